Background: an optimization exercise with open tools, aiming at small area and few clock cycles. Do not read the settings as production practice. RTL that was checked went through simulation tests only; none was proved equivalent to the original. Runs are listed by start time; runs that overlapped did not see each other's results, and the first one shown may already differ from the original design. Some runs may be left out. An edit can pass the tests and still lose a function that they never use. The RTL of run 17 was laid out without a check of its function. No activity file was given, so power comes from the tool's default toggle rates.

[flow/config.mk]
export PLATFORM = sky130hd
export DESIGN_NAME = c6502
export DESIGN_NICKNAME = c6502
export VERILOG_FILES = /design/flow/design.v
export SDC_FILE = /design/flow/constraint.sdc
export NUM_CORES = 4
export LEC_CHECK = 0
export CAP_MARGIN = 20
export CORE_MARGIN = 2
export CORE_UTILIZATION = 40
export SLEW_MARGIN = 20
[flow/constraint.sdc]
create_clock -name core_clock -period 10.0 [get_ports {clock}]
set_input_delay 2.0000 -clock core_clock [delete_from_list [all_inputs] [get_ports {clock}]]
set_output_delay 2.0000 -clock core_clock [all_outputs]
set_load 0.01 [all_outputs]
[flow/design.v]
module c6502
(
    input               clock,
    input               ce,
    input               reset_n,
    output      [15:0]  address,
    input       [ 7:0]  in,
    output reg  [ 7:0]  out,
    output reg          we
);
assign address = cp ? ab : pc;
localparam
    LDC = 0,
    ZP  = 1,    ZPX = 2,    ZPY = 3,
    ABS = 4,    ABX = 5,    ABY = 6,    ABZ = 7,
    IX  = 8,    IX2 = 9,    IX3 = 10,
    IY  = 11,   IY2 = 12,   IY3 = 13,
    RUN = 14,   BRA = 15,
    JP1 = 16,   JP2 = 17,
    JND = 18,   TRM = 19,   POP = 20,   JSR = 21,
    RTS = 22;
localparam
    ORA = 0,    AND = 1,    EOR = 2,    ADC = 3,
    STA = 4,    LDA = 5,    CMP = 6,    SBC = 7,
    ASL = 8,    ROL = 9,    LSR = 10,   ROR = 11,
    BIT = 13,   DEC = 14,   INC = 15;
localparam
    DST_A = 0,  DST_X = 1,  DST_Y = 2,  DST_S = 3,
    SRC_D = 0,  SRC_X = 1,  SRC_Y = 2,  SRC_A = 3;
reg [ 7:0]  a, x, y, s, p;
reg         cp;
reg [ 4:0]  t;           
reg [ 2:0]  m;           
reg [15:0]  ab, pc;
reg [ 7:0]  op, w;       
reg [ 3:0]  alu;         
reg [ 1:0]  dst, src;
wire [8:0] zpx = in + x;
wire [8:0] zpy = in + y;
wire [3:0] bra = {p[1], p[0], p[6], p[7]};  
wire [7:0] sn  = s + 1;
always @(posedge clock)
if (reset_n == 1'b0) begin
    p  <= 8'b01100001;
    t  <= 1'b0;
    cp <= 1'b0;
    pc <= 16'h0000;
    a  <= 8'h80;
    x  <= 8'hFE;
    y  <= 8'hDA;
    s  <= 8'h00;
    we <= 1'b0;
end
else if (ce) begin
    we  <= 1'b0;
    case (t)
    LDC: begin
        pc  <= pc + 1;
        m   <= 0;
        op  <= in;
        dst <= DST_A;
        src <= SRC_D;
        casex (in)
        8'b010_011_00: t <= JP1;  
        8'b011_011_00: t <= JND;  
        8'b001_000_00: t <= JSR;  
        8'b011_000_00: t <= RTS;  
        8'bxxx_000_x1: t <= IX;
        8'bxxx_010_x1,
        8'b1xx_000_x0: t <= RUN;  
        8'bxxx_100_x1: t <= IY;
        8'bxxx_110_x1: t <= ABY;
        8'bxxx_001_xx: t <= ZP;
        8'bxxx_011_xx,
        8'b001_000_00: t <= ABS;
        8'b10x_101_1x: t <= ZPY;
        8'bxxx_101_xx: t <= ZPX;
        8'b10x_111_1x: t <= ABY;
        8'bxxx_111_xx: t <= ABX;
        8'bxxx_100_00: t <= BRA;
        default:       t <= RUN;
        endcase
        casex (in)
        8'bxxx_xxx_01: begin alu <= in[7:5]; end
        8'b100_xx1_x0: begin alu <= STA; end
        8'b101_xx1_x0,
        8'b101_000_x0,
        8'b101_010_00,
        8'b10x_010_10,
        8'b100_110_00: begin alu <= LDA; end
        8'b11x_000_00,
        8'b11x_xx1_00: begin alu <= CMP; end
        8'b001_0x1_00: begin alu <= BIT; end
        8'b110_xx1_10,
        8'b100_010_00,
        8'b110_010_10: begin alu <= DEC; end
        8'b111_xx1_10,
        8'b11x_010_00: begin alu <= INC; end
        8'b00x_110_00: begin p[0] <= in[5]; t <= LDC; end  
        8'b01x_110_00: begin p[2] <= in[5]; t <= LDC; end  
        8'b101_110_00: begin p[6] <= 1'b0;  t <= LDC; end  
        8'b11x_110_00: begin p[3] <= in[5]; t <= LDC; end  
        8'b0xx_010_10: begin alu <= {1'b1, in[7:5]}; src <= SRC_A; end
        8'b0xx_xx1_10: begin alu <= {1'b1, in[7:5]}; end
        8'b111_010_10: begin t <= LDC; end
        8'b100_110_10: begin t <= LDC; s <= x; end
        8'b101_110_10: begin x <= s; p[7] <= s[7]; p[1] <= s == 0; t <= LDC; end
        8'b0x0_010_00: begin
            t   <= TRM;
            we  <= 1;
            cp  <= 1;
            out <= in[6] ? a : (p | 8'h30);
            ab  <= {8'h01, s};
            s   <= s - 1;
        end
        8'b0x1_010_00: begin t <= POP; cp <= 1; ab <= {8'h01, sn}; s <= sn; end
        8'b011_000_00: begin cp <= 1; ab <= {8'h01, sn}; end
        endcase
        casex (in)
        8'h86, 8'hA6, 8'hB6, 8'h96, 8'h8E, 8'hAE,
        8'hBE, 8'hA2, 8'hCA, 8'hE8, 8'h9A,
        8'hE0, 8'b111_xx1_00:
            dst <= DST_X;
        8'hA0, 8'h84, 8'hA4, 8'h88, 8'hC8,
        8'h8C, 8'hAC, 8'h94, 8'hB4, 8'hBC,
        8'hC0, 8'b110_xx1_00:
            dst <= DST_Y;
        endcase
        case (in)
        8'hE8, 8'hCA, 8'h8A: src <= SRC_X;  
        8'h88, 8'hC8, 8'h98: src <= SRC_Y;  
        8'hA8, 8'hAA: src <= SRC_A;  
        endcase
    end
    ZP:  begin t <= RUN; ab <= in;       cp <= 1; pc <= pc + 1; end
    ZPX: begin t <= RUN; ab <= zpx[7:0]; cp <= 1; pc <= pc + 1; end
    ZPY: begin t <= RUN; ab <= zpy[7:0]; cp <= 1; pc <= pc + 1; end
    ABS: begin t <= ABZ; pc <= pc + 1; ab <= in; end
    ABX: begin t <= ABZ; pc <= pc + 1; ab <= zpx; end
    ABY: begin t <= ABZ; pc <= pc + 1; ab <= zpy; end
    ABZ: begin t <= RUN; pc <= pc + 1; ab[15:8] <= ab[15:8] + in; cp <= 1; end
    IX:  begin t <= IX2; pc <= pc + 1; cp <= 1; ab <= zpx[7:0]; end
    IY:  begin t <= IY2; pc <= pc + 1; cp <= 1; ab <= in; end
    IX2: begin t <= IX3; w  <= in; ab[7:0] <= ab[7:0] + 1; end
    IY2: begin t <= IY3; w  <= in; ab[7:0] <= ab[7:0] + 1; end
    IX3: begin t <= RUN; ab <= {in, w}; end
    IY3: begin t <= RUN; ab <= {in, w} + y; end
    BRA: begin t <= LDC; pc <= pc + 1 + ((bra[op[7:6]] == op[5]) ? {{8{in[7]}}, in[7:0]} : 0); end
    JP1: begin t <= JP2; pc <= pc + 1; w <= in; end
    JP2: begin t <= LDC; pc <= {in, w}; end
    JND: case (m)
        0: begin m <= 1;   ab[ 7:0] <= in; pc <= pc + 1; end
        1: begin m <= 2;   ab[15:8] <= in; pc <= pc + 1; cp <= 1; end
        2: begin m <= 3;   pc[ 7:0] <= in; ab[7:0] <= ab[7:0] + 1; end
        3: begin t <= LDC; pc[15:8] <= in; cp <= 0; end
    endcase
    POP: begin t <= LDC; cp <= 0; if (op[6]) begin a <= in; p[7] <= in[7]; p[1] <= in == 0; end else p <= in; end
    JSR: case (m)
        0: begin m <= 1; w  <= in; pc <= pc + 1; end
        1: begin m <= 2; we <= 1; out <= pc[15:8]; ab      <= {8'h01, s};  pc[15:8] <= in; cp <= 1;end
        2: begin m <= 3; we <= 1; out <= pc[ 7:0]; ab[7:0] <= ab[7:0] - 1; pc[7:0]  <= w;  end
        3: begin t <= LDC; cp <= 0; s <= s - 2; end
    endcase
    RTS: case (m)
        0: begin m <= 1;   pc[7:0] <= in; ab[7:0] <= ab[7:0] + 1; end
        1: begin t <= LDC; pc <= {in, pc[7:0]} + 1; s <= s + 2; cp <= 0; end
    endcase
    RUN: begin
        cp <= 0;
        t  <= LDC;
        casex (op) 8'bxxx_010_x1, 8'b1xx_000_x0: pc <= pc + 1; endcase
        casex (op)
            8'b100_xxx_01,
            8'b100_xx1_x0: begin t <= TRM; out <= R; we <= 1'b1; cp <= 1'b1; end
            8'bxxx_xxx_01,
            8'b0xx_010_10,
            8'b100_010_10,
            8'b100_110_00: begin a <= R; p <= F; end
            8'b101_xx1_00,
            8'b101_000_00,
            8'b1x0_010_00,
            8'b101_010_00: begin y <= R; p <= F; end
            8'b101_xx1_10,
            8'b101_000_10,
            8'b111_010_00,
            8'b110_010_10,
            8'b101_010_10: begin x <= R; p <= F; end
            8'b0xx_xx1_10,
            8'b11x_xx1_10: begin t <= TRM; out <= R; we <= 1'b1; cp <= 1'b1; p <= F; end
            8'b110_xxx_01,
            8'b11x_000_00,
            8'b11x_xx1_00,
            8'b001_0x1_00: begin p <= F; end
        endcase
    end
    TRM: begin cp <= 0; t <= LDC; end
    endcase
end
wire [7:0] op1 =
    dst == DST_A ? a :
    dst == DST_X ? x :
    dst == DST_Y ? y : s;
wire [7:0] op2 =
    src == SRC_A ? a :
    src == SRC_X ? x :
    src == SRC_Y ? y : in;
wire [8:0] R =
    alu == ORA ? op1 | op2 :
    alu == AND ? op1 & op2 :
    alu == EOR ? op1 ^ op2 :
    alu == ADC ? op1 + op2 + cin :
    alu == STA ? op1 :
    alu == LDA ? op2 :
    alu == CMP ? op1 - op2 :
    alu == SBC ? op1 - op2 - !cin :
    alu == ASL ? {op2[6:0], 1'b0} :
    alu == ROL ? {op2[6:0], cin} :
    alu == LSR ? {1'b0, op2[7:1]} :
    alu == ROR ? {cin, op2[7:1]} :
    alu == BIT ? op1 & op2 :
    alu == DEC ? op2 - 1 :
    alu == INC ? op2 + 1 : 0;
wire sign  =  R[7];         
wire zero  = ~|R[7:0];      
wire oadc  = (op1[7] ^ op2[7] ^ 1'b1) & (op1[7] ^ R[7]);
wire osbc  = (op1[7] ^ op2[7] ^ 1'b0) & (op1[7] ^ R[7]);
wire cin   =  p[0];
wire carry =  R[8];
wire [7:0] F =
    alu == ADC ? {sign, oadc, p[5:2], zero,  carry} :
    alu == CMP ? {sign,       p[6:2], zero, ~carry} :
    alu == SBC ? {sign, osbc, p[5:2], zero, ~carry} :
    alu == ASL || alu == ROL ? {sign, p[6:2], zero, op2[7]} :
    alu == LSR || alu == ROR ? {sign, p[6:2], zero, op2[0]} :
    alu == BIT ? {op2[7:6], p[5:2], zero, p[0]} :
                 {sign,     p[6:2], zero, p[0]};
endmodule
[flow/run.sh]
#!/bin/bash
# synth_recipe.tcl (not shown) runs the flow's synth.tcl, then flattens the netlist and writes it again
# the make line also repeats each setting of config.mk as NAME=value (left out here)
make -C /OpenROAD-flow-scripts/flow DESIGN_CONFIG=/design/flow/config.mk WORK_HOME=/design/flow/orfs CLKGATE_MAP_FILE= SYNTH_SCRIPT=/design/flow/synth_recipe.tcl finish
==> Implementation_results.wiki, run 1 <==
{| class="wikitable"
! Metric !! Value
|-
| Count of hold buffers inserted by post-cts repair || 0
|-
| Final Hold Viols || 0
|-
| Setup Fix Bufs, Post-CTS || 0
|-
| Gate count after technology mapping || 1739
|-
| Path type of the worst setup path || in -> reg
|-
| Largest net degree at the start of global routing || 48
|-
| Sink count of the clock tree || 111
|-
| Clock network latency to the later pin of the worst-skew pair || 380 ps
|-
| Post-layout minimum cycle time || 5999 ps
|-
| Most instantiated flip-flop cell in the synthesis netlist || sky130_fd_sc_hd__dfxtp_1
|-
| Crit path max-delay cell type || sky130_fd_sc_hd__mux4_2
|-
| Fillers || 3365
|-
| Core Rows || 66
|-
| Worst endpoint required time || 10130 ps
|-
| Fin. max-slew vios || 0
|-
| Post-detailed-route wirelength per cell || 23.04 µm
|-
| Category of the worst setup path launch point || primary input
|-
| Weighted congestion reported at the end of routability-driven placement || 0.9746
|-
| Number of warnings reported in the yosys synthesis log || 1
|-
| Wire length of the first global-routing pass || 76340 µm
|-
| Vias after detailed routing || 13880
|-
| Post-synth ARST share || 0
|-
| Clock tree from TritonCTS || yes
|-
| Die width || 185.1 µm
|-
| Peak supply drop || 0.08071 mV
|-
| Share of the clock period used by the worst path after layout || 0.5999
|-
| Global router's overall resource usage || 0.2888
|-
| Power density of the placed cells || 117.6 nW/µm²
|-
| Total core area || 32450 µm²
|-
| F_max || 166.7 MHz
|-
| Final HPWL DP || 36230 µm
|-
| Mean cell area of the mapped netlist || 7.544 µm²
|-
| Highest routed metal layer || met4
|-
| Drt pass-1 iters || 9
|-
| Vertical die dimension || 185.1 µm
|-
| Count of nets after finishing || 1792
|-
| Data arrival time of the critical path || 6130 ps
|-
| Cell area after synthesis || 13120 µm²
|-
| Number of flops mapped to enable cells by yosys || 50
|-
| Count of different cell masters after synthesis || 96
|-
| Run status || finished clean
|-
| Final Routed Wirelength || 49300 µm
|-
| Share of final-layout standard cells stronger than drive strength 1 || 0.06423
|-
| Maximum clock path buffer count || 2
|-
| Area delta synth->final || 7.182%
|-
| Post-Route Setup TNS || 0 ps
|-
| Wire length on met1 || 19900 µm
|-
| Number of buffers created by CTS || 9
|-
| Highest cell delay on the worst timing path || 480 ps
|-
| Via/cell ratio || 6.484
|-
| Net count after synthesis || 1839
|-
| Post-detailed-placement cell area || 13760 µm²
|-
| Element type at the critical path end || flop
|-
| Max Clock Skew || 13.39 ps
|-
| Final routed DRC violation total || 0
|-
| Port bufs || 35
|-
| Final count of negative-setup-slack endpoints || 0
|-
| Remaining Overflow, GRT || 0
|-
| Number of antenna violations at the first check in global routing || 0
|-
| Post-route antenna net violation count || 0
|-
| Leakage power of the design || 5.280 nW
|-
| Crit path cell chain || clkdlybuf4s50_1, buf_4, mux4_2, inv_1, ha_1, or2_2, a21o_1, o41ai_1, xnor2_1, nand4_1, nor4_1, o21ai_1, a21oi_2, o41ai_2, a21oi_1, o21ai_0
|-
| Number of top-level pins || 36
|-
| Root Buffer Master || sky130_fd_sc_hd__clkbuf_16
|-
| Die Outline Area || 34260 µm²
|-
| Clock input transition at the sequential cells of the worst setup and hold paths || 90 ps
|-
| Type of the worst min-delay path || reg -> reg
|-
| Number of maximum-capacitance violations || 0
|-
| Share of synthesized area occupied by flip-flops and latches || 0.2075
|-
| Detailed route wirelength on metal2 || 22910 µm
|-
| Area of combinational cells with multiple inputs || 9635 µm²
|-
| H-tree depth reported by CTS || 3
|-
| Final design instance area without fill || 14060 µm²
|-
| Via count of the first global-routing pass || 12930
|-
| Max Fanout on Critical Path || 32
|-
| Total of flip-flops plus latches after synthesis || 111
|-
| Initial core utilization || 0.4042
|-
| First DRT Iteration DRCs || 1694
|-
| Sequential standard cell area || 2723 µm²
|-
| Number of gates given a new drive strength after cts || 0
|-
| Pin slew with the least headroom to its limit || 1156 ps
|-
| Tightest slew margin relative to the limit || 0.2236
|-
| Met3 wire length || 4448 µm
|-
| RSZ-0062 raised after global routing || false
|}
==> cells by family (layout without fill, tap and decap cells) <==
kind of cell    after synthesis  in the layout  share of synthesized area
xor+xnor                     97             97                    0.06476
simple gates                577            577                     0.2012
mux                          67             67                    0.07334
flops                       111            111                     0.2075
other cells                   0              1                          0
buf+inv                     198            156                    0.05951
fa+ha+maj                    89             89                    0.08946
compound gates              600            600                     0.3041
==> metrics by stage <==
step	hold slack (ps)	std cells	total power [mW]	utilization	setup WS, ps
6_report	508.3	2140	1.654	0.4333	4001
3_5_place_dp	487.9	2123	1.257	0.4240	3637
2_1_floorplan	447.3	1739	1.043	-	4487
3_3_place_gp	477.7	2123	1.254	0.4239	3657
5_1_grt	537.5	2139	1.747	0.4332	3718
4_1_cts	500.3	2139	1.649	0.4332	4028
==> per-layer routing <==
layer / track usage / up-vias
met5: 0 / -
met4: 0.1219 / 0
met2: 0.4793 / 735
li1: - / 6402
met1: 0.3710 / 6603
met3: 0.04778 / 135
==> layout by cell type, fill, tap and decap left out, types with 15 or more instances in the layout <==
master	n
sky130_fd_sc_hd__o211ai_1	27
sky130_fd_sc_hd__mux2i_1	32
sky130_fd_sc_hd__buf_4	32
sky130_fd_sc_hd__edfxtp_1	50
sky130_fd_sc_hd__a22oi_1	15
sky130_fd_sc_hd__a21oi_1	159
sky130_fd_sc_hd__ha_1	81
sky130_fd_sc_hd__a221oi_1	18
sky130_fd_sc_hd__a21o_1	22
sky130_fd_sc_hd__inv_1	69
sky130_fd_sc_hd__a211oi_1	15
sky130_fd_sc_hd__mux2_2	15
sky130_fd_sc_hd__a31oi_1	27
sky130_fd_sc_hd__nand3_1	45
sky130_fd_sc_hd__o21bai_1	24
sky130_fd_sc_hd__xnor2_1	63
sky130_fd_sc_hd__xor2_1	34
sky130_fd_sc_hd__nand2_1	195
sky130_fd_sc_hd__dfxtp_1	61
sky130_fd_sc_hd__nor3_1	56
sky130_fd_sc_hd__nor2b_1	20
sky130_fd_sc_hd__o21ai_0	133
sky130_fd_sc_hd__clkdlybuf4s50_1	32
sky130_fd_sc_hd__nor2_1	158
==> worst paths after layout <==
check	from	endpoint	slack, ps	cells past startpoint
worst max-delay path	in[2]	out[7]	4000	16
worst min-delay path	p[7]	p[7]	510	2
worst max register to register	op[7]	pc[15]	5060	15
worst min register to register	p[7]	p[7]	510	2
==> registers in the layout, indices dropped and copies added, names as in the netlist, 8 cells and up <==
signal,cells
a,8
ab,16
op,8
out,8
pc,16
s,8
w,8
x,8
y,8
==> critical path: cells and delay by family <==
family / cells / cell delay (ps)
AOI/OAI and AO/OA: 7 / 1140
xor gates and xnor gates: 1 / 340
adders and majority gates: 1 / 370
buffers and inverters: 3 / 930
muxes: 1 / 480
and+or+nand+nor: 3 / 850
==> Yosys cell counts (9+ instances only) <==
cell / instances / share of area
sky130_fd_sc_hd__clkbuf_1: 102 / 0.029
sky130_fd_sc_hd__dfxtp_1: 61 / 0.093
sky130_fd_sc_hd__o211ai_1: 27 / 0.015
sky130_fd_sc_hd__nor4_1: 10 / 0.0048
sky130_fd_sc_hd__edfxtp_1: 50 / 0.11
sky130_fd_sc_hd__mux2i_1: 32 / 0.024
sky130_fd_sc_hd__a221oi_1: 18 / 0.012
sky130_fd_sc_hd__o221ai_1: 9 / 0.0060
sky130_fd_sc_hd__mux4_2: 14 / 0.024
sky130_fd_sc_hd__a22oi_1: 15 / 0.0086
sky130_fd_sc_hd__ha_1: 81 / 0.077
sky130_fd_sc_hd__nand3_1: 45 / 0.017
sky130_fd_sc_hd__a31oi_1: 27 / 0.013
sky130_fd_sc_hd__a21o_1: 22 / 0.013
sky130_fd_sc_hd__nor2_1: 159 / 0.045
sky130_fd_sc_hd__nand2_1: 195 / 0.056
sky130_fd_sc_hd__or3_1: 11 / 0.0052
sky130_fd_sc_hd__nand2b_1: 14 / 0.0067
sky130_fd_sc_hd__o22ai_1: 14 / 0.0067
sky130_fd_sc_hd__xor2_1: 34 / 0.023
sky130_fd_sc_hd__buf_1: 9 / 0.0026
sky130_fd_sc_hd__mux2_2: 15 / 0.013
sky130_fd_sc_hd__o21ai_0: 133 / 0.051
sky130_fd_sc_hd__o311ai_0: 10 / 0.0067
sky130_fd_sc_hd__a32oi_1: 10 / 0.0067
sky130_fd_sc_hd__nor2b_1: 20 / 0.0095
sky130_fd_sc_hd__nor3_1: 56 / 0.021
sky130_fd_sc_hd__and3_1: 14 / 0.0067
sky130_fd_sc_hd__inv_1: 69 / 0.020
sky130_fd_sc_hd__a21oi_1: 159 / 0.061
sky130_fd_sc_hd__a211oi_1: 16 / 0.0092
sky130_fd_sc_hd__and2_1: 14 / 0.0067
sky130_fd_sc_hd__o21bai_1: 24 / 0.014
sky130_fd_sc_hd__a222oi_1: 11 / 0.0084
sky130_fd_sc_hd__xnor2_1: 63 / 0.042
sky130_fd_sc_hd__nand4_1: 14 / 0.0067
==> layout make-up <==
| cell class | instances | area share |
|---|---|---|
| Inverter | 73 | 0.01949 |
| Sequential cell | 111 | 0.1936 |
| Timing Repair Buffer | 67 | 0.04093 |
| Tap cell | 442 | 0.03933 |
| Multi-Input combinational cell | 1430 | 0.6853 |
| Antenna cell | 1 | 0.0001780 |
| Clock buffer | 11 | 0.01655 |
| Clock inverter | 5 | 0.004627 |
==> where the power goes <==
group / switching (mW) / internal, mW / total [mW]
combinational: 0.426 / 0.274 / 0.700
sequential: 0.0575 / 0.509 / 0.566
clock: 0.190 / 0.198 / 0.388
Testbench counts, summed over its fixed seeds: cycles 95,498.
==> run 2: changes to the inputs <==
==> flow/design.v (replaced) <==
module c6502
(
    input               clock,
    input               ce,
    input               reset_n,
    output reg  [15:0]  address,
    input       [ 7:0]  in,
    output      [ 7:0]  out,
    output              we
);
localparam [3:0]
    F   = 4'd0,      
    FA  = 4'd1,      
    OP1 = 4'd2,      
    OP2 = 4'd3,      
    IP1 = 4'd4,      
    IP2 = 4'd5,      
    DAT = 4'd6,      
    BR  = 4'd7,      
    BRH = 4'd8,      
    PSH = 4'd9,      
    PUL = 4'd10,     
    JS1 = 4'd11,     
    JS2 = 4'd12,     
    PL  = 4'd13,     
    PH  = 4'd14;     
localparam [3:0]
    LA = 4'd0, LX = 4'd1, LY = 4'd2, LS = 4'd3, LP = 4'd4,
    LPL = 4'd5, LPH = 4'd6, L0 = 4'd7, LFF = 4'd8;
localparam [1:0] RIN = 2'd0, RNOT = 2'd1, R00 = 2'd2, RFF = 2'd3;
localparam [1:0] C0 = 2'd0, C1 = 2'd1, CC = 2'd2, CT_ = 2'd3;
localparam [2:0] OSUM = 3'd0, OAND = 3'd1, OOR = 3'd2, OEOR = 3'd3, OSL = 3'd4, OSR = 3'd5;
reg [7:0] A, X, Y, S, IR, ABL, ABH, PCL, PCH;
reg       N, V, D, I, Z, C, CT;
reg [3:0] st;
wire [8:0] sum;
wire       cout;
wire isF = (st == F) | (st == FA);
wire [7:0] op = isF ? in : IR;
wire [2:0] aaa = op[7:5];
wire [2:0] bbb = op[4:2];
wire [1:0] cc  = op[1:0];
reg [3:0] e_l;
reg [1:0] e_r, e_c;
reg [2:0] e_o;
reg e_wA, e_wX, e_wY, e_wS, e_nz, e_wC, e_wV, e_bit, e_mem;
reg e_fC, e_fI, e_fD, e_fV;
always @* begin
    e_l = L0; e_r = R00; e_c = C0; e_o = OOR;
    e_wA = 0; e_wX = 0; e_wY = 0; e_wS = 0; e_nz = 0; e_wC = 0; e_wV = 0;
    e_bit = 0; e_mem = 0; e_fC = 0; e_fI = 0; e_fD = 0; e_fV = 0;
    case (cc)
    2'b01: case (aaa)
        3'd0: begin e_l = LA; e_r = RIN; e_o = OOR;  e_wA = 1; e_nz = 1; end
        3'd1: begin e_l = LA; e_r = RIN; e_o = OAND; e_wA = 1; e_nz = 1; end
        3'd2: begin e_l = LA; e_r = RIN; e_o = OEOR; e_wA = 1; e_nz = 1; end
        3'd3: begin e_l = LA; e_r = RIN; e_c = CC; e_o = OSUM; e_wA = 1; e_nz = 1; e_wC = 1; e_wV = 1; end
        3'd4: begin e_l = LA; e_mem = 1; end
        3'd5: begin e_r = RIN; e_wA = 1; e_nz = 1; end
        3'd6: begin e_l = LA; e_r = RNOT; e_c = C1; e_o = OSUM; e_wA = 1; e_nz = 1; e_wC = 1; end
        3'd7: begin e_l = LA; e_r = RNOT; e_c = CC; e_o = OSUM; e_wA = 1; e_nz = 1; e_wC = 1; e_wV = 1; end
    endcase
    2'b10: case (aaa)
        3'd0, 3'd1, 3'd2, 3'd3: begin
            e_o = aaa[1] ? OSR : OSL; e_nz = 1; e_wC = 1;
            if (bbb == 3'b010) begin e_l = LA; e_wA = 1; end
            else begin e_r = RIN; e_mem = 1; end
        end
        3'd4: begin
            e_l = LX;
            if (bbb == 3'b010) begin e_wA = 1; e_nz = 1; end
            else if (bbb == 3'b110) e_wS = 1;
            else e_mem = 1;
        end
        3'd5: begin
            e_nz = 1; e_wX = 1;
            if (bbb == 3'b010) e_l = LA;
            else if (bbb == 3'b110) e_l = LS;
            else e_r = RIN;
        end
        3'd6: begin
            e_o = OSUM; e_nz = 1;
            if (bbb == 3'b010) begin e_l = LX; e_r = RFF; e_wX = 1; end
            else begin e_l = LFF; e_r = RIN; e_mem = 1; end
        end
        3'd7: begin
            if (bbb != 3'b010) begin e_r = RIN; e_c = C1; e_o = OSUM; e_nz = 1; e_mem = 1; end
        end
    endcase
    default: begin  
        if (bbb == 3'b110) case (aaa)
            3'd0, 3'd1: e_fC = 1;
            3'd2, 3'd3: e_fI = 1;
            3'd4: begin e_l = LY; e_wA = 1; e_nz = 1; end
            3'd5: e_fV = 1;
            default: e_fD = 1;
        endcase
        else if (bbb == 3'b010) case (aaa)
            3'd4: begin e_l = LY; e_r = RFF; e_o = OSUM; e_wY = 1; e_nz = 1; end
            3'd5: begin e_l = LA; e_wY = 1; e_nz = 1; end
            3'd6: begin e_l = LY; e_c = C1; e_o = OSUM; e_wY = 1; e_nz = 1; end
            default: begin e_l = LX; e_c = C1; e_o = OSUM; e_wX = 1; e_nz = 1; end
        endcase
        else case (aaa)
            3'd4: begin e_l = LY; e_mem = 1; end
            3'd5: begin e_r = RIN; e_wY = 1; e_nz = 1; end
            3'd6: begin e_l = LY; e_r = RNOT; e_c = C1; e_o = OSUM; e_nz = 1; e_wC = 1; end
            3'd7: begin e_l = LX; e_r = RNOT; e_c = C1; e_o = OSUM; e_nz = 1; e_wC = 1; end
            default: begin e_l = LA; e_r = RIN; e_o = OAND; e_bit = 1; end
        endcase
    end
    endcase
end
wire i_impl = (in[1:0] == 2'b00) ? ((in[4:2] == 3'b110) | (in[4:2] == 3'b010 & in[7]))
                                 : (~in[0] & ((in[4:2] == 3'b010) | (in[4:2] == 3'b110)));
wire i_bra  = in[4:0] == 5'b10000;
wire i_psh  = {in[7], in[5:0]} == 7'b0_001000 & ~in[5];
wire i_pul  = {in[7], in[5:0]} == 7'b0_101000;
wire i_rts  = in == 8'h60;
wire m_imm  = (IR[1:0] == 2'b01) ? (IR[4:2] == 3'b010) : (IR[4:2] == 3'b000 & IR[7]);
wire m_zp   = IR[3:2] == 2'b01;                                
wire m_ind  = IR[1:0] == 2'b01 & IR[3:2] == 2'b00;             
wire m_jsr  = IR == 8'h20;
wire m_jmp  = IR[7:6] == 2'b01 & IR[4:0] == 5'b01100;          
wire useY   = (IR[1:0] == 2'b01) ? (IR[4:2] == 3'b110)
                                 : (IR[1:0] == 2'b10 & IR[7:6] == 2'b10 & IR[4]);
wire useX   = IR[4] & ~useY & ~(IR[1:0] == 2'b01 & IR[4:2] == 3'b100) |
              (IR[1:0] == 2'b01 & IR[4:2] == 3'b000);
reg fsel;
always @* case (in[7:6])
    2'b00: fsel = N;
    2'b01: fsel = V;
    2'b10: fsel = C;
    default: fsel = Z;
endcase
wire taken = fsel == in[5];
reg [3:0] lsel;
reg [1:0] rmode, csel;
reg [2:0] osel;
reg [3:0] nst;
reg wA, wX, wY, wSr, sinc, sdec, wnz, wC, wV, bitop, plp, wm;
reg fC, fI, fD, fV;
reg pcinc, skip, wPCL, wPCH, wABL, ablinc, ablh, wABH, wIR, zpf;
reg [1:0] asel;  
always @* begin
    lsel = L0; rmode = R00; csel = C0; osel = OOR; nst = st;
    wA = 0; wX = 0; wY = 0; wSr = 0; sinc = 0; sdec = 0; wnz = 0; wC = 0; wV = 0;
    bitop = 0; plp = 0; wm = 0; fC = 0; fI = 0; fD = 0; fV = 0;
    pcinc = 0; skip = 0; wPCL = 0; wPCH = 0; wABL = 0; ablinc = 0; ablh = 0; wABH = 0;
    wIR = 0; zpf = 0; asel = 2'd0;
    case (st)
    F, FA: begin
        asel = (st == FA) ? 2'd1 : 2'd0;
        wIR = 1; pcinc = 1;
        if (i_impl) begin
            lsel = e_l; rmode = e_r; csel = e_c; osel = e_o;
            wA = e_wA; wX = e_wX; wY = e_wY; wSr = e_wS; wnz = e_nz; wC = e_wC;
            fC = e_fC; fI = e_fI; fD = e_fD; fV = e_fV;
            nst = F;
        end else if (i_bra) begin
            skip = ~taken;
            nst = taken ? BR : F;
        end else if (i_psh) nst = PSH;
        else if (i_pul) begin sinc = 1; nst = PUL; end
        else if (i_rts) begin sinc = 1; nst = PL; end
        else nst = OP1;
    end
    OP1: begin
        pcinc = 1;
        if (m_imm) begin
            lsel = e_l; rmode = e_r; csel = e_c; osel = e_o;
            wA = e_wA; wX = e_wX; wY = e_wY; wnz = e_nz; wC = e_wC; wV = e_wV; bitop = e_bit;
            nst = F;
        end else begin
            lsel = useX ? LX : useY ? LY : L0; rmode = RIN; osel = OSUM; wABL = 1;
            nst = m_jsr ? JS1 : m_ind ? IP1 : m_zp ? DAT : OP2;
        end
    end
    OP2: begin
        pcinc = 1; rmode = RIN; csel = CT_; osel = OSUM; wABH = 1;
        nst = m_jsr | IR == 8'h4C ? FA : m_jmp ? PL : DAT;
    end
    IP1: begin
        asel = 2'd1; zpf = 1;
        lsel = IR[4] ? LY : L0; rmode = RIN; osel = OSUM; wABH = 1;
        wABL = 1; ablinc = 1;
        nst = IP2;
    end
    IP2: begin
        asel = 2'd1; zpf = 1;
        rmode = RIN; csel = CT_; osel = OSUM; wABH = 1;
        wABL = 1; ablh = 1;
        nst = DAT;
    end
    DAT: begin
        asel = 2'd1; zpf = m_zp;
        lsel = e_l; rmode = e_r; csel = e_c; osel = e_o;
        wA = e_wA; wX = e_wX; wY = e_wY; wnz = e_nz; wC = e_wC; wV = e_wV; bitop = e_bit;
        wm = e_mem;
        nst = F;
    end
    BR: begin
        lsel = LPL; rmode = RIN; csel = C1; osel = OSUM; wPCL = 1;
        nst = (cout ^ in[7]) ? BRH : F;
    end
    BRH: begin
        lsel = LPH; rmode = CT ? R00 : RFF; csel = CT_; osel = OSUM; wPCH = 1;
        nst = F;
    end
    PSH: begin
        asel = 2'd2; lsel = IR[6] ? LA : LP; wm = 1; sdec = 1;
        nst = F;
    end
    PUL: begin
        asel = 2'd2; rmode = RIN;
        if (IR[6]) begin wA = 1; wnz = 1; end else plp = 1;
        nst = F;
    end
    JS1: begin
        asel = 2'd2; lsel = LPH; wm = 1; sdec = 1;
        nst = JS2;
    end
    JS2: begin
        asel = 2'd2; lsel = LPL; wm = 1; sdec = 1;
        nst = OP2;
    end
    PL: begin
        asel = IR[3] ? 2'd1 : 2'd2; rmode = RIN; csel = IR[3] ? C0 : C1; osel = OSUM; wPCL = 1;
        wABL = 1; ablinc = 1; sinc = ~IR[3];
        nst = PH;
    end
    PH: begin
        asel = IR[3] ? 2'd1 : 2'd2; rmode = RIN; csel = CT_; osel = OSUM; wPCH = 1;
        nst = F;
    end
    default: nst = F;
    endcase
end
always @* case (asel)
    2'd1:    address = {ABH & {8{~zpf}}, ABL};
    2'd2:    address = {8'h01, S};
    default: address = {PCH, PCL};
endcase
wire [15:0] ic;
assign ic[0] = ~skip;
assign ic[1] = skip | address[0];
genvar gi;
generate for (gi = 2; gi < 16; gi = gi + 1) begin : icg
    assign ic[gi] = ic[gi-1] & address[gi-1];
end endgenerate
wire [15:0] inc = address ^ ic;
reg [7:0] L;
always @* case (lsel)
    LA:  L = A;
    LX:  L = X;
    LY:  L = Y;
    LS:  L = S;
    LP:  L = {N, V, 2'b11, D, I, Z, C};
    LPL: L = PCL;
    LPH: L = PCH;
    LFF: L = 8'hFF;
    default: L = 8'h00;
endcase
reg [7:0] R;
always @* case (rmode)
    RIN:  R = in;
    RNOT: R = ~in;
    R00:  R = 8'h00;
    default: R = 8'hFF;
endcase
reg cin;
always @* case (csel)
    C0: cin = 1'b0;
    C1: cin = 1'b1;
    CC: cin = C;
    default: cin = CT;
endcase
assign sum = {1'b0, L} + {1'b0, R} + {8'd0, cin};
assign cout = sum[8];
wire [7:0] lor = L | R;
wire       sin = op[5] & C;      
reg [7:0] res;
always @* case (osel)
    OSUM: res = sum[7:0];
    OAND: res = L & R;
    OEOR: res = L ^ R;
    OSL:  res = {lor[6:0], sin};
    OSR:  res = {sin, lor[7:1]};
    default: res = lor;
endcase
wire ovf = (L[7] ~^ R[7]) & (L[7] ^ sum[7]);
wire cnew = (osel == OSL) ? lor[7] : (osel == OSR) ? lor[0] : cout;
assign out = res;
assign we  = wm;
always @(posedge clock)
if (!reset_n) begin
    st  <= F;
    PCL <= 8'h00; PCH <= 8'h00;
    A   <= 8'h80; X <= 8'hFE; Y <= 8'hDA; S <= 8'h00;
    N <= 0; V <= 1; D <= 0; I <= 0; Z <= 0; C <= 1;
end else if (ce) begin
    st <= nst;
    CT <= cout;
    if (wIR) IR <= in;
    if (wA) A <= res;
    if (wX) X <= res;
    if (wY) Y <= res;
    if (wSr) S <= res;
    else if (sinc | sdec) S <= S + {{7{sdec}}, 1'b1};
    if (pcinc) begin PCL <= inc[7:0]; PCH <= inc[15:8]; end
    if (wPCL) PCL <= res;
    if (wPCH) PCH <= res;
    if (wABL) ABL <= ablinc ? inc[7:0] : ablh ? ABH : res;
    if (wABH) ABH <= res;
    if (wnz) begin N <= res[7]; Z <= res == 8'h00; end
    if (wC) C <= cnew;
    if (wV) V <= ovf;
    if (bitop) begin N <= in[7]; V <= in[6]; Z <= res == 8'h00; end
    if (plp) begin N <= res[7]; V <= res[6]; D <= res[3]; I <= res[2]; Z <= res[1]; C <= res[0]; end
    if (fC) C <= in[5];
    if (fI) I <= in[5];
    if (fD) D <= in[5];
    if (fV) V <= 1'b0;
end
endmodule
--- a/flow/config.mk
+++ b/flow/config.mk
@@ -5,6 +5,7 @@
 export SDC_FILE = /design/flow/constraint.sdc
 export NUM_CORES = 4
 export LEC_CHECK = 0
+export ABC_AREA = 1
 export CAP_MARGIN = 20
 export CORE_MARGIN = 2
 export CORE_UTILIZATION = 40
==> run 2 against run 1 <==
First-iteration DRC count fell by 46%. Register-to-register slack got worse by 1400 ps. Count of clock-buffer cells in the layout fell by 1. Combinational power fell by 23%. Core utilization rose by 2.4 points. Critical path depth rose by 15. Worst hold slack got worse by 43 ps. Largest power group unchanged. Critical path type is now in -> out. Synthesized cell count fell by 32%.
==> Implementation_results.wiki, run 2 <==
{| class="wikitable"
! Metric !! Value
|-
| Category of the worst setup path launch point || primary input
|-
| WP buf/inv || 7 (+4)
|-
| Initial core utilization || 0.4097 (+0.005434)
|-
| Tightest slew margin relative to the limit || 0.2848 (+0.06120)
|-
| Switch Pwr || 0.5384 mW (-20%)
|-
| Die width || 142.6 µm (-23%)
|-
| Worst flop-to-flop path startpoint || st[3]
|-
| Core Rows || 50 (-24%)
|-
| Max Fanout on Critical Path || 10 (-69%)
|-
| Sink count of the clock tree || 83 (-25%)
|-
| Post-synth ARST share || 0 (unchanged)
|-
| Final design instance area without fill || 8591 µm² (-39%)
|-
| Non-Filler Instances || 1454 (-32%)
|-
| Root Buffer Master || sky130_fd_sc_hd__clkbuf_16
|-
| Cell area after synthesis || 7689 µm² (-41%)
|-
| Area of combinational cells with multiple inputs || 4848 µm² (-50%)
|-
| Power density of the placed cells || 147.0 nW/µm² (+25%)
|-
| Switching part of the total power || 0.4264 (+0.01942)
|-
| Post-route total power || 1.263 mW (-24%)
|-
| Net count after synthesis || 1247 (-32%)
|-
| Element type at the critical path end || output port
|-
| Number of top-level pins || 36 (unchanged)
|-
| Clock tree from TritonCTS || yes
|-
| Peak supply drop || 0.1130 mV (+40%)
|-
| RSZ-0062 raised after global routing || false
|-
| Top cells by area, synth || sky130_fd_sc_hd__dfxtp_1, sky130_fd_sc_hd__nand2_1, sky130_fd_sc_hd__edfxtp_1
|-
| Highest cell delay on the worst timing path || 550 ps (+70 ps)
|-
| Portion of total power attributed to the clock network || 0.277 (+0.043)
|-
| Clock network latency to the later pin of the worst-skew pair || 350 ps (-30 ps)
|-
| Number of antenna violations at the first check in global routing || 0 (unchanged)
|-
| Die Outline Area || 20350 µm² (-41%)
|-
| Share of the clock period used by the worst path after layout || 0.9548 (+0.3550)
|-
| Share of final-layout standard cells stronger than drive strength 1 || 0.08279 (+0.01856)
|-
| Final routed DRC violation total || 0 (unchanged)
|-
| Final Routed Wirelength || 28070 µm (-43%)
|-
| Post-Place Cells || 1437 (-32%)
|-
| Core utilization of the finished layout || 0.4577 (+0.02447)
|-
| Final Hold Viols || 0 (unchanged)
|-
| Mean cell area of the mapped netlist || 6.483 µm² (-14%)
|-
| Largest net degree at the start of global routing || 39 (-19%)
|-
| Leakage power of the design || 4.038 nW (-24%)
|-
| Via/cell ratio || 5.663 (-13%)
|-
| Most frequent cell on the critical path || sky130_fd_sc_hd__nand2_1
|-
| Dominant cell type by area after synthesis || sky130_fd_sc_hd__dfxtp_1
|-
| Share of synthesized area occupied by flip-flops and latches || 0.2487 (+0.04112)
|-
| Drt pass-1 iters || 6 (-3)
|-
| Run status || finished clean
|-
| Fillers || 1983 (-41%)
|-
| Instance count on the critical path || 31 (+15)
|-
| Vias after detailed routing || 8234 (-41%)
|-
| Number of flops mapped to enable cells by yosys || 25 (-50%)
|-
| Port bufs || 35 (unchanged)
|-
| Pin slew with the least headroom to its limit || 1068 ps (-87.89 ps)
|-
| Via count of the first global-routing pass || 7813 (-40%)
|-
| Startpoint of the worst setup timing path || in[6]
|-
| Total core area || 18770 µm² (-42%)
|-
| Post-detailed-placement cell area || 8257 µm² (-40%)
|-
| Number of maximum-capacitance violations || 0 (unchanged)
|-
| Count of nets after finishing || 1276 (-29%)
|-
| Origin of the worst min-delay path || PCH[3]
|-
| Weighted congestion reported at the end of routability-driven placement || 0.9809 (+0.65%)
|-
| Final HPWL DP || 21870 µm (-40%)
|-
| H-tree depth reported by CTS || 3 (unchanged)
|-
| Share of power burned in registers || 0.296 (-0.046)
|-
| Proportion of netlist area held by the largest area contributor || 0.1510 (+0.03657)
|-
| Post-detailed-route wirelength per cell || 19.30 µm (-16%)
|-
| Area delta synth->final || 11.73%
|-
| Cell with the most instances after synthesis || sky130_fd_sc_hd__nand2_1
|-
| Depth of the worst hold-timing path || 2 (unchanged)
|-
| F_max || 104.7 MHz (-37%)
|-
| Post-Route Setup TNS || 0 ps (unchanged)
|-
| Post-layout minimum cycle time || 9548 ps (+3550 ps)
|-
| Sequential standard cell area || 1912 µm² (-30%)
|-
| Internal || 0.7243 mW (-26%)
|-
| Worst endpoint required time || 8000 ps (-2130 ps)
|-
| Clock input transition at the sequential cells of the worst setup and hold paths || 70 ps (-20 ps)
|-
| Inserted Diodes || 0 (-1)
|-
| Vertical die dimension || 142.6 µm (-23%)
|-
| Gate count after technology mapping || 1186 (-32%)
|-
| Crit path max-delay cell type || sky130_fd_sc_hd__clkdlybuf4s50_1
|-
| Number of buffers created by CTS || 9 (unchanged)
|-
| Leading post-synthesis cells by instance count || sky130_fd_sc_hd__nand2_1, sky130_fd_sc_hd__inv_1, sky130_fd_sc_hd__nor2_1
|-
| Combinational power share || 0.427 (+0.004)
|-
| Total of flip-flops plus latches after synthesis || 83 (-25%)
|-
| Number of warnings reported in the yosys synthesis log || 1 (unchanged)
|-
| Path type of the worst setup path || in -> out
|-
| Final count of negative-setup-slack endpoints || 0 (unchanged)
|-
| Type of the worst min-delay path || reg -> reg
|-
| Data arrival time of the critical path || 7550 ps (+1420 ps)
|-
| Family with the most delay on the worst path || simple AND/OR/NAND/NOR gates
|-
| R2R cell count || 37 (+22)
|-
| Most common cell after layout, fill and taps aside || sky130_fd_sc_hd__nand2_1
|-
| Max Clock Skew || 9.889 ps (-3.499 ps)
|-
| Count of different cell masters after synthesis || 52 (-46%)
|-
| Wire length of the first global-routing pass || 44100 µm (-42%)
|-
| Global router's overall resource usage || 0.2817 (-0.007168)
|-
| Most instantiated flip-flop cell in the synthesis netlist || sky130_fd_sc_hd__dfxtp_1
|-
| Maximum clock path buffer count || 2 (unchanged)
|-
| Fin. max-slew vios || 0 (unchanged)
|-
| First DRT Iteration DRCs || 912 (-46%)
|-
| Top library cells by usage in the layout, fill and taps aside || sky130_fd_sc_hd__nand2_1, sky130_fd_sc_hd__inv_1, sky130_fd_sc_hd__nor2_1
|-
| Remaining Overflow, GRT || 0 (unchanged)
|-
| Post-route antenna net violation count || 0 (unchanged)
|}
## run 2: cell types whose count changed in the layout (fill, tap and decap cells not counted), moves of 34 or more
cell,change
sky130_fd_sc_hd__inv_1,+118
sky130_fd_sc_hd__a21oi_1,-60
sky130_fd_sc_hd__xnor2_1,-59
sky130_fd_sc_hd__nor2_1,-51
sky130_fd_sc_hd__o21ai_0,-49
sky130_fd_sc_hd__nand2_1,+39
sky130_fd_sc_hd__ha_1,-34
## run 2: what timing repair did
action | 4_1_cts | 5_1_grt
gates resized for setup | 0 | 6
setup buffers | 0 | 0
hold buffers | 0 | 0
setup endpoints to repair | 0 | 4
## run 2: metrics by stage
stage                     hold WS (ps)  worst slack [ps]
after floorplan                  440.4              2007
after global placement           449.0             409.1
after detailed placement         454.2             371.1
after CTS                        464.8             350.6
after global routing             481.1             3.949
final                            464.9             451.7
## run 2: final cells by class
type,count,area share
multi-input combinational,865,0.5644
sequential,83,0.2225
inverter,208,0.09161
timing repair buffer,48,0.05243
tap,234,0.03408
clock buffer,10,0.02665
clock inverter,6,0.008302
## run 2: cells by family after synthesis
logic type	Yosys count	share of synthesized area
and+or+nand+nor	517	0.3107
xor gates and xnor gates	16	0.01823
adders and majority gates	50	0.08430
AOI/OAI and AO/OA	282	0.2148
buffers and inverters	238	0.1234
DFF	83	0.2487
## run 2: layer usage
| layer | GRT usage | vias up | part of all wire |
|---|---|---|---|
| li1 | - | 4011 | - |
| met2 | 0.4608 | 332 | 0.46 |
| met5 | 0 | - | 0 |
| met3 | 0.03421 | 61 | 0.062 |
| met1 | 0.3820 | 3830 | 0.44 |
| met4 | 0.1032 | 0 | 0.037 |
## run 2: worst paths after layout
| kind | end | slack [ps] |
|---|---|---|
| max | out[6] | 450 |
| min | PCH[3] | 460 |
| max reg2reg | Z | 3670 |
| min reg2reg | PCH[3] | 460 |
## run 2: power by group through the flow
stage | registers (mW) | logic (mW) | clock network, mW
finish | 0.374 | 0.539 | 0.350
global route | 0.375 | 0.587 | 0.367
CTS | 0.373 | 0.526 | 0.354
detailed placement | 0.381 | 0.524 | 0
global placement | 0.381 | 0.532 | 0
floorplan | 0.377 | 0.334 | 0
## run 2: tightest hold or removal path, stage by stage, from the launching register on
cell                      delay [ps]
sky130_fd_sc_hd__dfxtp_1         310
sky130_fd_sc_hd__nand2_1          60
sky130_fd_sc_hd__a21oi_1          50
Testbench counts for the RTL of run 2, summed over its fixed seeds: cycles 84,884.
==> run 3: changes to the inputs <==
--- a/flow/design.v
+++ b/flow/design.v
@@ -249,18 +249,9 @@
     assign ic[gi] = ic[gi-1] & address[gi-1];
 end endgenerate
 wire [15:0] inc = address ^ ic;
-reg [7:0] L;
-always @* case (lsel)
-    LA:  L = A;
-    LX:  L = X;
-    LY:  L = Y;
-    LS:  L = S;
-    LP:  L = {N, V, 2'b11, D, I, Z, C};
-    LPL: L = PCL;
-    LPH: L = PCH;
-    LFF: L = 8'hFF;
-    default: L = 8'h00;
-endcase
+wire [7:0] L = ({8{lsel == LA}}  & A) | ({8{lsel == LX}}  & X)   | ({8{lsel == LY}} & Y) |
+               ({8{lsel == LS}}  & S) | ({8{lsel == LP}}  & {N, V, 2'b11, D, I, Z, C}) |
+               ({8{lsel == LPL}} & PCL) | ({8{lsel == LPH}} & PCH) | {8{lsel == LFF}};
 reg [7:0] R;
 always @* case (rmode)
     RIN:  R = in;
@@ -275,21 +266,24 @@
     CC: cin = C;
     default: cin = CT;
 endcase
-assign sum = {1'b0, L} + {1'b0, R} + {8'd0, cin};
-assign cout = sum[8];
-wire [7:0] lor = L | R;
+wire [7:0] p = L ^ R;
+wire [7:0] g = L & R;
+wire [8:0] c;
+assign c[0] = cin;
+generate for (gi = 0; gi < 8; gi = gi + 1) begin : acg
+    assign c[gi+1] = g[gi] | (p[gi] & c[gi]);
+end endgenerate
+assign sum  = {c[8], p ^ c[7:0]};
+assign cout = c[8];
 wire       sin = op[5] & C;      
-reg [7:0] res;
-always @* case (osel)
-    OSUM: res = sum[7:0];
-    OAND: res = L & R;
-    OEOR: res = L ^ R;
-    OSL:  res = {lor[6:0], sin};
-    OSR:  res = {sin, lor[7:1]};
-    default: res = lor;
-endcase
-wire ovf = (L[7] ~^ R[7]) & (L[7] ^ sum[7]);
-wire cnew = (osel == OSL) ? lor[7] : (osel == OSR) ? lor[0] : cout;
+wire cen  = osel == OSUM;
+wire mp   = osel != OAND;
+wire gsel = (osel == OAND) | (osel == OOR);
+wire [7:0] core = ((p & {8{mp}}) ^ (c[7:0] & {8{cen}})) | (g & {8{gsel}});
+wire [7:0] res = (osel == OSL) ? {p[6:0], sin} :
+                 (osel == OSR) ? {sin, p[7:1]} : core;
+wire ovf  = c[8] ^ c[7];
+wire cnew = (osel == OSL) ? p[7] : (osel == OSR) ? p[0] : cout;
 assign out = res;
 assign we  = wm;
 always @(posedge clock)
==> run 3 against run 2 <==
Count of clock-buffer cells in the layout decreased by 1. Register-to-register slack got worse by 1200 ps. Global-route usage decreased by 0.35 points. Still clean on timing, DRC and antenna. Critical path depth increased by 8. Sequential share of layout area increased by 0.67 points. Cell area decreased by 2.9%. Sequential power about the same. Non-clock buffer count increased by 5. Setup slack improved by 20 ps. Largest cell class unchanged. Cell count decreased by 4.3%. Synthesized cell count decreased by 5.5%.
==> Implementation_results.wiki, run 3 <==
{| class="wikitable"
! Metric !! Value
|-
| Via count of the first global-routing pass || 7366 (-5.7%)
|-
| Die Outline Area || 19530 µm² (-4.0%)
|-
| Peak supply drop || 0.1033 mV (-8.6%)
|-
| Clock tree from TritonCTS || yes
|-
| Top cells by area, synth || sky130_fd_sc_hd__dfxtp_1, sky130_fd_sc_hd__nand2_1, sky130_fd_sc_hd__edfxtp_1
|-
| Number of warnings reported in the yosys synthesis log || 1 (unchanged)
|-
| Tightest slew margin relative to the limit || 0.2897 (+0.004953)
|-
| Element type at the critical path end || output port
|-
| Post-route antenna net violation count || 0 (unchanged)
|-
| Max Fanout on Critical Path || 8 (-2)
|-
| Inserted Diodes || 0 (unchanged)
|-
| Worst hold slack || 466.4 ps (+1.414 ps)
|-
| Post-synth ARST share || 0 (unchanged)
|-
| Share of the clock period used by the worst path after layout || 0.9528 (-0.002040)
|-
| Count of different cell masters after synthesis || 64 (+23%)
|-
| Highest cell delay on the worst timing path || 600 ps (+50 ps)
|-
| Final count of negative-setup-slack endpoints || 0 (unchanged)
|-
| Core Rows || 49 (-2.0%)
|-
| Total of flip-flops plus latches after synthesis || 83 (unchanged)
|-
| Fin. max-slew vios || 0 (unchanged)
|-
| Pin slew with the least headroom to its limit || 1065 ps (-2.445 ps)
|-
| Vertical die dimension || 139.7 µm (-2.0%)
|-
| Dominant cell type by area after synthesis || sky130_fd_sc_hd__dfxtp_1
|-
| Wire length of the first global-routing pass || 42420 µm (-3.8%)
|-
| Most common cell after layout, fill and taps aside || sky130_fd_sc_hd__nand2_1
|-
| Clock network latency to the later pin of the worst-skew pair || 350 ps (about the same)
|-
| Share of power burned in registers || 0.307 (+0.011)
|-
| Clock input transition at the sequential cells of the worst setup and hold paths || 70 ps (about the same)
|-
| Gate count after technology mapping || 1121 (-5.5%)
|-
| Final HPWL DP || 21490 µm (-1.7%)
|-
| Crit path max-delay cell type || sky130_fd_sc_hd__clkdlybuf4s50_1
|-
| Mean cell area of the mapped netlist || 6.575 µm² (+1.4%)
|-
| Vias after detailed routing || 8001 (-2.8%)
|-
| Initial core utilization || 0.4089 (-0.0007398)
|-
| Total core area || 18020 µm² (-4.0%)
|-
| Most frequent cell on the critical path || sky130_fd_sc_hd__nand2_2
|-
| First DRT Iteration DRCs || 927 (+1.6%)
|-
| Run status || finished clean
|-
| Share of synthesized area occupied by flip-flops and latches || 0.2594 (+0.01072)
|-
| Number of antenna violations at the first check in global routing || 0 (unchanged)
|-
| Share of final-layout standard cells stronger than drive strength 1 || 0.08606 (+0.003272)
|-
| Leading post-synthesis cells by instance count || sky130_fd_sc_hd__nand2_1, sky130_fd_sc_hd__inv_1, sky130_fd_sc_hd__a21oi_1
|-
| R2R cell count || 34 (-8.1%)
|-
| Top library cells by usage in the layout, fill and taps aside || sky130_fd_sc_hd__nand2_1, sky130_fd_sc_hd__inv_1, sky130_fd_sc_hd__a21oi_1
|-
| Global router's overall resource usage || 0.2782 (-0.003515)
|-
| Cell with the most instances after synthesis || sky130_fd_sc_hd__nand2_1
|-
| Post-detailed-route wirelength per cell || 19.62 µm (+1.7%)
|-
| Number of flops mapped to enable cells by yosys || 25 (unchanged)
|-
| Via/cell ratio || 5.752 (+1.6%)
|-
| Drt pass-1 iters || 6 (unchanged)
|-
| Count of nets after finishing || 1207 (-5.4%)
|-
| Number of top-level pins || 36 (unchanged)
|-
| Final routed DRC violation total || 0 (unchanged)
|-
| Depth of the worst hold-timing path || 2 (unchanged)
|-
| Fillers || 1959 (-1.2%)
|-
| Non-Filler Instances || 1391 (-4.3%)
|-
| Setup Fix Bufs, Post-CTS || 0 (unchanged)
|-
| Power density of the placed cells || 145.5 nW/µm² (-1.0%)
|-
| Data arrival time of the critical path || 7530 ps (-20 ps)
|-
| Final Routed Wirelength || 27300 µm (-2.7%)
|-
| Sink count of the clock tree || 83 (unchanged)
|-
| Most instantiated flip-flop cell in the synthesis netlist || sky130_fd_sc_hd__dfxtp_1
|-
| Root Buffer Master || sky130_fd_sc_hd__clkbuf_16
|-
| Net count after synthesis || 1171 (-6.1%)
|-
| Number of maximum-capacitance violations || 0 (unchanged)
|-
| Number of buffers created by CTS || 9 (unchanged)
|-
| Internal || 0.7366 mW (+1.7%)
|-
| Die width || 139.7 µm (-2.0%)
|-
| F_max || 105.0 MHz (+0.21%)
|-
| H-tree depth reported by CTS || 3 (unchanged)
|-
| Post-Route Setup TNS || 0 ps (unchanged)
|-
| Proportion of netlist area held by the largest area contributor || 0.1575 (+0.006511)
|-
| Max Clock Skew || 9.060 ps (-0.8289 ps)
|-
| Portion of total power attributed to the clock network || 0.308 (+0.031)
|-
| Area delta synth->final || 13.16%
|-
| Category of the worst setup path launch point || primary input
|-
| Switch Pwr || 0.4767 mW (-11%)
|-
| Remaining Overflow, GRT || 0 (unchanged)
|-
| Weighted congestion reported at the end of routability-driven placement || 0.9567 (-2.5%)
|-
| RSZ-0062 raised after global routing || false
|-
| Maximum clock path buffer count || 2 (unchanged)
|-
| Leakage power of the design || 3.698 nW (-8.4%)
|-
| Port bufs || 35 (unchanged)
|-
| Switching part of the total power || 0.3929 (-0.03348)
|-
| Cell area after synthesis || 7371 µm² (-4.1%)
|-
| Post-layout minimum cycle time || 9528 ps (-20.40 ps)
|-
| Type of the worst min-delay path || reg -> reg
|-
| Worst endpoint required time || 8000 ps (about the same)
|-
| Largest net degree at the start of global routing || 58 (+49%)
|-
| Final Hold Viols || 0 (unchanged)
|-
| Path type of the worst setup path || in -> out
|-
| Post-Place Cells || 1375 (-4.3%)
|-
| Combinational power share || 0.385 (-0.042)
|}
==> run 3: area by class of cell <==
class                      instances  area, µm²  share of cell area
multi-input combinational        819       4601              0.5516
sequential                        83       1912              0.2292
inverter                         191      730.7             0.08761
timing repair buffer              53      485.5             0.05821
tap                              229      286.5             0.03435
clock buffer                       9      225.2             0.02700
clock inverter                     7      100.1             0.01200
==> run 3: critical path, delay by kind of cell <==
kind,cells,cell delay [ps]
AO/OA/AOI/OAI,6,1140
adder cells (fa/ha/maj),2,510
buffers and inverters,6,1640
AND/OR/NAND/NOR,25,2200
==> run 3: through the flow <==
step / total power, mW / setup WS [ps] / utilization / area [µm²]
after floorplan: 0.6626 / 2304 / - / 7371
after global placement: 0.8387 / 536.2 / 0.4440 / 8003
after detailed placement: 0.8356 / 386.6 / 0.4442 / 8006
after CTS: 1.207 / 351.9 / 0.4622 / 8332
after global routing: 1.271 / 108.3 / 0.4627 / 8341
final: 1.213 / 472.1 / 0.4627 / 8341
==> run 3: kinds of logic after synthesis <==
family                     Yosys count  share of synthesized area
AOI/OAI and AO/OA                  286                     0.2280
and+or+nand+nor                    475                     0.3028
adders and majority gates           39                    0.06722
buffers and inverters              219                     0.1200
xor gates and xnor gates            19                    0.02258
DFF                                 83                     0.2594
==> run 3: layer usage <==
metal  routed length, µm  part of all wire  track usage  up-vias
met3                2041             0.075      0.03441       51
met1               12360              0.45       0.4009     3749
li1                    -                 -            -     3833
met5                   0                 0            0        -
met2               12210              0.45       0.4377      368
met4                 683             0.025      0.07789        0
==> run 3: what timing repair did <==
action,in CTS,in global routing
hold endpoints to repair,0,0
hold buffers,0,0
gates resized for setup,0,3
setup endpoints to repair,0,3
==> run 3: path summary, 6_finish.rpt <==
kind	from	to	slack, ps
worst max register to register	st[2]	PCH[7]	2430
worst min-delay path	PCL[2]	PCL[2]	470
worst max-delay path	in[6]	out[7]	470
worst min register to register	PCL[2]	PCL[2]	470
==> run 3: power groups by stage <==
| stage | clock network [mW] | registers [mW] | logic (mW) |
|---|---|---|---|
| 6_report | 0.374 | 0.372 | 0.467 |
| 2_1_floorplan | 0 | 0.376 | 0.286 |
| 3_5_place_dp | 0 | 0.380 | 0.456 |
| 3_3_place_gp | 0 | 0.379 | 0.459 |
| 5_1_grt | 0.392 | 0.373 | 0.505 |
| 4_1_cts | 0.376 | 0.372 | 0.458 |
Testbench counts for the RTL of run 3, summed over its fixed seeds: cycles 84,884.
==> run 4: changes to the inputs <==
==> flow/design.v (replaced) <==
module c6502
(
    input               clock,
    input               ce,
    input               reset_n,
    output reg  [15:0]  address,
    input       [ 7:0]  in,
    output      [ 7:0]  out,
    output              we
);
localparam [3:0]
    F   = 4'd0,      
    FA  = 4'd1,      
    OP1 = 4'd2,      
    OP2 = 4'd3,      
    IP1 = 4'd4,      
    IP2 = 4'd5,      
    DAT = 4'd6,      
    BR  = 4'd7,      
    BRH = 4'd8,      
    PSH = 4'd9,      
    PUL = 4'd10,     
    JS1 = 4'd11,     
    JS2 = 4'd12,     
    PL  = 4'd13,     
    PH  = 4'd14;     
localparam [1:0] C0 = 2'd0, C1 = 2'd1, CC = 2'd2, CT_ = 2'd3;
reg [7:0] A, X, Y, S, IR, ABL, ABH, PCL, PCH;
reg       N, V, D, I, Z, C, CT;
reg [3:0] st;
wire isF = (st == F) | (st == FA);
wire [2:0] aaa = IR[7:5];
wire [2:0] bbb = IR[4:2];
wire [1:0] cc  = IR[1:0];
reg eLA, eLX, eLY, eLS, eLFF, ren, rinv, emp, ecen, egsel, eshl, eshr;
reg [1:0] ecin;
reg e_wA, e_wX, e_wY, e_wS, e_nz, e_wC, e_wV, e_bit, e_mem;
reg e_fC, e_fI, e_fD, e_fV;
always @* begin
    {eLA, eLX, eLY, eLS, eLFF} = 5'b0;
    ren = 1'bx; rinv = 1'bx; ecin = 2'bxx;
    emp = 1'bx; ecen = 1'bx; egsel = 1'bx; eshl = 1'b0; eshr = 1'b0;
    e_wA = 0; e_wX = 0; e_wY = 0; e_wS = 0; e_nz = 0; e_wC = 0; e_wV = 0;
    e_bit = 0; e_mem = 0; e_fC = 0; e_fI = 0; e_fD = 0; e_fV = 0;
    case (cc)
    2'b01: begin
        eLA = aaa != 3'd5;
        ren = aaa != 3'd4;
        rinv = aaa[2] & aaa[1];
        e_wA = aaa != 3'd4;
        e_nz = aaa != 3'd4;
        e_mem = aaa == 3'd4;
        case (aaa)
            3'd0: begin emp = 1; ecen = 0; egsel = 1; end                  
            3'd1: begin emp = 0; ecen = 0; egsel = 1; end                  
            3'd2: begin emp = 1; ecen = 0; egsel = 0; end                  
            3'd3: begin emp = 1; ecen = 1; egsel = 0; ecin = CC; e_wC = 1; e_wV = 1; end  
            3'd4, 3'd5: begin emp = 1; ecen = 0; end                       
            3'd6: begin emp = 1; ecen = 1; egsel = 0; ecin = C1; e_wC = 1; end
            default: begin emp = 1; ecen = 1; egsel = 0; ecin = CC; e_wC = 1; e_wV = 1; end  
        endcase
    end
    2'b10: case (aaa)
        3'd0, 3'd1, 3'd2, 3'd3: begin                                      
            eshl = ~aaa[1]; eshr = aaa[1]; e_nz = 1; e_wC = 1;
            rinv = 0;
            if (bbb == 3'b010) begin eLA = 1; ren = 0; e_wA = 1; end
            else begin ren = 1; e_mem = 1; end
        end
        3'd4: begin                                                        
            eLX = 1; ren = 0; rinv = 0; emp = 1; ecen = 0;
            if (bbb == 3'b010) begin e_wA = 1; e_nz = 1; end
            else if (bbb == 3'b110) e_wS = 1;
            else e_mem = 1;
        end
        3'd5: begin                                                        
            e_nz = 1; e_wX = 1; rinv = 0; emp = 1; ecen = 0;
            if (bbb == 3'b010) begin eLA = 1; ren = 0; end
            else if (bbb == 3'b110) begin eLS = 1; ren = 0; end
            else ren = 1;
        end
        3'd6: begin                                                        
            emp = 1; ecen = 1; egsel = 0; ecin = C0; e_nz = 1;
            if (bbb == 3'b010) begin eLX = 1; ren = 0; rinv = 1; e_wX = 1; end
            else begin eLFF = 1; ren = 1; rinv = 0; e_mem = 1; end
        end
        default: begin                                                     
            if (bbb != 3'b010) begin
                ren = 1; rinv = 0; ecin = C1; emp = 1; ecen = 1; egsel = 0; e_nz = 1; e_mem = 1;
            end
        end
    endcase
    default: begin  
        if (bbb == 3'b110) case (aaa)
            3'd0, 3'd1: e_fC = 1;                                          
            3'd2, 3'd3: e_fI = 1;                                          
            3'd4: begin eLY = 1; ren = 0; rinv = 0; emp = 1; ecen = 0; e_wA = 1; e_nz = 1; end  
            3'd5: e_fV = 1;                                                
            default: e_fD = 1;                                             
        endcase
        else if (bbb == 3'b010) begin                                      
            ren = 0; emp = 1; e_nz = 1;
            case (aaa[1:0])
                2'd0: begin eLY = 1; rinv = 1; ecin = C0; ecen = 1; egsel = 0; e_wY = 1; end
                2'd1: begin eLA = 1; rinv = 0; ecen = 0; e_wY = 1; end
                2'd2: begin eLY = 1; rinv = 0; ecin = C1; ecen = 1; egsel = 0; e_wY = 1; end
                default: begin eLX = 1; rinv = 0; ecin = C1; ecen = 1; egsel = 0; e_wX = 1; end
            endcase
        end
        else case (aaa)
            3'd4: begin eLY = 1; ren = 0; rinv = 0; emp = 1; ecen = 0; e_mem = 1; end      
            3'd5: begin ren = 1; rinv = 0; emp = 1; ecen = 0; e_wY = 1; e_nz = 1; end     
            3'd6: begin eLY = 1; ren = 1; rinv = 1; ecin = C1; emp = 1; ecen = 1; egsel = 0; e_nz = 1; e_wC = 1; end  
            3'd7: begin eLX = 1; ren = 1; rinv = 1; ecin = C1; emp = 1; ecen = 1; egsel = 0; e_nz = 1; e_wC = 1; end  
            default: begin eLA = 1; ren = 1; rinv = 0; emp = 0; ecen = 0; egsel = 1; e_bit = 1; end  
        endcase
    end
    endcase
end
wire d_impl = (cc == 2'b00) ? ((bbb == 3'b110) | (bbb == 3'b010 & aaa[2]))
                            : (~cc[0] & ((bbb == 3'b010) | (bbb == 3'b110)));
wire d_imm  = (cc == 2'b01) ? (bbb == 3'b010) : (bbb == 3'b000 & aaa[2]);
wire m_zp   = IR[3:2] == 2'b01;                                
wire m_ind  = cc == 2'b01 & IR[3:2] == 2'b00;                  
wire m_jsr  = IR == 8'h20;
wire m_jmp  = IR[7:6] == 2'b01 & IR[4:0] == 5'b01100;          
wire useY   = (cc == 2'b01) ? (bbb == 3'b110) : (cc[1] & aaa[2:1] == 2'b10 & bbb[2]);
wire useX   = (cc == 2'b01) ? (bbb == 3'b000 | bbb == 3'b101 | bbb == 3'b111) : (bbb[2] & ~useY);
wire i_impl = (in[1:0] == 2'b00) ? ((in[4:2] == 3'b110) | (in[4:2] == 3'b010 & in[7]))
                                 : (~in[0] & ((in[4:2] == 3'b010) | (in[4:2] == 3'b110)));
wire i_bra  = in[4:0] == 5'b10000;
wire i_psh  = {in[7], in[5:0]} == 7'b0_001000;
wire i_pul  = {in[7], in[5:0]} == 7'b0_101000;
wire i_rts  = in == 8'h60;
reg sLA, sLX, sLY, sLS, sLP, sLPL, sLPH, sLFF;
reg sren, srinv, mp, cen, gsel, shl, shr;
reg [1:0] csel;
reg [3:0] nst;
reg wA, wX, wY, wSr, sinc, sdec, wnz, wC, wV, bitop, plp, wm;
reg fC, fI, fD, fV;
reg pcinc, skip, wPCL, wPCH, wABL, ablinc, ablh, wABH, zpf;
reg [1:0] asel;  
reg ex;          
reg taken;
always @* begin
    {sLA, sLX, sLY, sLS, sLP, sLPL, sLPH, sLFF} = 8'b0;
    sren = 1; srinv = 0; csel = C0; mp = 1; cen = 1; gsel = 0; shl = 0; shr = 0;
    nst = F; ex = 0;
    sinc = 0; sdec = 0; plp = 0; wm = 0; wA = 0; wnz = 0;
    pcinc = 0; skip = 0; wPCL = 0; wPCH = 0; wABL = 0; ablinc = 0; ablh = 0; wABH = 0;
    zpf = 0; asel = 2'd0;
    case (st)
    F, FA: begin
        asel = {1'b0, st == FA};
        pcinc = 1;
        ex = d_impl;
        skip = i_bra & ~taken;
        sinc = i_pul | i_rts;
        nst = i_impl | (i_bra & ~taken) ? F :
              i_bra ? BR : i_psh ? PSH : i_pul ? PUL : i_rts ? PL : OP1;
    end
    OP1: begin
        pcinc = 1;
        if (d_imm) ex = 1;
        else begin
            sLX = useX; sLY = useY; wABL = 1;
            nst = m_jsr ? JS1 : m_ind ? IP1 : m_zp ? DAT : OP2;
        end
    end
    OP2: begin
        pcinc = 1; csel = CT_; wABH = 1;
        nst = m_jsr | (m_jmp & ~IR[5]) ? FA : m_jmp ? PL : DAT;
    end
    IP1: begin
        asel = 2'd1; zpf = 1;
        sLY = IR[4]; wABH = 1;
        wABL = 1; ablinc = 1;
        nst = IP2;
    end
    IP2: begin
        asel = 2'd1; zpf = 1;
        csel = CT_; wABH = 1;
        wABL = 1; ablh = 1;
        nst = DAT;
    end
    DAT: begin
        asel = 2'd1; zpf = m_zp;
        ex = 1;
    end
    BR: begin
        sLPL = 1; csel = C1; wPCL = 1;
        nst = (CTn ^ in[7]) ? BRH : F;
    end
    BRH: begin
        sLPH = 1; sren = 0; srinv = ~CT; csel = CT_; wPCH = 1;
    end
    PSH: begin
        asel = 2'd2; sLA = IR[6]; sLP = ~IR[6]; sren = 0; wm = 1; sdec = 1;
    end
    PUL: begin
        asel = 2'd2;
        if (IR[6]) begin wA = 1; wnz = 1; end else plp = 1;
    end
    JS1: begin
        asel = 2'd2; sLPH = 1; sren = 0; wm = 1; sdec = 1;
        nst = JS2;
    end
    JS2: begin
        asel = 2'd2; sLPL = 1; sren = 0; wm = 1; sdec = 1;
        nst = OP2;
    end
    PL: begin
        asel = IR[3] ? 2'd1 : 2'd2; csel = IR[3] ? C0 : C1; wPCL = 1;
        wABL = 1; ablinc = 1; sinc = ~IR[3];
        nst = PH;
    end
    PH: begin
        asel = IR[3] ? 2'd1 : 2'd2; csel = CT_; wPCH = 1;
    end
    default: ;
    endcase
end
wire uLA  = ex ? eLA  : sLA;
wire uLX  = ex ? eLX  : sLX;
wire uLY  = ex ? eLY  : sLY;
wire uLS  = ex & eLS;
wire uLFF = ex & eLFF;
wire uren  = ex ? ren  : sren;
wire urinv = ex ? rinv : srinv;
wire [1:0] ucin = ex ? ecin : csel;
wire ump   = ex ? emp   : mp;
wire ucen  = ex ? ecen  : cen;
wire ugsel = ex ? egsel : gsel;
wire ushl  = ex & eshl;
wire ushr  = ex & eshr;
wire xA  = ex & e_wA | wA;
wire xX  = ex & e_wX;
wire xY  = ex & e_wY;
wire xS  = ex & e_wS;
wire xnz = ex & e_nz | wnz;
wire xC  = ex & e_wC;
wire xV  = ex & e_wV;
wire xbit = ex & e_bit;
wire xfC = ex & e_fC;
wire xfI = ex & e_fI;
wire xfD = ex & e_fD;
wire xfV = ex & e_fV;
assign we = ex & e_mem | wm;
always @* case (asel)
    2'd1:    address = {ABH & {8{~zpf}}, ABL};
    2'd2:    address = {8'h01, S};
    default: address = {PCH, PCL};
endcase
wire [15:0] ic;
assign ic[0] = ~skip;
assign ic[1] = skip | address[0];
genvar gi;
generate for (gi = 2; gi < 16; gi = gi + 1) begin : icg
    assign ic[gi] = ic[gi-1] & address[gi-1];
end endgenerate
wire [15:0] inc = address ^ ic;
wire [7:0] L = ({8{uLA}}  & A)   | ({8{uLX}}  & X)   | ({8{uLY}} & Y) |
               ({8{uLS}}  & S)   | ({8{sLP}}  & {N, V, 2'b11, D, I, Z, C}) |
               ({8{sLPL}} & PCL) | ({8{sLPH}} & PCH) | {8{uLFF}};
wire [7:0] R = (in & {8{uren}}) ^ {8{urinv}};
reg cin;
always @* case (ucin)
    C0: cin = 1'b0;
    C1: cin = 1'b1;
    CC: cin = C;
    default: cin = CT;
endcase
wire [7:0] p = L ^ R;
wire [7:0] g = L & R;
wire [8:0] c;
assign c[0] = cin;
generate for (gi = 0; gi < 8; gi = gi + 1) begin : acg
    assign c[gi+1] = g[gi] | (p[gi] & c[gi]);
end endgenerate
wire CTn = c[8];
wire sin = IR[5] & C;            
wire [7:0] core = ((p & {8{ump}}) ^ (c[7:0] & {8{ucen}})) | (g & {8{ugsel}});
wire [7:0] res = ushl ? {p[6:0], sin} : ushr ? {sin, p[7:1]} : core;
wire zres = res == 8'h00;
assign out = res;
wire Nn = plp ? res[7] : xbit ? in[7] : xnz ? res[7] : N;
wire Zn = plp ? res[1] : (xbit | xnz) ? zres : Z;
wire Cn = plp ? res[0] : xC ? (ushl ? p[7] : ushr ? p[0] : c[8]) : xfC ? IR[5] : C;
wire Vn = plp ? res[6] : xbit ? in[6] : xV ? c[8] ^ c[7] : ~xfV & V;
wire Dn = plp ? res[3] : xfD ? IR[5] : D;
wire In = plp ? res[2] : xfI ? IR[5] : I;
always @* case (in[7:6])
    2'b00:   taken = Nn == in[5];
    2'b01:   taken = Vn == in[5];
    2'b10:   taken = Cn == in[5];
    default: taken = Zn == in[5];
endcase
always @(posedge clock)
if (!reset_n) begin
    st  <= F;
    IR  <= 8'hEA;                
    PCL <= 8'h00; PCH <= 8'h00;
    A   <= 8'h80; X <= 8'hFE; Y <= 8'hDA; S <= 8'h00;
    N <= 0; V <= 1; D <= 0; I <= 0; Z <= 0; C <= 1;
end else if (ce) begin
    st <= nst;
    CT <= CTn;
    if (isF) IR <= in;
    if (xA) A <= res;
    if (xX) X <= res;
    if (xY) Y <= res;
    if (xS | sinc | sdec) S <= (xS ? res : S) + {{7{sdec}}, sinc | sdec};
    if (pcinc) begin PCL <= inc[7:0]; PCH <= inc[15:8]; end
    if (wPCL) PCL <= res;
    if (wPCH) PCH <= res;
    if (wABL) ABL <= ablinc ? inc[7:0] : ablh ? ABH : res;
    if (wABH) ABH <= res;
    N <= Nn; Z <= Zn; C <= Cn; V <= Vn; D <= Dn; I <= In;
end
endmodule
==> flow/flow/run.sh (new file) <==
#!/bin/bash
# Standard layout, except that the combinational part of the standard
# synthesis netlist is mapped again for area (flip-flops untouched), and the
# port buffers use the smallest buffer cell.
set -euo pipefail
RES=orfs/results/sky130hd/c6502/base
PORTBUF="BUFFER_PORTS_ARGS=-buffer_cell sky130_fd_sc_hd__buf_1"
bash standard.sh synth > synth.log 2>&1
cp $RES/1_2_yosys.v $RES/1_2_yosys_standard.v
bash flow/remap.sh $RES/1_2_yosys_standard.v $RES/1_2_yosys.v "$PWD/flow/area.abc" remap.log
rm -f $RES/1_synth.odb $RES/1_synth.sdc
bash standard.sh "$PORTBUF" finish > layout.log 2>&1
==> flow/flow/area.abc (new file) <==
strash
dch -f
amap
strash
dch -f
amap -m
topo
dnsize
==> flow/flow/dont_use.txt (new file) <==
-dont_use sky130_fd_sc_hd__lpflow_bleeder_1 -dont_use sky130_fd_sc_hd__lpflow_clkbufkapwr_1 -dont_use sky130_fd_sc_hd__lpflow_clkbufkapwr_16 -dont_use sky130_fd_sc_hd__lpflow_clkbufkapwr_2 -dont_use sky130_fd_sc_hd__lpflow_clkbufkapwr_4 -dont_use sky130_fd_sc_hd__lpflow_clkbufkapwr_8 -dont_use sky130_fd_sc_hd__lpflow_clkinvkapwr_1 -dont_use sky130_fd_sc_hd__lpflow_clkinvkapwr_16 -dont_use sky130_fd_sc_hd__lpflow_clkinvkapwr_2 -dont_use sky130_fd_sc_hd__lpflow_clkinvkapwr_4 -dont_use sky130_fd_sc_hd__lpflow_clkinvkapwr_8 -dont_use sky130_fd_sc_hd__lpflow_decapkapwr_12 -dont_use sky130_fd_sc_hd__lpflow_decapkapwr_3 -dont_use sky130_fd_sc_hd__lpflow_decapkapwr_4 -dont_use sky130_fd_sc_hd__lpflow_decapkapwr_6 -dont_use sky130_fd_sc_hd__lpflow_decapkapwr_8 -dont_use sky130_fd_sc_hd__lpflow_inputiso0n_1 -dont_use sky130_fd_sc_hd__lpflow_inputiso0p_1 -dont_use sky130_fd_sc_hd__lpflow_inputiso1n_1 -dont_use sky130_fd_sc_hd__lpflow_inputiso1p_1 -dont_use sky130_fd_sc_hd__lpflow_inputisolatch_1 -dont_use sky130_fd_sc_hd__lpflow_isobufsrc_1 -dont_use sky130_fd_sc_hd__lpflow_isobufsrc_16 -dont_use sky130_fd_sc_hd__lpflow_isobufsrc_2 -dont_use sky130_fd_sc_hd__lpflow_isobufsrc_4 -dont_use sky130_fd_sc_hd__lpflow_isobufsrc_8 -dont_use sky130_fd_sc_hd__lpflow_isobufsrckapwr_16 -dont_use sky130_fd_sc_hd__lpflow_lsbuf_lh_hl_isowell_tap_1 -dont_use sky130_fd_sc_hd__lpflow_lsbuf_lh_hl_isowell_tap_2 -dont_use sky130_fd_sc_hd__lpflow_lsbuf_lh_hl_isowell_tap_4 -dont_use sky130_fd_sc_hd__lpflow_lsbuf_lh_isowell_4 -dont_use sky130_fd_sc_hd__lpflow_lsbuf_lh_isowell_tap_1 -dont_use sky130_fd_sc_hd__lpflow_lsbuf_lh_isowell_tap_2 -dont_use sky130_fd_sc_hd__lpflow_lsbuf_lh_isowell_tap_4 -dont_use sky130_fd_sc_hd__probe_p_8 -dont_use sky130_fd_sc_hd__probec_p_8 
==> flow/flow/remap.sh (new file) <==
#!/bin/bash
# remap.sh IN_V OUT_V ABC_SCRIPT LOG
# Maps the combinational logic of the standard synthesis netlist again, with an
# area-oriented ABC script. Flip-flop instances (names, cell types and
# connections) are kept exactly as the standard synthesis made them.
set -euo pipefail
IN=$1; OUT=$2; SCR=$3; LOG=$4
HERE=$(cd "$(dirname "$0")" && pwd)
LIB=$FLOW_HOME/platforms/sky130hd/lib/sky130_fd_sc_hd__tt_025C_1v80.lib
DU=$(cat "$HERE/dont_use.txt")
SEQ=$(grep -oE "sky130_fd_sc_hd__(e?df|sdf|dl)[a-z0-9_]+" "$IN" | sort -u | tr '\n' ' ')
YS=$PWD/remap.ys
cat > "$YS" <<EOY
read_liberty -ignore_miss_func $LIB
read_verilog $IN
hierarchy -top c6502
setattr -mod -set keep_hierarchy 1 $SEQ
flatten
blackbox $SEQ
opt_clean -purge
abc -liberty $LIB $DU -D 10000 -script $SCR
opt_clean -purge
hilomap -singleton -hicell sky130_fd_sc_hd__conb_1 HI -locell sky130_fd_sc_hd__conb_1 LO
insbuf -buf sky130_fd_sc_hd__buf_4 A X
splitnets
opt_clean -purge
select -module c6502
stat -liberty $LIB
select -clear
write_verilog -noattr -nohex -nodec -selected $OUT.tmp
EOY
yosys -s "$YS" > "$LOG" 2>&1
# keep only the top module
awk '/^module c6502/{p=1} p{print} /^endmodule/{if(p) exit}' "$OUT.tmp" > "$OUT"
rm -f "$OUT.tmp"
==> flow/standard.sh (new file) <==
#!/bin/bash
# synth_recipe.tcl (not shown) runs the flow's synth.tcl, then flattens the netlist and writes it again
# the make line also repeats each setting of config.mk as NAME=value (left out here)
make -C /OpenROAD-flow-scripts/flow DESIGN_CONFIG=/design/flow/config.mk WORK_HOME=/design/flow/orfs CLKGATE_MAP_FILE= SYNTH_SCRIPT=/design/flow/synth_recipe.tcl "${@:-finish}"
--- a/flow/config.mk
+++ b/flow/config.mk
@@ -5,7 +5,6 @@
 export SDC_FILE = /design/flow/constraint.sdc
 export NUM_CORES = 4
 export LEC_CHECK = 0
-export ABC_AREA = 1
 export CAP_MARGIN = 20
 export CORE_MARGIN = 2
 export CORE_UTILIZATION = 40
removed: flow/run.sh
==> run 4 against run 3 <==
Non-clock buffer count grew 24. Global-route usage grew 3.6 points. Maximum frequency grew 5.9%. Largest power group unchanged.
==> Implementation_results.wiki, run 4 <==
{| class="wikitable"
! Metric !! Value
|-
| Path type of the worst setup path || reg -> reg
|-
| Count of hold buffers inserted by post-cts repair || 0 (unchanged)
|-
| Post-route antenna net violation count || 0 (unchanged)
|-
| First DRT Iteration DRCs || 1013 (+9.3%)
|-
| Peak supply drop || 0.1690 mV (+64%)
|-
| Post-route total power || 1.589 mW (+31%)
|-
| Fillers || 1558 (-20%)
|-
| Via count of the first global-routing pass || 6840 (-7.1%)
|-
| Post-layout minimum cycle time || 8996 ps (-531.6 ps)
|-
| Root Buffer Master || sky130_fd_sc_hd__clkbuf_16
|-
| Share of final-layout standard cells stronger than drive strength 1 || 0.06398 (-0.02208)
|-
| Remaining Overflow, GRT || 0 (unchanged)
|-
| Highest cell delay on the worst timing path || 660 ps (+60 ps)
|-
| Setup Fix Bufs, Post-CTS || 0 (unchanged)
|-
| Leakage power of the design || 2.323 nW (-37%)
|-
| Total core area || 15090 µm² (-16%)
|-
| Max Fanout on Critical Path || 10 (+2)
|-
| Number of buffers created by CTS || 9 (unchanged)
|-
| Die Outline Area || 16310 µm² (-16%)
|-
| F_max || 111.2 MHz (+5.9%)
|-
| Vias after detailed routing || 7598 (-5.0%)
|-
| Port bufs || 35 (unchanged)
|-
| Final Hold Viols || 0 (unchanged)
|-
| WP buf/inv || 8 (+2)
|-
| RSZ-0062 raised after global routing || false
|-
| Via/cell ratio || 6.311 (+9.7%)
|-
| Clock input transition at the sequential cells of the worst setup and hold paths || 60 ps (about the same)
|-
| Final HPWL DP || 19540 µm (-9.1%)
|-
| Type of the worst min-delay path || reg -> reg
|-
| Final count of negative-setup-slack endpoints || 0 (unchanged)
|-
| Wire length of the first global-routing pass || 39670 µm (-6.5%)
|-
| Most frequent cell on the critical path || sky130_fd_sc_hd__nor2_1
|-
| Max Clock Skew || 7.345 ps (-1.715 ps)
|-
| Die width || 127.7 µm (-8.6%)
|-
| Number of antenna violations at the first check in global routing || 0 (unchanged)
|-
| Worst endpoint required time || 10290 ps (+2290 ps)
|-
| Core Rows || 45 (-8.2%)
|-
| Net count after synthesis || 934 (-20%)
|-
| Element type at the critical path end || flop
|-
| Crit path max-delay cell type || sky130_fd_sc_hd__dfxtp_1
|-
| Area delta synth->final || 16.41%
|-
| Final design instance area without fill || 7127 µm² (-15%)
|-
| Weighted congestion reported at the end of routability-driven placement || 1.072 (+12%)
|-
| Fin. max-slew vios || 0 (unchanged)
|-
| Final routed DRC violation total || 0 (unchanged)
|-
| Vertical die dimension || 127.7 µm (-8.6%)
|-
| Largest net degree at the start of global routing || 46 (-21%)
|-
| Number of warnings reported in the yosys synthesis log || 1 (unchanged)
|-
| Category of the worst setup path launch point || flop
|-
| Cell area after synthesis || 6122 µm² (-17%)
|-
| Data arrival time of the critical path || 9290 ps (+1760 ps)
|-
| Count of nets after finishing || 1022 (-15%)
|-
| Gate count after technology mapping || 923 (-18%)
|-
| Number of top-level pins || 36 (unchanged)
|-
| Final Routed Wirelength || 25670 µm (-6.0%)
|-
| Maximum clock path buffer count || 2 (unchanged)
|-
| Post-detailed-route wirelength per cell || 21.32 µm (+8.6%)
|-
| Pin slew with the least headroom to its limit || 951.5 ps (-113.9 ps)
|-
| Initial core utilization || 0.4057 (-0.003205)
|-
| Global router's overall resource usage || 0.3146 (+0.03643)
|-
| Share of the clock period used by the worst path after layout || 0.8996 (-0.05316)
|-
| Drt pass-1 iters || 5 (-1)
|-
| Power density of the placed cells || 222.9 nW/µm² (+53%)
|-
| Tightest slew margin relative to the limit || 0.3657 (+0.07595)
|-
| Number of maximum-capacitance violations || 0 (unchanged)
|-
| Post-detailed-placement cell area || 6822 µm² (-15%)
|-
| Clock network latency to the later pin of the worst-skew pair || 350 ps (about the same)
|-
| Most common cell after layout, fill and taps aside || sky130_fd_sc_hd__nor2_1
|-
| Core utilization of the finished layout || 0.4723 (+0.009581)
|-
| Top library cells by usage in the layout, fill and taps aside || sky130_fd_sc_hd__nor2_1, sky130_fd_sc_hd__clkinv_1, sky130_fd_sc_hd__a21oi_1
|-
| Mean cell area of the mapped netlist || 6.633 µm² (+0.88%)
|-
| Run status || finished clean
|-
| Clock tree from TritonCTS || yes
|-
| H-tree depth reported by CTS || 3 (unchanged)
|-
| Family with the most delay on the worst path || simple AND/OR/NAND/NOR gates
|-
| Sink count of the clock tree || 83 (unchanged)
|-
| Inserted Diodes || 0 (unchanged)
|-
| Post-Route Setup TNS || 0 ps (unchanged)
|}
## run 4: per-layer routing
metal | share of wire | wire [µm] | global-route usage | vias up
met5 | 0 | 0 | 0 | -
met4 | 0.040 | 1030 | 0.1325 | 0
met3 | 0.088 | 2266 | 0.06469 | 76
met2 | 0.43 | 11080 | 0.4803 | 436
met1 | 0.44 | 11300 | 0.4324 | 3488
li1 | - | - | - | 3598
## run 4: stage by stage
stage / instances / worst slack, ps / hold WS (ps)
after floorplan: 923 / 565.5 / 434.5
after global placement: 1188 / 1010 / 462.2
after detailed placement: 1188 / 687.7 / 460.7
after CTS: 1204 / 632.9 / 469.2
after global routing: 1204 / 51.20 / 480.9
final: 1204 / 1004 / 468.8
## run 4: worst reg2reg max path, delay by kind of cell (launching register included)
kind	cells	cell delay (ps)
DFF	1	660
buffers and inverters	8	1550
AOI/OAI and AO/OA	14	2620
and+or+nand+nor	27	4070
## run 4: power by group
| part | switching (mW) | internal (mW) |
|---|---|---|
| logic | 0.602 | 0.250 |
| registers | 0.0204 | 0.385 |
| clock network | 0.147 | 0.184 |
| total | 0.770 | 0.819 |
## run 4: final cells by class
type | instances | area [µm²] | share of cell area
multi-input cells | 704 | 3817 | 0.5356
flip-flops and latches | 83 | 1832 | 0.2570
inverters | 136 | 514.2 | 0.07216
repair buffers | 77 | 446.7 | 0.06268
clock buffers | 13 | 261.5 | 0.03669
well taps | 188 | 235.2 | 0.03301
clock inverters | 3 | 20.02 | 0.002809
## run 4: final timing paths
| check | startpoint | end | slack (ps) | depth (start not counted) |
|---|---|---|---|---|
| worst min-delay path | A[1] | A[1] | 470 | 2 |
| worst min register to register | A[1] | A[1] | 470 | 2 |
| worst max-delay path | IR[5] | PCH[7] | 1000 | 49 |
| worst max register to register | IR[5] | PCH[7] | 1000 | 49 |
## run 4: timing repair
item                                    CTS  global route
resized for setup                         0             8
endpoints found under the setup margin    0             7
hold endpoints to repair                  0             0
Testbench counts for the RTL of run 4, summed over its fixed seeds: cycles 84,884.
==> run 5: changes to the inputs <==
==> flow/run.sh (new file) <==
#!/bin/bash
# synth_recipe.tcl (not shown) runs the flow's synth.tcl, then flattens the netlist and writes it again
# the make line also repeats each setting of config.mk as NAME=value (left out here)
make -C /OpenROAD-flow-scripts/flow DESIGN_CONFIG=/design/flow/config.mk WORK_HOME=/design/flow/orfs CLKGATE_MAP_FILE= SYNTH_SCRIPT=/design/flow/synth_recipe.tcl finish
--- a/flow/config.mk
+++ b/flow/config.mk
@@ -5,6 +5,7 @@
 export SDC_FILE = /design/flow/constraint.sdc
 export NUM_CORES = 4
 export LEC_CHECK = 0
+export ABC_AREA = 1
 export CAP_MARGIN = 20
 export CORE_MARGIN = 2
 export CORE_UTILIZATION = 40
removed: flow/flow/run.sh
removed: flow/flow/area.abc
removed: flow/flow/dont_use.txt
removed: flow/flow/remap.sh
removed: flow/standard.sh
==> run 5 against run 4 <==
Still clean on timing, DRC and antenna. Cell count increased by 7.4%. Area after synthesis increased by 11%. Sequential cell count unchanged. Global-route usage decreased by 4.5 points. Register-to-register slack improved by 700 ps. Power decreased by 5.6%. Core utilization decreased by 1.4 points. Critical path depth increased by 2. Sequential power decreased by 2%. Largest power group unchanged.
==> Implementation_results.wiki, run 5 <==
{| class="wikitable"
! Metric !! Value
|-
| Run status || finished clean
|-
| Clock network latency to the later pin of the worst-skew pair || 360 ps (about the same)
|-
| Path type of the worst setup path || reg -> reg
|-
| Worst endpoint required time || 10290 ps (about the same)
|-
| Number of buffers created by CTS || 9 (unchanged)
|-
| Highest cell delay on the worst timing path || 730 ps (+70 ps)
|-
| Final HPWL DP || 18180 µm (-7.0%)
|-
| Net count after synthesis || 1099 (+18%)
|-
| Setup Fix Bufs, Post-CTS || 0 (unchanged)
|-
| Max Clock Skew || 9.408 ps (+2.063 ps)
|-
| Count of different cell masters after synthesis || 52
|-
| Clock input transition at the sequential cells of the worst setup and hold paths || 70 ps (about the same)
|-
| Depth of the worst hold-timing path || 2 (unchanged)
|-
| Top cells by area, synth || sky130_fd_sc_hd__dfxtp_1, sky130_fd_sc_hd__nand2_1, sky130_fd_sc_hd__inv_1
|-
| Vias after detailed routing || 7289 (-4.1%)
|-
| Die Outline Area || 18120 µm² (+11%)
|-
| Number of gates given a new drive strength after cts || 0 (unchanged)
|-
| Cell area after synthesis || 6825 µm² (+11%)
|-
| H-tree depth reported by CTS || 3 (unchanged)
|-
| Most common cell after layout, fill and taps aside || sky130_fd_sc_hd__nand2_1
|-
| Vertical die dimension || 134.6 µm (+5.4%)
|-
| Maximum clock path buffer count || 2 (unchanged)
|-
| Port bufs || 35 (unchanged)
|-
| Core Rows || 47 (+4.4%)
|-
| Number of maximum-capacitance violations || 0 (unchanged)
|-
| Post-detailed-route wirelength per cell || 18.49 µm (-13%)
|-
| Final Hold Viols || 0 (unchanged)
|-
| Largest net degree at the start of global routing || 37 (-20%)
|-
| Total of flip-flops plus latches after synthesis || 83
|-
| Via count of the first global-routing pass || 6715 (-1.8%)
|-
| Sink count of the clock tree || 83 (unchanged)
|-
| Share of the clock period used by the worst path after layout || 0.8292 (-0.07048)
|-
| Leading post-synthesis cells by instance count || sky130_fd_sc_hd__nand2_1, sky130_fd_sc_hd__inv_1, sky130_fd_sc_hd__o21ai_0
|-
| Cell with the most instances after synthesis || sky130_fd_sc_hd__nand2_1
|-
| Remaining Overflow, GRT || 0 (unchanged)
|-
| Max Fanout on Critical Path || 8 (-2)
|-
| Gate count after technology mapping || 1052 (+14%)
|-
| Origin of the worst min-delay path || Y[2]
|-
| Pin slew with the least headroom to its limit || 1017 ps (+65.57 ps)
|-
| F_max || 120.6 MHz (+8.5%)
|-
| Number of warnings reported in the yosys synthesis log || 1 (unchanged)
|-
| Final count of negative-setup-slack endpoints || 0 (unchanged)
|-
| Tightest slew margin relative to the limit || 0.3220 (-0.04372)
|-
| Post-Place Cells || 1277 (+7.5%)
|-
| Data arrival time of the critical path || 8580 ps (-710 ps)
|-
| First DRT Iteration DRCs || 597 (-41%)
|-
| Element type at the critical path end || flop
|-
| Setup slack of the worst register-to-register path || 1710 ps (+700 ps)
|-
| Mean cell area of the mapped netlist || 6.488 µm² (-2.2%)
|-
| Type of the worst min-delay path || reg -> reg
|-
| Total core area || 16640 µm² (+10%)
|-
| Category of the worst setup path launch point || flop
|-
| Count of nets after finishing || 1115 (+9.1%)
|-
| Post-layout minimum cycle time || 8292 ps (-704.8 ps)
|-
| RSZ-0062 raised after global routing || false
|-
| Most frequent cell on the critical path || sky130_fd_sc_hd__ha_1
|-
| Non-Filler Instances || 1293 (+7.4%)
|-
| Leakage power of the design || 3.351 nW (+44%)
|-
| Top library cells by usage in the layout, fill and taps aside || sky130_fd_sc_hd__nand2_1, sky130_fd_sc_hd__inv_1, sky130_fd_sc_hd__o21ai_0
|-
| Setup slack after placement || 1727 ps (+1040 ps)
|-
| Post-route total power || 1.499 mW (-5.6%)
|-
| Die width || 134.6 µm (+5.4%)
|-
| Clock tree from TritonCTS || yes
|-
| Setup slack of the critical path after layout || 1708 ps (+704.8 ps)
|-
| Most instantiated flip-flop cell in the synthesis netlist || sky130_fd_sc_hd__dfxtp_1
|-
| Area delta synth->final || 11.84%
|-
| Dominant cell type by area after synthesis || sky130_fd_sc_hd__dfxtp_1
|-
| Final routed DRC violation total || 0 (unchanged)
|-
| Global router's overall resource usage || 0.2696 (-0.04498)
|-
| Wire length of the first global-routing pass || 37650 µm (-5.1%)
|-
| R2R cell count || 51 (+4.1%)
|-
| Worst hold slack || 467.4 ps (-1.388 ps)
|-
| Crit path max-delay cell type || sky130_fd_sc_hd__o21ai_1
|-
| Share of synthesized area occupied by flip-flops and latches || 0.2684
|-
| Drt pass-1 iters || 5 (unchanged)
|-
| Power density of the placed cells || 196.4 nW/µm² (-12%)
|-
| Count of hold buffers inserted by post-cts repair || 0 (unchanged)
|-
| Post-synth ARST share || 0
|-
| Weighted congestion reported at the end of routability-driven placement || 0.9821 (-8.4%)
|-
| Number of top-level pins || 36 (unchanged)
|-
| Number of antenna violations at the first check in global routing || 0 (unchanged)
|-
| Post-route antenna net violation count || 0 (unchanged)
|-
| Final Routed Wirelength || 23910 µm (-6.8%)
|-
| Fin. max-slew vios || 0 (unchanged)
|-
| RR Endpoint || PCH[7]
|-
| Inserted Diodes || 0 (unchanged)
|-
| Proportion of netlist area held by the largest area contributor || 0.1936
|-
| Via/cell ratio || 5.637 (-11%)
|-
| Root Buffer Master || sky130_fd_sc_hd__clkbuf_16
|-
| Initial core utilization || 0.4101 (+0.004398)
|-
| Share of final-layout standard cells stronger than drive strength 1 || 0.08481 (+0.02083)
|-
| Worst flop-to-flop path startpoint || IR[3]
|-
| Post-Route Setup TNS || 0 ps (unchanged)
|-
| Peak supply drop || 0.1113 mV (-34%)
|-
| Number of flops mapped to enable cells by yosys || 17
|-
| End of the worst hold path || Y[2]
|}
## run 5: where the power goes
part	internal, mW	total [mW]	switching [mW]
Clock	0.204	0.358	0.154
Sequential	0.382	0.399	0.0170
Combinational	0.239	0.742	0.503
## run 5: final cells by class
type	count	area (µm²)
clock inverters	6	72.57
inverters	172	648.1
fillers	1771	9009
clock buffers	10	239.0
repair buffers	41	395.4
well taps	220	275.3
multi-input cells	761	4172
flip-flops and latches	83	1832
## run 5: worst max-delay path: cells and delay by family, from the launching register on
kind	cells	cell delay [ps]
AO/OA/AOI/OAI	10	2350
AND/OR/NAND/NOR	22	1910
flip-flops	1	530
buffers and inverters	3	390
adder cells (fa/ha/maj)	16	3020
## run 5: cell families (layout without fill, tap and decap cells)
logic type,after synthesis,after routing,synth area share
xor+xnor,17,17,0.02182
buf+inv,208,229,0.1234
flops,83,83,0.2684
simple gates,427,427,0.2764
fa+ha+maj,36,36,0.06709
compound gates,281,281,0.2429
## run 5: stage by stage
| stage | utilization | area (µm²) |
|---|---|---|
| after detailed placement | 0.4394 | 7312 |
| final | 0.4587 | 7634 |
| after CTS | 0.4581 | 7624 |
| after global routing | 0.4587 | 7634 |
| after global placement | 0.4391 | 7308 |
| after floorplan | - | 6825 |
## run 5: per-layer routing
layer  global-route usage  wire [µm]  vias to the layer above
li1                     -          -                     3532
met1               0.3690      10510                     3384
met2               0.4351      11000                      318
met3              0.03491       1591                       55
met4              0.09825        812                        0
met5                    0          0                        -
## run 5: worst max-delay path by stage
stage,slack (ps),start,endpoint
after floorplan,2880,in[0],PCH[6]
after global placement,1900,in[0],PCH[6]
after detailed placement,1730,in[0],PCH[6]
after CTS,1830,IR[1],PCH[7]
after global routing,1050,IR[1],PCH[6]
final,1710,IR[3],PCH[7]
==> run 6: changes to the inputs <==
==> flow/flow/run.sh (new file) <==
#!/bin/bash
# Standard layout, except that the combinational part of the standard
# synthesis netlist is mapped again for area (flip-flops untouched), and the
# port buffers use the smallest buffer cell.
set -euo pipefail
RES=orfs/results/sky130hd/c6502/base
PORTBUF="BUFFER_PORTS_ARGS=-buffer_cell sky130_fd_sc_hd__buf_1"
bash standard.sh synth > synth.log 2>&1
cp $RES/1_2_yosys.v $RES/1_2_yosys_standard.v
bash flow/remap.sh $RES/1_2_yosys_standard.v $RES/1_2_yosys.v "$PWD/flow/area.abc" remap.log
rm -f $RES/1_synth.odb $RES/1_synth.sdc
bash standard.sh "$PORTBUF" finish > layout.log 2>&1
==> flow/flow/area.abc (new file) <==
strash
dch -f
amap
strash
dch -f
amap -m
topo
dnsize
==> flow/flow/dont_use.txt (new file) <==
-dont_use sky130_fd_sc_hd__lpflow_bleeder_1 -dont_use sky130_fd_sc_hd__lpflow_clkbufkapwr_1 -dont_use sky130_fd_sc_hd__lpflow_clkbufkapwr_16 -dont_use sky130_fd_sc_hd__lpflow_clkbufkapwr_2 -dont_use sky130_fd_sc_hd__lpflow_clkbufkapwr_4 -dont_use sky130_fd_sc_hd__lpflow_clkbufkapwr_8 -dont_use sky130_fd_sc_hd__lpflow_clkinvkapwr_1 -dont_use sky130_fd_sc_hd__lpflow_clkinvkapwr_16 -dont_use sky130_fd_sc_hd__lpflow_clkinvkapwr_2 -dont_use sky130_fd_sc_hd__lpflow_clkinvkapwr_4 -dont_use sky130_fd_sc_hd__lpflow_clkinvkapwr_8 -dont_use sky130_fd_sc_hd__lpflow_decapkapwr_12 -dont_use sky130_fd_sc_hd__lpflow_decapkapwr_3 -dont_use sky130_fd_sc_hd__lpflow_decapkapwr_4 -dont_use sky130_fd_sc_hd__lpflow_decapkapwr_6 -dont_use sky130_fd_sc_hd__lpflow_decapkapwr_8 -dont_use sky130_fd_sc_hd__lpflow_inputiso0n_1 -dont_use sky130_fd_sc_hd__lpflow_inputiso0p_1 -dont_use sky130_fd_sc_hd__lpflow_inputiso1n_1 -dont_use sky130_fd_sc_hd__lpflow_inputiso1p_1 -dont_use sky130_fd_sc_hd__lpflow_inputisolatch_1 -dont_use sky130_fd_sc_hd__lpflow_isobufsrc_1 -dont_use sky130_fd_sc_hd__lpflow_isobufsrc_16 -dont_use sky130_fd_sc_hd__lpflow_isobufsrc_2 -dont_use sky130_fd_sc_hd__lpflow_isobufsrc_4 -dont_use sky130_fd_sc_hd__lpflow_isobufsrc_8 -dont_use sky130_fd_sc_hd__lpflow_isobufsrckapwr_16 -dont_use sky130_fd_sc_hd__lpflow_lsbuf_lh_hl_isowell_tap_1 -dont_use sky130_fd_sc_hd__lpflow_lsbuf_lh_hl_isowell_tap_2 -dont_use sky130_fd_sc_hd__lpflow_lsbuf_lh_hl_isowell_tap_4 -dont_use sky130_fd_sc_hd__lpflow_lsbuf_lh_isowell_4 -dont_use sky130_fd_sc_hd__lpflow_lsbuf_lh_isowell_tap_1 -dont_use sky130_fd_sc_hd__lpflow_lsbuf_lh_isowell_tap_2 -dont_use sky130_fd_sc_hd__lpflow_lsbuf_lh_isowell_tap_4 -dont_use sky130_fd_sc_hd__probe_p_8 -dont_use sky130_fd_sc_hd__probec_p_8 
==> flow/flow/remap.sh (new file) <==
#!/bin/bash
# remap.sh IN_V OUT_V ABC_SCRIPT LOG
# Maps the combinational logic of the standard synthesis netlist again, with an
# area-oriented ABC script. Flip-flop instances (names, cell types and
# connections) are kept exactly as the standard synthesis made them.
set -euo pipefail
IN=$1; OUT=$2; SCR=$3; LOG=$4
HERE=$(cd "$(dirname "$0")" && pwd)
LIB=$FLOW_HOME/platforms/sky130hd/lib/sky130_fd_sc_hd__tt_025C_1v80.lib
DU=$(cat "$HERE/dont_use.txt")
SEQ=$(grep -oE "sky130_fd_sc_hd__(e?df|sdf|dl)[a-z0-9_]+" "$IN" | sort -u | tr '\n' ' ')
YS=$PWD/remap.ys
cat > "$YS" <<EOY
read_liberty -ignore_miss_func $LIB
read_verilog $IN
hierarchy -top c6502
setattr -mod -set keep_hierarchy 1 $SEQ
flatten
blackbox $SEQ
opt_clean -purge
abc -liberty $LIB $DU -D 10000 -script $SCR
opt_clean -purge
hilomap -singleton -hicell sky130_fd_sc_hd__conb_1 HI -locell sky130_fd_sc_hd__conb_1 LO
insbuf -buf sky130_fd_sc_hd__buf_4 A X
splitnets
opt_clean -purge
select -module c6502
stat -liberty $LIB
select -clear
write_verilog -noattr -nohex -nodec -selected $OUT.tmp
EOY
yosys -s "$YS" > "$LOG" 2>&1
# keep only the top module
awk '/^module c6502/{p=1} p{print} /^endmodule/{if(p) exit}' "$OUT.tmp" > "$OUT"
rm -f "$OUT.tmp"
==> flow/standard.sh (new file) <==
#!/bin/bash
# synth_recipe.tcl (not shown) runs the flow's synth.tcl, then flattens the netlist and writes it again
# the make line also repeats each setting of config.mk as NAME=value (left out here)
make -C /OpenROAD-flow-scripts/flow DESIGN_CONFIG=/design/flow/config.mk WORK_HOME=/design/flow/orfs CLKGATE_MAP_FILE= SYNTH_SCRIPT=/design/flow/synth_recipe.tcl "${@:-finish}"
--- a/flow/config.mk
+++ b/flow/config.mk
@@ -9,4 +9,5 @@
 export CAP_MARGIN = 20
 export CORE_MARGIN = 2
 export CORE_UTILIZATION = 40
+export GPL_TIMING_DRIVEN = 0
 export SLEW_MARGIN = 20
removed: flow/run.sh
==> run 6 against run 5 <==
Die area fell by 14%. Largest power group unchanged. Still clean on timing, DRC and antenna. Critical path type unchanged. Combinational power fell by 12%. Sequential cell count did not move. Clock skew about the same. Register-to-register slack worse by 900 ps.
==> Implementation_results.wiki, run 6 <==
{| class="wikitable"
! Metric !! Value
|-
| Worst endpoint required time || 10230 ps (-60 ps)
|-
| Weighted congestion reported at the end of routability-driven placement || 0.9517 (-3.1%)
|-
| Tightest slew margin relative to the limit || 0.2519 (-0.07008)
|-
| Final HPWL DP || 17340 µm (-4.6%)
|-
| Switch Pwr || 0.6286 mW (-6.8%)
|-
| Post-Place Cells || 1105 (-13%)
|-
| Port bufs || 35 (unchanged)
|-
| Post-detailed-route wirelength per cell || 20.54 µm (+11%)
|-
| Switching part of the total power || 0.4498 (about the same)
|-
| Net count after synthesis || 889 (-19%)
|-
| Leakage power of the design || 2.264 nW (-32%)
|-
| Fin. max-slew vios || 0 (unchanged)
|-
| Crit path max-delay cell type || sky130_fd_sc_hd__dfxtp_2
|-
| Maximum clock path buffer count || 2 (unchanged)
|-
| H-tree depth reported by CTS || 3 (unchanged)
|-
| Drt pass-1 iters || 6 (+1)
|-
| Number of buffers created by CTS || 9 (unchanged)
|-
| Clock tree from TritonCTS || yes
|-
| Vias after detailed routing || 7058 (-3.2%)
|-
| Max Fanout on Critical Path || 10 (+2)
|-
| Area of combinational cells with multiple inputs || 3735 µm² (-10%)
|-
| Share of final-layout standard cells stronger than drive strength 1 || 0.09283 (+0.008018)
|-
| Combinational power share || 0.467 (-0.028)
|-
| Peak supply drop || 0.1182 mV (+6.3%)
|-
| Die Outline Area || 15520 µm² (-14%)
|-
| Type of the worst min-delay path || reg -> reg
|-
| Run status || finished clean
|-
| Highest cell delay on the worst timing path || 370 ps (-360 ps)
|-
| Fillers || 1549 (-13%)
|-
| Sink count of the clock tree || 83 (unchanged)
|-
| Final Hold Viols || 0 (unchanged)
|-
| Non-Filler Instances || 1132 (-12%)
|-
| Via/cell ratio || 6.235 (+11%)
|-
| Clock network latency to the later pin of the worst-skew pair || 360 ps (about the same)
|-
| Data arrival time of the critical path || 9420 ps (+840 ps)
|-
| Vertical die dimension || 124.6 µm (-7.5%)
|-
| Final count of negative-setup-slack endpoints || 0 (unchanged)
|-
| Remaining Overflow, GRT || 0 (unchanged)
|-
| Post-Route Setup TNS || 0 ps (unchanged)
|-
| Clock input transition at the sequential cells of the worst setup and hold paths || 70 ps (about the same)
|-
| Share of the clock period used by the worst path after layout || 0.9188 (+0.08964)
|-
| First DRT Iteration DRCs || 868 (+45%)
|-
| Element type at the critical path end || flop
|-
| Gate count after technology mapping || 878 (-17%)
|-
| Final Routed Wirelength || 23250 µm (-2.8%)
|-
| Wire length of the first global-routing pass || 36070 µm (-4.2%)
|-
| Post-route antenna net violation count || 0 (unchanged)
|-
| Power density of the placed cells || 203.4 nW/µm² (+3.5%)
|-
| Path type of the worst setup path || reg -> reg
|-
| Root Buffer Master || sky130_fd_sc_hd__clkbuf_16
|-
| Number of maximum-capacitance violations || 0 (unchanged)
|-
| Final design instance area without fill || 6873 µm² (-10%)
|-
| Category of the worst setup path launch point || flop
|-
| Setup slack of the critical path after layout || 812.1 ps (-896.4 ps)
|-
| Internal || 0.7690 mW (-6.8%)
|-
| Core Rows || 44 (-6.4%)
|-
| Post-detailed-placement cell area || 6305 µm² (-14%)
|-
| Number of top-level pins || 36 (unchanged)
|-
| Mean cell area of the mapped netlist || 6.625 µm² (+2.1%)
|-
| Portion of total power attributed to the clock network || 0.247 (+0.008)
|-
| Pin slew with the least headroom to its limit || 1110 ps (+93.38 ps)
|-
| Setup slack of the worst register-to-register path || 810 ps (-900 ps)
|-
| Share of power burned in registers || 0.286 (+0.020)
|-
| Post-layout minimum cycle time || 9188 ps (+896.4 ps)
|-
| Final routed DRC violation total || 0 (unchanged)
|-
| Inserted Diodes || 0 (unchanged)
|-
| Setup slack after placement || -2130 ps (-3858 ps)
|-
| Global router's overall resource usage || 0.2949 (+0.02534)
|-
| Via count of the first global-routing pass || 6319 (-5.9%)
|-
| Cell area after synthesis || 5817 µm² (-15%)
|-
| Most frequent cell on the critical path || sky130_fd_sc_hd__nor2_1
|-
| Largest net degree at the start of global routing || 38 (+2.7%)
|-
| Most common cell after layout, fill and taps aside || sky130_fd_sc_hd__nor2_1
|-
| Total core area || 14370 µm² (-14%)
|-
| Top library cells by usage in the layout, fill and taps aside || sky130_fd_sc_hd__nor2_1, sky130_fd_sc_hd__o21ai_0, sky130_fd_sc_hd__clkinv_1
|-
| F_max || 108.8 MHz (-9.8%)
|-
| Max Clock Skew || 9.303 ps (-0.1052 ps)
|-
| Count of nets after finishing || 954 (-14%)
|-
| Count of hold buffers inserted by post-cts repair || 0 (unchanged)
|-
| Sequential standard cell area || 1836 µm² (+0.20%)
|-
| Initial core utilization || 0.4048 (-0.005295)
|-
| Die width || 124.6 µm (-7.5%)
|-
| Area delta synth->final || 18.15%
|-
| Number of warnings reported in the yosys synthesis log || 1 (unchanged)
|-
| Number of antenna violations at the first check in global routing || 0 (unchanged)
|}
[run 6: power groups by stage]
stage / Clock (mW) / Combinational, mW / Sequential (mW)
after floorplan: 0 / 0.360 / 0.399
after global placement: 0 / 0.562 / 0.405
after detailed placement: 0 / 0.596 / 0.405
after CTS: 0.348 / 0.607 / 0.398
after global routing: 0.364 / 0.701 / 0.402
final: 0.345 / 0.652 / 0.400
[run 6: metrics by stage]
| stage | power, mW | hold WS [ps] | utilization |
|---|---|---|---|
| CTS | 1.353 | 479.3 | 0.4652 |
| global placement | 0.9675 | 454.5 | 0.4300 |
| global route | 1.467 | 518.8 | 0.4783 |
| finish | 1.398 | 481.9 | 0.4783 |
| detailed placement | 1.000 | 461.6 | 0.4388 |
| floorplan | 0.7591 | 437.5 | - |
[run 6: final timing paths]
path,start,depth (start not counted),endpoint
setup reg to reg,IR[3],64,PCH[6]
setup / recovery,IR[3],64,PCH[6]
hold reg to reg,X[7],2,X[7]
hold / removal,X[7],2,X[7]
[run 6: worst max-delay path, delay by kind of cell (launching register included)]
family                 cells  cell delay [ps]
buffers and inverters      9             1180
AO/OA/AOI/OAI             18             2920
flip-flops                 1              370
AND/OR/NAND/NOR           37             4600
[run 6: metal layers]
metal | GRT usage | routed length, µm | vias to the layer above
met2 | 0.4497 | 10300 | 371
met3 | 0.05842 | 2169 | 50
met1 | 0.4181 | 10120 | 3300
met5 | 0 | 0 | -
met4 | 0.09584 | 665 | 0
li1 | - | - | 3337
[run 6: what timing repair did]
item	in CTS	in global routing
setup buffers	1	9
resized for setup	20	31
setup endpoints to repair	26	12
pin swaps	1	2
[run 6: layout make-up]
type / instances / area share
clock inverter: 7 / 0.01129
multi-input combinational: 670 / 0.5434
inverter: 124 / 0.07155
buffer: 1 / 0.001456
clock buffer: 9 / 0.03277
sequential: 83 / 0.2671
timing repair buffer: 54 / 0.03896
tap: 184 / 0.03350
==> run 7: changes to the inputs <==
--- a/flow/config.mk
+++ b/flow/config.mk
@@ -8,6 +8,6 @@
 export ABC_AREA = 1
 export CAP_MARGIN = 20
 export CORE_MARGIN = 2
-export CORE_UTILIZATION = 40
+export CORE_UTILIZATION = 60
 export GPL_TIMING_DRIVEN = 0
 export SLEW_MARGIN = 20
==> run 7 against run 6 <==
Clock skew up 2.7 ps. Critical endpoint unchanged. Still clean on timing, DRC and antenna. Largest cell class unchanged. Setup slack worse by 180 ps. Critical path depth fell by 8. Area after synthesis unchanged.
==> Implementation_results.wiki, run 7 <==
{| class="wikitable"
! Metric !! Value
|-
| Final count of negative-setup-slack endpoints || 0 (unchanged)
|-
| Number of warnings reported in the yosys synthesis log || 1 (unchanged)
|-
| Clock input transition at the sequential cells of the worst setup and hold paths || 100 ps (+30 ps)
|-
| Type of the worst min-delay path || reg -> reg
|-
| Clock tree from TritonCTS || yes
|-
| Post-route antenna net violation count || 0 (unchanged)
|-
| Path type of the worst setup path || reg -> reg
|-
| Sequential standard cell area || 1833 µm² (-0.14%)
|-
| Cell area after synthesis || 5817 µm² (unchanged)
|-
| Origin of the worst min-delay path || PCL[1]
|-
| Top library cells by usage in the layout, fill and taps aside || sky130_fd_sc_hd__nor2_1, sky130_fd_sc_hd__o21ai_0, sky130_fd_sc_hd__clkinv_1
|-
| Category of the worst setup path launch point || flop
|-
| Area of combinational cells with multiple inputs || 3734 µm² (about the same)
|-
| Crit path max-delay cell type || sky130_fd_sc_hd__a2111oi_0
|-
| Initial core utilization || 0.6236 (+0.2188)
|-
| Number of buffers created by CTS || 9 (unchanged)
|-
| Setup slack of the critical path after layout || 631.9 ps (-180.1 ps)
|-
| Gate count after technology mapping || 878 (unchanged)
|-
| Data arrival time of the critical path || 9620 ps (+200 ps)
|-
| Post-detailed-route wirelength per cell || 20.63 µm (+0.46%)
|-
| Via count of the first global-routing pass || 6293 (-0.41%)
|-
| Sink count of the clock tree || 83 (unchanged)
|-
| Port bufs || 35 (unchanged)
|-
| End of the worst hold path || PCL[1]
|-
| Weighted congestion reported at the end of routability-driven placement || 1.070 (+12%)
|-
| Number of top-level pins || 36 (unchanged)
|-
| Setup slack of the worst register-to-register path || 630 ps (-180 ps)
|-
| Worst flop-to-flop path startpoint || IR[1]
|-
| Wire length of the first global-routing pass || 33010 µm (-8.5%)
|-
| Max Clock Skew || 11.96 ps (+2.662 ps)
|-
| Post-detailed-placement cell area || 6205 µm² (-1.6%)
|-
| Internal || 0.6651 mW (-14%)
|-
| Share of the clock period used by the worst path after layout || 0.9368 (+0.01801)
|-
| Largest net degree at the start of global routing || 38 (unchanged)
|-
| Post-Route Setup TNS || 0 ps (unchanged)
|-
| Max Fanout on Critical Path || 10 (unchanged)
|-
| Drt pass-1 iters || 6 (unchanged)
|-
| Post-route total power || 1.293 mW (-7.5%)
|-
| Clock network latency to the later pin of the worst-skew pair || 370 ps (about the same)
|-
| Number of maximum-capacitance violations || 0 (unchanged)
|-
| Most common cell after layout, fill and taps aside || sky130_fd_sc_hd__nor2_1
|-
| Die width || 102.5 µm (-18%)
|-
| Depth of the worst hold-timing path || 2 (unchanged)
|-
| Maximum clock path buffer count || 2 (unchanged)
|-
| Vertical die dimension || 102.5 µm (-18%)
|-
| Worst endpoint required time || 10250 ps (+20 ps)
|-
| Number of antenna violations at the first check in global routing || 0 (unchanged)
|-
| Combinational power share || 0.507 (+0.040)
|-
| Peak supply drop || 0.1687 mV (+43%)
|-
| Net count after synthesis || 889 (unchanged)
|-
| Global router's overall resource usage || 0.4142 (+0.1193)
|-
| Count of nets after finishing || 950 (-0.42%)
|-
| Fin. max-slew vios || 0 (unchanged)
|-
| Portion of total power attributed to the clock network || 0.184 (-0.063)
|-
| Element type at the critical path end || flop
|-
| Final Hold Viols || 0 (unchanged)
|-
| Share of power burned in registers || 0.309 (+0.023)
|-
| Share of final-layout standard cells stronger than drive strength 1 || 0.08475 (-0.008081)
|-
| Switch Pwr || 0.6275 mW (-0.18%)
|-
| Startpoint of the worst setup timing path || IR[1]
|-
| Core Rows || 35 (-20%)
|-
| Total core area || 9328 µm² (-35%)
|-
| Leakage power of the design || 2.222 nW (-1.9%)
|-
| Post-Place Cells || 1047 (-5.2%)
|-
| Mean cell area of the mapped netlist || 6.625 µm² (unchanged)
|-
| Pin slew with the least headroom to its limit || 1171 ps (+60.20 ps)
|-
| Via/cell ratio || 6.852 (+9.9%)
|-
| Vias after detailed routing || 7352 (+4.2%)
|-
| Tightest slew margin relative to the limit || 0.2113 (-0.04056)
|-
| Core utilization of the finished layout || 0.7159 (+0.2376)
|-
| Fillers || 834 (-46%)
|-
| Setup slack after placement || -2605 ps (-475.0 ps)
|-
| RR Endpoint || PCH[6]
|-
| Die Outline Area || 10500 µm² (-32%)
|-
| Power density of the placed cells || 193.6 nW/µm² (-4.8%)
|-
| Final routed DRC violation total || 0 (unchanged)
|-
| Final HPWL DP || 16400 µm (-5.4%)
|-
| Highest cell delay on the worst timing path || 620 ps (+250 ps)
|-
| H-tree depth reported by CTS || 3 (unchanged)
|-
| Final design instance area without fill || 6678 µm² (-2.8%)
|-
| Inserted Diodes || 0 (unchanged)
|-
| Non-Filler Instances || 1073 (-5.2%)
|-
| R2R cell count || 56 (-13%)
|-
| Switching part of the total power || 0.4855 (+0.03568)
|-
| Post-layout minimum cycle time || 9368 ps (+180.1 ps)
|-
| Final Routed Wirelength || 22140 µm (-4.8%)
|-
| Remaining Overflow, GRT || 0 (unchanged)
|-
| Run status || finished clean
|-
| Count of hold buffers inserted by post-cts repair || 0 (unchanged)
|-
| Area delta synth->final || 14.80%
|-
| Worst hold slack || 491.0 ps (+9.101 ps)
|-
| F_max || 106.7 MHz (-1.9%)
|-
| Root Buffer Master || sky130_fd_sc_hd__clkbuf_8
|-
| Most frequent cell on the critical path || sky130_fd_sc_hd__nor2_1
|-
| First DRT Iteration DRCs || 1154 (+33%)
|}
## run 7: cell type report
| class | count | area share |
|---|---|---|
| Buffer | 1 | 0.001499 |
| Timing Repair Buffer | 50 | 0.04010 |
| Tap cell | 129 | 0.02417 |
| Multi-Input combinational cell | 670 | 0.5591 |
| Inverter | 124 | 0.07326 |
| Clock inverter | 7 | 0.008806 |
| Clock buffer | 9 | 0.01855 |
| Sequential cell | 83 | 0.2745 |
## run 7: worst max path at each step
stage                        end  slack, ps  cells after the start
after floorplan           PCH[6]        830                     59
after CTS                 PCH[6]         20                     60
after detailed placement  PCH[6]      -2610                     50
after global routing      PCH[6]        -10                     64
after global placement    PCH[6]      -2790                     54
final                     PCH[6]        630                     56
## run 7: critical path, delay by kind of cell (launching register included)
family                 cells  cell delay [ps]
DFF                        1              360
AOI/OAI and AO/OA         19             3480
buffers and inverters     10             1390
and+or+nand+nor           27             4020
## run 7: power groups by stage
stage	combinational (mW)	clock, mW	sequential (mW)
CTS	0.593	0.235	0.398
finish	0.656	0.238	0.399
detailed placement	0.582	0	0.405
global placement	0.545	0	0.404
global route	0.693	0.249	0.402
floorplan	0.360	0	0.399
## run 7: metal layers
metal,global-route usage,share of wire,up-vias
met5,0,0,-
met4,0.1733,0.042,0
met1,0.5791,0.39,3332
met2,0.6224,0.43,592
li1,-,-,3328
met3,0.08482,0.14,100
## run 7: repair_timing
| action | in CTS | in global routing |
|---|---|---|
| endpoints found under the setup margin | 33 | 11 |
| pin swaps | 1 | 2 |
| resized for setup | 17 | 36 |
| buffers inserted | 1 | 8 |
==> run 8: changes to the inputs <==
--- a/flow/design.v
+++ b/flow/design.v
@@ -11,24 +11,25 @@
 localparam [3:0]
     F   = 4'd0,      
     FA  = 4'd1,      
-    OP1 = 4'd2,      
-    OP2 = 4'd3,      
-    IP1 = 4'd4,      
-    IP2 = 4'd5,      
-    DAT = 4'd6,      
-    BR  = 4'd7,      
-    BRH = 4'd8,      
-    PSH = 4'd9,      
-    PUL = 4'd10,     
-    JS1 = 4'd11,     
+    FB  = 4'd2,      
+    OP1 = 4'd3,      
+    OP2 = 4'd4,      
+    IP1 = 4'd5,      
+    IP2 = 4'd6,      
+    DAT = 4'd7,      
+    BR  = 4'd8,      
+    HI  = 4'd9,      
+    PSH = 4'd10,     
+    PUL = 4'd11,     
     JS2 = 4'd12,     
-    PL  = 4'd13,     
-    PH  = 4'd14;     
+    RL  = 4'd13,     
+    JL  = 4'd14,     
+    JH  = 4'd15;     
 localparam [1:0] C0 = 2'd0, C1 = 2'd1, CC = 2'd2, CT_ = 2'd3;
 reg [7:0] A, X, Y, S, IR, ABL, ABH, PCL, PCH;
 reg       N, V, D, I, Z, C, CT;
 reg [3:0] st;
-wire isF = (st == F) | (st == FA);
+wire isF = (st == F) | (st == FA) | (st == FB);
 wire [2:0] aaa = IR[7:5];
 wire [2:0] bbb = IR[4:2];
 wire [1:0] cc  = IR[1:0];
@@ -138,84 +139,95 @@
 reg [3:0] nst;
 reg wA, wX, wY, wSr, sinc, sdec, wnz, wC, wV, bitop, plp, wm;
 reg fC, fI, fD, fV;
-reg pcinc, skip, wPCL, wPCH, wABL, ablinc, ablh, wABH, zpf;
-reg [1:0] asel;  
+reg pcinc, skip, wABL, ablinc, ablh, ablir, wABH, zpf, wIR;
+reg [1:0] alo, ahi;  
 reg ex;          
+wire hz = (st == F) & d_impl & (e_nz | e_wC | e_fC | e_fV);
 reg taken;
 always @* begin
     {sLA, sLX, sLY, sLS, sLP, sLPL, sLPH, sLFF} = 8'b0;
     sren = 1; srinv = 0; csel = C0; mp = 1; cen = 1; gsel = 0; shl = 0; shr = 0;
     nst = F; ex = 0;
     sinc = 0; sdec = 0; plp = 0; wm = 0; wA = 0; wnz = 0;
-    pcinc = 0; skip = 0; wPCL = 0; wPCH = 0; wABL = 0; ablinc = 0; ablh = 0; wABH = 0;
-    zpf = 0; asel = 2'd0;
+    pcinc = 0; skip = 0; wABL = 0; ablinc = 0; ablh = 0; ablir = 0; wABH = 0;
+    zpf = 0; alo = 2'd0; ahi = 2'd0; wIR = 0;
     case (st)
-    F, FA: begin
-        asel = {1'b0, st == FA};
-        pcinc = 1;
-        ex = d_impl;
-        skip = i_bra & ~taken;
+    F, FA, FB: begin
+        alo = {1'b0, st != F};
+        ahi = {1'b0, st == FA};
+        pcinc = 1; wIR = 1;
+        ex = (st == F) & d_impl;
+        skip = i_bra & ~taken & ~hz;
         sinc = i_pul | i_rts;
-        nst = i_impl | (i_bra & ~taken) ? F :
-              i_bra ? BR : i_psh ? PSH : i_pul ? PUL : i_rts ? PL : OP1;
+        nst = i_impl | skip ? F :
+              i_bra ? BR : i_psh ? PSH : i_pul ? PUL : i_rts ? RL : OP1;
     end
     OP1: begin
         pcinc = 1;
         if (d_imm) ex = 1;
         else begin
             sLX = useX; sLY = useY; wABL = 1;
-            nst = m_jsr ? JS1 : m_ind ? IP1 : m_zp ? DAT : OP2;
+            nst = m_jsr ? PSH : m_ind ? IP1 : m_zp ? DAT : OP2;
         end
     end
     OP2: begin
         pcinc = 1; csel = CT_; wABH = 1;
-        nst = m_jsr | (m_jmp & ~IR[5]) ? FA : m_jmp ? PL : DAT;
+        nst = m_jsr | (m_jmp & ~IR[5]) ? FA : m_jmp ? JL : DAT;
     end
     IP1: begin
-        asel = 2'd1; zpf = 1;
+        alo = 2'd1; ahi = 2'd1; zpf = 1;
         sLY = IR[4]; wABH = 1;
         wABL = 1; ablinc = 1;
         nst = IP2;
     end
     IP2: begin
-        asel = 2'd1; zpf = 1;
+        alo = 2'd1; ahi = 2'd1; zpf = 1;
         csel = CT_; wABH = 1;
         wABL = 1; ablh = 1;
         nst = DAT;
     end
     DAT: begin
-        asel = 2'd1; zpf = m_zp;
+        alo = 2'd1; ahi = 2'd1; zpf = m_zp;
         ex = 1;
     end
     BR: begin
-        sLPL = 1; csel = C1; wPCL = 1;
-        nst = (CTn ^ in[7]) ? BRH : F;
-    end
-    BRH: begin
-        sLPH = 1; sren = 0; srinv = ~CT; csel = CT_; wPCH = 1;
+        sLPL = 1; csel = C1;
+        if (btaken) begin
+            wABL = 1;
+            nst = (CTn ^ in[7]) ? HI : FB;
+        end else pcinc = 1;
+    end
+    HI: begin
+        alo = 2'd2; ahi = 2'd2;
+        sLPH = IR[4]; sren = ~IR[4]; srinv = IR[4] & ~CT; csel = CT_; wABH = 1;
+        nst = FA;
     end
     PSH: begin
-        asel = 2'd2; sLA = IR[6]; sLP = ~IR[6]; sren = 0; wm = 1; sdec = 1;
+        alo = 2'd2; ahi = 2'd2; sren = 0; wm = 1; sdec = 1;
+        sLPH = IR[5]; sLA = ~IR[5] & IR[6]; sLP = ~IR[5] & ~IR[6];
+        nst = IR[5] ? JS2 : F;
     end
     PUL: begin
-        asel = 2'd2;
+        alo = 2'd2; ahi = 2'd2;
         if (IR[6]) begin wA = 1; wnz = 1; end else plp = 1;
     end
-    JS1: begin
-        asel = 2'd2; sLPH = 1; sren = 0; wm = 1; sdec = 1;
-        nst = JS2;
-    end
     JS2: begin
-        asel = 2'd2; sLPL = 1; sren = 0; wm = 1; sdec = 1;
+        alo = 2'd2; ahi = 2'd2; sLPL = 1; sren = 0; wm = 1; sdec = 1;
         nst = OP2;
     end
-    PL: begin
-        asel = IR[3] ? 2'd1 : 2'd2; csel = IR[3] ? C0 : C1; wPCL = 1;
-        wABL = 1; ablinc = 1; sinc = ~IR[3];
-        nst = PH;
+    RL: begin
+        alo = 2'd2; ahi = 2'd2; csel = C1; wABL = 1; sinc = 1;
+        nst = HI;
     end
-    PH: begin
-        asel = IR[3] ? 2'd1 : 2'd2; csel = CT_; wPCH = 1;
+    JL: begin
+        alo = 2'd1; ahi = 2'd1; wIR = 1;
+        wABL = 1; ablinc = 1;
+        nst = JH;
+    end
+    JH: begin
+        alo = 2'd1; ahi = 2'd1; wABH = 1;
+        wABL = 1; ablir = 1;
+        nst = FA;
     end
     default: ;
     endcase
@@ -246,11 +258,18 @@
 wire xfD = ex & e_fD;
 wire xfV = ex & e_fV;
 assign we = ex & e_mem | wm;
-always @* case (asel)
-    2'd1:    address = {ABH & {8{~zpf}}, ABL};
-    2'd2:    address = {8'h01, S};
-    default: address = {PCH, PCL};
-endcase
+always @* begin
+    case (alo)
+        2'd1:    address[7:0] = ABL;
+        2'd2:    address[7:0] = S;
+        default: address[7:0] = PCL;
+    endcase
+    case (ahi)
+        2'd1:    address[15:8] = ABH & {8{~zpf}};
+        2'd2:    address[15:8] = 8'h01;
+        default: address[15:8] = PCH;
+    endcase
+end
 wire [15:0] ic;
 assign ic[0] = ~skip;
 assign ic[1] = skip | address[0];
@@ -280,7 +299,7 @@
 wire CTn = c[8];
 wire sin = IR[5] & C;            
 wire [7:0] core = ((p & {8{ump}}) ^ (c[7:0] & {8{ucen}})) | (g & {8{ugsel}});
-wire [7:0] res = ushl ? {p[6:0], sin} : ushr ? {sin, p[7:1]} : core;
+wire [7:0] res = ({8{ushl}} & {p[6:0], sin}) | ({8{ushr}} & {sin, p[7:1]}) | ({8{~ushl & ~ushr}} & core);
 wire zres = res == 8'h00;
 assign out = res;
 wire Nn = plp ? res[7] : xbit ? in[7] : xnz ? res[7] : N;
@@ -290,10 +309,17 @@
 wire Dn = plp ? res[3] : xfD ? IR[5] : D;
 wire In = plp ? res[2] : xfI ? IR[5] : I;
 always @* case (in[7:6])
-    2'b00:   taken = Nn == in[5];
-    2'b01:   taken = Vn == in[5];
-    2'b10:   taken = Cn == in[5];
-    default: taken = Zn == in[5];
+    2'b00:   taken = N == in[5];
+    2'b01:   taken = V == in[5];
+    2'b10:   taken = C == in[5];
+    default: taken = Z == in[5];
+endcase
+reg btaken;
+always @* case (IR[7:6])
+    2'b00:   btaken = N == IR[5];
+    2'b01:   btaken = V == IR[5];
+    2'b10:   btaken = C == IR[5];
+    default: btaken = Z == IR[5];
 endcase
 always @(posedge clock)
 if (!reset_n) begin
@@ -305,15 +331,13 @@
 end else if (ce) begin
     st <= nst;
     CT <= CTn;
-    if (isF) IR <= in;
+    if (wIR) IR <= in;
     if (xA) A <= res;
     if (xX) X <= res;
     if (xY) Y <= res;
     if (xS | sinc | sdec) S <= (xS ? res : S) + {{7{sdec}}, sinc | sdec};
     if (pcinc) begin PCL <= inc[7:0]; PCH <= inc[15:8]; end
-    if (wPCL) PCL <= res;
-    if (wPCH) PCH <= res;
-    if (wABL) ABL <= ablinc ? inc[7:0] : ablh ? ABH : res;
+    if (wABL) ABL <= ablinc ? inc[7:0] : ablh ? ABH : ablir ? IR : res;
     if (wABH) ABH <= res;
     N <= Nn; Z <= Zn; C <= Cn; V <= Vn; D <= Dn; I <= In;
 end
--- a/flow/config.mk
+++ b/flow/config.mk
@@ -8,6 +8,6 @@
 export ABC_AREA = 1
 export CAP_MARGIN = 20
 export CORE_MARGIN = 2
-export CORE_UTILIZATION = 60
+export CORE_UTILIZATION = 40
 export GPL_TIMING_DRIVEN = 0
 export SLEW_MARGIN = 20
==> run 8 against run 7 <==
Setup slack lost 160 ps. Sequential share of layout area grew 0.37 points. Area after synthesis is essentially flat. Core utilization shrank 26 points. Global-route usage shrank 12 points. Critical path type is now reg -> out. Largest cell class unchanged.
==> Implementation_results.wiki, run 8 <==
{| class="wikitable"
! Metric !! Value
|-
| Most frequent cell on the critical path || sky130_fd_sc_hd__nor2_1
|-
| F_max || 105.0 MHz (-1.7%)
|-
| Via count of the first global-routing pass || 6263 (-0.48%)
|-
| Internal || 0.7498 mW (+13%)
|-
| Number of warnings reported in the yosys synthesis log || 1 (unchanged)
|-
| RR Endpoint || S[7]
|-
| Clock tree from TritonCTS || yes
|-
| R2R cell count || 39 (-30%)
|-
| Cell area after synthesis || 5812 µm² (about the same)
|-
| Sink count of the clock tree || 83 (unchanged)
|-
| Clock network latency to the later pin of the worst-skew pair || 360 ps (about the same)
|-
| Largest net degree at the start of global routing || 50 (+32%)
|-
| Initial core utilization || 0.4045 (-0.2191)
|-
| Data arrival time of the critical path || 7530 ps (-2090 ps)
|-
| Final count of negative-setup-slack endpoints || 0 (unchanged)
|-
| Number of antenna violations at the first check in global routing || 0 (unchanged)
|-
| Vertical die dimension || 124.5 µm (+22%)
|-
| Power density of the placed cells || 202.4 nW/µm² (+4.6%)
|-
| Worst endpoint required time || 8000 ps (-2250 ps)
|-
| Category of the worst setup path launch point || flop
|-
| Max Fanout on Critical Path || 11 (+1)
|-
| Drt pass-1 iters || 7 (+1)
|-
| H-tree depth reported by CTS || 3 (unchanged)
|-
| Inserted Diodes || 0 (unchanged)
|-
| Clock input transition at the sequential cells of the worst setup and hold paths || 70 ps (-30 ps)
|-
| Leakage power of the design || 2.154 nW (-3.0%)
|-
| Fillers || 1497 (+79%)
|-
| Total core area || 14370 µm² (+54%)
|-
| Number of maximum-capacitance violations || 0 (unchanged)
|-
| Area delta synth->final || 13.28%
|-
| Switch Pwr || 0.5831 mW (-7.1%)
|-
| Post-detailed-route wirelength per cell || 21.04 µm (+2.0%)
|-
| Die width || 124.5 µm (+22%)
|-
| Share of power burned in registers || 0.305 (-0.004)
|-
| Final HPWL DP || 17290 µm (+5.4%)
|-
| Most common cell after layout, fill and taps aside || sky130_fd_sc_hd__nor2_1
|-
| Fin. max-slew vios || 0 (unchanged)
|-
| Peak supply drop || 0.1744 mV (+3.3%)
|-
| Portion of total power attributed to the clock network || 0.256 (+0.072)
|-
| Gate count after technology mapping || 855 (-2.6%)
|-
| Remaining Overflow, GRT || 0 (unchanged)
|-
| First DRT Iteration DRCs || 892 (-23%)
|-
| Share of final-layout standard cells stronger than drive strength 1 || 0.03842 (-0.04633)
|-
| Max Clock Skew || 12.38 ps (+0.4116 ps)
|-
| Run status || finished clean
|-
| Die Outline Area || 15510 µm² (+48%)
|-
| Highest cell delay on the worst timing path || 630 ps (about the same)
|-
| Root Buffer Master || sky130_fd_sc_hd__clkbuf_16
|-
| Tightest slew margin relative to the limit || 0.3162 (+0.1049)
|-
| Global router's overall resource usage || 0.2933 (-0.1210)
|-
| Post-layout minimum cycle time || 9527 ps (+159.3 ps)
|-
| End of the worst hold path || PCH[3]
|-
| Pin slew with the least headroom to its limit || 1019 ps (-151.8 ps)
|-
| Path type of the worst setup path || reg -> out
|-
| Port bufs || 35 (unchanged)
|-
| Switching part of the total power || 0.4375 (-0.04799)
|-
| Number of top-level pins || 36 (unchanged)
|-
| Worst hold slack || 463.1 ps (-27.90 ps)
|-
| Core utilization of the finished layout || 0.4582 (-0.2577)
|-
| Core Rows || 44 (+26%)
|-
| Origin of the worst min-delay path || PCH[3]
|-
| Vias after detailed routing || 6783 (-7.7%)
|-
| Top library cells by usage in the layout, fill and taps aside || sky130_fd_sc_hd__nor2_1, sky130_fd_sc_hd__clkinv_1, sky130_fd_sc_hd__o21ai_0
|-
| Crit path max-delay cell type || sky130_fd_sc_hd__or3_1
|-
| Depth of the worst hold-timing path || 2 (unchanged)
|-
| Via/cell ratio || 6.195 (-9.6%)
|-
| Count of nets after finishing || 917 (-3.5%)
|-
| Final Hold Viols || 0 (unchanged)
|-
| Setup slack of the worst register-to-register path || 1450 ps (+820 ps)
|-
| Number of buffers created by CTS || 9 (unchanged)
|-
| Final routed DRC violation total || 0 (unchanged)
|-
| Final Routed Wirelength || 23040 µm (+4.1%)
|-
| Element type at the critical path end || output port
|-
| Weighted congestion reported at the end of routability-driven placement || 0.9622 (-10%)
|-
| Maximum clock path buffer count || 2 (unchanged)
|-
| Combinational power share || 0.439 (-0.068)
|-
| RSZ-0062 raised after global routing || false
|-
| Net count after synthesis || 866 (-2.6%)
|-
| Worst flop-to-flop path startpoint || IR[3]
|-
| Type of the worst min-delay path || reg -> reg
|-
| Post-route antenna net violation count || 0 (unchanged)
|-
| Mean cell area of the mapped netlist || 6.797 µm² (+2.6%)
|-
| Wire length of the first global-routing pass || 36050 µm (+9.2%)
|-
| Share of the clock period used by the worst path after layout || 0.9527 (+0.01593)
|}
run 8: cell types whose count changed in the layout (fill, tap and decap cells not counted), moves of 8 or more:
cell	change
sky130_fd_sc_hd__o21ai_0	-31
sky130_fd_sc_hd__a221oi_1	+18
sky130_fd_sc_hd__a21oi_1	-17
sky130_fd_sc_hd__clkbuf_16	+10
sky130_fd_sc_hd__nand3_1	+9
sky130_fd_sc_hd__or2_0	+9
sky130_fd_sc_hd__buf_4	-8
sky130_fd_sc_hd__clkbuf_8	-8
run 8: metal layers:
metal	track usage	vias to the layer above	part of all wire
li1	-	3257	-
met1	0.4107	3142	0.45
met2	0.4564	329	0.44
met3	0.04854	55	0.076
met4	0.1044	0	0.029
met5	0	-	0
run 8: through the flow:
step                setup WS (ps)  total power, mW  cell area, µm²  TNS (ps)  std cells
global placement            -1299           0.9704            6173     -6022       1074
CTS                         152.3            1.313            6564         0       1094
finish                      472.7            1.333            6584         0       1095
floorplan                    2088           0.7780            5812         0        855
global route                15.50            1.394            6584         0       1095
detailed placement         -503.7           0.9739            6247    -665.9       1078
run 8: cell type report:
cell class	count	area, µm²	share of cell area
clock buffer	12	267.8	0.04067
clock inverter	4	31.28	0.004751
inverter	119	449.2	0.06823
multi-input combinational	653	3608	0.5481
sequential	83	1832	0.2782
tap	184	230.2	0.03497
timing repair buffer	40	165.2	0.02509
run 8: worst max path at each step:
stage / start / to / depth (start not counted)
global route: IR[3] / out[7] / 34
global placement: IR[3] / out[7] / 30
CTS: IR[3] / out[7] / 34
floorplan: IR[3] / out[7] / 32
finish: IR[3] / out[7] / 34
detailed placement: IR[3] / out[7] / 35
run 8: power groups by stage:
| stage | Clock (mW) | Sequential [mW] | Combinational [mW] |
|---|---|---|---|
| 2_1_floorplan | 0 | 0.403 | 0.375 |
| 3_3_place_gp | 0 | 0.412 | 0.558 |
| 3_5_place_dp | 0 | 0.413 | 0.561 |
| 4_1_cts | 0.341 | 0.406 | 0.567 |
| 5_1_grt | 0.352 | 0.409 | 0.634 |
| 6_report | 0.341 | 0.407 | 0.585 |
run 8: repair_timing:
item                       CTS  global route
setup buffers                0             0
hold buffers                 0             0
resized for setup            5             4
cloned                       0             0
setup endpoints to repair    4             3
pin swaps                    0             1
run 8: worst max-delay path, delay by kind of cell (launching register included):
| family | cells | cell delay (ps) |
|---|---|---|
| DFF | 1 | 410 |
| and+or+nand+nor | 16 | 2640 |
| AOI/OAI and AO/OA | 12 | 2660 |
| buffers and inverters | 6 | 1450 |
Testbench counts for the RTL of run 8, summed over its fixed seeds: cycles 85,565.
==> run 9: changes to the inputs <==
==> flow/flow/area.abc (replaced) <==
strash
&get -n
&deepsyn -T 60
&put
amap -m
topo
dnsize
==> run 9 against run 8 <==
Combinational power down 37%. Sequential share of layout area up 2.1 points. Clock skew down 5.0 ps. Critical path depth down 3. Clock power up 4%. Count of clock-buffer cells in the layout down 3. Power down 16%. Sequential cell count unchanged. Critical path type unchanged.
==> Implementation_results.wiki, run 9 <==
{| class="wikitable"
! Metric !! Value
|-
| Number of buffers created by CTS || 9 (unchanged)
|-
| Root Buffer Master || sky130_fd_sc_hd__clkbuf_16
|-
| Mean cell area of the mapped netlist || 7.083 µm² (+4.2%)
|-
| Max Clock Skew || 7.377 ps (-4.999 ps)
|-
| Die Outline Area || 14470 µm² (-6.7%)
|-
| Post-Route Setup TNS || 0 ps (unchanged)
|-
| Share of final-layout standard cells stronger than drive strength 1 || 0.03060 (-0.007820)
|-
| Net count after synthesis || 775 (-11%)
|-
| Run status || finished clean
|-
| Port bufs || 35 (unchanged)
|-
| Gate count after technology mapping || 764 (-11%)
|-
| Core Rows || 42 (-4.5%)
|-
| Share of power burned in registers || 0.353 (+0.048)
|-
| Post-layout minimum cycle time || 9550 ps (+22.38 ps)
|-
| Crit path max-delay cell type || sky130_fd_sc_hd__dfxtp_1
|-
| Post-detailed-route wirelength per cell || 21.81 µm (+3.7%)
|-
| Fillers || 1418 (-5.3%)
|-
| Switching part of the total power || 0.4032 (-0.03430)
|-
| WP buf/inv || 10 (+4)
|-
| Family with the most delay on the worst path || compound AO/OA/AOI/OAI gates
|-
| Number of top-level pins || 36 (unchanged)
|-
| Sink count of the clock tree || 83 (unchanged)
|-
| Total core area || 13240 µm² (-7.8%)
|-
| Data arrival time of the critical path || 7550 ps (+20 ps)
|-
| Switch Pwr || 0.4495 mW (-23%)
|-
| Internal || 0.6655 mW (-11%)
|-
| Element type at the critical path end || output port
|-
| Tightest slew margin relative to the limit || 0.2203 (-0.09590)
|-
| Post-route antenna net violation count || 0 (unchanged)
|-
| Portion of total power attributed to the clock network || 0.316 (+0.060)
|-
| Final HPWL DP || 16950 µm (-2.0%)
|-
| Leakage power of the design || 2.014 nW (-6.5%)
|-
| Inserted Diodes || 0 (unchanged)
|-
| Die width || 120.3 µm (-3.4%)
|-
| H-tree depth reported by CTS || 3 (unchanged)
|-
| Count of nets after finishing || 823 (-10%)
|-
| Clock tree from TritonCTS || yes
|-
| Final Hold Viols || 0 (unchanged)
|-
| Number of antenna violations at the first check in global routing || 0 (unchanged)
|-
| Category of the worst setup path launch point || flop
|-
| F_max || 104.7 MHz (-0.23%)
|-
| Top library cells by usage in the layout, fill and taps aside || sky130_fd_sc_hd__clkinv_1, sky130_fd_sc_hd__nor2_1, sky130_fd_sc_hd__dfxtp_1
|-
| Vertical die dimension || 120.3 µm (-3.4%)
|-
| RSZ-0062 raised after global routing || false
|-
| Peak supply drop || 0.1177 mV (-32%)
|-
| Via/cell ratio || 6.359 (+2.6%)
|-
| Drt pass-1 iters || 7 (unchanged)
|-
| Path type of the worst setup path || reg -> out
|-
| Maximum clock path buffer count || 2 (unchanged)
|-
| Type of the worst min-delay path || reg -> reg
|-
| Global router's overall resource usage || 0.3044 (+0.01107)
|-
| Final routed DRC violation total || 0 (unchanged)
|-
| Number of maximum-capacitance violations || 0 (unchanged)
|-
| Most frequent cell on the critical path || sky130_fd_sc_hd__clkinv_1
|-
| Remaining Overflow, GRT || 0 (unchanged)
|-
| Setup Fix Bufs, Post-CTS || 0 (unchanged)
|-
| Highest cell delay on the worst timing path || 480 ps (-150 ps)
|-
| Initial core utilization || 0.4086 (+0.004160)
|-
| Final Routed Wirelength || 21660 µm (-6.0%)
|-
| First DRT Iteration DRCs || 1055 (+18%)
|-
| Clock input transition at the sequential cells of the worst setup and hold paths || 70 ps (about the same)
|-
| Pin slew with the least headroom to its limit || 1157 ps (+138.5 ps)
|-
| Non-Filler Instances || 993 (-9.3%)
|-
| Cell area after synthesis || 5411 µm² (-6.9%)
|-
| Power density of the placed cells || 182.0 nW/µm² (-10%)
|-
| Vias after detailed routing || 6314 (-6.9%)
|-
| Wire length of the first global-routing pass || 33490 µm (-7.1%)
|-
| Weighted congestion reported at the end of routability-driven placement || 1.026 (+6.6%)
|-
| Post-Place Cells || 977 (-9.4%)
|-
| Largest net degree at the start of global routing || 19 (-62%)
|-
| Max Fanout on Critical Path || 9 (-2)
|-
| Combinational power share || 0.330 (-0.109)
|-
| Clock network latency to the later pin of the worst-skew pair || 360 ps (about the same)
|-
| Worst endpoint required time || 8000 ps (about the same)
|-
| Share of the clock period used by the worst path after layout || 0.9550 (+0.002238)
|-
| Area delta synth->final || 13.20% (about the same)
|-
| Number of warnings reported in the yosys synthesis log || 1 (unchanged)
|-
| Via count of the first global-routing pass || 5768 (-7.9%)
|-
| Final count of negative-setup-slack endpoints || 0 (unchanged)
|-
| Fin. max-slew vios || 0 (unchanged)
|}
## run 9: stage by stage
| stage | power, mW | hold slack [ps] | utilization | worst slack, ps | area [µm²] |
|---|---|---|---|---|---|
| final | 1.115 | 458.3 | 0.4626 | 450.3 | 6126 |
| after global routing | 1.161 | 480.7 | 0.4626 | 75.45 | 6126 |
| after CTS | 1.099 | 461.0 | 0.4615 | 309.1 | 6112 |
| after detailed placement | 0.7533 | 451.6 | 0.4377 | 420.1 | 5797 |
| after global placement | 0.7493 | 441.3 | 0.4352 | 529.1 | 5763 |
| after floorplan | 0.6197 | 432.0 | - | 2793 | 5411 |
## run 9: area by class of cell
type,instances,area (µm²),share of cell area
multi-input combinational,541,3098,0.5057
sequential,83,1832,0.2990
inverter,140,525.5,0.08578
clock buffer,9,225.2,0.03676
tap,176,220.2,0.03595
timing repair buffer,37,141.4,0.02308
clock inverter,7,83.83,0.01368
## run 9: timing repair
item	CTS	global route
pin swaps	0	0
endpoints found under the setup margin	1	2
hold buffers	0	0
resized for setup	1	3
## run 9: power groups by stage
stage	Clock [mW]	Combinational, mW	Sequential (mW)
2_1_floorplan	0	0.231	0.389
3_3_place_gp	0	0.349	0.400
3_5_place_dp	0	0.353	0.400
4_1_cts	0.351	0.356	0.393
5_1_grt	0.367	0.398	0.395
6_report	0.353	0.368	0.394
## run 9: metal layers
metal  global-route usage  part of all wire  vias up
met4               0.1221             0.042        0
met2               0.4670              0.43      354
met1               0.4149              0.43     2953
li1                     -                 -     2938
met5                    0                 0        -
met3              0.06840             0.096       69
## run 9: worst paths after layout
kind	startpoint	end	slack, ps	cells after the start
max	st[1]	out[6]	450	31
min	A[6]	A[6]	460	2
max reg2reg	st[1]	S[7]	1530	32
min reg2reg	A[6]	A[6]	460	2
## run 9: worst reg2reg max path, delay by kind of cell (launching register included)
family	cells	cell delay (ps)
buffers and inverters	9	2030
AOI/OAI and AO/OA	9	2200
DFF	1	480
and+or+nand+nor	14	3680
==> run 10: changes to the inputs <==
--- a/flow/design.v
+++ b/flow/design.v
@@ -71,13 +71,13 @@
         3'd4: begin                                                        
             eLX = 1; ren = 0; rinv = 0; emp = 1; ecen = 0;
             if (bbb == 3'b010) begin e_wA = 1; e_nz = 1; end
-            else if (bbb == 3'b110) e_wS = 1;
+            else if (bbb == 3'b110) begin ecin = C1; ecen = 1; egsel = 0; e_wS = 1; end  
             else e_mem = 1;
         end
         3'd5: begin                                                        
             e_nz = 1; e_wX = 1; rinv = 0; emp = 1; ecen = 0;
             if (bbb == 3'b010) begin eLA = 1; ren = 0; end
-            else if (bbb == 3'b110) begin eLS = 1; ren = 0; end
+            else if (bbb == 3'b110) begin eLS = 1; ren = 0; rinv = 1; ecin = C0; ecen = 1; egsel = 0; end  
             else ren = 1;
         end
         3'd6: begin                                                        
@@ -158,7 +158,7 @@
         pcinc = 1; wIR = 1;
         ex = (st == F) & d_impl;
         skip = i_bra & ~taken & ~hz;
-        sinc = i_pul | i_rts;
+        sdec = i_psh;
         nst = i_impl | skip ? F :
               i_bra ? BR : i_psh ? PSH : i_pul ? PUL : i_rts ? RL : OP1;
     end
@@ -166,7 +166,7 @@
         pcinc = 1;
         if (d_imm) ex = 1;
         else begin
-            sLX = useX; sLY = useY; wABL = 1;
+            sLX = useX; sLY = useY; wABL = 1; sdec = m_jsr;
             nst = m_jsr ? PSH : m_ind ? IP1 : m_zp ? DAT : OP2;
         end
     end
@@ -200,19 +200,20 @@
     HI: begin
         alo = 2'd2; ahi = 2'd2;
         sLPH = IR[4]; sren = ~IR[4]; srinv = IR[4] & ~CT; csel = CT_; wABH = 1;
+        sinc = ~IR[4];
         nst = FA;
     end
     PSH: begin
-        alo = 2'd2; ahi = 2'd2; sren = 0; wm = 1; sdec = 1;
+        alo = 2'd2; ahi = 2'd2; sren = 0; wm = 1; sdec = IR[5];
         sLPH = IR[5]; sLA = ~IR[5] & IR[6]; sLP = ~IR[5] & ~IR[6];
         nst = IR[5] ? JS2 : F;
     end
     PUL: begin
-        alo = 2'd2; ahi = 2'd2;
+        alo = 2'd2; ahi = 2'd2; sinc = 1;
         if (IR[6]) begin wA = 1; wnz = 1; end else plp = 1;
     end
     JS2: begin
-        alo = 2'd2; ahi = 2'd2; sLPL = 1; sren = 0; wm = 1; sdec = 1;
+        alo = 2'd2; ahi = 2'd2; sLPL = 1; sren = 0; wm = 1;
         nst = OP2;
     end
     RL: begin
@@ -321,12 +322,19 @@
     2'b10:   btaken = C == IR[5];
     default: btaken = Z == IR[5];
 endcase
+wire [7:0] sb = xS ? res : S;
+wire [8:0] sbw;
+assign sbw[0] = sdec;
+generate for (gi = 0; gi < 8; gi = gi + 1) begin : sbg
+    assign sbw[gi+1] = sbw[gi] & ~sb[gi];
+end endgenerate
+wire [7:0] sn = sb ^ sbw[7:0];
 always @(posedge clock)
 if (!reset_n) begin
     st  <= F;
     IR  <= 8'hEA;                
     PCL <= 8'h00; PCH <= 8'h00;
-    A   <= 8'h80; X <= 8'hFE; Y <= 8'hDA; S <= 8'h00;
+    A   <= 8'h80; X <= 8'hFE; Y <= 8'hDA; S <= 8'h01;
     N <= 0; V <= 1; D <= 0; I <= 0; Z <= 0; C <= 1;
 end else if (ce) begin
     st <= nst;
@@ -335,7 +343,8 @@
     if (xA) A <= res;
     if (xX) X <= res;
     if (xY) Y <= res;
-    if (xS | sinc | sdec) S <= (xS ? res : S) + {{7{sdec}}, sinc | sdec};
+    if (sinc) S <= inc[7:0];
+    else if (xS | sdec) S <= sn;
     if (pcinc) begin PCL <= inc[7:0]; PCH <= inc[15:8]; end
     if (wABL) ABL <= ablinc ? inc[7:0] : ablh ? ABH : ablir ? IR : res;
     if (wABH) ABH <= res;
==> run 10 against run 9 <==
Largest power group is now combinational cells. Power up 4.5%. Area after synthesis up 0.74%. Critical endpoint is now out[7]. Via count up 1.3%.
==> Implementation_results.wiki, run 10 <==
{| class="wikitable"
! Metric !! Value
|-
| Run status || finished clean
|-
| Clock input transition at the sequential cells of the worst setup and hold paths || 70 ps (about the same)
|-
| Tightest slew margin relative to the limit || 0.1975 (-0.02285)
|-
| Non-Filler Instances || 1012 (+1.9%)
|-
| Post-detailed-route wirelength per cell || 21.72 µm (-0.41%)
|-
| Worst hold slack || 457.2 ps (-1.109 ps)
|-
| Leakage power of the design || 1.938 nW (-3.8%)
|-
| Sequential standard cell area || 1832 µm² (unchanged)
|-
| Max Fanout on Critical Path || 8 (-1)
|-
| Number of buffers created by CTS || 9 (unchanged)
|-
| Number of maximum-capacitance violations || 0 (unchanged)
|-
| Sink count of the clock tree || 83 (unchanged)
|-
| Data arrival time of the critical path || 7330 ps (-220 ps)
|-
| Highest routed metal layer || met4
|-
| Clock network latency to the later pin of the worst-skew pair || 360 ps (about the same)
|-
| Global router's overall resource usage || 0.3063 (+0.001931)
|-
| Root Buffer Master || sky130_fd_sc_hd__clkbuf_16
|-
| Total core area || 13300 µm² (+0.40%)
|-
| Final Hold Viols || 0 (unchanged)
|-
| Crit path max-delay cell type || sky130_fd_sc_hd__or3_1
|-
| Setup slack of the worst register-to-register path || 2240 ps (+710 ps)
|-
| RSZ-0062 raised after global routing || false
|-
| Weighted congestion reported at the end of routability-driven placement || 0.9543 (-7.0%)
|-
| Detailed route wirelength on metal2 || 9715 µm (+3.5%)
|-
| Cell area after synthesis || 5451 µm² (+0.74%)
|-
| Core Rows || 42 (unchanged)
|-
| Wire length of the first global-routing pass || 33720 µm (+0.70%)
|-
| Remaining Overflow, GRT || 0 (unchanged)
|-
| Post-route antenna net violation count || 0 (unchanged)
|-
| Worst endpoint required time || 8000 ps (about the same)
|-
| Via/cell ratio || 6.323 (-0.56%)
|-
| Final Routed Wirelength || 21980 µm (+1.5%)
|-
| H-tree depth reported by CTS || 3 (unchanged)
|-
| Setup Fix Bufs, Post-CTS || 0 (unchanged)
|-
| Number of warnings reported in the yosys synthesis log || 1 (unchanged)
|-
| Via count of the first global-routing pass || 5757 (-0.19%)
|-
| Share of final-layout standard cells stronger than drive strength 1 || 0.03349 (+0.002893)
|-
| Count of nets after finishing || 842 (+2.3%)
|-
| Largest net degree at the start of global routing || 17 (-2)
|-
| Share of the clock period used by the worst path after layout || 0.9331 (-0.02187)
|-
| Highest cell delay on the worst timing path || 500 ps (+20 ps)
|-
| Wire length on met1 || 9450 µm (+1.7%)
|-
| Vertical die dimension || 120.7 µm (+0.36%)
|-
| Post-route total power || 1.165 mW (+4.5%)
|-
| Post-Route Setup TNS || 0 ps (unchanged)
|-
| Origin of the worst min-delay path || A[6]
|-
| F_max || 107.2 MHz (+2.3%)
|-
| Gate count after technology mapping || 783 (+2.5%)
|-
| Element type at the critical path end || output port
|-
| Initial core utilization || 0.4100 (+0.001396)
|-
| Category of the worst setup path launch point || flop
|-
| Post-Place Cells || 996 (+1.9%)
|-
| Met3 wire length || 2226 µm (+7.0%)
|-
| Max Clock Skew || 16.04 ps (+8.663 ps)
|-
| Top library cells by usage in the layout, fill and taps aside || sky130_fd_sc_hd__nor2_1, sky130_fd_sc_hd__clkinv_1, sky130_fd_sc_hd__dfxtp_1
|-
| Post-detailed-placement cell area || 5828 µm² (+0.54%)
|-
| Final design instance area without fill || 6150 µm² (+0.39%)
|-
| Final HPWL DP || 17040 µm (+0.51%)
|-
| Mean cell area of the mapped netlist || 6.962 µm² (-1.7%)
|-
| Vias after detailed routing || 6399 (+1.3%)
|-
| Final routed DRC violation total || 0 (unchanged)
|-
| Drt pass-1 iters || 8 (+1)
|-
| Post-layout minimum cycle time || 9331 ps (-218.7 ps)
|-
| Path type of the worst setup path || reg -> out
|-
| First DRT Iteration DRCs || 1036 (-1.8%)
|-
| Area delta synth->final || 12.81%
|-
| Port bufs || 35 (unchanged)
|-
| Most frequent cell on the critical path || sky130_fd_sc_hd__nor2_1
|-
| Clock tree from TritonCTS || yes
|-
| Die Outline Area || 14580 µm² (+0.72%)
|-
| Net count after synthesis || 794 (+2.5%)
|-
| Maximum clock path buffer count || 2 (unchanged)
|-
| Type of the worst min-delay path || reg -> reg
|-
| Die width || 120.7 µm (+0.36%)
|-
| Worst flop-to-flop path startpoint || IR[3]
|-
| Inserted Diodes || 0 (unchanged)
|-
| Startpoint of the worst setup timing path || IR[3]
|-
| Number of antenna violations at the first check in global routing || 0 (unchanged)
|-
| Pin slew with the least headroom to its limit || 1173 ps (+16.16 ps)
|-
| Count of hold buffers inserted by post-cts repair || 0 (unchanged)
|-
| Final count of negative-setup-slack endpoints || 0 (unchanged)
|-
| Area of combinational cells with multiple inputs || 3110 µm² (+0.40%)
|-
| Fin. max-slew vios || 0 (unchanged)
|-
| Power density of the placed cells || 189.4 nW/µm² (+4.1%)
|-
| Fillers || 1393 (-1.8%)
|-
| Number of top-level pins || 36 (unchanged)
|-
| Peak supply drop || 0.1253 mV (+6.5%)
|-
| Most common cell after layout, fill and taps aside || sky130_fd_sc_hd__nor2_1
|}
[run 10: worst max-delay path: cells and delay by family, from the launching register on]
kind            cells  cell delay [ps]
compound gates     12             2760
buf+inv             6             1330
flops               1              390
simple gates       14             2480
[run 10: final cells by class]
| class | count | share of cell area |
|---|---|---|
| multi-input combinational | 550 | 0.5058 |
| inverter | 150 | 0.09217 |
| tap | 176 | 0.03581 |
| sequential | 83 | 0.2979 |
| timing repair buffer | 37 | 0.02380 |
| clock inverter | 7 | 0.007935 |
| clock buffer | 9 | 0.03662 |
[run 10: power by group]
part           internal, mW  total [mW]  switching [mW]
combinational         0.118       0.449           0.332
sequential            0.374       0.395          0.0218
clock                 0.170       0.320           0.151
[run 10: through the flow]
step           worst slack [ps]  utilization
6_report                  669.0       0.4625
5_1_grt                   147.0       0.4625
4_1_cts                   94.56       0.4599
3_5_place_dp             -202.7       0.4384
3_3_place_gp             -185.9       0.4365
2_1_floorplan              2497            -
[run 10: path summary, 6_finish.rpt]
kind | cells past startpoint | endpoint
setup reg to reg | 34 | S[7]
hold reg to reg | 2 | A[6]
hold / removal | 2 | A[6]
setup / recovery | 32 | out[7]
[run 10: what timing repair did]
| action | in CTS | in global routing |
|---|---|---|
| endpoints found under the setup margin | 1 | 3 |
| gates resized for setup | 3 | 7 |
| pin swaps | 0 | 0 |
| cloned | 0 | 0 |
[run 10: routing by layer]
layer,global-route usage,vias to the layer above
met3,0.06887,44
li1,-,2976
met5,0,-
met2,0.4626,392
met1,0.4263,2987
met4,0.1126,0
Testbench counts for the RTL of run 10, summed over its fixed seeds: cycles 85,565.
==> run 11: changes to the inputs <==
--- a/flow/config.mk
+++ b/flow/config.mk
@@ -9,5 +9,6 @@
 export CAP_MARGIN = 20
 export CORE_MARGIN = 2
 export CORE_UTILIZATION = 40
+export CTS_BUF_LIST = sky130_fd_sc_hd__clkbuf_8
 export GPL_TIMING_DRIVEN = 0
 export SLEW_MARGIN = 20
==> run 11 against run 10 <==
Still clean. Synthesized cell count unchanged. Via count decreased by 0.20%. Cell area fell by 1.6%. Core utilization is 0.76 points lower. Power is 7.5% lower. Sequential cell count unchanged. Register-to-register slack worse by 60 ps. Combinational power about the same. Cell count stayed put. Largest cell class unchanged. Largest power group unchanged.
==> Implementation_results.wiki, run 11 <==
{| class="wikitable"
! Metric !! Value
|-
| Final Hold Viols || 0 (unchanged)
|-
| Path type of the worst setup path || reg -> out
|-
| Peak supply drop || 0.1206 mV (-3.8%)
|-
| RR Endpoint || S[7]
|-
| Net count after synthesis || 794 (unchanged)
|-
| RSZ-0062 raised after global routing || false
|-
| Root Buffer Master || sky130_fd_sc_hd__clkbuf_8
|-
| Run status || finished clean
|-
| Post-layout minimum cycle time || 9381 ps (+49.69 ps)
|-
| Via count of the first global-routing pass || 5750 (-0.12%)
|-
| Weighted congestion reported at the end of routability-driven placement || 0.9543 (unchanged)
|-
| Data arrival time of the critical path || 7380 ps (+50 ps)
|-
| First DRT Iteration DRCs || 946 (-8.7%)
|-
| Number of warnings reported in the yosys synthesis log || 1 (unchanged)
|-
| Max Fanout on Critical Path || 8 (unchanged)
|-
| Number of antenna violations at the first check in global routing || 0 (unchanged)
|-
| Non-Filler Instances || 1012 (unchanged)
|-
| Global router's overall resource usage || 0.3053 (-0.0009980)
|-
| Area of combinational cells with multiple inputs || 3110 µm² (unchanged)
|-
| End of the worst hold path || A[6]
|-
| Cell area after synthesis || 5451 µm² (unchanged)
|-
| Share of final-layout standard cells stronger than drive strength 1 || 0.03349 (unchanged)
|-
| Die Outline Area || 14580 µm² (unchanged)
|-
| Most frequent cell on the critical path || sky130_fd_sc_hd__nor2_1
|-
| F_max || 106.6 MHz (-0.53%)
|-
| Sequential standard cell area || 1832 µm² (unchanged)
|-
| Drt pass-1 iters || 9 (+1)
|-
| Post-route antenna net violation count || 0 (unchanged)
|-
| Total core area || 13300 µm² (unchanged)
|-
| Post-Route Setup TNS || 0 ps (unchanged)
|-
| Die width || 120.7 µm (unchanged)
|-
| Port bufs || 35 (unchanged)
|-
| Core Rows || 42 (unchanged)
|-
| Tightest slew margin relative to the limit || 0.1667 (-0.03079)
|-
| Post-detailed-route wirelength per cell || 21.69 µm (-0.14%)
|-
| Clock network latency to the later pin of the worst-skew pair || 400 ps (+40 ps)
|-
| Final count of negative-setup-slack endpoints || 0 (unchanged)
|-
| Most common cell after layout, fill and taps aside || sky130_fd_sc_hd__nor2_1
|-
| Worst flop-to-flop path startpoint || IR[3]
|-
| Vertical die dimension || 120.7 µm (unchanged)
|-
| Remaining Overflow, GRT || 0 (unchanged)
|-
| Via/cell ratio || 6.310 (-0.20%)
|-
| Mean cell area of the mapped netlist || 6.962 µm² (unchanged)
|-
| Final Routed Wirelength || 21950 µm (-0.14%)
|-
| Power density of the placed cells || 178.3 nW/µm² (-5.9%)
|-
| Type of the worst min-delay path || reg -> reg
|-
| Fillers || 1394 (+0.072%)
|-
| Max Clock Skew || 21.99 ps (+5.950 ps)
|-
| Post-Place Cells || 996 (unchanged)
|-
| Initial core utilization || 0.4100 (unchanged)
|-
| Inserted Diodes || 0 (unchanged)
|-
| Pin slew with the least headroom to its limit || 1218 ps (+45.02 ps)
|-
| Clock input transition at the sequential cells of the worst setup and hold paths || 100 ps (+30 ps)
|-
| Count of nets after finishing || 842 (unchanged)
|-
| Element type at the critical path end || output port
|-
| Category of the worst setup path launch point || flop
|-
| Depth of the worst hold-timing path || 2 (unchanged)
|-
| Setup slack of the worst register-to-register path || 2180 ps (-60 ps)
|-
| Number of buffers created by CTS || 9 (unchanged)
|-
| Crit path max-delay cell type || sky130_fd_sc_hd__or3_1
|-
| Fin. max-slew vios || 0 (unchanged)
|-
| Worst endpoint required time || 8000 ps (about the same)
|-
| Largest net degree at the start of global routing || 17 (unchanged)
|-
| Share of the clock period used by the worst path after layout || 0.9381 (+0.004969)
|-
| Origin of the worst min-delay path || A[6]
|-
| Final routed DRC violation total || 0 (unchanged)
|-
| Number of top-level pins || 36 (unchanged)
|-
| Count of hold buffers inserted by post-cts repair || 0 (unchanged)
|-
| R2R cell count || 34 (unchanged)
|-
| Final HPWL DP || 17040 µm (unchanged)
|-
| Highest cell delay on the worst timing path || 490 ps (about the same)
|-
| Leakage power of the design || 1.892 nW (-2.4%)
|-
| Gate count after technology mapping || 783 (unchanged)
|-
| H-tree depth reported by CTS || 3 (unchanged)
|-
| Clock tree from TritonCTS || yes
|-
| Area delta synth->final || 10.95%
|-
| Maximum clock path buffer count || 2 (unchanged)
|-
| Top library cells by usage in the layout, fill and taps aside || sky130_fd_sc_hd__nor2_1, sky130_fd_sc_hd__clkinv_1, sky130_fd_sc_hd__dfxtp_1
|-
| Wire length of the first global-routing pass || 33620 µm (-0.29%)
|-
| Sink count of the clock tree || 83 (unchanged)
|-
| Number of maximum-capacitance violations || 0 (unchanged)
|-
| Vias after detailed routing || 6386 (-0.20%)
|}
[run 11: worst max-delay path, delay by kind of cell, from the launching register on]
kind                   cells  cell delay [ps]
AO/OA/AOI/OAI             12             2770
buffers and inverters      6             1340
AND/OR/NAND/NOR           14             2460
flip-flops                 1              400
[run 11: final cells by class]
type | instances | area share
Sequential cell | 83 | 0.3029
Multi-Input combinational cell | 550 | 0.5143
Tap cell | 176 | 0.03641
Clock inverter | 7 | 0.008068
Timing Repair Buffer | 37 | 0.02420
Inverter | 150 | 0.09371
Clock buffer | 9 | 0.02048
[run 11: worst max-delay path by stage]
stage,to,startpoint,depth (start not counted)
2_1_floorplan,out[7],IR[0],30
3_3_place_gp,out[7],IR[0],28
3_5_place_dp,out[7],IR[0],29
4_1_cts,out[7],IR[0],32
5_1_grt,out[7],IR[3],31
6_report,out[7],IR[3],32
[run 11: power by group]
part | leakage (nW) | switching, mW | internal (mW) | total (mW)
Clock | 0.0918 | 0.140 | 0.0915 | 0.232
Sequential | 0.692 | 0.0218 | 0.373 | 0.395
Combinational | 1.11 | 0.334 | 0.118 | 0.451
[run 11: per-stage QoR]
stage / utilization / cell area (µm²) / worst slack [ps] / total power, mW / hold WS (ps)
6_report: 0.4549 / 6048 / 619.3 / 1.078 / 458.8
4_1_cts: 0.4523 / 6013 / 41.43 / 1.062 / 461.5
5_1_grt: 0.4549 / 6048 / 85.46 / 1.130 / 473.2
2_1_floorplan: - / 5451 / 2497 / 0.6663 / 433.0
3_5_place_dp: 0.4384 / 5828 / -202.7 / 0.8317 / 449.7
3_3_place_gp: 0.4365 / 5803 / -185.9 / 0.8257 / 444.6
[run 11: metal layers]
| layer | global-route usage | routed length, µm |
|---|---|---|
| met1 | 0.4251 | 9427 |
| met2 | 0.4672 | 9785 |
| met5 | 0 | 0 |
| met4 | 0.1025 | 465 |
| met3 | 0.06651 | 2275 |
[run 11: what timing repair did]
item | CTS | global route
gates cloned | 0 | 0
resized for setup | 3 | 7
setup buffers | 0 | 0
endpoints found under the setup margin | 1 | 3
==> run 12: changes to the inputs <==
==> flow/design.v: back to that of run 8 <==
==> flow/flow/run.sh (replaced) <==
#!/bin/bash
# Standard layout, except that:
# - the combinational part of the standard synthesis netlist is mapped again
#   for area (flip-flops untouched: same names, cells and connections);
# - the port buffers use the smallest buffer cell;
# - clock tree synthesis uses clkbuf_8 and inserts no dummy loads.
set -euo pipefail
RES=orfs/results/sky130hd/c6502/base
VARS=("BUFFER_PORTS_ARGS=-buffer_cell sky130_fd_sc_hd__buf_1"
      "CTS_ARGS=-sink_clustering_enable -repair_clock_nets -dont_use_dummy_load -buf_list sky130_fd_sc_hd__clkbuf_8")
bash standard.sh synth > synth.log 2>&1
cp $RES/1_2_yosys.v $RES/1_2_yosys_standard.v
bash flow/remap.sh $RES/1_2_yosys_standard.v $RES/1_2_yosys.v "$PWD/flow/area.abc" remap.log
rm -f $RES/1_synth.odb $RES/1_synth.sdc
bash standard.sh "${VARS[@]}" finish > layout.log 2>&1
--- a/flow/config.mk
+++ b/flow/config.mk
@@ -8,7 +8,6 @@
 export ABC_AREA = 1
 export CAP_MARGIN = 20
 export CORE_MARGIN = 2
-export CORE_UTILIZATION = 40
-export CTS_BUF_LIST = sky130_fd_sc_hd__clkbuf_8
+export CORE_UTILIZATION = 55
 export GPL_TIMING_DRIVEN = 0
 export SLEW_MARGIN = 20
==> run 12 against run 11 <==
Cell count fell by 6.7%. Critical endpoint is now out[6]. Core utilization rose by 16 points. Still clean. Maximum frequency barely moved. Sequential share of layout area rose by 0.83 points. Register-to-register slack got worse by 360 ps. Count of clock-buffer cells in the layout did not move. Clock skew rose by 14 ps. Sequential cell count did not move. Routed wire length fell by 6.1%. Power fell by 12%. Critical path type unchanged.
==> Implementation_results.wiki, run 12 <==
{| class="wikitable"
! Metric !! Value
|-
| Post-layout minimum cycle time || 9377 ps (-4.160 ps)
|-
| Data arrival time of the critical path || 7380 ps (about the same)
|-
| Drt pass-1 iters || 9 (unchanged)
|-
| Inserted Diodes || 0 (unchanged)
|-
| Total core area || 9639 µm² (-27%)
|-
| RSZ-0062 raised after global routing || false
|-
| Post-detailed-route wirelength per cell || 21.83 µm (+0.61%)
|-
| F_max || 106.6 MHz (about the same)
|-
| Post-route total power || 0.9482 mW (-12%)
|-
| Highest cell delay on the worst timing path || 470 ps (-20 ps)
|-
| Power density of the placed cells || 161.1 nW/µm² (-9.6%)
|-
| Mean cell area of the mapped netlist || 7.083 µm² (+1.7%)
|-
| Category of the worst setup path launch point || flop
|-
| Clock network latency to the later pin of the worst-skew pair || 360 ps (-40 ps)
|-
| Wire length of the first global-routing pass || 30880 µm (-8.1%)
|-
| Largest net degree at the start of global routing || 19 (+2)
|-
| Core Rows || 36 (-14%)
|-
| Final count of negative-setup-slack endpoints || 0 (unchanged)
|-
| Path type of the worst setup path || reg -> out
|-
| Clock input transition at the sequential cells of the worst setup and hold paths || 80 ps (-20 ps)
|-
| Remaining Overflow, GRT || 0 (unchanged)
|-
| Root Buffer Master || sky130_fd_sc_hd__clkbuf_8
|-
| Number of buffers created by CTS || 9 (unchanged)
|-
| Vertical die dimension || 103.2 µm (-15%)
|-
| Most frequent cell on the critical path || sky130_fd_sc_hd__clkinv_1
|-
| Final Hold Viols || 0 (unchanged)
|-
| Clock tree from TritonCTS || yes
|-
| Element type at the critical path end || output port
|-
| Post-route antenna net violation count || 0 (unchanged)
|-
| Peak supply drop || 0.1189 mV (-1.4%)
|-
| Max Fanout on Critical Path || 9 (+1)
|-
| Final routed DRC violation total || 0 (unchanged)
|-
| Cell area after synthesis || 5411 µm² (-0.73%)
|-
| Worst endpoint required time || 8000 ps (about the same)
|-
| Number of antenna violations at the first check in global routing || 0 (unchanged)
|-
| Pin slew with the least headroom to its limit || 1090 ps (-128.7 ps)
|-
| Weighted congestion reported at the end of routability-driven placement || 1.074 (+13%)
|-
| Sink count of the clock tree || 83 (unchanged)
|-
| Crit path max-delay cell type || sky130_fd_sc_hd__dfxtp_1
|-
| Final Routed Wirelength || 20600 µm (-6.1%)
|-
| Post-Route Setup TNS || 0 ps (unchanged)
|-
| Maximum clock path buffer count || 2 (unchanged)
|-
| Number of warnings reported in the yosys synthesis log || 1 (unchanged)
|-
| Top library cells by usage in the layout, fill and taps aside || sky130_fd_sc_hd__clkinv_1, sky130_fd_sc_hd__nor2_1, sky130_fd_sc_hd__dfxtp_1
|-
| Area delta synth->final || 8.786%
|-
| Vias after detailed routing || 6408 (+0.34%)
|-
| Gate count after technology mapping || 764 (-2.4%)
|-
| Share of the clock period used by the worst path after layout || 0.9377 (about the same)
|-
| Run status || finished clean
|-
| First DRT Iteration DRCs || 902 (-4.7%)
|-
| Via/cell ratio || 6.788 (+7.6%)
|-
| Fin. max-slew vios || 0 (unchanged)
|-
| Initial core utilization || 0.5614 (+0.1514)
|-
| Via count of the first global-routing pass || 5597 (-2.7%)
|-
| Number of maximum-capacitance violations || 0 (unchanged)
|-
| H-tree depth reported by CTS || 3 (unchanged)
|-
| Final HPWL DP || 16030 µm (-5.9%)
|-
| Leakage power of the design || 1.935 nW (+2.3%)
|-
| Type of the worst min-delay path || reg -> reg
|-
| Tightest slew margin relative to the limit || 0.2735 (+0.1068)
|-
| Share of final-layout standard cells stronger than drive strength 1 || 0.02219 (-0.01130)
|-
| Die width || 103.2 µm (-15%)
|-
| Max Clock Skew || 35.95 ps (+13.96 ps)
|-
| Die Outline Area || 10650 µm² (-27%)
|-
| Number of top-level pins || 36 (unchanged)
|-
| Port bufs || 35 (unchanged)
|-
| Global router's overall resource usage || 0.3888 (+0.08356)
|-
| Net count after synthesis || 775 (-2.4%)
|-
| Count of nets after finishing || 824 (-2.1%)
|}
==> run 12: final cells by class <==
type	instances	area [µm²]
timing repair buffer	38	146.4
clock buffer	9	123.9
fill	915	3752
inverter	140	525.5
tap	133	166.4
multi-input combinational	541	3093
sequential	83	1832
==> run 12: what timing repair did <==
item / CTS / global route
resized for setup: 0 / 4
endpoints found under the setup margin: 0 / 3
setup buffers: 0 / 0
hold endpoints to repair: 0 / 0
hold buffers: 0 / 0
==> run 12: final timing paths <==
kind	from	endpoint	slack, ps	cells after the start
hold reg to reg	X[0]	X[0]	460	2
setup reg to reg	st[1]	S[7]	1820	32
hold / removal	X[0]	X[0]	460	2
setup / recovery	st[1]	out[6]	620	31
==> run 12: report_power, final <==
| group | total [mW] | switching, mW | internal, mW |
|---|---|---|---|
| Sequential | 0.394 | 0.0251 | 0.369 |
| Combinational | 0.366 | 0.268 | 0.0985 |
| Clock | 0.188 | 0.107 | 0.0805 |
==> run 12: layer usage <==
metal / up-vias / GRT usage / wire, µm
met3: 78 / 0.1075 / 2841
met5: - / 0 / 0
li1: 2922 / - / -
met4: 0 / 0.1559 / 833
met2: 488 / 0.5929 / 9082
met1: 2920 / 0.5237 / 7845
==> run 12: worst max-delay path, delay by kind of cell, from the launching register on <==
| kind | cells | cell delay (ps) |
|---|---|---|
| AO/OA/AOI/OAI | 13 | 3120 |
| buffers and inverters | 10 | 2230 |
| AND/OR/NAND/NOR | 8 | 1200 |
| flip-flops | 1 | 470 |
==> run 12: through the flow <==
| stage | instance area [µm²] | utilization | hold slack [ps] | instances | setup WS (ps) |
|---|---|---|---|---|---|
| after floorplan | 5411 | - | 432.0 | 764 | 2793 |
| after global placement | 5709 | 0.5923 | 441.1 | 932 | 693.8 |
| after detailed placement | 5733 | 0.5948 | 445.8 | 933 | 677.0 |
| after CTS | 5857 | 0.6076 | 458.9 | 942 | 293.9 |
| after global routing | 5887 | 0.6107 | 479.2 | 944 | 174.2 |
| final | 5887 | 0.6107 | 462.5 | 944 | 623.5 |
Testbench counts for the RTL of run 12, summed over its fixed seeds: cycles 85,565.
==> run 13: changes to the inputs <==
==> flow/design.v: back to that of run 10 <==
==> run 13 against run 12 <==
Still clean. Sequential cell count stayed put. Power is 9.7% higher. Sequential share of layout area is 0.38 points lower. Non-clock buffer count is 1 higher. Routed wire length is 0.68% higher. Register-to-register slack better by 220 ps. Cell count is 2.1% higher. Setup slack worse by 6.8 ps. Die area is 0.71% higher. Largest power group is now combinational cells. Highest routed layer unchanged.
==> Implementation_results.wiki, run 13 <==
{| class="wikitable"
! Metric !! Value
|-
| Worst hold slack || 462.3 ps (-0.2500 ps)
|-
| Most common cell after layout, fill and taps aside || sky130_fd_sc_hd__nor2_1
|-
| Mean cell area of the mapped netlist || 6.962 µm² (-1.7%)
|-
| Combinational power share || 0.433 (+0.047)
|-
| Category of the worst setup path launch point || flop
|-
| Post-route antenna net violation count || 0 (unchanged)
|-
| Vias after detailed routing || 6407 (-0.016%)
|-
| Via count of the first global-routing pass || 6039 (+7.9%)
|-
| Fin. max-slew vios || 0 (unchanged)
|-
| Root Buffer Master || sky130_fd_sc_hd__clkbuf_8
|-
| Post-route total power || 1.040 mW (+9.7%)
|-
| Core Rows || 36 (unchanged)
|-
| F_max || 106.6 MHz (about the same)
|-
| H-tree depth reported by CTS || 3 (unchanged)
|-
| Portion of total power attributed to the clock network || 0.188 (-0.010)
|-
| Family with the most delay on the worst path || compound AO/OA/AOI/OAI gates
|-
| Max Fanout on Critical Path || 8 (-1)
|-
| Total core area || 9684 µm² (+0.47%)
|-
| Tightest slew margin relative to the limit || 0.2204 (-0.05316)
|-
| Number of top-level pins || 36 (unchanged)
|-
| Post-Place Cells || 953 (+2.1%)
|-
| Die Outline Area || 10720 µm² (+0.71%)
|-
| RSZ-0062 raised after global routing || false
|-
| Element type at the critical path end || output port
|-
| Inserted Diodes || 0 (unchanged)
|-
| Switching part of the total power || 0.4465 (+0.02491)
|-
| Count of hold buffers inserted by post-cts repair || 0 (unchanged)
|-
| Post-detailed-placement cell area || 5774 µm² (+0.72%)
|-
| Core utilization of the finished layout || 0.6154 (+0.004653)
|-
| Pin slew with the least headroom to its limit || 1157 ps (+67.52 ps)
|-
| Final HPWL DP || 16090 µm (+0.36%)
|-
| Final Hold Viols || 0 (unchanged)
|-
| Initial core utilization || 0.5629 (+0.001523)
|-
| Number of antenna violations at the first check in global routing || 0 (unchanged)
|-
| Gate count after technology mapping || 783 (+2.5%)
|-
| Non-Filler Instances || 964 (+2.1%)
|-
| Crit path max-delay cell type || sky130_fd_sc_hd__or3_1
|-
| Number of maximum-capacitance violations || 0 (unchanged)
|-
| Switch Pwr || 0.4643 mW (+16%)
|-
| Via/cell ratio || 6.646 (-2.1%)
|-
| Sink count of the clock tree || 83 (unchanged)
|-
| WP buf/inv || 7 (-3)
|-
| Share of final-layout standard cells stronger than drive strength 1 || 0.02768 (+0.005483)
|-
| Data arrival time of the critical path || 7380 ps (about the same)
|-
| Post-layout minimum cycle time || 9383 ps (+6.808 ps)
|-
| Final routed DRC violation total || 0 (unchanged)
|-
| Peak supply drop || 0.1237 mV (+4.0%)
|-
| Clock tree from TritonCTS || yes
|-
| Share of power burned in registers || 0.379 (-0.037)
|-
| Cell area after synthesis || 5451 µm² (+0.74%)
|-
| Number of warnings reported in the yosys synthesis log || 1 (unchanged)
|-
| Count of nets after finishing || 844 (+2.4%)
|-
| Type of the worst min-delay path || reg -> reg
|-
| Remaining Overflow, GRT || 0 (unchanged)
|-
| Clock network latency to the later pin of the worst-skew pair || 370 ps (about the same)
|-
| Post-detailed-route wirelength per cell || 21.52 µm (-1.4%)
|-
| Wire length of the first global-routing pass || 32790 µm (+6.2%)
|-
| Final count of negative-setup-slack endpoints || 0 (unchanged)
|-
| Port bufs || 35 (unchanged)
|-
| Net count after synthesis || 794 (+2.5%)
|-
| Worst endpoint required time || 8000 ps (about the same)
|-
| Leakage power of the design || 1.872 nW (-3.2%)
|-
| Post-Route Setup TNS || 0 ps (unchanged)
|-
| Weighted congestion reported at the end of routability-driven placement || 0.9886 (-8.0%)
|-
| Global router's overall resource usage || 0.3885 (about the same)
|-
| Run status || finished clean
|-
| Highest cell delay on the worst timing path || 490 ps (+20 ps)
|-
| First DRT Iteration DRCs || 879 (-2.5%)
|-
| Clock input transition at the sequential cells of the worst setup and hold paths || 70 ps (about the same)
|-
| Die width || 103.6 µm (+0.35%)
|-
| Top library cells by usage in the layout, fill and taps aside || sky130_fd_sc_hd__nor2_1, sky130_fd_sc_hd__clkinv_1, sky130_fd_sc_hd__dfxtp_1
|-
| Share of the clock period used by the worst path after layout || 0.9383 (about the same)
|-
| Final design instance area without fill || 5959 µm² (+1.2%)
|-
| Power density of the placed cells || 174.5 nW/µm² (+8.3%)
|-
| Path type of the worst setup path || reg -> out
|-
| Final Routed Wirelength || 20740 µm (+0.68%)
|-
| Setup slack after placement || -152.7 ps (-829.7 ps)
|-
| Maximum clock path buffer count || 2 (unchanged)
|-
| Area delta synth->final || 9.318%
|-
| Drt pass-1 iters || 10 (+1)
|-
| Internal || 0.5755 mW (+4.9%)
|-
| Most frequent cell on the critical path || sky130_fd_sc_hd__nor2_1
|-
| Largest net degree at the start of global routing || 17 (-2)
|-
| Number of buffers created by CTS || 9 (unchanged)
|-
| Vertical die dimension || 103.6 µm (+0.35%)
|-
| Setup slack of the critical path after layout || 616.7 ps (-6.808 ps)
|-
| Max Clock Skew || 21.43 ps (-14.51 ps)
|}
run 13: power groups by stage:
stage | registers (mW) | logic (mW) | clock network, mW
2_1_floorplan | 0.393 | 0.274 | 0
3_3_place_gp | 0.400 | 0.411 | 0
3_5_place_dp | 0.400 | 0.420 | 0
4_1_cts | 0.393 | 0.422 | 0.197
5_1_grt | 0.396 | 0.479 | 0.209
6_report | 0.394 | 0.450 | 0.196
run 13: layout make-up:
cell class / count / area, µm²
Timing Repair Buffer: 39 / 161.4
Sequential cell: 83 / 1832
Fill cell: 928 / 3725
Multi-Input combinational cell: 550 / 3105
Tap cell: 133 / 166.4
Clock buffer: 9 / 123.9
Inverter: 150 / 570.5
run 13: layer usage:
layer  GRT usage  vias up  part of all wire
met3      0.1064       75              0.11
li1            -     2962                 -
met4      0.1708        0             0.047
met5           0        -                 0
met2      0.6050      424              0.44
met1      0.5065     2946              0.40
run 13: worst paths after layout:
path | startpoint | endpoint | slack (ps) | depth (start not counted)
setup / recovery | IR[3] | out[7] | 620 | 33
hold / removal | A[6] | A[6] | 460 | 2
setup reg to reg | IR[3] | S[7] | 2040 | 34
hold reg to reg | A[6] | A[6] | 460 | 2
run 13: worst min-delay path, stage by stage (launching register included):
cell	delay, ps
sky130_fd_sc_hd__dfxtp_1	300
sky130_fd_sc_hd__clkinv_1	50
sky130_fd_sc_hd__o22ai_1	70
run 13: timing repair:
item | in CTS | in global routing
setup endpoints to repair | 1 | 2
gates cloned | 0 | 0
pin swaps | 0 | 2
gates resized for setup | 3 | 6
setup buffers | 0 | 2
Testbench counts for the RTL of run 13, summed over its fixed seeds: cycles 85,565.
==> run 14: changes to the inputs <==
--- a/flow/design.v
+++ b/flow/design.v
@@ -71,7 +71,7 @@
         3'd4: begin                                                        
             eLX = 1; ren = 0; rinv = 0; emp = 1; ecen = 0;
             if (bbb == 3'b010) begin e_wA = 1; e_nz = 1; end
-            else if (bbb == 3'b110) begin ecin = C1; ecen = 1; egsel = 0; e_wS = 1; end  
+            else if (bbb == 3'b110) begin ecin = CT_; ecen = 1; egsel = 0; e_wS = 1; end  
             else e_mem = 1;
         end
         3'd5: begin                                                        
@@ -158,7 +158,7 @@
         pcinc = 1; wIR = 1;
         ex = (st == F) & d_impl;
         skip = i_bra & ~taken & ~hz;
-        sdec = i_psh;
+        sdec = i_psh & ~xS;
         nst = i_impl | skip ? F :
               i_bra ? BR : i_psh ? PSH : i_pul ? PUL : i_rts ? RL : OP1;
     end
@@ -288,7 +288,7 @@
     C0: cin = 1'b0;
     C1: cin = 1'b1;
     CC: cin = C;
-    default: cin = CT;
+    default: cin = ex ? ~i_psh : CT;
 endcase
 wire [7:0] p = L ^ R;
 wire [7:0] g = L & R;
@@ -322,7 +322,7 @@
     2'b10:   btaken = C == IR[5];
     default: btaken = Z == IR[5];
 endcase
-wire [7:0] sb = xS ? res : S;
+wire [7:0] sb = S;
 wire [8:0] sbw;
 assign sbw[0] = sdec;
 generate for (gi = 0; gi < 8; gi = gi + 1) begin : sbg
@@ -332,7 +332,7 @@
 always @(posedge clock)
 if (!reset_n) begin
     st  <= F;
-    IR  <= 8'hEA;                
+    IR[0] <= 1'b1;               
     PCL <= 8'h00; PCH <= 8'h00;
     A   <= 8'h80; X <= 8'hFE; Y <= 8'hDA; S <= 8'h01;
     N <= 0; V <= 1; D <= 0; I <= 0; Z <= 0; C <= 1;
@@ -344,7 +344,8 @@
     if (xX) X <= res;
     if (xY) Y <= res;
     if (sinc) S <= inc[7:0];
-    else if (xS | sdec) S <= sn;
+    else if (xS) S <= res;
+    else if (sdec) S <= sn;
     if (pcinc) begin PCL <= inc[7:0]; PCH <= inc[15:8]; end
     if (wABL) ABL <= ablinc ? inc[7:0] : ablh ? ABH : ablir ? IR : res;
     if (wABH) ABH <= res;
==> flow/flow/run.sh (replaced) <==
#!/bin/bash
# Standard layout, except that:
# - the combinational part of the standard synthesis netlist is mapped again
#   for area, twice (flip-flops untouched: same names, cells and connections);
# - the port buffers use the smallest buffer cell;
# - clock tree synthesis uses clkbuf_8 and inserts no dummy loads.
set -euo pipefail
RES=orfs/results/sky130hd/c6502/base
VARS=("BUFFER_PORTS_ARGS=-buffer_cell sky130_fd_sc_hd__buf_1"
      "CTS_ARGS=-sink_clustering_enable -repair_clock_nets -dont_use_dummy_load -buf_list sky130_fd_sc_hd__clkbuf_8")
bash standard.sh synth > synth.log 2>&1
cp $RES/1_2_yosys.v $RES/1_2_yosys_standard.v
bash flow/remap.sh $RES/1_2_yosys_standard.v $RES/1_2_yosys_pass1.v "$PWD/flow/area.abc" remap1.log
bash flow/remap.sh $RES/1_2_yosys_pass1.v $RES/1_2_yosys.v "$PWD/flow/area.abc" remap2.log
rm -f $RES/1_synth.odb $RES/1_synth.sdc
bash standard.sh "${VARS[@]}" finish > layout.log 2>&1
==> run 14 against run 13 <==
Sequential power decreased by 3%. Still clean. Non-clock buffer count decreased by 4. Critical path type unchanged. Critical path depth decreased by 5. Count of clock-buffer cells in the layout unchanged. Cell count decreased by 3.7%. Cell area decreased by 1.9%. Worst hold slack improved by 13 ps. Clock skew increased by 4.5 ps.
==> Implementation_results.wiki, run 14 <==
{| class="wikitable"
! Metric !! Value
|-
| Post-layout minimum cycle time || 9230 ps (-153.5 ps)
|-
| First DRT Iteration DRCs || 915 (+4.1%)
|-
| Run status || finished clean
|-
| Most frequent cell on the critical path || sky130_fd_sc_hd__nor2_1
|-
| Most common cell after layout, fill and taps aside || sky130_fd_sc_hd__clkinv_1
|-
| Core Rows || 36 (unchanged)
|-
| Largest net degree at the start of global routing || 18 (+1)
|-
| Vertical die dimension || 103.1 µm (-0.45%)
|-
| Drt pass-1 iters || 9 (-1)
|-
| Via count of the first global-routing pass || 5745 (-4.9%)
|-
| Global router's overall resource usage || 0.4004 (+0.01194)
|-
| Depth of the worst hold-timing path || 2 (unchanged)
|-
| Final HPWL DP || 16340 µm (+1.6%)
|-
| Share of power burned in registers || 0.452 (+0.073)
|-
| R2R cell count || 30 (-12%)
|-
| Leakage power of the design || 1.851 nW (-1.1%)
|-
| Family with the most delay on the worst path || compound AO/OA/AOI/OAI gates
|-
| Number of warnings reported in the yosys synthesis log || 1 (unchanged)
|-
| Count of nets after finishing || 808 (-4.3%)
|-
| Switch Pwr || 0.3296 mW (-29%)
|-
| Worst endpoint required time || 8000 ps (about the same)
|-
| Category of the worst setup path launch point || flop
|-
| Clock input transition at the sequential cells of the worst setup and hold paths || 70 ps (about the same)
|-
| WP buf/inv || 4 (-3)
|-
| Post-detailed-route wirelength per cell || 22.57 µm (+4.9%)
|-
| RSZ-0062 raised after global routing || false
|-
| Element type at the critical path end || output port
|-
| Inserted Diodes || 0 (unchanged)
|-
| Net count after synthesis || 762 (-4.0%)
|-
| Area delta synth->final || 8.248%
|-
| Clock tree from TritonCTS || yes
|-
| H-tree depth reported by CTS || 3 (unchanged)
|-
| Number of maximum-capacitance violations || 0 (unchanged)
|-
| Top library cells by usage in the layout, fill and taps aside || sky130_fd_sc_hd__clkinv_1, sky130_fd_sc_hd__nor2_1, sky130_fd_sc_hd__o21ai_0
|-
| Gate count after technology mapping || 751 (-4.1%)
|-
| Total core area || 9639 µm² (-0.47%)
|-
| Vias after detailed routing || 6398 (-0.14%)
|-
| Die width || 103.1 µm (-0.45%)
|-
| Origin of the worst min-delay path || A[3]
|-
| Highest cell delay on the worst timing path || 700 ps (+210 ps)
|-
| Final Hold Viols || 0 (unchanged)
|-
| Number of buffers created by CTS || 9 (unchanged)
|-
| Global routing usage on met2 || 0.6114 (+0.006374)
|-
| Routing usage on met3 || 0.08271 (-0.02364)
|-
| Die Outline Area || 10630 µm² (-0.90%)
|-
| Startpoint of the worst setup timing path || IR[0]
|-
| Remaining Overflow, GRT || 0 (unchanged)
|-
| Max Fanout on Critical Path || 16 (+8)
|-
| Sink count of the clock tree || 83 (unchanged)
|-
| Instance count on the critical path || 28 (-15%)
|-
| GRT met1 Usage || 0.5431 (+0.03658)
|-
| Tightest slew margin relative to the limit || 0.2273 (+0.006932)
|-
| Via/cell ratio || 6.894 (+3.7%)
|-
| Crit path max-delay cell type || sky130_fd_sc_hd__a221oi_1
|-
| Share of the clock period used by the worst path after layout || 0.9230 (-0.01535)
|-
| Worst flop-to-flop path startpoint || IR[0]
|-
| Combinational power share || 0.318 (-0.115)
|-
| Post-route total power || 0.8462 mW (-19%)
|-
| Internal || 0.5166 mW (-10%)
|-
| Port bufs || 35 (unchanged)
|-
| Initial core utilization || 0.5602 (-0.002691)
|-
| Final Routed Wirelength || 20950 µm (+0.99%)
|-
| F_max || 108.3 MHz (+1.7%)
|-
| Pin slew with the least headroom to its limit || 1159 ps (+1.831 ps)
|-
| Root Buffer Master || sky130_fd_sc_hd__clkbuf_8
|-
| Routing layer with the top usage in global route || met2
|-
| Max Clock Skew || 25.92 ps (+4.491 ps)
|-
| Type of the worst min-delay path || reg -> reg
|-
| Mean cell area of the mapped netlist || 7.191 µm² (+3.3%)
|-
| Final count of negative-setup-slack endpoints || 0 (unchanged)
|-
| Peak supply drop || 0.07357 mV (-41%)
|-
| Data arrival time of the critical path || 7230 ps (-150 ps)
|-
| Post-route antenna net violation count || 0 (unchanged)
|-
| Post-Route Setup TNS || 0 ps (unchanged)
|-
| Number of top-level pins || 36 (unchanged)
|-
| Path type of the worst setup path || reg -> out
|-
| Portion of total power attributed to the clock network || 0.230 (+0.042)
|-
| Number of antenna violations at the first check in global routing || 0 (unchanged)
|-
| Weighted congestion reported at the end of routability-driven placement || 1.026 (+3.8%)
|-
| Share of final-layout standard cells stronger than drive strength 1 || 0.01635 (-0.01133)
|-
| Count of hold buffers inserted by post-cts repair || 0 (unchanged)
|-
| Final routed DRC violation total || 0 (unchanged)
|-
| Maximum clock path buffer count || 2 (unchanged)
|-
| Switching part of the total power || 0.3895 (-0.05699)
|-
| Clock network latency to the later pin of the worst-skew pair || 380 ps (about the same)
|-
| Wire length of the first global-routing pass || 31600 µm (-3.6%)
|-
| Fin. max-slew vios || 0 (unchanged)
|-
| Power density of the placed cells || 144.8 nW/µm² (-17%)
|-
| Cell area after synthesis || 5400 µm² (-0.94%)
|}
## run 14: area by class of cell
cell class | instances | area, µm²
fill | 899 | 3794
multi-input combinational | 521 | 2970
sequential | 83 | 1902
inverter | 147 | 551.8
tap | 133 | 166.4
timing repair buffer | 35 | 131.4
clock buffer | 9 | 123.9
## run 14: worst paths after layout
kind                               end  slack, ps
worst max-delay path            out[7]        770
worst min-delay path              A[3]        480
worst min register to register    A[3]        480
worst max register to register       Z       2710
## run 14: repair_timing
item                                   4_1_cts  5_1_grt
buffers inserted                             0        0
setup endpoints to repair                    0        1
resized for setup                            0        1
endpoints found under the hold margin        0        0
## run 14: power by group through the flow
stage	Sequential [mW]	Clock [mW]	Combinational [mW]
after global routing	0.383	0.206	0.292
after CTS	0.381	0.191	0.257
after detailed placement	0.388	0	0.256
final	0.382	0.195	0.269
after global placement	0.388	0	0.251
after floorplan	0.381	0	0.171
## run 14: routing by layer
metal  share of wire  wire length [µm]  vias to the layer above
met5               0                 0                        -
met4           0.046               971                        0
met1            0.38              8041                     2922
met2            0.44              9194                      542
met3            0.13              2743                       80
li1                -                 -                     2854
## run 14: worst register-to-register path, delay by kind of cell, from the launching register on
| kind | cells | cell delay, ps |
|---|---|---|
| AO/OA/AOI/OAI | 11 | 3410 |
| AND/OR/NAND/NOR | 16 | 2630 |
| buffers and inverters | 3 | 740 |
| flip-flops | 1 | 430 |
## run 14: per-stage QoR
step	hold slack (ps)	area (µm²)	setup WS, ps	util	cells
finish	475.1	5846	770.2	0.6064	928
global route	485.2	5846	51.47	0.6064	928
CTS	470.8	5827	178.9	0.6045	928
detailed placement	460.0	5703	577.3	0.5916	919
global placement	452.6	5698	535.8	0.5911	919
floorplan	443.6	5400	2785	-	751
Testbench counts for the RTL of run 14, summed over its fixed seeds: cycles 85,565.
==> run 15: changes to the inputs <==
--- a/flow/flow/run.sh
+++ b/flow/flow/run.sh
@@ -7,7 +7,7 @@
 set -euo pipefail
 RES=orfs/results/sky130hd/c6502/base
 VARS=("BUFFER_PORTS_ARGS=-buffer_cell sky130_fd_sc_hd__buf_1"
-      "CTS_ARGS=-sink_clustering_enable -repair_clock_nets -dont_use_dummy_load -buf_list sky130_fd_sc_hd__clkbuf_8")
+      "CTS_ARGS=-sink_clustering_enable -repair_clock_nets -dont_use_dummy_load -buf_list sky130_fd_sc_hd__clkbuf_8 -sink_clustering_size 30 -sink_clustering_max_diameter 150")
 bash standard.sh synth > synth.log 2>&1
 cp $RES/1_2_yosys.v $RES/1_2_yosys_standard.v
 bash flow/remap.sh $RES/1_2_yosys_standard.v $RES/1_2_yosys_pass1.v "$PWD/flow/area.abc" remap1.log
==> run 15 against run 14 <==
Maximum frequency unchanged. Power did not move. Critical endpoint unchanged. Via count is the same. Sequential power hardly changed. Largest power group unchanged. First-iteration DRC count is the same. Cell count unchanged. Die area did not move. Count of clock-buffer cells in the layout did not move. Non-clock buffer count unchanged. Core utilization is the same. Register-to-register slack about the same. Largest cell class unchanged.
==> Implementation_results.wiki, run 15 <==
{| class="wikitable"
! Metric !! Value
|-
| Via count of the first global-routing pass || 5745 (unchanged)
|-
| Sink count of the clock tree || 83 (unchanged)
|-
| Element type at the critical path end || output port
|-
| Run status || finished clean
|-
| Number of maximum-capacitance violations || 0 (unchanged)
|-
| Number of gates given a new drive strength after cts || 0 (unchanged)
|-
| Number of buffers created by CTS || 9 (unchanged)
|-
| Wire length of the first global-routing pass || 31600 µm (unchanged)
|-
| Mean cell area of the mapped netlist || 7.191 µm² (unchanged)
|-
| RSZ-0062 raised after global routing || false
|-
| Crit path max-delay cell type || sky130_fd_sc_hd__a221oi_1
|-
| Net count after synthesis || 762 (unchanged)
|-
| Worst flop-to-flop path startpoint || IR[0]
|-
| Top library cells by usage in the layout, fill and taps aside || sky130_fd_sc_hd__clkinv_1, sky130_fd_sc_hd__nor2_1, sky130_fd_sc_hd__o21ai_0
|-
| Final HPWL DP || 16340 µm (unchanged)
|-
| Setup slack after placement || 577.3 ps (unchanged)
|-
| Drt pass-1 iters || 9 (unchanged)
|-
| Setup Fix Bufs, Post-CTS || 0 (unchanged)
|-
| Setup slack of the critical path after layout || 770.2 ps (unchanged)
|-
| Vertical die dimension || 103.1 µm (unchanged)
|-
| Pin slew with the least headroom to its limit || 1159 ps (unchanged)
|-
| Worst endpoint required time || 8000 ps (about the same)
|-
| First DRT Iteration DRCs || 915 (unchanged)
|-
| Area delta synth->final || 8.248% (unchanged)
|-
| Leakage power of the design || 1.851 nW (unchanged)
|-
| Initial core utilization || 0.5602 (unchanged)
|-
| Data arrival time of the critical path || 7230 ps (about the same)
|-
| Origin of the worst min-delay path || A[3]
|-
| Post-detailed-route wirelength per cell || 22.57 µm (unchanged)
|-
| Die Outline Area || 10630 µm² (unchanged)
|-
| Root Buffer Master || sky130_fd_sc_hd__clkbuf_8
|-
| Clock input transition at the sequential cells of the worst setup and hold paths || 70 ps (about the same)
|-
| Clock tree from TritonCTS || yes
|-
| Fillers || 899 (unchanged)
|-
| RR Endpoint || Z
|-
| Category of the worst setup path launch point || flop
|-
| Final count of negative-setup-slack endpoints || 0 (unchanged)
|-
| Final Routed Wirelength || 20950 µm (unchanged)
|-
| Post-layout minimum cycle time || 9230 ps (unchanged)
|-
| Port bufs || 35 (unchanged)
|-
| Via/cell ratio || 6.894 (unchanged)
|-
| Type of the worst min-delay path || reg -> reg
|-
| Count of hold buffers inserted by post-cts repair || 0 (unchanged)
|-
| Share of the clock period used by the worst path after layout || 0.9230 (unchanged)
|-
| Total core area || 9639 µm² (unchanged)
|-
| Fin. max-slew vios || 0 (unchanged)
|-
| Inserted Diodes || 0 (unchanged)
|-
| Share of final-layout standard cells stronger than drive strength 1 || 0.01635 (unchanged)
|-
| Die width || 103.1 µm (unchanged)
|-
| Worst Setup EP || out[7]
|-
| Final Hold Viols || 0 (unchanged)
|-
| Post-Route Setup TNS || 0 ps (unchanged)
|-
| Most frequent cell on the critical path || sky130_fd_sc_hd__nor2_1
|-
| Peak supply drop || 0.07357 mV (unchanged)
|-
| Weighted congestion reported at the end of routability-driven placement || 1.026 (unchanged)
|-
| Max Fanout on Critical Path || 16 (unchanged)
|-
| Final routed DRC violation total || 0 (unchanged)
|-
| Count of nets after finishing || 808 (unchanged)
|-
| Core Rows || 36 (unchanged)
|-
| Depth of the worst hold-timing path || 2 (unchanged)
|-
| Highest cell delay on the worst timing path || 700 ps (about the same)
|-
| Tightest slew margin relative to the limit || 0.2273 (unchanged)
|-
| Setup slack of the worst register-to-register path || 2710 ps (about the same)
|-
| Gate count after technology mapping || 751 (unchanged)
|-
| H-tree depth reported by CTS || 3 (unchanged)
|-
| Clock network latency to the later pin of the worst-skew pair || 380 ps (about the same)
|-
| Post-route antenna net violation count || 0 (unchanged)
|-
| Power density of the placed cells || 144.8 nW/µm² (unchanged)
|-
| F_max || 108.3 MHz (unchanged)
|-
| Number of top-level pins || 36 (unchanged)
|-
| Cell area after synthesis || 5400 µm² (unchanged)
|-
| Number of antenna violations at the first check in global routing || 0 (unchanged)
|-
| Max Clock Skew || 25.92 ps (unchanged)
|-
| Startpoint of the worst setup timing path || IR[0]
|-
| Global router's overall resource usage || 0.4004 (unchanged)
|-
| R2R cell count || 30 (unchanged)
|-
| Area of combinational cells with multiple inputs || 2970 µm² (unchanged)
|-
| Sequential standard cell area || 1902 µm² (unchanged)
|-
| Vias after detailed routing || 6398 (unchanged)
|-
| Most common cell after layout, fill and taps aside || sky130_fd_sc_hd__clkinv_1
|-
| Largest net degree at the start of global routing || 18 (unchanged)
|-
| Remaining Overflow, GRT || 0 (unchanged)
|-
| Maximum clock path buffer count || 2 (unchanged)
|-
| Path type of the worst setup path || reg -> out
|-
| Number of warnings reported in the yosys synthesis log || 1 (unchanged)
|}
## run 15: power by group
part           internal [mW]  switching (mW)  total, mW
Clock                 0.0806           0.114      0.195
Combinational         0.0708           0.198      0.269
Sequential             0.365          0.0170      0.382
## run 15: final cells by class
class                      count  area share
multi-input combinational    521      0.5081
sequential                    83      0.3253
inverter                     147     0.09439
tap                          133     0.02847
timing repair buffer          35     0.02247
clock buffer                   9     0.02119
## run 15: metal layers
metal | track usage | vias up | routed length [µm]
met5 | 0 | - | 0
met2 | 0.6114 | 542 | 9194
li1 | - | 2854 | -
met4 | 0.1883 | 0 | 971
met3 | 0.08271 | 80 | 2743
met1 | 0.5431 | 2922 | 8041
## run 15: worst min-delay path by stage
stage | to | slack [ps]
finish | A[3] | 480
global route | A[3] | 490
CTS | A[1] | 470
detailed placement | A[1] | 460
global placement | A[2] | 450
floorplan | A[1] | 440
## run 15: worst max-delay path, delay by kind of cell (launching register included)
kind,cells,cell delay [ps]
compound gates,9,3170
buf+inv,4,950
flops,1,430
simple gates,15,2300
## run 15: per-stage QoR
step           power, mW  area (µm²)  utilization  std cells  hold slack, ps
3_5_place_dp      0.6439        5703       0.5916        919           460.0
6_report          0.8462        5846       0.6064        928           475.1
3_3_place_gp      0.6388        5698       0.5911        919           452.6
4_1_cts           0.8285        5827       0.6045        928           470.8
2_1_floorplan     0.5519        5400            -        751           443.6
5_1_grt           0.8799        5846       0.6064        928           485.2
==> run 16: changes to the inputs <==
--- a/flow/design.v
+++ b/flow/design.v
@@ -332,7 +332,7 @@
 always @(posedge clock)
 if (!reset_n) begin
     st  <= F;
-    IR[0] <= 1'b1;               
+    IR  <= 8'hEA;                
     PCL <= 8'h00; PCH <= 8'h00;
     A   <= 8'h80; X <= 8'hFE; Y <= 8'hDA; S <= 8'h01;
     N <= 0; V <= 1; D <= 0; I <= 0; Z <= 0; C <= 1;
==> flow/flow/run.sh (replaced) <==
#!/bin/bash
# Standard layout, except that:
# - the combinational part of the standard synthesis netlist is mapped again
#   for area, in two passes, keeping the smaller (flip-flops untouched: same names, cells and connections);
# - the port buffers use the smallest buffer cell;
# - clock tree synthesis uses clkbuf_8 and inserts no dummy loads.
set -euo pipefail
RES=orfs/results/sky130hd/c6502/base
VARS=("BUFFER_PORTS_ARGS=-buffer_cell sky130_fd_sc_hd__buf_1"
      "CTS_ARGS=-sink_clustering_enable -repair_clock_nets -dont_use_dummy_load -buf_list sky130_fd_sc_hd__clkbuf_8")
bash standard.sh synth > synth.log 2>&1
cp $RES/1_2_yosys.v $RES/1_2_yosys_standard.v
bash flow/remap.sh $RES/1_2_yosys_standard.v $RES/1_2_yosys_pass1.v "$PWD/flow/area.abc" remap1.log
bash flow/remap.sh $RES/1_2_yosys_pass1.v $RES/1_2_yosys_pass2.v "$PWD/flow/area.abc" remap2.log
# keep the smaller of the two passes
a1=$(grep "Chip area" remap1.log | tail -1 | awk '{print $NF}')
a2=$(grep "Chip area" remap2.log | tail -1 | awk '{print $NF}')
if awk -v a="$a1" -v b="$a2" 'BEGIN { exit !(b < a) }'; then
  cp $RES/1_2_yosys_pass2.v $RES/1_2_yosys.v
else
  cp $RES/1_2_yosys_pass1.v $RES/1_2_yosys.v
fi
rm -f $RES/1_synth.odb $RES/1_synth.sdc
bash standard.sh "${VARS[@]}" finish > layout.log 2>&1
--- a/flow/config.mk
+++ b/flow/config.mk
@@ -8,6 +8,6 @@
 export ABC_AREA = 1
 export CAP_MARGIN = 20
 export CORE_MARGIN = 2
-export CORE_UTILIZATION = 55
+export CORE_UTILIZATION = 60
 export GPL_TIMING_DRIVEN = 0
 export SLEW_MARGIN = 20
==> run 16 against run 15 <==
Clock power rose by 4%. Worst hold slack got worse by 5.7 ps. Combinational power rose by 130%. Global-route usage rose by 2.2 points. Sequential share of layout area fell by 0.84 points. First-iteration DRC count rose by 5.9%. Power rose by 48%. Critical endpoint unchanged. Largest cell class unchanged. Highest routed layer unchanged.
==> Implementation_results.wiki, run 16 <==
{| class="wikitable"
! Metric !! Value
|-
| Drt pass-1 iters || 10 (+1)
|-
| RSZ-0062 raised after global routing || false
|-
| Number of gates given a new drive strength after cts || 0 (unchanged)
|-
| Root Buffer Master || sky130_fd_sc_hd__clkbuf_8
|-
| H-tree depth reported by CTS || 3 (unchanged)
|-
| Final routed DRC violation total || 0 (unchanged)
|-
| Total core area || 8678 µm² (-10%)
|-
| Switch Pwr || 0.6114 mW (+85%)
|-
| Area delta synth->final || 7.870%
|-
| Core Rows || 34 (-5.6%)
|-
| Die width || 98.50 µm (-4.5%)
|-
| Setup Fix Bufs, Post-CTS || 0 (unchanged)
|-
| Fin. max-slew vios || 0 (unchanged)
|-
| Inserted Diodes || 0 (unchanged)
|-
| Initial core utilization || 0.6174 (+0.05713)
|-
| Max Fanout on Critical Path || 15 (-1)
|-
| Data arrival time of the critical path || 7510 ps (+280 ps)
|-
| Setup slack after placement || 1262 ps (+684.2 ps)
|-
| Largest net degree at the start of global routing || 18 (unchanged)
|-
| Setup slack of the critical path after layout || 493.0 ps (-277.1 ps)
|-
| Final count of negative-setup-slack endpoints || 0 (unchanged)
|-
| Share of final-layout standard cells stronger than drive strength 1 || 0.01746 (+0.001104)
|-
| Cell area after synthesis || 5358 µm² (-0.79%)
|-
| Element type at the critical path end || output port
|-
| Post-Route Setup TNS || 0 ps (unchanged)
|-
| Highest cell delay on the worst timing path || 870 ps (+170 ps)
|-
| Peak supply drop || 0.1608 mV (+120%)
|-
| Type of the worst min-delay path || reg -> reg
|-
| Leakage power of the design || 1.896 nW (+2.4%)
|-
| Share of the clock period used by the worst path after layout || 0.9507 (+0.02771)
|-
| Vias after detailed routing || 6553 (+2.4%)
|-
| Pin slew with the least headroom to its limit || 1197 ps (+37.66 ps)
|-
| Share of power burned in registers || 0.334 (-0.118)
|-
| Power density of the placed cells || 216.7 nW/µm² (+50%)
|-
| Number of top-level pins || 36 (unchanged)
|-
| Post-route antenna net violation count || 0 (unchanged)
|-
| Fillers || 773 (-14%)
|-
| Category of the worst setup path launch point || flop
|-
| Mean cell area of the mapped netlist || 7.087 µm² (-1.4%)
|-
| Count of nets after finishing || 815 (+0.87%)
|-
| Sink count of the clock tree || 83 (unchanged)
|-
| Clock input transition at the sequential cells of the worst setup and hold paths || 80 ps (about the same)
|-
| Wire length of the first global-routing pass || 31970 µm (+1.2%)
|-
| Die Outline Area || 9701 µm² (-8.7%)
|-
| Combinational power share || 0.504 (+0.186)
|-
| Gate count after technology mapping || 756 (+0.67%)
|-
| Via count of the first global-routing pass || 6125 (+6.6%)
|-
| Final Hold Viols || 0 (unchanged)
|-
| Max Clock Skew || 34.92 ps (+9.000 ps)
|-
| Most common cell after layout, fill and taps aside || sky130_fd_sc_hd__clkinv_1
|-
| Count of hold buffers inserted by post-cts repair || 0 (unchanged)
|-
| Clock tree from TritonCTS || yes
|-
| Final Routed Wirelength || 20670 µm (-1.3%)
|-
| Remaining Overflow, GRT || 0 (unchanged)
|-
| Via/cell ratio || 7.201 (+4.4%)
|-
| WP buf/inv || 3 (-1)
|-
| Number of antenna violations at the first check in global routing || 0 (unchanged)
|-
| Final HPWL DP || 15890 µm (-2.8%)
|-
| Portion of total power attributed to the clock network || 0.162 (-0.068)
|-
| First DRT Iteration DRCs || 969 (+5.9%)
|-
| Internal || 0.6411 mW (+24%)
|-
| Post-detailed-route wirelength per cell || 22.72 µm (+0.63%)
|-
| Crit path max-delay cell type || sky130_fd_sc_hd__nor3_1
|-
| Family with the most delay on the worst path || compound AO/OA/AOI/OAI gates
|-
| Path type of the worst setup path || reg -> out
|-
| Clock network latency to the later pin of the worst-skew pair || 370 ps (about the same)
|-
| Number of warnings reported in the yosys synthesis log || 1 (unchanged)
|-
| Top library cells by usage in the layout, fill and taps aside || sky130_fd_sc_hd__clkinv_1, sky130_fd_sc_hd__nor2_1, sky130_fd_sc_hd__o21ai_0
|-
| Net count after synthesis || 767 (+0.66%)
|-
| Port bufs || 35 (unchanged)
|-
| Global router's overall resource usage || 0.4219 (+0.02152)
|-
| Worst endpoint required time || 8000 ps (about the same)
|-
| Weighted congestion reported at the end of routability-driven placement || 1.045 (+1.8%)
|-
| Run status || finished clean
|-
| Most frequent cell on the critical path || sky130_fd_sc_hd__o21ai_0
|-
| Post-layout minimum cycle time || 9507 ps (+277.1 ps)
|-
| F_max || 105.2 MHz (-2.9%)
|-
| Maximum clock path buffer count || 2 (unchanged)
|-
| Switching part of the total power || 0.4881 (+0.09861)
|-
| Number of maximum-capacitance violations || 0 (unchanged)
|-
| Number of buffers created by CTS || 9 (unchanged)
|-
| Vertical die dimension || 98.50 µm (-4.5%)
|-
| Tightest slew margin relative to the limit || 0.1938 (-0.03354)
|}
==> run 16: cell types whose count changed in the layout (fill, tap and decap cells not counted), sizes merged, moves of 7 or more <==
cell    previous run  this run
dfxtp             59        66
edfxtp            24        17
nand2             38        65
nor2             145       120
o21ai             80        70
o221ai            14        23
o22ai             34        46
==> run 16: metrics by stage <==
stage / total power [mW] / utilization / hold WS [ps] / instance area, µm² / std cells
final: 1.253 / 0.6659 / 469.5 / 5779 / 910
after floorplan: 0.8149 / - / 431.4 / 5358 / 756
after global routing: 1.300 / 0.6659 / 486.9 / 5779 / 910
after CTS: 1.212 / 0.6659 / 468.5 / 5779 / 910
after detailed placement: 1.020 / 0.6517 / 457.6 / 5655 / 901
after global placement: 0.9999 / 0.6481 / 448.4 / 5624 / 899
==> run 16: final timing paths <==
path | to | depth (start not counted) | slack (ps) | startpoint
max | out[7] | 28 | 490 | IR[7]
min | A[5] | 2 | 470 | A[5]
max reg2reg | Z | 30 | 2110 | IR[7]
min reg2reg | A[5] | 2 | 470 | A[5]
==> run 16: power groups by stage <==
stage	Combinational [mW]	Clock, mW	Sequential, mW
6_report	0.631	0.203	0.418
5_1_grt	0.673	0.208	0.419
4_1_cts	0.600	0.196	0.415
3_5_place_dp	0.597	0	0.423
3_3_place_gp	0.578	0	0.422
2_1_floorplan	0.403	0	0.412
==> run 16: worst register-to-register path: cells and delay by family, from the launching register on <==
| family | cells | cell delay (ps) |
|---|---|---|
| buffers and inverters | 3 | 1370 |
| AOI/OAI and AO/OA | 15 | 3540 |
| DFF | 1 | 680 |
| and+or+nand+nor | 12 | 2190 |
==> run 16: layout make-up <==
class                           count  area, µm²  area share
Clock buffer                        9      123.9     0.02143
Inverter                          141      529.3     0.09158
Multi-Input combinational cell    532       3015      0.5218
Sequential cell                    83       1832      0.3170
Tap cell                          108      135.1     0.02338
Timing Repair Buffer               37      143.9     0.02490
==> run 16: routing by layer <==
layer  up-vias  share of wire  GRT usage
li1       2889              -          -
met1      2947           0.37     0.5546
met2       600           0.43     0.6468
met3       117           0.14     0.1106
met4         0          0.055     0.2086
met5         -              0          0
Testbench counts for the RTL of run 16, summed over its fixed seeds: cycles 85,565.
==> run 17: changes to the inputs <==
--- a/flow/design.v
+++ b/flow/design.v
@@ -142,7 +142,6 @@
 reg pcinc, skip, wABL, ablinc, ablh, ablir, wABH, zpf, wIR;
 reg [1:0] alo, ahi;  
 reg ex;          
-wire hz = (st == F) & d_impl & (e_nz | e_wC | e_fC | e_fV);
 reg taken;
 always @* begin
     {sLA, sLX, sLY, sLS, sLP, sLPL, sLPH, sLFF} = 8'b0;
@@ -157,7 +156,7 @@
         ahi = {1'b0, st == FA};
         pcinc = 1; wIR = 1;
         ex = (st == F) & d_impl;
-        skip = i_bra & ~taken & ~hz;
+        skip = i_bra & ~taken;
         sdec = i_psh & ~xS;
         nst = i_impl | skip ? F :
               i_bra ? BR : i_psh ? PSH : i_pul ? PUL : i_rts ? RL : OP1;
@@ -191,11 +190,8 @@
         ex = 1;
     end
     BR: begin
-        sLPL = 1; csel = C1;
-        if (btaken) begin
-            wABL = 1;
-            nst = (CTn ^ in[7]) ? HI : FB;
-        end else pcinc = 1;
+        sLPL = 1; csel = C1; wABL = 1;
+        nst = (CTn ^ in[7]) ? HI : FB;
     end
     HI: begin
         alo = 2'd2; ahi = 2'd2;
@@ -310,17 +306,10 @@
 wire Dn = plp ? res[3] : xfD ? IR[5] : D;
 wire In = plp ? res[2] : xfI ? IR[5] : I;
 always @* case (in[7:6])
-    2'b00:   taken = N == in[5];
-    2'b01:   taken = V == in[5];
-    2'b10:   taken = C == in[5];
-    default: taken = Z == in[5];
-endcase
-reg btaken;
-always @* case (IR[7:6])
-    2'b00:   btaken = N == IR[5];
-    2'b01:   btaken = V == IR[5];
-    2'b10:   btaken = C == IR[5];
-    default: btaken = Z == IR[5];
+    2'b00:   taken = Nn == in[5];
+    2'b01:   taken = Vn == in[5];
+    2'b10:   taken = Cn == in[5];
+    default: taken = Zn == in[5];
 endcase
 wire [7:0] sb = S;
 wire [8:0] sbw;
==> run 17 against run 16 <==
Still clean. Setup slack better by 160 ps. Global-route usage is 0.29 points higher. Register-to-register slack got worse by 1500 ps. Count of clock-buffer cells in the layout unchanged. Combinational power down 18%. Critical path depth increased by 29. Worst hold slack worse by 4.2 ps. Sequential power down 4%.
==> Implementation_results.wiki, run 17 <==
{| class="wikitable"
! Metric !! Value
|-
| Routing layer with the top usage in global route || met2
|-
| Final routed DRC violation total || 0 (unchanged)
|-
| Type of the worst min-delay path || reg -> reg
|-
| Drt pass-1 iters || 12 (+2)
|-
| Area delta synth->final || 10.87%
|-
| Worst hold slack || 465.3 ps (-4.193 ps)
|-
| Vertical die dimension || 97.92 µm (-0.58%)
|-
| Path type of the worst setup path || reg -> reg
|-
| Category of the worst setup path launch point || flop
|-
| Fin. max-slew vios || 0 (unchanged)
|-
| Number of warnings reported in the yosys synthesis log || 1 (unchanged)
|-
| Worst endpoint required time || 10210 ps (+2210 ps)
|-
| Final Routed Wirelength || 20720 µm (+0.23%)
|-
| Weighted congestion reported at the end of routability-driven placement || 1.021 (-2.3%)
|-
| Post-layout minimum cycle time || 9351 ps (-156.0 ps)
|-
| Vias after detailed routing || 6569 (+0.24%)
|-
| Number of buffers created by CTS || 9 (unchanged)
|-
| Count of hold buffers inserted by post-cts repair || 0 (unchanged)
|-
| Post-Place Cells || 897 (-0.44%)
|-
| Share of final-layout standard cells stronger than drive strength 1 || 0.05081 (+0.03335)
|-
| Count of nets after finishing || 820 (+0.61%)
|-
| Most frequent cell on the critical path || sky130_fd_sc_hd__nor2_1
|-
| Leakage power of the design || 1.904 nW (+0.40%)
|-
| Run status || finished clean
|-
| Die Outline Area || 9588 µm² (-1.2%)
|-
| Remaining Overflow, GRT || 0 (unchanged)
|-
| Max Clock Skew || 28.22 ps (-6.704 ps)
|-
| Number of maximum-capacitance violations || 0 (unchanged)
|-
| Post-route antenna net violation count || 0 (unchanged)
|-
| Root Buffer Master || sky130_fd_sc_hd__clkbuf_8
|-
| Clock tree from TritonCTS || yes
|-
| Setup slack of the critical path after layout || 649.0 ps (+156.0 ps)
|-
| Initial core utilization || 0.6129 (-0.004493)
|-
| Net count after synthesis || 765 (-0.26%)
|-
| Wire length of the first global-routing pass || 32080 µm (+0.33%)
|-
| Sink count of the clock tree || 83 (unchanged)
|-
| Final count of negative-setup-slack endpoints || 0 (unchanged)
|-
| Global router's overall resource usage || 0.4249 (+0.002925)
|-
| Via count of the first global-routing pass || 6175 (+0.82%)
|-
| Max Fanout on Critical Path || 8 (-7)
|-
| F_max || 106.9 MHz (+1.7%)
|-
| Post-detailed-placement cell area || 5559 µm² (-1.7%)
|-
| Setup slack after placement || -699.0 ps (-1961 ps)
|-
| Final Hold Viols || 0 (unchanged)
|-
| Post-route total power || 1.120 mW (-11%)
|-
| First DRT Iteration DRCs || 1039 (+7.2%)
|-
| Die width || 97.92 µm (-0.58%)
|-
| Power density of the placed cells || 190.8 nW/µm² (-12%)
|-
| Peak supply drop || 0.1415 mV (-12%)
|-
| Cell area after synthesis || 5293 µm² (-1.2%)
|-
| Post-Route Setup TNS || 0 ps (unchanged)
|-
| Inserted Diodes || 0 (unchanged)
|-
| Most common cell after layout, fill and taps aside || sky130_fd_sc_hd__nor2_1
|-
| Top library cells by usage in the layout, fill and taps aside || sky130_fd_sc_hd__nor2_1, sky130_fd_sc_hd__clkinv_1, sky130_fd_sc_hd__o21ai_0
|-
| H-tree depth reported by CTS || 3 (unchanged)
|-
| Via/cell ratio || 7.179 (-0.30%)
|-
| Highest cell delay on the worst timing path || 440 ps (-430 ps)
|-
| Post-detailed-route wirelength per cell || 22.64 µm (-0.32%)
|-
| Global routing usage on met2 || 0.6591 (+0.01233)
|-
| Mean cell area of the mapped netlist || 7.019 µm² (-0.95%)
|-
| Port bufs || 35 (unchanged)
|-
| Element type at the critical path end || flop
|-
| Number of top-level pins || 36 (unchanged)
|-
| Total core area || 8636 µm² (-0.49%)
|-
| Routing usage on met3 || 0.1081 (-0.002550)
|-
| Data arrival time of the critical path || 9560 ps (+2050 ps)
|-
| Core utilization of the finished layout || 0.6795 (+0.01357)
|-
| Non-Filler Instances || 915 (+0.55%)
|-
| Core Rows || 34 (unchanged)
|-
| Crit path max-delay cell type || sky130_fd_sc_hd__dfxtp_1
|-
| Final HPWL DP || 15810 µm (-0.45%)
|-
| Largest net degree at the start of global routing || 19 (+1)
|-
| Number of antenna violations at the first check in global routing || 0 (unchanged)
|-
| Final design instance area without fill || 5868 µm² (+1.5%)
|-
| Gate count after technology mapping || 754 (-0.26%)
|-
| Share of the clock period used by the worst path after layout || 0.9351 (-0.01560)
|-
| Pin slew with the least headroom to its limit || 1245 ps (+48.27 ps)
|-
| Clock network latency to the later pin of the worst-skew pair || 370 ps (about the same)
|-
| Tightest slew margin relative to the limit || 0.1682 (-0.02554)
|-
| Maximum clock path buffer count || 2 (unchanged)
|-
| GRT met1 Usage || 0.5328 (-0.02178)
|-
| Clock input transition at the sequential cells of the worst setup and hold paths || 80 ps (about the same)
|}
run 17: final timing paths:
kind	endpoint	cells past startpoint	slack [ps]	start
max	PCH[7]	57	650	IR[0]
max reg2reg	PCH[7]	57	650	IR[0]
min	A[4]	2	470	A[4]
min reg2reg	A[4]	2	470	A[4]
run 17: area by class of cell:
cell class	instances	area [µm²]
fillers	776	2768
multi-input cells	547	3094
clock buffers	9	123.9
inverters	124	484.2
well taps	108	135.1
flip-flops and latches	83	1834
repair buffers	44	196.4
run 17: what timing repair did:
item | CTS | global route
pin swaps | 1 | 5
buffers inserted | 1 | 7
gates resized for setup | 4 | 29
cloned | 0 | 0
endpoints found under the setup margin | 11 | 18
run 17: critical path, delay by kind of cell, from the launching register on:
kind                   cells  cell delay [ps]
AND/OR/NAND/NOR           32             4520
AO/OA/AOI/OAI             15             2960
buffers and inverters     10             1280
flip-flops                 1              440
run 17: where the power goes:
group / switching (mW) / internal [mW] / leakage, nW
clock: 0.116 / 0.0808 / 0.0647
combinational: 0.375 / 0.144 / 1.15
sequential: 0.0262 / 0.377 / 0.692
run 17: per-layer routing:
metal  vias to the layer above  wire length [µm]
met5                         -                 0
met1                      2918              7324
li1                       2899                 -
met3                       150              2803
met4                         0              1509
met2                       602              9083
==> run 18: changes to the inputs <==
--- a/flow/design.v
+++ b/flow/design.v
@@ -142,6 +142,7 @@
 reg pcinc, skip, wABL, ablinc, ablh, ablir, wABH, zpf, wIR;
 reg [1:0] alo, ahi;  
 reg ex;          
+wire hz = (st == F) & d_impl & (e_nz | e_wC | e_fC | e_fV);
 reg taken;
 always @* begin
     {sLA, sLX, sLY, sLS, sLP, sLPL, sLPH, sLFF} = 8'b0;
@@ -156,7 +157,7 @@
         ahi = {1'b0, st == FA};
         pcinc = 1; wIR = 1;
         ex = (st == F) & d_impl;
-        skip = i_bra & ~taken;
+        skip = i_bra & ~taken & ~hz;
         sdec = i_psh & ~xS;
         nst = i_impl | skip ? F :
               i_bra ? BR : i_psh ? PSH : i_pul ? PUL : i_rts ? RL : OP1;
@@ -190,8 +191,11 @@
         ex = 1;
     end
     BR: begin
-        sLPL = 1; csel = C1; wABL = 1;
-        nst = (CTn ^ in[7]) ? HI : FB;
+        sLPL = 1; csel = C1;
+        if (btaken) begin
+            wABL = 1;
+            nst = (CTn ^ in[7]) ? HI : FB;
+        end else pcinc = 1;
     end
     HI: begin
         alo = 2'd2; ahi = 2'd2;
@@ -306,10 +310,17 @@
 wire Dn = plp ? res[3] : xfD ? IR[5] : D;
 wire In = plp ? res[2] : xfI ? IR[5] : I;
 always @* case (in[7:6])
-    2'b00:   taken = Nn == in[5];
-    2'b01:   taken = Vn == in[5];
-    2'b10:   taken = Cn == in[5];
-    default: taken = Zn == in[5];
+    2'b00:   taken = N == in[5];
+    2'b01:   taken = V == in[5];
+    2'b10:   taken = C == in[5];
+    default: taken = Z == in[5];
+endcase
+reg btaken;
+always @* case (IR[7:6])
+    2'b00:   btaken = N == IR[5];
+    2'b01:   btaken = V == IR[5];
+    2'b10:   btaken = C == IR[5];
+    default: btaken = Z == IR[5];
 endcase
 wire [7:0] sb = S;
 wire [8:0] sbw;
--- a/flow/flow/run.sh
+++ b/flow/flow/run.sh
@@ -3,11 +3,13 @@
 # - the combinational part of the standard synthesis netlist is mapped again
 #   for area, in two passes, keeping the smaller (flip-flops untouched: same names, cells and connections);
 # - the port buffers use the smallest buffer cell;
-# - clock tree synthesis uses clkbuf_8 and inserts no dummy loads.
+# - clock tree synthesis uses clkbuf_8 and inserts no dummy loads;
+# - after global routing, gates with slack to spare are downsized (RECOVER_POWER).
 set -euo pipefail
 RES=orfs/results/sky130hd/c6502/base
 VARS=("BUFFER_PORTS_ARGS=-buffer_cell sky130_fd_sc_hd__buf_1"
-      "CTS_ARGS=-sink_clustering_enable -repair_clock_nets -dont_use_dummy_load -buf_list sky130_fd_sc_hd__clkbuf_8")
+      "CTS_ARGS=-sink_clustering_enable -repair_clock_nets -dont_use_dummy_load -buf_list sky130_fd_sc_hd__clkbuf_8"
+      "RECOVER_POWER=100")
 bash standard.sh synth > synth.log 2>&1
 cp $RES/1_2_yosys.v $RES/1_2_yosys_standard.v
 bash flow/remap.sh $RES/1_2_yosys_standard.v $RES/1_2_yosys_pass1.v "$PWD/flow/area.abc" remap1.log
==> run 18 against run 17 <==
The layout now fails its checks (max-capacitance violations, max-slew violations). Area after synthesis grew 1.2%. Setup slack lost 290 ps. Global-route usage shrank 0.29 points. Sequential cell count is the same. Cell count shrank 0.55%. Die area grew 1.2%. Synthesized cell count grew 0.27%. First-iteration DRC count shrank 14%. Clock skew grew 2.7 ps. Critical path type is now reg -> out. Critical endpoint is now out[6]. Largest cell class unchanged. Largest power group unchanged.
==> Implementation_results.wiki, run 18 <==
{| class="wikitable"
! Metric !! Value
|-
| H-tree depth reported by CTS || 3 (unchanged)
|-
| Combinational power share || 0.505 (+0.041)
|-
| Post-route antenna net violation count || 0 (unchanged)
|-
| R2R cell count || 28 (-51%)
|-
| Final Routed Wirelength || 20740 µm (+0.11%)
|-
| Data arrival time of the critical path || 7640 ps (-1920 ps)
|-
| Most frequent cell on the critical path || sky130_fd_sc_hd__o21ai_0
|-
| Remaining Overflow, GRT || 0 (unchanged)
|-
| Share of the clock period used by the worst path after layout || 0.9638 (+0.02866)
|-
| Pin slew with the least headroom to its limit || 1502 ps (+256.7 ps)
|-
| Crit path max-delay cell type || sky130_fd_sc_hd__o21ai_0
|-
| Inserted Diodes || 0 (unchanged)
|-
| Drt pass-1 iters || 10 (-2)
|-
| Final HPWL DP || 15890 µm (+0.45%)
|-
| Worst hold slack || 469.1 ps (+3.768 ps)
|-
| Clock tree from TritonCTS || yes
|-
| Clock input transition at the sequential cells of the worst setup and hold paths || 80 ps (about the same)
|-
| WP buf/inv || 3 (-7)
|-
| Most common cell after layout, fill and taps aside || sky130_fd_sc_hd__clkinv_1
|-
| Vias after detailed routing || 6619 (+0.76%)
|-
| Number of maximum-capacitance violations || 1 (+1)
|-
| Area delta synth->final || 7.777%
|-
| Weighted congestion reported at the end of routability-driven placement || 1.045 (+2.3%)
|-
| Portion of total power attributed to the clock network || 0.162 (-0.014)
|-
| Number of buffers created by CTS || 9 (unchanged)
|-
| Highest cell delay on the worst timing path || 1040 ps (+600 ps)
|-
| Setup slack of the critical path after layout || 362.5 ps (-286.6 ps)
|-
| Instance count on the critical path || 26 (-54%)
|-
| Setup Fix Bufs, Post-CTS || 0 (-1)
|-
| Depth of the worst hold-timing path || 2 (unchanged)
|-
| Clock network latency to the later pin of the worst-skew pair || 370 ps (about the same)
|-
| Max Clock Skew || 30.88 ps (+2.658 ps)
|-
| Maximum clock path buffer count || 2 (unchanged)
|-
| Final count of negative-setup-slack endpoints || 0 (unchanged)
|-
| Via count of the first global-routing pass || 6125 (-0.81%)
|-
| Via/cell ratio || 7.274 (+1.3%)
|-
| Power density of the placed cells || 217.2 nW/µm² (+14%)
|-
| F_max || 103.8 MHz (-3.0%)
|-
| Non-Filler Instances || 910 (-0.55%)
|-
| Die Outline Area || 9701 µm² (+1.2%)
|-
| Fin. max-slew vios || 13 (+13)
|-
| Die width || 98.50 µm (+0.59%)
|-
| Switching part of the total power || 0.4890 (+0.02708)
|-
| Largest net degree at the start of global routing || 18 (-1)
|-
| Sink count of the clock tree || 83 (unchanged)
|-
| Number of top-level pins || 36 (unchanged)
|-
| Internal || 0.6410 mW (+6.4%)
|-
| Net count after synthesis || 767 (+0.26%)
|-
| Worst endpoint required time || 8000 ps (-2210 ps)
|-
| Type of the worst min-delay path || reg -> reg
|-
| Count of nets after finishing || 815 (-0.61%)
|-
| Port bufs || 35 (unchanged)
|-
| Path type of the worst setup path || reg -> out
|-
| Cell area after synthesis || 5358 µm² (+1.2%)
|-
| Count of hold buffers inserted by post-cts repair || 0 (unchanged)
|-
| Element type at the critical path end || output port
|-
| RSZ-0062 raised after global routing || false
|-
| Global router's overall resource usage || 0.4219 (-0.002925)
|-
| Final Hold Viols || 0 (unchanged)
|-
| Family with the most delay on the worst path || compound AO/OA/AOI/OAI gates
|-
| Share of power burned in registers || 0.333 (-0.027)
|-
| Peak supply drop || 0.1619 mV (+14%)
|-
| Total core area || 8678 µm² (+0.49%)
|-
| Vertical die dimension || 98.50 µm (+0.59%)
|-
| Layout check faults || max-capacitance violations, max-slew violations
|-
| Gate count after technology mapping || 756 (+0.27%)
|-
| First DRT Iteration DRCs || 892 (-14%)
|-
| Final routed DRC violation total || 0 (unchanged)
|-
| Mean cell area of the mapped netlist || 7.087 µm² (+0.96%)
|-
| Initial core utilization || 0.6174 (+0.004493)
|-
| Run status || complete, but fails checks
|-
| Number of warnings reported in the yosys synthesis log || 1 (unchanged)
|-
| Core utilization of the finished layout || 0.6654 (-0.01414)
|-
| Max Fanout on Critical Path || 15 (+7)
|-
| Tightest slew margin relative to the limit || -0.008851 (-0.1771)
|-
| Setup slack after placement || 1262 ps (+1961 ps)
|-
| Post-Route Setup TNS || 0 ps (unchanged)
|-
| Number of antenna violations at the first check in global routing || 0 (unchanged)
|-
| Category of the worst setup path launch point || flop
|-
| Switch Pwr || 0.6133 mW (+19%)
|-
| Root Buffer Master || sky130_fd_sc_hd__clkbuf_8
|-
| Core Rows || 34 (unchanged)
|-
| Wire length of the first global-routing pass || 31970 µm (-0.32%)
|-
| Setup slack of the worst register-to-register path || 2000 ps (+1350 ps)
|-
| Number of gates given a new drive strength after cts || 0 (-4)
|-
| Post-layout minimum cycle time || 9638 ps (+286.6 ps)
|-
| Share of final-layout standard cells stronger than drive strength 1 || 0.01621 (-0.03460)
|-
| Leakage power of the design || 1.896 nW (-0.42%)
|-
| Top library cells by usage in the layout, fill and taps aside || sky130_fd_sc_hd__clkinv_1, sky130_fd_sc_hd__nor2_1, sky130_fd_sc_hd__o21ai_0
|-
| Post-detailed-route wirelength per cell || 22.79 µm (+0.66%)
|-
| Post-Place Cells || 901 (+0.45%)
|}
## run 18: layout make-up
| type | instances | area, µm² |
|---|---|---|
| Clock buffer | 9 | 123.9 |
| Fill cell | 774 | 2904 |
| Inverter | 141 | 529.3 |
| Multi-Input combinational cell | 532 | 3010 |
| Sequential cell | 83 | 1832 |
| Tap cell | 108 | 135.1 |
| Timing Repair Buffer | 37 | 143.9 |
## run 18: tightest hold or removal path: stages (launching register included)
cell,delay [ps]
sky130_fd_sc_hd__dfxtp_1,310
sky130_fd_sc_hd__clkinv_1,50
sky130_fd_sc_hd__o22ai_1,60
## run 18: per-layer routing
| metal | global-route usage | wire length (µm) |
|---|---|---|
| met1 | 0.5546 | 7674 |
| met2 | 0.6468 | 8968 |
| met3 | 0.1106 | 2959 |
| met4 | 0.2086 | 1141 |
| met5 | 0 | 0 |
## run 18: final timing paths
kind	from	to
hold reg to reg	A[5]	A[5]
setup reg to reg	IR[7]	Z
hold / removal	A[5]	A[5]
setup / recovery	IR[7]	out[6]
## run 18: per-stage QoR
step	total power, mW	cell area [µm²]
4_1_cts	1.212	5779
3_3_place_gp	0.9999	5624
3_5_place_dp	1.020	5655
5_1_grt	1.299	5774
2_1_floorplan	0.8149	5358
6_report	1.254	5774
## run 18: power by group through the flow
| stage | logic (mW) | clock network, mW | registers [mW] |
|---|---|---|---|
| CTS | 0.600 | 0.196 | 0.415 |
| global route | 0.672 | 0.208 | 0.419 |
| detailed placement | 0.597 | 0 | 0.423 |
| floorplan | 0.403 | 0 | 0.412 |
| global placement | 0.578 | 0 | 0.422 |
| finish | 0.633 | 0.203 | 0.418 |
Testbench counts for the RTL of run 18, summed over its fixed seeds: cycles 85,565.
==> run 19: changes to the inputs <==
--- a/flow/flow/run.sh
+++ b/flow/flow/run.sh
@@ -3,13 +3,11 @@
 # - the combinational part of the standard synthesis netlist is mapped again
 #   for area, in two passes, keeping the smaller (flip-flops untouched: same names, cells and connections);
 # - the port buffers use the smallest buffer cell;
-# - clock tree synthesis uses clkbuf_8 and inserts no dummy loads;
-# - after global routing, gates with slack to spare are downsized (RECOVER_POWER).
+# - clock tree synthesis uses clkbuf_8 and inserts no dummy loads.
 set -euo pipefail
 RES=orfs/results/sky130hd/c6502/base
 VARS=("BUFFER_PORTS_ARGS=-buffer_cell sky130_fd_sc_hd__buf_1"
-      "CTS_ARGS=-sink_clustering_enable -repair_clock_nets -dont_use_dummy_load -buf_list sky130_fd_sc_hd__clkbuf_8"
-      "RECOVER_POWER=100")
+      "CTS_ARGS=-sink_clustering_enable -repair_clock_nets -dont_use_dummy_load -buf_list sky130_fd_sc_hd__clkbuf_8")
 bash standard.sh synth > synth.log 2>&1
 cp $RES/1_2_yosys.v $RES/1_2_yosys_standard.v
 bash flow/remap.sh $RES/1_2_yosys_standard.v $RES/1_2_yosys_pass1.v "$PWD/flow/area.abc" remap1.log
--- a/flow/config.mk
+++ b/flow/config.mk
@@ -8,6 +8,6 @@
 export ABC_AREA = 1
 export CAP_MARGIN = 20
 export CORE_MARGIN = 2
-export CORE_UTILIZATION = 60
+export CORE_UTILIZATION = 70
 export GPL_TIMING_DRIVEN = 0
 export SLEW_MARGIN = 20
==> run 19 against run 18 <==
The run now finishes clean. Global-route usage increased by 5.1 points. Sequential power rose by 1%. Critical path depth unchanged. Clock skew fell by 2.1 ps. Core utilization up 12 points. Die area is 14% lower. Area after synthesis hardly changed. Critical endpoint is now out[7]. Largest cell class unchanged.
==> Implementation_results.wiki, run 19 <==
{| class="wikitable"
! Metric !! Value
|-
| Top library cells by usage in the layout, fill and taps aside || sky130_fd_sc_hd__clkinv_1, sky130_fd_sc_hd__nor2_1, sky130_fd_sc_hd__o21ai_0
|-
| Number of maximum-capacitance violations || 0 (-1)
|-
| Data arrival time of the critical path || 7440 ps (-200 ps)
|-
| Final routed DRC violation total || 0 (unchanged)
|-
| Final Routed Wirelength || 20010 µm (-3.6%)
|-
| Switch Pwr || 0.6196 mW (+1.0%)
|-
| Post-route total power || 1.262 mW (+0.63%)
|-
| Clock tree from TritonCTS || yes
|-
| Number of top-level pins || 36 (unchanged)
|-
| Largest net degree at the start of global routing || 18 (unchanged)
|-
| Mean cell area of the mapped netlist || 6.961 µm² (-1.8%)
|-
| Power density of the placed cells || 219.7 nW/µm² (+1.1%)
|-
| Tightest slew margin relative to the limit || 0.1424 (+0.1513)
|-
| Combinational power share || 0.509 (+0.004)
|-
| Root Buffer Master || sky130_fd_sc_hd__clkbuf_8
|-
| Initial core utilization || 0.7302 (+0.1128)
|-
| RSZ-0062 raised after global routing || false
|-
| F_max || 106.0 MHz (+2.1%)
|-
| Non-Filler Instances || 913 (+0.33%)
|-
| Clock input transition at the sequential cells of the worst setup and hold paths || 100 ps (+20 ps)
|-
| Number of gates given a new drive strength after cts || 0 (unchanged)
|-
| Sequential standard cell area || 1832 µm² (unchanged)
|-
| Maximum clock path buffer count || 2 (unchanged)
|-
| Post-route antenna net violation count || 0 (unchanged)
|-
| Fillers || 566 (-27%)
|-
| Drt pass-1 iters || 10 (unchanged)
|-
| Remaining Overflow, GRT || 0 (unchanged)
|-
| Weighted congestion reported at the end of routability-driven placement || 1.069 (+2.4%)
|-
| Total core area || 7331 µm² (-16%)
|-
| Count of nets after finishing || 827 (+1.5%)
|-
| Clock network latency to the later pin of the worst-skew pair || 370 ps (about the same)
|-
| Post-layout minimum cycle time || 9437 ps (-201.0 ps)
|-
| Core Rows || 31 (-8.8%)
|-
| Vertical die dimension || 91.45 µm (-7.2%)
|-
| Port bufs || 35 (unchanged)
|-
| Type of the worst min-delay path || reg -> reg
|-
| Path type of the worst setup path || reg -> out
|-
| Element type at the critical path end || output port
|-
| Pin slew with the least headroom to its limit || 1282 ps (-219.3 ps)
|-
| Inserted Diodes || 0 (unchanged)
|-
| Number of buffers created by CTS || 9 (unchanged)
|-
| Number of warnings reported in the yosys synthesis log || 1 (unchanged)
|-
| Count of hold buffers inserted by post-cts repair || 0 (unchanged)
|-
| Final Hold Viols || 0 (unchanged)
|-
| Final HPWL DP || 15040 µm (-5.3%)
|-
| Run status || finished clean
|-
| Peak supply drop || 0.1707 mV (+5.4%)
|-
| Final count of negative-setup-slack endpoints || 0 (unchanged)
|-
| Number of antenna violations at the first check in global routing || 0 (unchanged)
|-
| Switching part of the total power || 0.4909 (+0.001901)
|-
| Die width || 91.45 µm (-7.2%)
|-
| Fin. max-slew vios || 0 (-13)
|-
| Post-Place Cells || 904 (+0.33%)
|-
| Setup Fix Bufs, Post-CTS || 0 (unchanged)
|-
| Post-Route Setup TNS || 0 ps (unchanged)
|-
| Leakage power of the design || 1.899 nW (+0.17%)
|-
| Internal || 0.6426 mW (+0.26%)
|-
| Wire length of the first global-routing pass || 31020 µm (-3.0%)
|-
| Net count after synthesis || 780 (+1.7%)
|-
| Max Clock Skew || 28.79 ps (-2.093 ps)
|-
| Share of final-layout standard cells stronger than drive strength 1 || 0.01351 (-0.002696)
|-
| Global router's overall resource usage || 0.4725 (+0.05053)
|-
| Share of the clock period used by the worst path after layout || 0.9437 (-0.02010)
|-
| Setup slack after placement || 1564 ps (+302.6 ps)
|-
| Most common cell after layout, fill and taps aside || sky130_fd_sc_hd__clkinv_1
|-
| Via/cell ratio || 7.423 (+2.1%)
|-
| Area of combinational cells with multiple inputs || 2919 µm² (-3.0%)
|-
| Cell area after synthesis || 5353 µm² (about the same)
|-
| First DRT Iteration DRCs || 1407 (+58%)
|-
| Gate count after technology mapping || 769 (+1.7%)
|-
| Post-detailed-route wirelength per cell || 21.91 µm (-3.9%)
|-
| Die Outline Area || 8362 µm² (-14%)
|-
| Max Fanout on Critical Path || 8 (-7)
|-
| Via count of the first global-routing pass || 6135 (+0.16%)
|-
| Category of the worst setup path launch point || flop
|-
| Share of power burned in registers || 0.336 (+0.003)
|-
| Worst endpoint required time || 8000 ps (about the same)
|-
| Setup slack of the critical path after layout || 563.5 ps (+201.0 ps)
|-
| Area delta synth->final || 7.340%
|-
| Sink count of the clock tree || 83 (unchanged)
|-
| Portion of total power attributed to the clock network || 0.154 (-0.008)
|-
| H-tree depth reported by CTS || 3 (unchanged)
|-
| Vias after detailed routing || 6777 (+2.4%)
|}
==> run 19: cell count changes in the layout (fill, tap and decap cells not counted), sizes merged, moves of 4 or more <==
cell,delta
nand2,-6
a2111o,+4
clkinv,+21
nor2,+13
o221ai,-9
a222oi,+9
a22oi,-4
o22a,-5
a211oi,-8
o22ai,+4
a221oi,-9
a21oi,+10
a2111oi,+4
==> run 19: stage by stage <==
| stage | hold slack (ps) | area (µm²) | utilization |
|---|---|---|---|
| after global routing | 478.2 | 5746 | 0.7838 |
| after CTS | 464.2 | 5739 | 0.7829 |
| after global placement | 444.5 | 5608 | 0.7650 |
| after floorplan | 435.0 | 5353 | - |
| final | 469.3 | 5746 | 0.7838 |
| after detailed placement | 449.8 | 5615 | 0.7660 |
==> run 19: routing by layer <==
metal  up-vias  global-route usage  part of all wire
met3       197              0.1469              0.17
met4         0              0.2727             0.081
li1       2883                   -                 -
met1      2958              0.5989              0.34
met5         -                   0                 0
met2       739              0.7077              0.41
==> run 19: worst max-delay path: stages (launching register included) <==
cell and delay (ps):
sky130_fd_sc_hd__dfxtp_1 360, sky130_fd_sc_hd__clkinv_1 190, sky130_fd_sc_hd__nor2_1 570, sky130_fd_sc_hd__clkinv_1 460, sky130_fd_sc_hd__o21ai_0 200, sky130_fd_sc_hd__a41oi_1 220
sky130_fd_sc_hd__clkinv_1 120, sky130_fd_sc_hd__a21oi_1 70, sky130_fd_sc_hd__nor2_1 550, sky130_fd_sc_hd__clkinv_1 460, sky130_fd_sc_hd__nor3_1 670, sky130_fd_sc_hd__clkinv_1 330
sky130_fd_sc_hd__o21ai_0 360, sky130_fd_sc_hd__a2111o_1 210, sky130_fd_sc_hd__nor2_1 70, sky130_fd_sc_hd__nor2_1 90, sky130_fd_sc_hd__nor2_1 60, sky130_fd_sc_hd__nor2_1 80
sky130_fd_sc_hd__nor2_1 60, sky130_fd_sc_hd__o21ai_0 220, sky130_fd_sc_hd__o21ai_0 140, sky130_fd_sc_hd__a21oi_1 240, sky130_fd_sc_hd__o21ai_0 140, sky130_fd_sc_hd__a21oi_1 250
sky130_fd_sc_hd__nand2b_1 100, sky130_fd_sc_hd__o21ai_0 620, sky130_fd_sc_hd__buf_1 240
==> run 19: path summary, 6_finish.rpt <==
kind / cells past startpoint / from / end / slack (ps)
setup reg to reg: 28 / IR[0] / Z / 2170
hold reg to reg: 2 / A[1] / A[1] / 470
hold / removal: 2 / A[1] / A[1] / 470
setup / recovery: 26 / IR[0] / out[7] / 560
==> run 19: cell type report <==
class / instances / share of cell area
tap: 99 / 0.02156
timing repair buffer: 36 / 0.02417
multi-input combinational: 524 / 0.5081
sequential: 83 / 0.3188
clock buffer: 9 / 0.02156
inverter: 162 / 0.1058
==> run 19: power by group through the flow <==
stage	registers, mW	clock network [mW]	logic [mW]
after floorplan	0.416	0	0.413
after global placement	0.427	0	0.577
after detailed placement	0.428	0	0.598
after CTS	0.421	0.188	0.603
after global routing	0.425	0.200	0.678
final	0.424	0.195	0.643
==> run 20: changes to the inputs <==
--- a/flow/design.v
+++ b/flow/design.v
@@ -10,21 +10,21 @@
 );
 localparam [3:0]
     F   = 4'd0,      
-    FA  = 4'd1,      
-    FB  = 4'd2,      
-    OP1 = 4'd3,      
-    OP2 = 4'd4,      
-    IP1 = 4'd5,      
-    IP2 = 4'd6,      
-    DAT = 4'd7,      
-    BR  = 4'd8,      
-    HI  = 4'd9,      
-    PSH = 4'd10,     
-    PUL = 4'd11,     
-    JS2 = 4'd12,     
-    RL  = 4'd13,     
-    JL  = 4'd14,     
-    JH  = 4'd15;     
+    FA  = 4'd4,      
+    FB  = 4'd15,      
+    OP1 = 4'd1,      
+    OP2 = 4'd2,      
+    IP1 = 4'd6,      
+    IP2 = 4'd7,      
+    DAT = 4'd5,      
+    BR  = 4'd3,      
+    HI  = 4'd12,      
+    PSH = 4'd8,     
+    PUL = 4'd9,     
+    JS2 = 4'd10,     
+    RL  = 4'd11,     
+    JL  = 4'd13,     
+    JH  = 4'd14;     
 localparam [1:0] C0 = 2'd0, C1 = 2'd1, CC = 2'd2, CT_ = 2'd3;
 reg [7:0] A, X, Y, S, IR, ABL, ABH, PCL, PCH;
 reg       N, V, D, I, Z, C, CT;
--- a/flow/config.mk
+++ b/flow/config.mk
@@ -8,6 +8,6 @@
 export ABC_AREA = 1
 export CAP_MARGIN = 20
 export CORE_MARGIN = 2
-export CORE_UTILIZATION = 70
+export CORE_UTILIZATION = 60
 export GPL_TIMING_DRIVEN = 0
 export SLEW_MARGIN = 20
==> run 20 against run 19 <==
Cell count down 2.8%. Synthesized cell count down 4.4%. Combinational power down 25%. Critical path depth unchanged. Critical path type unchanged.
==> Implementation_results.wiki, run 20 <==
{| class="wikitable"
! Metric !! Value
|-
| Die width || 97.73 µm (+6.9%)
|-
| Final count of negative-setup-slack endpoints || 0 (unchanged)
|-
| Root Buffer Master || sky130_fd_sc_hd__clkbuf_8
|-
| Routing layer with the top usage in global route || met2
|-
| RR Endpoint || Z
|-
| Sink count of the clock tree || 83 (unchanged)
|-
| Startpoint of the worst setup timing path || IR[3]
|-
| Post-Route Setup TNS || 0 ps (unchanged)
|-
| Highest cell delay on the worst timing path || 720 ps (+50 ps)
|-
| Power density of the placed cells || 190.9 nW/µm² (-13%)
|-
| Post-layout minimum cycle time || 9557 ps (+120.3 ps)
|-
| Initial core utilization || 0.6104 (-0.1198)
|-
| Area delta synth->final || 8.046%
|-
| Final design instance area without fill || 5695 µm² (-0.87%)
|-
| Port bufs || 35 (unchanged)
|-
| H-tree depth reported by CTS || 3 (unchanged)
|-
| Largest net degree at the start of global routing || 19 (+1)
|-
| Family with the most delay on the worst path || compound AO/OA/AOI/OAI gates
|-
| Post-route antenna net violation count || 0 (unchanged)
|-
| Vertical die dimension || 97.73 µm (+6.9%)
|-
| Category of the worst setup path launch point || flop
|-
| Depth of the worst hold-timing path || 2 (unchanged)
|-
| Post-detailed-placement cell area || 5550 µm² (-1.2%)
|-
| Gate count after technology mapping || 735 (-4.4%)
|-
| Element type at the critical path end || output port
|-
| Die Outline Area || 9551 µm² (+14%)
|-
| Number of maximum-capacitance violations || 0 (unchanged)
|-
| Final routed DRC violation total || 0 (unchanged)
|-
| Post-detailed-route wirelength per cell || 22.84 µm (+4.2%)
|-
| Count of nets after finishing || 792 (-4.2%)
|-
| Crit path max-delay cell type || sky130_fd_sc_hd__nor2_1
|-
| Global routing usage on met2 || 0.6355 (-0.07218)
|-
| Clock tree from TritonCTS || yes
|-
| Clock input transition at the sequential cells of the worst setup and hold paths || 80 ps (-20 ps)
|-
| Top library cells by usage in the layout, fill and taps aside || sky130_fd_sc_hd__clkinv_1, sky130_fd_sc_hd__nor2_1, sky130_fd_sc_hd__dfxtp_1
|-
| Share of the clock period used by the worst path after layout || 0.9557 (+0.01203)
|-
| Wire length of the first global-routing pass || 31460 µm (+1.4%)
|-
| Number of buffers created by CTS || 9 (unchanged)
|-
| F_max || 104.6 MHz (-1.3%)
|-
| Global router's overall resource usage || 0.4192 (-0.05329)
|-
| Cell area after synthesis || 5271 µm² (-1.5%)
|-
| Path type of the worst setup path || reg -> out
|-
| Remaining Overflow, GRT || 0 (unchanged)
|-
| Final Hold Viols || 0 (unchanged)
|-
| Weighted congestion reported at the end of routability-driven placement || 1.016 (-5.0%)
|-
| Via count of the first global-routing pass || 5858 (-4.5%)
|-
| Tightest slew margin relative to the limit || 0.2487 (+0.1063)
|-
| Peak supply drop || 0.1348 mV (-21%)
|-
| Worst endpoint required time || 8000 ps (about the same)
|-
| Total core area || 8636 µm² (+18%)
|-
| R2R cell count || 27 (-3.6%)
|-
| Clock network latency to the later pin of the worst-skew pair || 370 ps (about the same)
|-
| Worst flop-to-flop path startpoint || IR[3]
|-
| Number of top-level pins || 36 (unchanged)
|-
| Max Fanout on Critical Path || 16 (+8)
|-
| Drt pass-1 iters || 9 (-1)
|-
| Fin. max-slew vios || 0 (unchanged)
|-
| Core Rows || 34 (+9.7%)
|-
| Share of final-layout standard cells stronger than drive strength 1 || 0.01797 (+0.004458)
|-
| Maximum clock path buffer count || 2 (unchanged)
|-
| Setup Fix Bufs, Post-CTS || 0 (unchanged)
|-
| GRT met1 Usage || 0.5489 (-0.05004)
|-
| Type of the worst min-delay path || reg -> reg
|-
| Via/cell ratio || 7.197 (-3.0%)
|-
| Net count after synthesis || 746 (-4.4%)
|-
| Post-route total power || 1.087 mW (-14%)
|-
| Origin of the worst min-delay path || A[0]
|-
| Mean cell area of the mapped netlist || 7.172 µm² (+3.0%)
|-
| Final Routed Wirelength || 20260 µm (+1.3%)
|-
| Routing usage on met3 || 0.1124 (-0.03450)
|-
| Vias after detailed routing || 6384 (-5.8%)
|-
| Max Clock Skew || 38.84 ps (+10.06 ps)
|-
| Final HPWL DP || 15260 µm (+1.5%)
|-
| WP buf/inv || 6 (unchanged)
|-
| Run status || finished clean
|-
| Most common cell after layout, fill and taps aside || sky130_fd_sc_hd__clkinv_1
|-
| Pin slew with the least headroom to its limit || 1127 ps (-155.5 ps)
|-
| Number of antenna violations at the first check in global routing || 0 (unchanged)
|-
| First DRT Iteration DRCs || 978 (-30%)
|-
| RSZ-0062 raised after global routing || false
|-
| Number of warnings reported in the yosys synthesis log || 1 (unchanged)
|-
| Leakage power of the design || 1.815 nW (-4.4%)
|-
| Setup slack of the worst register-to-register path || 2370 ps (+200 ps)
|-
| End of the worst hold path || A[0]
|-
| Data arrival time of the critical path || 7560 ps (+120 ps)
|-
| Inserted Diodes || 0 (unchanged)
|}
==> run 20: cell type report <==
class / instances / area, µm²
tap: 108 / 135.1
clock buffer: 9 / 123.9
sequential: 83 / 1832
multi-input combinational: 518 / 2970
timing repair buffer: 35 / 131.4
inverter: 134 / 503.0
fill: 774 / 2940
==> run 20: timing repair <==
action / in CTS / in global routing
setup endpoints to repair: 0 / 3
resized for setup: 0 / 5
hold buffers: 0 / 0
==> run 20: power by group <==
| part | switching (mW) | leakage [nW] | total [mW] | internal (mW) |
|---|---|---|---|---|
| Sequential | 0.0254 | 0.693 | 0.406 | 0.381 |
| Combinational | 0.353 | 1.06 | 0.481 | 0.128 |
| Clock | 0.119 | 0.0647 | 0.200 | 0.0809 |
| Total | 0.498 | 1.82 | 1.09 | 0.590 |
==> run 20: worst min-delay path, delay by kind of cell, from the launching register on <==
kind	cells	cell delay, ps
compound gates	1	70
flops	1	310
buf+inv	1	50
==> run 20: stage by stage <==
stage	std cells	worst slack, ps	utilization	hold slack (ps)
2_1_floorplan	735	2861	-	435.6
3_3_place_gp	878	588.6	0.6413	447.5
3_5_place_dp	878	809.7	0.6427	456.4
4_1_cts	887	436.2	0.6571	467.8
5_1_grt	887	95.66	0.6595	486.1
6_report	887	443.2	0.6595	470.3
==> run 20: metal layers <==
| layer | wire, µm | share of wire | vias up |
|---|---|---|---|
| met1 | 7440 | 0.37 | 2840 |
| met4 | 1199 | 0.059 | 2 |
| li1 | - | - | 2824 |
| met5 | 11 | 0.00054 | - |
| met3 | 2996 | 0.15 | 115 |
| met2 | 8610 | 0.43 | 603 |
==> run 20: worst max path at each step <==
stage	slack [ps]	to	cells after the start
6_report	440	out[7]	26
5_1_grt	100	out[7]	26
3_3_place_gp	590	out[7]	27
2_1_floorplan	2860	out[7]	25
3_5_place_dp	810	out[7]	26
4_1_cts	440	out[7]	26
Testbench counts for the RTL of run 20, summed over its fixed seeds: cycles 85,565.
==> run 21: changes to the inputs <==
--- a/flow/config.mk
+++ b/flow/config.mk
@@ -8,6 +8,6 @@
 export ABC_AREA = 1
 export CAP_MARGIN = 20
 export CORE_MARGIN = 2
-export CORE_UTILIZATION = 60
+export CORE_UTILIZATION = 65
 export GPL_TIMING_DRIVEN = 0
 export SLEW_MARGIN = 20
==> run 21 against run 20 <==
Via count grew 0.85%. Clock power is essentially flat. Clock skew grew 2.0 ps. Maximum frequency shrank 0.96%. Sequential share of layout area shrank 0.27 points. Global-route usage grew 2.9 points. Critical endpoint unchanged. Largest cell class unchanged.
==> Implementation_results.wiki, run 21 <==
{| class="wikitable"
! Metric !! Value
|-
| Remaining Overflow, GRT || 0 (unchanged)
|-
| Setup slack of the worst register-to-register path || 2510 ps (+140 ps)
|-
| Final HPWL DP || 15070 µm (-1.3%)
|-
| Number of maximum-capacitance violations || 0 (unchanged)
|-
| Path type of the worst setup path || reg -> out
|-
| Fin. max-slew vios || 0 (unchanged)
|-
| Final routed DRC violation total || 0 (unchanged)
|-
| Portion of total power attributed to the clock network || 0.185 (about the same)
|-
| Worst flop-to-flop path startpoint || IR[0]
|-
| Largest net degree at the start of global routing || 19 (unchanged)
|-
| Die width || 94.15 µm (-3.7%)
|-
| Initial core utilization || 0.6766 (+0.06620)
|-
| Worst Setup EP || out[7]
|-
| Clock network latency to the later pin of the worst-skew pair || 370 ps (about the same)
|-
| Tightest slew margin relative to the limit || 0.2532 (+0.004465)
|-
| Max Fanout on Critical Path || 10 (-6)
|-
| Run status || finished clean
|-
| Leakage power of the design || 1.884 nW (+3.8%)
|-
| Total core area || 7807 µm² (-9.6%)
|-
| Max Clock Skew || 40.79 ps (+1.951 ps)
|-
| F_max || 103.6 MHz (-0.96%)
|-
| Area delta synth->final || 8.740%
|-
| Pin slew with the least headroom to its limit || 1108 ps (-18.41 ps)
|-
| Family with the most delay on the worst path || compound AO/OA/AOI/OAI gates
|-
| Peak supply drop || 0.1421 mV (+5.4%)
|-
| Via/cell ratio || 7.275 (+1.1%)
|-
| RR Endpoint || N
|-
| Port bufs || 35 (unchanged)
|-
| Highest cell delay on the worst timing path || 460 ps (-260 ps)
|-
| Type of the worst min-delay path || reg -> reg
|-
| Combinational power share || 0.439 (-0.003)
|-
| Final Hold Viols || 0 (unchanged)
|-
| Instance count on the critical path || 31 (+19%)
|-
| Cell area after synthesis || 5283 µm² (+0.21%)
|-
| Share of the clock period used by the worst path after layout || 0.9649 (+0.009225)
|-
| Share of final-layout standard cells stronger than drive strength 1 || 0.02810 (+0.01013)
|-
| WP buf/inv || 7 (+1)
|-
| Final count of negative-setup-slack endpoints || 0 (unchanged)
|-
| Maximum clock path buffer count || 2 (unchanged)
|-
| Die Outline Area || 8864 µm² (-7.2%)
|-
| Most frequent cell on the critical path || sky130_fd_sc_hd__clkinv_1
|-
| Post-detailed-placement cell area || 5578 µm² (+0.50%)
|-
| Worst endpoint required time || 8000 ps (about the same)
|-
| Gate count after technology mapping || 737 (+0.27%)
|-
| Post-detailed-route wirelength per cell || 22.47 µm (-1.6%)
|-
| Setup slack of the critical path after layout || 350.9 ps (-92.25 ps)
|-
| Switch Pwr || 0.4863 mW (-2.3%)
|-
| H-tree depth reported by CTS || 3 (unchanged)
|-
| Net count after synthesis || 748 (+0.27%)
|-
| Element type at the critical path end || output port
|-
| Number of warnings reported in the yosys synthesis log || 1 (unchanged)
|-
| First DRT Iteration DRCs || 1071 (+9.5%)
|-
| Vias after detailed routing || 6438 (+0.85%)
|-
| Via count of the first global-routing pass || 5783 (-1.3%)
|-
| Power density of the placed cells || 186.6 nW/µm² (-2.3%)
|-
| Root Buffer Master || sky130_fd_sc_hd__clkbuf_8
|-
| Core utilization of the finished layout || 0.7357 (+0.07622)
|-
| Crit path max-delay cell type || sky130_fd_sc_hd__nor2_1
|-
| Post-Place Cells || 876 (-0.23%)
|-
| Mean cell area of the mapped netlist || 7.168 µm² (about the same)
|-
| Internal || 0.5858 mW (-0.66%)
|-
| Core Rows || 32 (-5.9%)
|-
| Clock input transition at the sequential cells of the worst setup and hold paths || 80 ps (about the same)
|-
| Non-Filler Instances || 885 (-0.23%)
|-
| Post-route antenna net violation count || 0 (unchanged)
|-
| Number of top-level pins || 36 (unchanged)
|-
| Final Routed Wirelength || 19880 µm (-1.9%)
|-
| Data arrival time of the critical path || 7650 ps (+90 ps)
|-
| Most common cell after layout, fill and taps aside || sky130_fd_sc_hd__clkinv_1
|-
| Post-route total power || 1.072 mW (-1.4%)
|-
| Vertical die dimension || 94.15 µm (-3.7%)
|-
| Top library cells by usage in the layout, fill and taps aside || sky130_fd_sc_hd__clkinv_1, sky130_fd_sc_hd__nor2_1, sky130_fd_sc_hd__nand2_1
|-
| Post-layout minimum cycle time || 9649 ps (+92.25 ps)
|-
| Number of antenna violations at the first check in global routing || 0 (unchanged)
|-
| Clock tree from TritonCTS || yes
|-
| Startpoint of the worst setup timing path || IR[0]
|-
| Worst hold slack || 458.0 ps (-12.35 ps)
|-
| Share of power burned in registers || 0.376 (+0.003)
|-
| Category of the worst setup path launch point || flop
|-
| Final design instance area without fill || 5744 µm² (+0.86%)
|-
| RSZ-0062 raised after global routing || false
|-
| Number of buffers created by CTS || 9 (unchanged)
|-
| Wire length of the first global-routing pass || 30090 µm (-4.3%)
|-
| Count of nets after finishing || 796 (+0.51%)
|-
| Global router's overall resource usage || 0.4483 (+0.02910)
|-
| Post-Route Setup TNS || 0 ps (unchanged)
|-
| Count of hold buffers inserted by post-cts repair || 0 (unchanged)
|-
| Switching part of the total power || 0.4536 (-0.004119)
|-
| Setup slack after placement || 179.0 ps (-630.6 ps)
|-
| Depth of the worst hold-timing path || 2 (unchanged)
|-
| Inserted Diodes || 0 (unchanged)
|-
| R2R cell count || 32 (+19%)
|-
| Weighted congestion reported at the end of routability-driven placement || 1.131 (+11%)
|-
| Sink count of the clock tree || 83 (unchanged)
|-
| Drt pass-1 iters || 6 (-3)
|}
[run 21: worst min path at each step]
stage / start / end / slack [ps]
final: A[2] / A[2] / 460
after global routing: A[6] / A[6] / 480
after CTS: A[6] / A[6] / 460
after detailed placement: A[2] / A[2] / 450
after global placement: A[2] / A[2] / 440
after floorplan: A[2] / A[2] / 430
[run 21: layout make-up]
class                   instances  area (µm²)
multi-input cells             506        2959
fillers                       642        2063
flip-flops and latches         83        1832
inverters                     148       555.5
repair buffers                 37       146.4
well taps                     102       127.6
clock buffers                   9       123.9
[run 21: what timing repair did]
item / CTS / global route
setup buffers: 0 / 0
endpoints found under the setup margin: 1 / 5
resized for setup: 1 / 8
[run 21: worst min-delay path: stages (launching register included)]
cell                       delay [ps]
sky130_fd_sc_hd__dfxtp_1          300
sky130_fd_sc_hd__clkinv_1          40
sky130_fd_sc_hd__o22ai_1           60
[run 21: power groups by stage]
stage                     clock network, mW  logic (mW)  registers, mW
after floorplan                           0       0.293          0.399
after global placement                    0       0.419          0.407
after detailed placement                  0       0.440          0.408
after CTS                             0.190       0.442          0.400
after global routing                  0.205       0.495          0.404
final                                 0.198       0.471          0.403
[run 21: metal layers]
metal,GRT usage,share of wire,vias to the layer above
met1,0.5935,0.37,2888
met2,0.6804,0.42,602
li1,-,-,2824
met3,0.1091,0.15,124
met5,0,0,-
met4,0.2271,0.057,0

-- afterwards: timing with drivers on the ports --
In the flow no input, the clock included, has a driving cell. The finished layouts below were timed again as built, in two steps.
Step 1 (the two cells are an assumption about what drives the block):
set clk [get_ports {clock}]
set_driving_cell -lib_cell sky130_fd_sc_hd__clkbuf_16 $clk
set_driving_cell -lib_cell sky130_fd_sc_hd__buf_2 [delete_from_list [all_inputs] $clk]
Step 2 times the ports against the registers' clock, not the clock port: input delays grow and output delays shrink by t, the midpoint of the rising clock arrivals with the driver on.
a / b / c = ideal ports / drivers / drivers and shift; a / b = the first two.
run	shift t [ns]	setup WS [ns]	worst setup path at the end	clock arrival spread, ns	worst data-port slew with drivers (ns)
run 1	0.429	4.001 / 4.032 / 3.602	input to register	0.014 / 0.013	0.03
run 2	0.392	0.452 / 0.430 / 0.430	input to output	0.010 / 0.009	0.04
run 3	0.394	0.472 / 0.450 / 0.450	input to output	0.009 / 0.009	0.03
run 4	0.392	1.004 / 1.004 / 0.972	input to register	0.008 / 0.007	0.03
run 5	0.396	1.708 / 1.708 / 1.647	input to register	0.010 / 0.010	0.03
run 6	0.397	0.812 / 0.812 / 0.779	input to register	0.009 / 0.009	0.04
run 7	0.400	0.632 / 0.632 / 0.632	register to register	0.012 / 0.012	0.03
run 8	0.399	0.473 / 0.426 / 0.825	register to output	0.012 / 0.012	0.03
run 9	0.394	0.450 / 0.408 / 0.802	register to output	0.008 / 0.008	0.03
run 10	0.397	0.669 / 0.625 / 1.022	register to output	0.016 / 0.016	0.03
run 11	0.427	0.619 / 0.582 / 1.009	register to output	0.022 / 0.022	0.03
run 12	0.380	0.623 / 0.590 / 0.970	register to output	0.036 / 0.036	0.03
run 13	0.399	0.617 / 0.580 / 0.979	register to output	0.021 / 0.021	0.03
run 14	0.405	0.770 / 0.732 / 1.137	register to output	0.026 / 0.026	0.03
run 15	0.405	0.770 / 0.732 / 1.137	register to output	0.026 / 0.026	0.03
run 16	0.391	0.493 / 0.458 / 0.850	register to output	0.035 / 0.035	0.03
run 17	0.391	0.649 / 0.649 / 0.649	register to register	0.028 / 0.028	0.03
run 18	0.391	0.362 / 0.328 / 0.718	register to output	0.031 / 0.031	0.03
run 19	0.391	0.563 / 0.529 / 0.919	register to output	0.029 / 0.029	0.03
run 20	0.388	0.443 / 0.408 / 0.796	register to output	0.039 / 0.038	0.03
run 21	0.387	0.351 / 0.317 / 0.705	register to output	0.041 / 0.041	0.04
The setup slack of run 1, which loses most, moves by +0.031 ns with the drivers and by -0.399 ns with both steps.
